Context: an optimization exercise on an open-source flow, tuned for small area. The choices shown serve that exercise and are no tape-out recipe.
At most, simulation tests tie the RTL to the original design; equivalence was not proved.
Runs are listed by start time; runs that overlapped did not see each other's results, and the first one shown may already differ from the original design.
Not every run is shown, and edits may drop behaviour that the tests do not exercise.
No functional check of the RTL was part of run 1.
No activity file was given, so power comes from the tool's default toggle rates.

`flow/config.mk`:
```
export PLATFORM = sky130hd
export DESIGN_NAME = finalproject
export DESIGN_NICKNAME = finalproject
export VERILOG_FILES = /design/flow/design.v
export SDC_FILE = /design/flow/constraint.sdc
export NUM_CORES = 4
export LEC_CHECK = 0
export CAP_MARGIN = 20
export CORE_MARGIN = 2
export CORE_UTILIZATION = 40
export SLEW_MARGIN = 20
```
`flow/constraint.sdc`:
```
create_clock -name core_clock -period 10.0 [get_ports {clk}]
set_input_delay 2.0000 -clock core_clock [delete_from_list [all_inputs] [get_ports {clk}]]
set_output_delay 2.0000 -clock core_clock [all_outputs]
set_load 0.01 [all_outputs]
```
`flow/design.v`:
```
module finalproject(clk, rst, rows, LEDs, columns, signalout, ss1, ss2, ss3, ss4, ss5, ss6);
input [3:0] rows;  
input clk;  
input rst;  
output [9:0] LEDs;  
output [3:0] columns;  
output signalout;  
output [6:0] ss1, ss2, ss3, ss4, ss5, ss6;  
wire [31:0] countlow, counthigh;  
keypadwithtones kwt(.rows(rows), .clk(clk), .rst(rst), .LEDs(LEDs), .columns(columns), .countlow(countlow), .counthigh(counthigh));
rotatingdisplay rd(.clk(clk), .rst(rst), .ss1(ss1), .ss2(ss2), .ss3(ss3), .ss4(ss4), .ss5(ss5), .ss6(ss6));
toneprocessor tp(.clk(clk), .rst(rst), .countlow(countlow), .counthigh(counthigh), .signalout(signalout));
endmodule
module keypadwithtones(rows, clk, rst, LEDs, columns, countlow, counthigh);
input [3:0] rows; 
input clk;
input rst;
output [9:0] LEDs;
reg [9:0] LEDs;
output [3:0] columns;
reg [3:0] columns;
reg[2:0] progress, colprogress;   
reg [3:0] val1, val2;  
reg [15:0] button1, button2;  
reg [31:0] counter;  
output [31:0] countlow, counthigh;
reg [31:0] countlow, counthigh;
always @(posedge clk) begin  
if (rst) begin
LEDs = 10'b00_0000_0000;   
progress = 3'b000;  
colprogress = 3'b000;  
counter = 0;  
columns = 4'b1110;  
val1 = 4'b0000;
val2 = 4'b0000;
button1 = 16'h0000;
button2 = 16'h0000;
countlow = 1136;  
counthigh = 2272;
end else begin
case(progress) 
3'b000: begin  
case(columns)  
4'b1110: begin 
val1 = ~rows;  
button1 = val1;
columns = 4'b1101;  
end
4'b1101: begin
val1 = ~rows;  
button1 = button1 << 4;  
button1 = button1 + val1;  
columns = 4'b1011;  
end
4'b1011: begin 
val1 = ~rows;  
button1 = button1 << 4;  
button1 = button1 + val1;  
columns = 4'b0111;  
end
4'b0111: begin
val1 = ~rows;  
button1 = button1 << 4;  
button1 = button1 + val1;  
columns = 4'b1110;  
progress = 3'b001;  
end
endcase
end
3'b001: begin   
counter = counter + 1'b1;
if (counter >= 500) begin   
case(columns)  
4'b1110: begin
val2 = ~rows;
button2 = val2;
columns = 4'b1101;
end
4'b1101: begin
val2 = ~rows;
button2 = button2 << 4;
button2 = button2 + val2;
columns = 4'b1011;
end
4'b1011: begin
val2 = ~rows;
button2 = button2 << 4;
button2 = button2 + val2;
columns = 4'b0111;
end
4'b0111: begin
val2 = ~rows;
button2 = button2 << 4;
button2 = button2 + val2;
columns = 4'b1110;
counter = 0;
progress = 3'b010;
end
endcase
end
end
3'b010: begin   
if ((button1 == button2) && (button1 != 16'h0000)) begin  
case(button1)  
	16'h80: begin  
	countlow = 1136;
   counthigh = 2272;
	end
	16'h1: begin  
	LEDs = LEDs + 1'b1;
	countlow = 47755;
	counthigh = 95510;
	end
	16'h10: begin  
	LEDs = LEDs + 2'b10;
		countlow = 42565;
		counthigh = 85131;
	end
	16'h100: begin  
	LEDs = LEDs + 2'b11;
		countlow = 37921;
		counthigh = 75842;
	end
	16'h2: begin  
	LEDs = LEDs + 3'b100;
	countlow = 35803;
   counthigh = 71606;
	end
	16'h20: begin  
	LEDs = LEDs + 3'b101;
		countlow = 31888;
		counthigh = 63776;
	end
	16'h200: begin  
	LEDs = LEDs + 3'b110;
		countlow = 28409;
		counthigh = 56818;
	end
	16'h4: begin  
	LEDs = LEDs + 3'b111;
		countlow = 25390;
		counthigh = 50619;
	end
	16'h40: begin  
	LEDs = LEDs + 4'b1000;
		countlow = 23889;
		counthigh = 47778;
	end
	16'h400: begin  
	LEDs = LEDs + 4'b1001;
		countlow = 21282;
		counthigh = 42564;
	end
	16'h1000: begin  
	LEDs = LEDs + 4'b1010;
		countlow = 18960;
		counthigh = 37921;
	end
	16'h2000: begin  
	LEDs = LEDs + 4'b1011;
		countlow = 17896;
		counthigh = 35793;
	end
	16'h4000: begin  
	LEDs = LEDs + 4'b1100;
		countlow = 15943;
		counthigh = 31887;
	end
	16'h8000: begin  
	LEDs = LEDs + 4'b1101;
		countlow = 14204;
		counthigh = 28409;
	end
	16'h8: begin  
	LEDs = LEDs + 4'b1110;
		countlow = 12651;
		counthigh = 25303;
	end
	16'h800: begin  
	LEDs = LEDs + 4'b1111;
		countlow = 11944;
		counthigh = 23889;
	end
	endcase
progress = 3'b011;  
end else progress = 3'b000;  
end
3'b011: begin
counter = counter + 1'b1;
if (counter >= 5000) begin  
case(columns)  
4'b1110: begin
val2 = ~rows;
button2 = val2;
columns = 4'b1101;
end
4'b1101: begin
val2 = ~rows;
button2 = button2 << 4;
button2 = button2 + val2;
columns = 4'b1011;
end
4'b1011: begin
val2 = ~rows;
button2 = button2 << 4;
button2 = button2 + val2;
columns = 4'b0111;
end
4'b0111: begin
val2 = ~rows;
button2 = button2 << 4;
button2 = button2 + val2;
columns = 4'b1110;
counter = 0;
progress = 3'b100;
end
endcase
end
end
3'b100: begin
if (button2 == 16'h0000) begin  
progress = 3'b000;  
countlow = 1136;  
counthigh = 2272;
end else progress = 3'b011;  
end
endcase 
end
end
endmodule 
module toneprocessor(clk, rst, countlow, counthigh, signalout);
output signalout;
reg signalout;
input clk;
input rst;
input [31:0] countlow, counthigh;
reg [31:0] onesecond, mycounter;
reg [3:0] progress;
always@(posedge clk) begin
if (rst) begin
signalout=0;  
onesecond = 100000000;  
mycounter = 0;  
progress = 4'b0000;  
end else begin
case(progress)
default: begin              
			end
4'b0000: begin
	mycounter = mycounter + 1'b1;  
	if (mycounter < countlow) begin  
	signalout = 0;  
	end
	else begin
	progress = 4'b0001;  
	end
end
4'b0001: begin
	mycounter = mycounter + 1'b1;  
	if ((mycounter >= countlow) && (mycounter < counthigh)) begin 
	signalout = 1;  
	end
	else begin
	progress = 4'b0010;  
	end
end
4'b0010: begin
	mycounter = mycounter + 1'b1;  
	if (mycounter >= counthigh) begin  
	signalout = 0;  
	mycounter = 0;  
	end
	else begin
	progress = 4'b0000;  
	end
end
endcase
end
end
endmodule 
module rotatingdisplay(clk, rst, ss1, ss2, ss3, ss4, ss5, ss6);
input clk;  
input rst;
output reg [6:0] ss1, ss2, ss3, ss4, ss5, ss6;  
reg [31:0] counter;  
reg [6:0] g,e,r1,r2,i,f1,o,x,f2,a,l1,l2,two1,zero1,two2,zero2,start;  
always @(posedge clk) begin  
if (rst) begin
counter = 0;
start = 7'b0000000;
ss1 = 7'hFF;
ss2 = 7'hFF;
ss3 = 7'hFF;
ss4 = 7'hFF;
ss5 = 7'hFF;
ss6 = 7'hFF;
g = 7'b0010000;
e = 7'b0000110;
r1 = 7'b1001110;
r2 = 7'b1001110;
i = 7'b1111001;
f1 = 7'b0001110;
o = 7'b1000000;
x = 7'b0001001;
f2 = 7'b0001110;
a = 7'b0001000;
l1 = 7'b1000111;
l2 = 7'b1000111;
two1 = 7'b0100100;
zero1 = 7'b1000000;
two2 = 7'b0100100;
zero2 = 7'b1000000;
end else begin
counter = counter + 1'b1;
if (counter >= 50000) begin  
counter = 0;  
ss6 = ss5;
ss5 = ss4;
ss4 = ss3;
ss3 = ss2;
ss2 = ss1;
ss1 = g;  
start = g;
g = e;
e = r1;
r1 = r2;
r2 = i;
i = f1;
f1 = o;
o = x;
x = f2;
f2 = a;
a = l1;
l1 = l2;
l2 = two1;
two1 = zero1;
zero1 = two2;
two2 = zero2;
zero2 = start;
end
end
end
endmodule
```
`flow/run.sh`:
```
#!/bin/bash
# synth_recipe.tcl (not shown) runs the flow's synth.tcl, then flattens the netlist and writes it again
# the make line also repeats each setting of config.mk as NAME=value (left out here)
make -C /OpenROAD-flow-scripts/flow DESIGN_CONFIG=/design/flow/config.mk WORK_HOME=/design/flow/orfs CLKGATE_MAP_FILE= SYNTH_SCRIPT=/design/flow/synth_recipe.tcl finish
```
==> results of run 1 <==
worst max-delay path: cells and delay by family (launching register included):
kind            cells  cell delay, ns
xor+xnor            1            0.27
fa+ha+maj           1            0.31
simple gates        6            2.15
flops               1            0.43
mux                 1            0.34
compound gates      5            1.00
through the flow:
step	setup WS [ns]	hold slack (ns)	power [W]	instance area (µm²)	util (%)
after floorplan	6.53	0.432	0.00176	16900	-
after global placement	5.58	0.442	0.00186	17600	42.3
after detailed placement	5.46	0.446	0.00187	17600	42.3
after CTS	5.43	0.454	0.00322	18900	45.1
after global routing	5.13	0.470	0.00334	18900	45.2
final	5.38	0.451	0.00318	18900	45.2
area by class of cell:
type	instances	area (µm²)
fillers	4067	22900
multi-input cells	1573	9540
flip-flops and latches	325	6510
clock buffers	50	1040
repair buffers	71	718
well taps	539	674
inverters	55	206
clock inverters	15	165
flip-flops by register name (all words and copies together), names as in the netlist, 8 cells and up:
signal / count
rd.counter: 32
kwt.counter: 32
kwt.LEDs: 10
kwt.button1: 16
kwt.button2: 16
tp.mycounter: 32
kwt.countlow: 16
kwt.counthigh: 8
final timing paths:
kind	start	end
worst max-delay path	tp.mycounter[0]	tp.progress[0]
worst min-delay path	kwt.countlow[2]	kwt.countlow[2]
worst max register to register	tp.mycounter[0]	tp.progress[0]
worst min register to register	kwt.countlow[2]	kwt.countlow[2]
power by group through the flow:
stage / logic (W) / clock network, W / registers (W)
2_1_floorplan: 0.000362 / 0 / 0.00140
3_3_place_gp: 0.000435 / 0 / 0.00142
3_5_place_dp: 0.000444 / 0 / 0.00143
4_1_cts: 0.000445 / 0.00138 / 0.00140
5_1_grt: 0.000501 / 0.00143 / 0.00141
6_report: 0.000448 / 0.00133 / 0.00140
per-layer routing:
metal / up-vias / part of all wire (%) / wire length, µm / global-route usage (%)
li1: 7379 / - / - / -
met1: 6728 / 49 / 18500 / 23.5
met2: 278 / 45 / 17200 / 27.4
met3: 47 / 4.4 / 1650 / 2.99
met4: 0 / 1.6 / 625 / 4.88
met5: - / 0 / 0 / 0
synthesized netlist by cell type (5+ instances only):
cell type  number
nor2_1        333
dfxtp_1       325
a21oi_1       167
nand2_1       131
nor3_1        124
clkbuf_1       92
nand3_1        87
mux2i_1        85
inv_1          55
o21ai_0        54
xnor2_1        54
nand4_1        52
ha_1           48
buf_2          46
nor4_1         33
xor2_1         33
a22oi_1        25
and3_1         22
and4_1         22
a21o_1         21
nand2b_1       21
a211oi_1       19
or3_1          16
a31oi_1        15
and2_1         13
nor2b_1        13
nand3b_1       11
a2bb2oi_1      10
o311ai_0        9
buf_4           8
o21bai_1        8
or2_2           8
nand4b_1        7
o21a_1          7
clkbuf_2        6
o211ai_1        6
nor4_2          5
or4_1           5
logic make-up (layout without fill, tap and decap cells):
kind of cell / Yosys count / after routing / share of synthesized area (%)
xor+xnor: 87 / 87 / 4.52
fa+ha+maj: 51 / 51 / 3.92
flops: 325 / 325 / 38.6
simple gates: 940 / 940 / 28.0
mux: 87 / 87 / 5.18
other cells: 1 / 16 / 0.0222
buf+inv: 207 / 191 / 5.17
compound gates: 392 / 392 / 14.6
==> summary.txt, run 1 <==
Synth Register Bits=around 330; clock power share=41.9%; layout cell share with drive strength beyond 1=5.17%; routed vias=14400; antenna viol nets, final=0; Flop pwr share=around 44%; number of port buffers=62; Setup-failing EPs final=0; Setup crit end kind=flip-flop; Tcrit/Tclk final=46.2%; startpoint types=flip-flop; latest clock arrival within the worst-skew pair=0.57 ns; RSZ-0062 raised after global routing=false; PD cells=169 nW/µm²; Final GP Congestion=0.866; EDFF count, synth=0; pin count of the biggest net entering global routing=254; R2R Setup Slk=approximately 5.4 ns; DRC viols=0; Slowest-stage cell, CP=nor2_2; Hold Crit Class=reg -> reg; clk slew on worst S/H paths=around 0.060 ns; Final Non-Filler Cells=roughly 2600; critical path class=reg -> reg; most frequent cells in the layout=333 x nor2_1, 325 x dfxtp_1, 167 x a21oi_1; Cell Chain, Critical Path=nand3_1 -> nor2_1 -> and4_1 -> and3_1 -> xor2_1 -> ha_1 -> a21oi_1 -> o21ai_0 -> a221oi_1 -> o211a_1 -> a41oi_2 -> nor2_2 -> and3_1 -> mux2_2; row count=75; Die ar.=43800 µm²; Synth area leaders=dfxtp_1 39%, nor2_1 7.4%, mux2i_1 5.0%; clock root buffer master=clkbuf_16; DP Wirelength=24900 µm; worst reg-to-reg path cell count=14; per-cell routed wire length=14.4 µm; Worst VDD drop=0.100 mV; Internal=approximately 0.0023 W; antenna cells=0; syn avg cell area=8.07 µm²; WL final=37900 µm; Syn. warnings=9; CTS tree=done; Initial DRT Pass Iterations=5; initial antenna violation count=0; Achievable Freq=217 MHz; Initial Util=40.4%; Arr. time, crit path=5.07 ns; first-pass GRT wire length=64000 µm; io pins=63; Max Root-Sink Buffers=3; Final Hold Vio Count=0; FFs w/ async S/R, synth=0%; DIE HEIGHT=209 µm; Die W=209 µm; vias in the first global route=13100; Rel. slew slack=28.4%; Yosys top cell by area=dfxtp_1; Area growth, synth to finish=11.8%; CTS Hold Bufs=0; DRT iter0 DRCs=923; skew final=0.0233 ns; proportion of netlist area held by the largest area contributor=about two fifths; crit-path most repeated cell=and3_1; total of max-cap violations=0; worst hold path cell count=2; Total GRT Usage=17.0%; sw power=0.000900 W; commonest non-fill, non-tap cell in the layout=nor2_1; Worst path max stage delay=0.61 ns; Switching Share=between 20 and 30%; Pins Over Slew Limit=0; postcts setup bufs=0; Main synth FF type=dfxtp_1; Num CTS Buffers=37; Worst-Margin Slew=1.07 ns; outcome=no timing/DRC/antenna violations; grt ovf=0; core area=41800 µm²; nets=2120; placed insts=2563; Post-Syn Area=16900 µm²; CP required=~10 ns; fin crit period=4.62 ns; PostCTS Resize Cnt=0; clk sink count=325; Combinational Power Share=approximately 14%; Cell variety after synth=between 80 and 90; Leak=approximately 7.5 nW; H-tree Lvls=2; instance count of the mapped netlist=2090; setup TNS=0 ns; via density per instance=approximately 5.5; Seq/Total Area, Yosys=38.6%; Crit Path Max Fanout=15
==> run 2, diff against run 1 <==
==> flow/design.v (replaced) <==
module finalproject(clk, rst, rows, LEDs, columns, signalout, ss1, ss2, ss3, ss4, ss5, ss6);
input clk;
input rst;
input [3:0] rows;
output [9:0] LEDs;
output [3:0] columns;
output signalout;
output [6:0] ss1, ss2, ss3, ss4, ss5, ss6;
wire [3:0] tone;
keypadwithtones kwt(.clk(clk), .rst(rst), .rows(rows), .LEDs(LEDs), .columns(columns), .tone(tone));
toneprocessor tp(.clk(clk), .rst(rst), .tone(tone), .signalout(signalout));
rotatingdisplay rd(.clk(clk), .rst(rst), .ss1(ss1), .ss2(ss2), .ss3(ss3), .ss4(ss4), .ss5(ss5), .ss6(ss6));
endmodule
module keypadwithtones(clk, rst, rows, LEDs, columns, tone);
input clk;
input rst;
input [3:0] rows;
output reg [9:0] LEDs;
output [3:0] columns;
output reg [3:0] tone;    
localparam SA = 3'd0, WB = 3'd1, SB = 3'd2, CK2 = 3'd3, WC = 3'd4, SC = 3'd5, CK4 = 3'd6;
reg [2:0] st;
reg [12:0] c;
reg [15:0] button;
reg m;
wire sa = (st == SA), wb = (st == WB), sb = (st == SB), ck2 = (st == CK2);
wire wc = (st == WC), sc = (st == SC), ck4 = (st == CK4);
wire scan = sa | sb | sc;
assign columns[0] = scan & c[0];
assign columns[1] = ~(scan & c[0] & ~c[1]);
assign columns[2] = ~(scan & c[1] & ~c[2]);
assign columns[3] = ~(scan & c[2]);
wire scan_end = scan & c[2];
wire wb_end = wb & c[0] & ~c[1] & c[6] & ~c[8] & c[9] & ~c[11] & ~c[12];
wire wc_end = wc & ~c[0] & c[1] & c[2] & c[3] & c[4] & ~c[5] & c[6] & ~c[7] & ~c[8] & ~c[9] & ~c[11];
wire [12:0] c_step = {c[11:0], ~(c[12] ^ c[11] ^ c[9] ^ c[8])};
wire c_clr = rst | scan_end | wb_end | wc_end | ck2 | ck4;
wire [3:0] val = ~rows;
wire eq = (val == button[11:8]);
wire [15:0] b = {button[11:0], button[15:12]};
wire [3:0] k1, k0;
assign k1[0] = b[0] | b[2] | b[5] | b[8] | b[10] | b[11] | b[13] | b[15];
assign k0[0] = b[1] | b[3] | b[4] | b[6] | b[7] | b[9] | b[12] | b[14];
assign k1[1] = b[2] | b[3] | b[4] | b[8] | b[9] | b[11] | b[12] | b[13];
assign k0[1] = b[0] | b[1] | b[5] | b[6] | b[7] | b[10] | b[14] | b[15];
assign k1[2] = b[1] | b[2] | b[3] | b[5] | b[9] | b[11] | b[14] | b[15];
assign k0[2] = b[0] | b[4] | b[6] | b[7] | b[8] | b[10] | b[12] | b[13];
assign k1[3] = b[3] | b[6] | b[10] | b[11] | b[12] | b[13] | b[14] | b[15];
assign k0[3] = b[0] | b[1] | b[2] | b[4] | b[5] | b[7] | b[8] | b[9];
wire nz = k1[0] | k0[0];
wire multi = |(k1 & k0);
wire take = ck2 & ~m & ~multi;
wire [3:0] addk = take ? k1 : 4'd0;
always @(posedge clk) begin
  if (rst) begin
    LEDs <= 10'd0;
    tone <= 4'd0;
  end else begin
    LEDs <= LEDs + addk;
    if (take & nz) tone <= k1;
    else if (ck4 & ~nz) tone <= 4'd0;
  end
end
always @(posedge clk) begin
  if (rst) st <= SA;
  else case (st)
    SA:  if (scan_end) st <= WB;
    WB:  if (wb_end) st <= SB;
    SB:  if (scan_end) st <= CK2;
    CK2: st <= (nz & ~m) ? WC : SA;
    WC:  if (wc_end) st <= SC;
    SC:  if (scan_end) st <= CK4;
    CK4: st <= nz ? WC : SA;
    default: ;
  endcase
end
always @(posedge clk) begin
  c <= c_clr ? 13'd0 : c_step;
  button <= {button[11:0], (sa | sc) ? val : button[15:12]};
  m <= (m & ~sa) | (sb & ~eq);
end
endmodule
module toneprocessor(clk, rst, tone, signalout);
input clk;
input rst;
input [3:0] tone;
output reg signalout;
reg [16:0] mc;
reg [1:0] region;
localparam [16*17-1:0] LTAB = {17'd11943, 17'd12650, 17'd14203, 17'd15942, 17'd17895, 17'd18959, 17'd21281, 17'd23888, 17'd25389, 17'd28408, 17'd31887, 17'd35802, 17'd37920, 17'd42564, 17'd47754, 17'd1135};
localparam [16*17-1:0] HTAB = {17'd23888, 17'd25302, 17'd28408, 17'd31886, 17'd35792, 17'd37920, 17'd42563, 17'd47777, 17'd50618, 17'd56817, 17'd63775, 17'd71605, 17'd75841, 17'd85130, 17'd95509, 17'd2271};
wire [16:0] lm1 = LTAB[tone*17 +: 17];
wire [16:0] hm1 = HTAB[tone*17 +: 17];
function lt17;
  input [16:0] x, y;
  integer i;
  reg cy;
  begin
    cy = 1'b0;
    for (i = 0; i < 17; i = i + 1)
      cy = (~x[i] & y[i]) | (~x[i] & cy) | (y[i] & cy);
    lt17 = cy;
  end
endfunction
wire a = lt17(mc, lm1);    
wire b = lt17(mc, hm1);    
always @(posedge clk) begin
  if (rst) begin
    signalout <= 1'b0;
    mc <= 17'd0;
    region <= 2'd0;
  end else begin
    case (region)
    2'd0: begin
      mc <= mc + 1'b1;
      if (a) signalout <= 1'b0; else region <= 2'd1;
    end
    2'd1: begin
      mc <= mc + 1'b1;
      if (!a && b) signalout <= 1'b1; else region <= 2'd2;
    end
    2'd2: begin
      if (!b) begin signalout <= 1'b0; mc <= 17'd0; end
      else begin region <= 2'd0; mc <= mc + 1'b1; end
    end
    default: ;
    endcase
  end
end
endmodule
module rotatingdisplay(clk, rst, ss1, ss2, ss3, ss4, ss5, ss6);
input clk;
input rst;
output [6:0] ss1, ss2, ss3, ss4, ss5, ss6;
reg [15:0] counter;
reg [3:0] idx;    
reg full;         
wire step = counter[0] & counter[1] & counter[2] & ~counter[3] & ~counter[4] & ~counter[5] & ~counter[6] & counter[7]
          & ~counter[8] & ~counter[9] & ~counter[11] & counter[12] & ~counter[14] & counter[15];
always @(posedge clk) begin
  counter <= (rst | step) ? 16'd0 : {counter[14:0], ~(counter[15] ^ counter[14] ^ counter[12] ^ counter[3])};
  if (rst) begin
    idx <= 4'd0;
    full <= 1'b0;
  end else if (step) begin
    idx <= idx + 1'b1;
    if (idx == 4'd5) full <= 1'b1;
  end
end
function [6:0] text;
  input [3:0] p;
  case (p)
  4'd0:  text = 7'b0010000;  
  4'd1:  text = 7'b0000110;  
  4'd2:  text = 7'b1001110;  
  4'd3:  text = 7'b1001110;  
  4'd4:  text = 7'b1111001;  
  4'd5:  text = 7'b0001110;  
  4'd6:  text = 7'b1000000;  
  4'd7:  text = 7'b0001001;  
  4'd8:  text = 7'b0001110;  
  4'd9:  text = 7'b0001000;  
  4'd10: text = 7'b1000111;  
  4'd11: text = 7'b1000111;  
  4'd12: text = 7'b0100100;  
  4'd13: text = 7'b1000000;  
  4'd14: text = 7'b0100100;  
  default: text = 7'b1000000;  
  endcase
endfunction
assign ss1 = (!full && idx < 4'd1) ? 7'h7F : text(idx - 4'd1);
assign ss2 = (!full && idx < 4'd2) ? 7'h7F : text(idx - 4'd2);
assign ss3 = (!full && idx < 4'd3) ? 7'h7F : text(idx - 4'd3);
assign ss4 = (!full && idx < 4'd4) ? 7'h7F : text(idx - 4'd4);
assign ss5 = (!full && idx < 4'd5) ? 7'h7F : text(idx - 4'd5);
assign ss6 = (!full && idx < 4'd6) ? 7'h7F : text(idx - 4'd6);
endmodule
==> run 2 against run 1 <==
Combinational power down 85%. Fmax down 17%. Die area down 64%. Non-clock buffer count down 4. Wire length down 61%. Clock power down 71%. Count of clock-buffer cells in the layout down 41. Global-route usage up 1.4 points. Via count down 62%. Largest cell class unchanged. Total power down 74%. Critical endpoint is now ss1[2]. Sequential share of layout area down 9.0 points.
==> summary.txt, run 2 <==
FFs w/ async S/R, synth=0% (unchanged); CP delay by family, top=buffers and inverters (was simple AND/OR/NAND/NOR gates); final core occ=47.8% (was 45.2%); Die W=126 µm (was 209 µm); DIE HEIGHT=126 µm (was 209 µm); setup ws final=4.43 ns (was 5.38 ns); proportion of netlist area held by the largest area contributor=29.8% (was 38.6%); H-tree Lvls=3 (was 2); Hold Crit Class=reg -> reg (unchanged); Leak=2.48 nW (was 7.49 nW); syn avg cell area=8.01 µm² (was 8.07 µm²); Area growth, synth to finish=17.1% (was 11.8%); Worst path max stage delay=0.66 ns (was 0.61 ns); CTS Hold Bufs=0 (unchanged); Crit Path Max Fanout=14 (was 15); first-pass GRT wire length=24700 µm (was 64000 µm); clock power share=46.2% (was 41.9%); EDFF count, synth=0 (unchanged); Seq/Total Area, Yosys=29.8% (was 38.6%); skew final=0.00882 ns (was 0.0233 ns); Max Root-Sink Buffers=2 (was 3); worst reg-to-reg path cell count=10 (was 14); row count=44 (was 75); via density per instance=5.63 (was 5.49); DRT iter0 DRCs=405 (was 923); Num CTS Buffers=9 (was 37); Internal=0.000645 W (was 0.00228 W); most frequent cells after synthesis=91 x nor2_1, 88 x dfxtp_1, 72 x nand2_1 (was 333 x nor2_1, 325 x dfxtp_1, 167 x a21oi_1); clk sink count=88 (was 325); Combinational Power Share=7.8% (was 14.1%); outcome=no timing/DRC/antenna violations (unchanged); sw power=0.000195 W (was 0.000900 W); grt ovf=0 (unchanged); core area=14500 µm² (was 41800 µm²); Worst-Margin Slew=0.845 ns (was 1.07 ns); clk slew on worst S/H paths=0.06 ns (about the same); most frequent cells in the layout=91 x nor2_1, 88 x dfxtp_1, 72 x nand2_1 (was 333 x nor2_1, 325 x dfxtp_1, 167 x a21oi_1); setup TNS=0 ns (unchanged); nets=819 (was 2120); postcts setup bufs=0 (unchanged); CP required=8.00 ns (was 10.45 ns); Die ar.=15800 µm² (was 43800 µm²); initial antenna violation count=0 (unchanged); Initial DRT Pass Iterations=5 (unchanged); DP Wirelength=10700 µm (was 24900 µm); routed vias=5443 (was 14400); placed insts=951 (was 2563); Initial Util=40.8% (was 40.4%); Final Hold Vio Count=0 (unchanged); Stages on worst setup path=8 (was 14); CTS tree=done (unchanged); number of port buffers=62 (unchanged); PostCTS Resize Cnt=0 (unchanged); Setup-failing EPs final=0 (unchanged); Yosys top cell by area=dfxtp_1 (unchanged); Post-Syn Area=5910 µm² (was 16900 µm²); Synth Register Bits=88 (was 325); Achievable Freq=179 MHz (was 217 MHz); total of max-cap violations=0 (unchanged); count leader, synth=nor2_1 (unchanged); startpoint types=flip-flop (unchanged); Main synth FF type=dfxtp_1 (unchanged); Total GRT Usage=18.5% (was 17.0%); latest clock arrival within the worst-skew pair=0.33 ns (was 0.57 ns); worst hold path cell count=0 (was 2); Switching Share=23.2% (was 28.3%); Setup crit end kind=primary output (was flip-flop); clock root buffer master=clkbuf_16 (unchanged); Worst VDD drop=0.0815 mV (was 0.100 mV); io pins=63 (unchanged); vias in the first global route=5103 (was 13100); per-cell routed wire length=15.2 µm (was 14.4 µm); PD cells=121 nW/µm² (was 169 nW/µm²); RSZ-0062 raised after global routing=false (unchanged); Syn. warnings=3 (was 9); Final Non-Filler Cells=967 (was 2628); Top reg by flops=tp.mc; Rel. slew slack=43.3% (was 28.4%); Cell Chain, Critical Path=inv_1 -> ha_1 -> a21boi_0 -> xnor2_1 -> o21ai_0 -> o311ai_0 -> o21bai_1 -> clkdlybuf4s50_1 (was nand3_1 -> nor2_1 -> and4_1 -> and3_1 -> xor2_1 -> ha_1 -> a21oi_1 -> o21ai_0 -> a221oi_1 -> o211a_1 -> a41oi_2 -> nor2_2 -> and3_1 -> mux2_2); Final GP Congestion=0.903 (was 0.866); Tcrit/Tclk final=55.7% (was 46.2%); layout cell share with drive strength beyond 1=5.75% (was 5.17%); Cell variety after synth=84 (was 81); antenna viol nets, final=0 (unchanged); max reg flops=17; DRC viols=0 (unchanged); Pins Over Slew Limit=0 (unchanged); fin crit period=5.57 ns (was 4.62 ns); dpl ws=4.85 ns (was 5.46 ns); Slowest-stage cell, CP=dfxtp_1 (was nor2_2); CP Buf/Inv Count=2 (was 0); pin count of the biggest net entering global routing=53 (was 254); WL final=14700 µm (was 37900 µm); Synth area leaders=dfxtp_1 30%, ha_1 7.2%, nor2_1 5.8% (was dfxtp_1 39%, nor2_1 7.4%, mux2i_1 5.0%); Flop pwr share=46.0% (was 44.0%); critical path class=reg -> out (was reg -> reg); antenna cells=0 (unchanged); Arr. time, crit path=3.57 ns (was 5.07 ns); commonest non-fill, non-tap cell in the layout=nor2_1 (unchanged); instance count of the mapped netlist=737 (was 2090)
[run 2: layer usage]
| layer | global-route usage, % | wire [µm] | up-vias |
|---|---|---|---|
| li1 | - | - | 2694 |
| met1 | 24.8 | 6920 | 2587 |
| met2 | 30.6 | 7030 | 152 |
| met3 | 3.51 | 690 | 10 |
| met4 | 4.38 | 102 | 0 |
| met5 | 0 | 0 | - |
[run 2: cells by family after synthesis]
kind of cell,Yosys count,synth area share (%)
xor+xnor,46,6.82
compound gates,188,21.9
buf+inv,65,5.66
flops,88,29.8
mux,8,1.80
simple gates,302,25.6
fa+ha+maj,40,8.43
[run 2: power groups by stage]
stage          Clock, W  Combinational (W)  Sequential [W]
5_1_grt        0.000415          0.0000750        0.000388
4_1_cts        0.000399          0.0000654        0.000386
3_3_place_gp          0          0.0000626        0.000393
3_5_place_dp          0          0.0000647        0.000394
6_report       0.000388          0.0000656        0.000386
2_1_floorplan         0          0.0000545        0.000385
[run 2: final cells by class]
type	instances	area, µm²
clock inverters	7	128
flip-flops and latches	88	1760
repair buffers	67	658
well taps	184	230
multi-input cells	584	3810
clock buffers	9	225
inverters	28	105
fillers	1437	7560
[run 2: worst paths after layout]
check	from	to	slack, ns
hold / removal	kwt.button[7]	kwt.button[11]	0.37
hold reg to reg	kwt.button[7]	kwt.button[11]	0.37
setup reg to reg	kwt.tone[1]	tp.region[0]	6.13
setup / recovery	rd.idx[2]	ss1[2]	4.43
[run 2: metrics by stage]
step                area, µm²  power (W)  hold slack, ns
floorplan                5910   0.000440           0.350
global placement         6570   0.000456           0.359
detailed placement       6570   0.000458           0.361
CTS                      6920   0.000850           0.369
global route             6920   0.000878           0.377
finish                   6920   0.000840           0.370
==> run 3, diff against run 2 <==
==> flow/flow/run.sh (new file) <==
#!/bin/bash
# Layout flow: the standard synthesis, then the combinational logic between
# the flip-flops is re-mapped for area with ABC (flip-flops untouched), then
# the standard layout from floorplan to finish on the re-mapped netlist.
set -euo pipefail
HERE=$(pwd)
FLOWDIR=$HERE/flow
PLAT=${FLOW_PLATFORM:-sky130hd}
LIB=$FLOW_HOME/platforms/$PLAT/lib/sky130_fd_sc_hd__tt_025C_1v80.lib
RES=$HERE/orfs/results/$PLAT/finalproject/base
YOSYS=$(command -v yosys || echo "$FLOW_HOME/../tools/install/yosys/bin/yosys")

# 1. standard synthesis
bash standard.sh synth > "$HERE/log_1_synth.txt" 2>&1

# 2. re-map the logic
cp "$RES/1_2_yosys.v" "$HERE/std_1_2_yosys.v"
python3 "$FLOWDIR/mkcells.py" "$LIB" "$HERE/cells_comb.v" > "$HERE/log_2_mkcells.txt" 2>&1
DONTUSE=""
for c in $(grep -o 'cell *( *"\?sky130_fd_sc_hd__\(lpflow_[a-z0-9_]*\|probec\?_p_8\)' "$LIB" | sed 's/.*sky130/sky130/' | sort -u); do
  DONTUSE="$DONTUSE -dont_use $c"
done
sed -e "s#LIBFILE#$LIB#g" -e "s#CELLFILE#$HERE/cells_comb.v#" -e "s#INFILE#$HERE/std_1_2_yosys.v#" \
    -e "s#TOPNAME#$FLOW_TOP#" -e "s#DONTUSE#$DONTUSE#" -e "s#ABCSCRIPT#$FLOWDIR/area.abc#" \
    -e "s#STATFILE#$HERE/resyn_stat.txt#" -e "s#OUTFILE#$HERE/resyn.v#" "$FLOWDIR/resyn.ys" > "$HERE/resyn_run.ys"
"$YOSYS" -l "$HERE/log_2_resyn.txt" -q "$HERE/resyn_run.ys" > /dev/null 2>&1
cp "$HERE/resyn.v" "$RES/1_2_yosys.v"
touch "$RES/1_2_yosys.v"

# 3. standard layout on the re-mapped netlist (1_synth.odb is rebuilt from it)
bash standard.sh > "$HERE/log_3_layout.txt" 2>&1
==> flow/flow/area.abc (new file) <==
strash
&get -n
&deepsyn -T 20
&put
dch -f
map -a
==> flow/flow/mkcells.py (new file) <==
import re
import sys
t=open(sys.argv[1]).read()
out=[]
for m in re.finditer(r'\n\s*cell\s*\(\s*"?(\w+)"?\s*\)\s*\{', t):
    name=m.group(1)
    start=m.end(); depth=1; i=start
    while depth:
        if t[i]=='{': depth+=1
        elif t[i]=='}': depth-=1
        i+=1
    body=t[start:i]
    if re.search(r'\b(ff|latch|statetable)\s*\(', body): continue
    pins=[]; funcs={}
    for pm in re.finditer(r'\n\s*pin\s*\(\s*"?(\w+)"?\s*\)\s*\{', body):
        pn=pm.group(1); s=pm.end(); d=1; j=s
        while d:
            if body[j]=='{': d+=1
            elif body[j]=='}': d-=1
            j+=1
        pb=body[s:j]
        dirm=re.search(r'direction\s*:\s*"?(\w+)"?',pb)
        # only top-level attributes: strip nested groups
        top=re.sub(r'\{[^{}]*\}','',pb)
        while re.search(r'\{[^{}]*\}',top): top=re.sub(r'\{[^{}]*\}','',top)
        fm=re.search(r'\bfunction\s*:\s*"([^"]*)"',top)
        pins.append((pn,dirm.group(1) if dirm else None))
        if fm: funcs[pn]=fm.group(1)
    outs=[p for p,d in pins if d=='output']
    if not outs or any(o not in funcs for o in outs): continue
    ins=[p for p,d in pins if d=='input']
    v=f"module {name}({', '.join(ins+outs)});\n"
    for p in ins: v+=f"  input {p};\n"
    for p in outs:
        f=funcs[p].replace('!','~')
        f=re.sub(r'\)\s*\(', ')&(', f)
        f=re.sub(r'(\w)\s+(\w)', r'\1&\2', f)
        f=re.sub(r'(\w)\s+(\w)', r'\1&\2', f)
        v+=f"  output {p};\n  assign {p} = {f};\n"
    v+="endmodule\n"
    out.append(v)
open(sys.argv[2],'w').write("".join(out))
==> flow/flow/resyn.ys (new file) <==
# Re-map the combinational logic of the standard synthesis netlist for area.
# The flip-flops stay exactly as standard synthesis made them (same instances,
# names and cell types); only the logic between them is re-synthesized.
read_liberty -lib LIBFILE
read_verilog -overwrite CELLFILE
read_verilog INFILE
hierarchy -top TOPNAME
flatten
rename -hide w:_*_.*
techmap
opt -purge
abc -liberty LIBFILE DONTUSE -script ABCSCRIPT
opt_clean -purge
hilomap -singleton -hicell sky130_fd_sc_hd__conb_1 HI -locell sky130_fd_sc_hd__conb_1 LO
insbuf -buf sky130_fd_sc_hd__buf_4 A X
splitnets
opt_clean -purge
check
tee -o STATFILE stat -liberty LIBFILE
write_verilog -noattr -noexpr -nohex -nodec OUTFILE
==> flow/standard.sh (new file) <==
#!/bin/bash
# synth_recipe.tcl (not shown) runs the flow's synth.tcl, then flattens the netlist and writes it again
# the make line also repeats each setting of config.mk as NAME=value (left out here)
make -C /OpenROAD-flow-scripts/flow DESIGN_CONFIG=/design/flow/config.mk WORK_HOME=/design/flow/orfs CLKGATE_MAP_FILE= SYNTH_SCRIPT=/design/flow/synth_recipe.tcl "${@:-finish}"
removed: flow/run.sh
==> run 3 against run 2 <==
Still clean on timing, DRC and antenna. Global-route usage rose by 1.6 points. Clock power fell by 41%. Setup slack improved by 0.58 ns. Via count fell by 15%. Cell area fell by 22%. Synthesized area fell by 26%. Sequential power fell by 5%. Total power fell by 26%. Largest cell class unchanged.
==> summary.txt, run 3 <==
outcome=no timing/DRC/antenna violations (unchanged); routed vias=4617 (was 5443); CP delay by family, top=buffers and inverters (unchanged); DP Wirelength=8840 µm (was 10700 µm); Arr. time, crit path=2.99 ns (was 3.57 ns); Initial DRT Pass Iterations=5 (unchanged); antenna viol nets, final=0 (unchanged); Cell Chain, Critical Path=clkinv_1 -> nor2_1 -> nor2_1 -> o32ai_1 -> nand2_1 -> nand3_1 -> o21bai_1 -> clkdlybuf4s50_1 (was inv_1 -> ha_1 -> a21boi_0 -> xnor2_1 -> o21ai_0 -> o311ai_0 -> o21bai_1 -> clkdlybuf4s50_1); Worst path max stage delay=0.54 ns (was 0.66 ns); core area=10800 µm² (was 14500 µm²); placed insts=878 (was 951); Switching Share=25.4% (was 23.2%); Combinational Power Share=4.2% (was 7.8%); Initial Util=40.7% (was 40.8%); Stages on worst setup path=8 (unchanged); nets=755 (was 819); Setup crit end kind=primary output (unchanged); CTS Hold Bufs=0 (unchanged); Post-Syn Area=4390 µm² (was 5910 µm²); layout cell share with drive strength beyond 1=2.52% (was 5.75%); reg-to-reg critical path startpoint=kwt.tone[2] (was kwt.tone[1]); WL final=11200 µm (was 14700 µm); clk sink count=88 (unchanged); worst r2r dst=tp.signalout (was tp.region[0]); setup TNS=0 ns (unchanged); H-tree Lvls=3 (unchanged); clock power share=36.7% (was 46.2%); Achievable Freq=200 MHz (was 179 MHz); Tcrit/Tclk final=49.9% (was 55.7%); Leak=1.94 nW (was 2.48 nW); DRT iter0 DRCs=191 (was 405); latest clock arrival within the worst-skew pair=0.36 ns (was 0.33 ns); Final Hold Vio Count=0 (unchanged); antenna cells=0 (unchanged); fin crit period=4.99 ns (was 5.57 ns); PD cells=116 nW/µm² (was 121 nW/µm²); Die ar.=11800 µm² (was 15800 µm²); Internal=0.000464 W (was 0.000645 W); vias in the first global route=4254 (was 5103); Critical path origin=rd.idx[0] (was rd.idx[2]); Final GP Congestion=0.965 (was 0.903); dpl ws=5.47 ns (was 4.85 ns); Max Root-Sink Buffers=2 (unchanged); CTS tree=done (unchanged); Setup-failing EPs final=0 (unchanged); Worst-Margin Slew=0.637 ns (was 0.845 ns); RSZ-0062 raised after global routing=false (unchanged); Worst VDD drop=0.0915 mV (was 0.0815 mV); Syn. warnings=3 (unchanged); Slowest-stage cell, CP=clkdlybuf4s50_1 (was dfxtp_1); Die W=109 µm (was 126 µm); postcts setup bufs=0 (unchanged); Rel. slew slack=57.1% (was 43.3%); Pins Over Slew Limit=0 (unchanged); Top reg by flops=tp.mc (unchanged); crit-path most repeated cell=nor2_1; total of max-cap violations=0 (unchanged); max reg flops=17 (unchanged); via density per instance=5.16 (was 5.63); Area growth, synth to finish=22.5% (was 17.1%); Total GRT Usage=20.1% (was 18.5%); row count=38 (was 44); CP required=8.00 ns (about the same); commonest non-fill, non-tap cell in the layout=nor2_1 (unchanged); grt ovf=0 (unchanged); clk slew on worst S/H paths=0.09 ns (was 0.06 ns); DRC viols=0 (unchanged); number of port buffers=62 (unchanged); setup ws final=5.01 ns (was 4.43 ns); skew final=0.00878 ns (was 0.00882 ns); R2R Setup Slk=6.05 ns (was 6.13 ns); initial antenna violation count=0 (unchanged); per-cell routed wire length=12.5 µm (was 15.2 µm); startpoint types=flip-flop (unchanged); Final Non-Filler Cells=894 (was 967); first-pass GRT wire length=19000 µm (was 24700 µm); worst reg-to-reg path cell count=21 (was 10); Flop pwr share=59.1% (was 46.0%); clock root buffer master=clkbuf_8 (was clkbuf_16); pin count of the biggest net entering global routing=24 (was 53); PostCTS Resize Cnt=0 (unchanged); syn avg cell area=6.51 µm² (was 8.01 µm²); Num CTS Buffers=9 (unchanged); CP endpoint=ss6[2] (was ss1[2]); instance count of the mapped netlist=674 (was 737); io pins=63 (unchanged); sw power=0.000158 W (was 0.000195 W); critical path class=reg -> out (unchanged); Crit Path Max Fanout=11 (was 14); most frequent cells in the layout=161 x nor2_1, 125 x clkinv_1, 94 x nand2_1 (was 91 x nor2_1, 88 x dfxtp_1, 72 x nand2_1); CP Buf/Inv Count=2 (unchanged); Hold Crit Class=reg -> reg (unchanged); DIE HEIGHT=109 µm (was 126 µm)
-- run 3: layer usage --
layer	vias up	wire length (µm)	GRT usage (%)
li1	2366	-	-
met1	2102	5080	25.6
met4	0	232	9.52
met2	129	5280	32.9
met5	-	0	0
met3	20	611	3.59
-- run 3: cell type report --
class / instances / area [µm²]
sequential: 88 / 1760
multi-input combinational: 461 / 2160
clock buffer: 10 / 128
timing repair buffer: 64 / 636
fill: 1107 / 5420
inverter: 125 / 469
tap: 140 / 175
clock inverter: 6 / 50.0
-- run 3: power groups by stage --
| stage | sequential [W] | clock, W | combinational (W) |
|---|---|---|---|
| 6_report | 0.000368 | 0.000228 | 0.0000262 |
| 4_1_cts | 0.000368 | 0.000237 | 0.0000265 |
| 3_5_place_dp | 0.000376 | 0 | 0.0000264 |
| 5_1_grt | 0.000370 | 0.000252 | 0.0000296 |
| 3_3_place_gp | 0.000376 | 0 | 0.0000259 |
| 2_1_floorplan | 0.000374 | 0 | 0.0000155 |
-- run 3: stage by stage --
stage	util [%]	hold WS [ns]	total power, W	instance area, µm²
after global routing	49.8	0.383	0.000651	5380
after global placement	48.2	0.361	0.000402	5200
after floorplan	-	0.350	0.000389	4390
final	49.8	0.376	0.000622	5380
after CTS	49.8	0.378	0.000631	5380
after detailed placement	48.2	0.365	0.000403	5200
-- run 3: worst min-delay path by stage --
stage                  startpoint              to  slack, ns  depth (start not counted)
global route        kwt.button[6]  kwt.button[10]       0.38                          0
global placement    kwt.button[1]   kwt.button[5]       0.36                          0
detailed placement  kwt.button[6]  kwt.button[10]       0.36                          0
CTS                 kwt.button[6]  kwt.button[10]       0.38                          0
floorplan           kwt.button[2]   kwt.button[6]       0.35                          0
finish              kwt.button[6]  kwt.button[10]       0.38                          0
==> run 4, diff against run 3 <==
--- a/flow/flow/run.sh
+++ b/flow/flow/run.sh
@@ -11,2 +11,5 @@
 YOSYS=$(command -v yosys || echo "$FLOW_HOME/../tools/install/yosys/bin/yosys")
+
+# Port buffers: the smallest buffer cell.
+export BUFFER_PORTS_ARGS="-buffer_cell sky130_fd_sc_hd__buf_1"
 
==> run 4 against run 3 <==
Critical endpoint unchanged. Register-to-register slack lost 0.25 ns. Clock power grew 6%. Total power grew 1.7%. Critical path type unchanged. Largest power group unchanged. Hold slack gained 0.0019 ns. Cell area shrank 7.0%. Utilization shrank 3.5 points. Die area is the same. Sequential power is essentially flat.
==> summary.txt, run 4 <==
outcome=no timing/DRC/antenna violations (unchanged); Num CTS Buffers=9 (unchanged); placed insts=877 (was 878); Crit Path Max Fanout=11 (unchanged); final core occ=46.3% (was 49.8%); WL final=11200 µm (about the same); first-pass GRT wire length=18600 µm (was 19000 µm); Tcrit/Tclk final=47.4% (was 49.9%); number of port buffers=62 (unchanged); fill count=1142 (was 1107); fin crit period=4.74 ns (was 4.99 ns); total of max-cap violations=0 (unchanged); Cell Chain, Critical Path=clkinv_1 -> nor2_1 -> nor2_1 -> o32ai_1 -> nand2_1 -> nand3_1 -> o21bai_1 -> buf_1 (was clkinv_1 -> nor2_1 -> nor2_1 -> o32ai_1 -> nand2_1 -> nand3_1 -> o21bai_1 -> clkdlybuf4s50_1); skew final=0.0126 ns (was 0.00878 ns); Die W=109 µm (unchanged); vias in the first global route=4133 (was 4254); routed vias=4542 (was 4617); row count=38 (unchanged); setup ws final=5.26 ns (was 5.01 ns); grt ovf=0 (unchanged); Syn. warnings=3 (unchanged); CTS Hold Bufs=0 (unchanged); Leak=1.76 nW (was 1.94 nW); PD cells=127 nW/µm² (was 116 nW/µm²); Hold Crit Class=reg -> reg (unchanged); nets=754 (was 755); Initial Util=40.7% (unchanged); CTS tree=done (unchanged); CP Buf/Inv Count=2 (unchanged); clk sink count=88 (unchanged); setup TNS=0 ns (unchanged); DRC viols=0 (unchanged); per-cell routed wire length=12.5 µm (about the same); antenna viol nets, final=0 (unchanged); DIE HEIGHT=109 µm (unchanged); CP required=8.00 ns (about the same); Achievable Freq=211 MHz (was 200 MHz); Worst-Margin Slew=0.762 ns (was 0.637 ns); Final GP Congestion=0.955 (was 0.965); Total GRT Usage=19.7% (was 20.1%); antenna cells=0 (unchanged); pin count of the biggest net entering global routing=24 (unchanged); instance count of the mapped netlist=674 (unchanged); io pins=63 (unchanged); DP Wirelength=8620 µm (was 8840 µm); clock root buffer master=clkbuf_8 (unchanged); most frequent cells in the layout=161 x nor2_1, 125 x clkinv_1, 94 x nand2_1 (unchanged); commonest non-fill, non-tap cell in the layout=nor2_1 (unchanged); RSZ-0062 raised after global routing=false (unchanged); crit-path most repeated cell=nor2_1 (unchanged); Setup-failing EPs final=0 (unchanged); Initial DRT Pass Iterations=5 (unchanged); clk slew on worst S/H paths=0.10 ns (was 0.09 ns); Arr. time, crit path=2.74 ns (was 2.99 ns); Worst path max stage delay=0.54 ns (about the same); latest clock arrival within the worst-skew pair=0.38 ns (was 0.36 ns); Slowest-stage cell, CP=dfxtp_1 (was clkdlybuf4s50_1); hold_ws=0.378 ns (was 0.376 ns); Rel. slew slack=49.2% (was 57.1%); initial antenna violation count=0 (unchanged); critical path class=reg -> out (unchanged); Top reg by flops=tp.mc (unchanged); CP delay by family, top=simple AND/OR/NAND/NOR gates (was buffers and inverters); Pins Over Slew Limit=0 (unchanged); startpoint types=flip-flop (unchanged); Max Root-Sink Buffers=2 (unchanged); postcts setup bufs=0 (unchanged); Setup crit end kind=primary output (unchanged); layout cell share with drive strength beyond 1=2.66% (was 2.52%); H-tree Lvls=3 (unchanged); via density per instance=5.09 (was 5.16); Final Non-Filler Cells=893 (was 894); Die ar.=11800 µm² (unchanged); Worst VDD drop=0.136 mV (was 0.0915 mV); Area growth, synth to finish=13.9% (was 22.5%); PostCTS Resize Cnt=0 (unchanged); syn avg cell area=6.51 µm² (unchanged); DRT iter0 DRCs=357 (was 191); max reg flops=17 (unchanged); Post-Syn Area=4390 µm² (unchanged); core area=10800 µm² (unchanged); dpl ws=5.68 ns (was 5.47 ns); Final Hold Vio Count=0 (unchanged)
run 4: area by class of cell:
type,instances,area (µm²),share of cell area (%)
clock buffers,9,124,2.48
clock inverters,7,68.8,1.38
inverters,125,469,9.38
multi-input cells,461,2160,43.2
flip-flops and latches,88,1760,35.2
well taps,140,175,3.50
repair buffers,63,240,4.80
run 4: worst reg2reg max path: stages (launching register included):
cell      delay, ns
dfxtp_1        0.45
clkinv_1       0.25
nor2_1         0.28
nor2_1         0.14
nand2_1        0.12
nand4_1        0.09
o21ai_0        0.21
o21ai_0        0.31
nand3_1        0.16
nand2_1        0.13
o21a_1         0.20
clkinv_1       0.07
o221ai_1       0.10
a31oi_1        0.17
o221ai_1       0.13
a21oi_1        0.15
nor2_1         0.06
o22ai_1        0.15
o21ai_0        0.14
o21ai_2        0.62
nor3_1         0.13
run 4: final timing paths:
path,startpoint,end,slack (ns),depth (start not counted)
max,rd.idx[0],ss6[2],5.26,8
min reg2reg,kwt.button[6],kwt.button[10],0.38,0
min,kwt.button[6],kwt.button[10],0.38,0
max reg2reg,kwt.tone[2],tp.signalout,5.80,20
run 4: stage by stage:
stage	power, W	cell area, µm²
finish	0.000633	5000
global route	0.000663	5000
CTS	0.000643	5000
detailed placement	0.000399	4810
global placement	0.000399	4800
floorplan	0.000389	4390
run 4: layer usage:
metal  routed length (µm)  part of all wire (%)  GRT usage, %
met5                    0                     0             0
met4                  323                   2.9          10.1
met3                  555                   5.0          4.00
met2                 5070                    45          31.4
met1                 5250                    47          25.3
run 4: power by group:
part	internal, W	switching [W]	leakage [nW]
logic	0.00000779	0.0000149	0.947
registers	0.000360	0.00000871	0.717
clock network	0.0000980	0.000144	0.100
total	0.000466	0.000167	1.76
==> run 5, diff against run 4 <==
--- a/flow/flow/run.sh
+++ b/flow/flow/run.sh
@@ -14,2 +14,4 @@
 export BUFFER_PORTS_ARGS="-buffer_cell sky130_fd_sc_hd__buf_1"
+
+export CTS_ARGS="-sink_clustering_enable -repair_clock_nets -dont_use_dummy_load -sink_clustering_size 25 -buf_list sky130_fd_sc_hd__clkbuf_8"
 
==> run 5 against run 4 <==
First-iteration DRC count decreased by 2.5%. Utilization down 0.64 points. Largest cell class unchanged. Clock power is 22% lower. Clock skew increased by 0.023 ns. Total power is 8.3% lower. Sequential cell count did not move. Critical path depth unchanged. Global-route usage is essentially flat.
==> summary.txt, run 5 <==
outcome=no timing/DRC/antenna violations (unchanged); CP Buf/Inv Count=2 (unchanged); Setup-failing EPs final=0 (unchanged); skew final=0.0354 ns (was 0.0126 ns); RSZ-0062 raised after global routing=false (unchanged); Area growth, synth to finish=12.4% (was 13.9%); CP required=8.00 ns (about the same); Initial Util=40.7% (unchanged); startpoint types=flip-flop (unchanged); antenna cells=0 (unchanged); nets=754 (unchanged); worst hold path cell count=0 (unchanged); CP delay by family, top=simple AND/OR/NAND/NOR gates (unchanged); Worst VDD drop=0.135 mV (was 0.136 mV); fin crit period=4.70 ns (was 4.74 ns); Num CTS Buffers=9 (unchanged); initial antenna violation count=0 (unchanged); Hold Crit Class=reg -> reg (unchanged); Setup crit end kind=primary output (unchanged); Final Hold Vio Count=0 (unchanged); H-tree Lvls=3 (unchanged); routed vias=4513 (was 4542); Worst path max stage delay=0.53 ns (was 0.54 ns); Pins Over Slew Limit=0 (unchanged); Leak=1.73 nW (was 1.76 nW); worst reg-to-reg path cell count=20 (unchanged); Syn. warnings=3 (unchanged); CTS Hold Bufs=0 (unchanged); via density per instance=5.09 (about the same); DRT iter0 DRCs=348 (was 357); clock root buffer master=clkbuf_8 (unchanged); first-pass GRT wire length=18500 µm (was 18600 µm); WL final=11100 µm (was 11200 µm); latest clock arrival within the worst-skew pair=0.38 ns (about the same); Crit Path Max Fanout=11 (unchanged); setup TNS=0 ns (unchanged); Slowest-stage cell, CP=dfxtp_1 (unchanged); Arr. time, crit path=2.70 ns (was 2.74 ns); instance count of the mapped netlist=674 (unchanged); Rel. slew slack=49.4% (was 49.2%); Max Root-Sink Buffers=2 (unchanged); Worst-Margin Slew=0.760 ns (was 0.762 ns); DP Wirelength=8620 µm (unchanged); PD cells=118 nW/µm² (was 127 nW/µm²); commonest non-fill, non-tap cell in the layout=nor2_1 (unchanged); row count=38 (unchanged); max reg flops=17 (unchanged); antenna viol nets, final=0 (unchanged); Tcrit/Tclk final=47.0% (was 47.4%); R2R Setup Slk=5.81 ns (was 5.80 ns); Post-Syn Area=4390 µm² (unchanged); critical path class=reg -> out (unchanged); pin count of the biggest net entering global routing=24 (unchanged); DIE HEIGHT=109 µm (unchanged); Hold Crit Endpoint=kwt.button[10] (unchanged); Top reg by flops=tp.mc (unchanged); postcts setup bufs=0 (unchanged); most frequent cells in the layout=161 x nor2_1, 125 x clkinv_1, 94 x nand2_1 (unchanged); Initial DRT Pass Iterations=5 (unchanged); CTS tree=done (unchanged); Achievable Freq=213 MHz (was 211 MHz); clk sink count=88 (unchanged); crit-path most repeated cell=nor2_1 (unchanged); layout cell share with drive strength beyond 1=1.74% (was 2.66%); Total GRT Usage=19.7% (about the same); PostCTS Resize Cnt=0 (unchanged); Final GP Congestion=0.955 (unchanged); hold_ws=0.376 ns (was 0.378 ns); reg-to-reg critical path startpoint=kwt.tone[2] (unchanged); Die W=109 µm (unchanged); io pins=63 (unchanged); number of port buffers=62 (unchanged); per-cell routed wire length=12.6 µm (was 12.5 µm); Cell Chain, Critical Path=clkinv_1 -> nor2_1 -> nor2_1 -> o32ai_1 -> nand2_1 -> nand3_1 -> o21bai_1 -> buf_1 (unchanged); total of max-cap violations=0 (unchanged); Die ar.=11800 µm² (unchanged); clk slew on worst S/H paths=0.08 ns (was 0.10 ns); grt ovf=0 (unchanged); core area=10800 µm² (unchanged); vias in the first global route=4131 (was 4133); syn avg cell area=6.51 µm² (unchanged); min-delay src=kwt.button[6] (unchanged); worst r2r dst=tp.signalout (unchanged); DRC viols=0 (unchanged)
-- run 5: power by group --
part	total (W)	leakage, nW	switching, W	internal (W)
clock	0.000189	0.0647	0.000109	0.0000805
sequential	0.000369	0.717	0.00000872	0.000360
combinational	0.0000226	0.947	0.0000148	0.00000779
total	0.000581	1.73	0.000132	0.000448
-- run 5: cell type report --
type                    instances  area, µm²
flip-flops and latches         88       1760
fillers                      1150       5860
clock buffers                   9        124
inverters                     125        469
repair buffers                 63        240
well taps                     140        175
multi-input cells             461       2160
-- run 5: worst max path at each step --
stage | start | to | cells after the start
final | rd.idx[0] | ss6[2] | 8
after global routing | rd.idx[0] | ss6[2] | 8
after CTS | rd.idx[0] | ss6[2] | 8
after detailed placement | rd.idx[0] | ss6[2] | 8
after global placement | kwt.tone[2] | tp.signalout | 20
after floorplan | kwt.tone[2] | tp.signalout | 20
-- run 5: layer usage --
metal | track usage (%) | vias up | wire length (µm)
met5 | 0 | - | 0
met4 | 10.1 | 0 | 307
met3 | 4.00 | 26 | 553
met2 | 31.3 | 128 | 5050
met1 | 25.2 | 2001 | 5210
li1 | - | 2358 | -
-- run 5: stage by stage --
stage | total power, W | instances | setup slack [ns] | instance area, µm² | utilization [%]
detailed placement | 0.000399 | 877 | 5.68 | 4810 | 44.6
finish | 0.000581 | 886 | 5.30 | 4930 | 45.7
global route | 0.000610 | 886 | 5.00 | 4930 | 45.7
CTS | 0.000590 | 886 | 5.27 | 4930 | 45.7
global placement | 0.000399 | 877 | 5.64 | 4800 | 44.5
floorplan | 0.000389 | 674 | 6.11 | 4390 | -
==> run 6, diff against run 5 <==
--- a/flow/flow/run.sh
+++ b/flow/flow/run.sh
@@ -15,3 +15,3 @@
 
-export CTS_ARGS="-sink_clustering_enable -repair_clock_nets -dont_use_dummy_load -sink_clustering_size 25 -buf_list sky130_fd_sc_hd__clkbuf_8"
+export CTS_ARGS="-sink_clustering_enable -repair_clock_nets -dont_use_dummy_load -root_buf sky130_fd_sc_hd__clkbuf_8 -buf_list sky130_fd_sc_hd__clkbuf_4"
 
==> run 6 against run 5 <==
Sequential cell count stayed put. Combinational power about the same. Synthesized area unchanged. Global-route usage is the same. Wire length unchanged. Largest cell class unchanged. Sequential share of layout area unchanged. Clock skew did not move. Cell count unchanged. First-iteration DRC count stayed put. Utilization did not move.
==> summary.txt, run 6 <==
DP Wirelength=8620 µm (unchanged); Initial DRT Pass Iterations=5 (unchanged); skew final=0.0354 ns (unchanged); Top reg by flops=tp.mc (unchanged); Hold Crit Class=reg -> reg (unchanged); layout cell share with drive strength beyond 1=1.74% (unchanged); Worst path max stage delay=0.53 ns (about the same); clk sink count=88 (unchanged); postcts setup bufs=0 (unchanged); core area=10800 µm² (unchanged); final core occ=45.7% (unchanged); pin count of the biggest net entering global routing=24 (unchanged); crit-path most repeated cell=nor2_1 (unchanged); commonest non-fill, non-tap cell in the layout=nor2_1 (unchanged); Setup-failing EPs final=0 (unchanged); DRC viols=0 (unchanged); max reg flops=17 (unchanged); fin crit period=4.70 ns (unchanged); Arr. time, crit path=2.70 ns (about the same); Initial Util=40.7% (unchanged); register area=1760 µm² (unchanged); antenna viol nets, final=0 (unchanged); Final GP Congestion=0.955 (unchanged); nets=754 (unchanged); RSZ-0062 raised after global routing=false (unchanged); worst hold path cell count=0 (unchanged); CTS tree=done (unchanged); CP required=8.00 ns (about the same); Die ar.=11800 µm² (unchanged); syn avg cell area=6.51 µm² (unchanged); via density per instance=5.09 (unchanged); Leak=1.73 nW (unchanged); Die W=109 µm (unchanged); latest clock arrival within the worst-skew pair=0.38 ns (about the same); Tcrit/Tclk final=47.0% (unchanged); Area growth, synth to finish=12.4% (unchanged); Worst-Margin Slew=0.760 ns (unchanged); DRT iter0 DRCs=348 (unchanged); number of port buffers=62 (unchanged); most frequent cells in the layout=161 x nor2_1, 125 x clkinv_1, 94 x nand2_1 (unchanged); Pins Over Slew Limit=0 (unchanged); Setup crit end kind=primary output (unchanged); Total GRT Usage=19.7% (unchanged); first-pass GRT wire length=18500 µm (unchanged); Num CTS Buffers=9 (unchanged); footprint of the multi-input gates=2160 µm² (unchanged); outcome=no timing/DRC/antenna violations (unchanged); H-tree Lvls=3 (unchanged); Cell Chain, Critical Path=clkinv_1 -> nor2_1 -> nor2_1 -> o32ai_1 -> nand2_1 -> nand3_1 -> o21bai_1 -> buf_1 (unchanged); Post-Syn Area=4390 µm² (unchanged); total of max-cap violations=0 (unchanged); vias in the first global route=4131 (unchanged); per-cell routed wire length=12.6 µm (unchanged); grt ovf=0 (unchanged); Syn. warnings=3 (unchanged); Rel. slew slack=49.4% (unchanged); PostCTS Resize Cnt=0 (unchanged); WL final=11100 µm (unchanged); critical path class=reg -> out (unchanged); instance count of the mapped netlist=674 (unchanged); DIE HEIGHT=109 µm (unchanged); setup TNS=0 ns (unchanged); initial antenna violation count=0 (unchanged); clock root buffer master=clkbuf_8 (unchanged); routed vias=4513 (unchanged); io pins=63 (unchanged); antenna cells=0 (unchanged); Achievable Freq=213 MHz (unchanged); fill count=1150 (unchanged); CTS Hold Bufs=0 (unchanged); startpoint types=flip-flop (unchanged); Worst VDD drop=0.135 mV (unchanged); clk slew on worst S/H paths=0.08 ns (about the same); Final Hold Vio Count=0 (unchanged); PD cells=118 nW/µm² (unchanged); Slowest-stage cell, CP=dfxtp_1 (unchanged); Max Root-Sink Buffers=2 (unchanged); worst reg-to-reg path cell count=20 (unchanged); row count=38 (unchanged); Crit Path Max Fanout=11 (unchanged)
==> run 6: through the flow <==
| stage | hold slack [ns] | area (µm²) | std cells | worst slack [ns] | total power (W) |
|---|---|---|---|---|---|
| floorplan | 0.350 | 4390 | 674 | 6.11 | 0.000389 |
| global placement | 0.360 | 4800 | 877 | 5.64 | 0.000399 |
| detailed placement | 0.366 | 4810 | 877 | 5.68 | 0.000399 |
| CTS | 0.379 | 4930 | 886 | 5.27 | 0.000590 |
| global route | 0.395 | 4930 | 886 | 5.00 | 0.000610 |
| finish | 0.376 | 4930 | 886 | 5.30 | 0.000581 |
==> run 6: critical path: cells and delay by family, from the launching register on <==
family	cells	cell delay (ns)
compound gates	2	0.51
buf+inv	2	0.55
flops	1	0.53
simple gates	4	0.74
==> run 6: area by class of cell <==
| type | count | share of cell area [%] |
|---|---|---|
| clock buffer | 9 | 2.51 |
| timing repair buffer | 63 | 4.87 |
| sequential | 88 | 35.7 |
| multi-input combinational | 461 | 43.8 |
| tap | 140 | 3.55 |
| inverter | 125 | 9.51 |
==> run 6: path summary, 6_finish.rpt <==
kind,startpoint,endpoint,slack (ns)
hold reg to reg,kwt.button[6],kwt.button[10],0.38
hold / removal,kwt.button[6],kwt.button[10],0.38
setup reg to reg,kwt.tone[2],tp.signalout,5.81
setup / recovery,rd.idx[0],ss6[2],5.30
==> run 6: power by group <==
group / internal, W / leakage, nW / switching (W)
logic: 0.00000779 / 0.947 / 0.0000148
registers: 0.000360 / 0.717 / 0.00000872
clock network: 0.0000805 / 0.0647 / 0.000109
total: 0.000448 / 1.73 / 0.000132
==> run 6: metal layers <==
metal / global-route usage [%] / wire, µm
met1: 25.2 / 5210
met3: 4.00 / 553
met2: 31.3 / 5050
met5: 0 / 0
met4: 10.1 / 307
==> run 7, diff against run 6 <==
--- a/flow/flow/run.sh
+++ b/flow/flow/run.sh
@@ -15,3 +15,3 @@
 
-export CTS_ARGS="-sink_clustering_enable -repair_clock_nets -dont_use_dummy_load -root_buf sky130_fd_sc_hd__clkbuf_8 -buf_list sky130_fd_sc_hd__clkbuf_4"
+export CTS_ARGS="-sink_clustering_enable -repair_clock_nets -dont_use_dummy_load"
 
--- a/flow/config.mk
+++ b/flow/config.mk
@@ -9,3 +9,4 @@
 export CORE_MARGIN = 2
-export CORE_UTILIZATION = 40
+export CORE_UTILIZATION = 70
+export PLACE_DENSITY = 0.8
 export SLEW_MARGIN = 20
==> run 7 against run 6 <==
Hold slack worse by 0.0019 ns. Clock skew decreased by 0.010 ns. Sequential power barely moved. Combinational power is 6% higher. Utilization rose by 35 points. Sequential cell count did not move. Global-route usage up 13 points. Critical path type unchanged. Largest power group unchanged. Fmax increased by 5.6%. Cell area fell by 1.6%. Still clean. Total power is 0.28% higher. Non-clock buffer count is 1 higher.
==> summary.txt, run 7 <==
outcome=no timing/DRC/antenna violations (unchanged); latest clock arrival within the worst-skew pair=0.35 ns (was 0.38 ns); DRC viols=0 (unchanged); number of port buffers=62 (unchanged); critical path class=reg -> out (unchanged); fin crit period=4.45 ns (was 4.70 ns); Leak=1.73 nW (about the same); row count=28 (was 38); Total GRT Usage=32.6% (was 19.7%); Tcrit/Tclk final=44.5% (was 47.0%); Num CTS Buffers=9 (unchanged); clk sink count=88 (unchanged); Setup-failing EPs final=0 (unchanged); routing usage on met2=55.5% (was 31.3%); clk slew on worst S/H paths=0.07 ns (was 0.08 ns); syn avg cell area=6.51 µm² (unchanged); Worst-Margin Slew=0.757 ns (was 0.760 ns); CP Buf/Inv Count=2 (unchanged); Internal=0.000449 W (was 0.000448 W); setup TNS=0 ns (unchanged); Worst path max stage delay=0.48 ns (was 0.53 ns); PostCTS Resize Cnt=0 (unchanged); DP Wirelength=8450 µm (was 8620 µm); Cell Chain, Critical Path=clkinv_1 -> nor2_1 -> nor2_1 -> o32ai_1 -> nand2_1 -> nand3_1 -> o21bai_1 -> buf_1 (unchanged); pin count of the biggest net entering global routing=24 (unchanged); core area=5990 µm² (was 10800 µm²); H-tree Lvls=3 (unchanged); Max Root-Sink Buffers=2 (unchanged); total of max-cap violations=0 (unchanged); Arr. time, crit path=2.45 ns (was 2.70 ns); CTS tree=done (unchanged); Hold Crit Class=reg -> reg (unchanged); postcts setup bufs=0 (unchanged); crit-path most repeated cell=nor2_1 (unchanged); Initial DRT Pass Iterations=5 (unchanged); Achievable Freq=225 MHz (was 213 MHz); Slowest-stage cell, CP=dfxtp_1 (unchanged); skew final=0.0250 ns (was 0.0354 ns); CTS Hold Bufs=0 (unchanged); placed insts=813 (was 877); nets=755 (was 754); antenna cells=0 (unchanged); Switching Share=22.9% (was 22.8%); CP delay by family, top=simple AND/OR/NAND/NOR gates (unchanged); final core occ=81.0% (was 45.7%); Post-Syn Area=4390 µm² (unchanged); io pins=63 (unchanged); Setup crit end kind=primary output (unchanged); met1 usage=41.5% (was 25.2%); PD cells=120 nW/µm² (was 118 nW/µm²); per-cell routed wire length=13.8 µm (was 12.6 µm); Final GP Congestion=1.05 (was 0.955); fill count=414 (was 1150); grt ovf=0 (unchanged); Area growth, synth to finish=10.6% (was 12.4%); commonest non-fill, non-tap cell in the layout=nor2_1 (unchanged); WL final=11400 µm (was 11100 µm); vias in the first global route=4381 (was 4131); Placed Area=4730 µm² (was 4810 µm²); fin area=4850 µm² (was 4930 µm²); Top Usage Layer GRT=met2 (unchanged); via density per instance=5.86 (was 5.09); first-pass GRT wire length=19100 µm (was 18500 µm); layout cell share with drive strength beyond 1=1.74% (about the same); Flop pwr share=63.4% (was 63.5%); instance count of the mapped netlist=674 (unchanged); Top reg by flops=tp.mc (unchanged); clock power share=32.5% (was 32.6%); Final Hold Vio Count=0 (unchanged); Syn. warnings=3 (unchanged); Worst VDD drop=0.168 mV (was 0.135 mV); Final Non-Filler Cells=822 (was 886); Rel. slew slack=49.0% (was 49.4%); Initial Util=73.3% (was 40.7%); Pins Over Slew Limit=0 (unchanged); DRT iter0 DRCs=425 (was 348); Tot Pwr=0.000582 W (was 0.000581 W); DIE HEIGHT=83.2 µm (was 109 µm); Crit Path Max Fanout=11 (unchanged); sw power=0.000134 W (was 0.000132 W); most frequent cells in the layout=161 x nor2_1, 125 x clkinv_1, 94 x nand2_1 (unchanged); clock root buffer master=clkbuf_8 (unchanged); antenna viol nets, final=0 (unchanged); max reg flops=17 (unchanged); Die ar.=6920 µm² (was 11800 µm²); startpoint types=flip-flop (unchanged); met3 Usage GRT=6.36% (was 4.00%); Combinational Power Share=4.1% (was 3.9%); routed vias=4816 (was 4513); CP required=8.00 ns (about the same); initial antenna violation count=0 (unchanged); RSZ-0062 raised after global routing=false (unchanged); Die W=83.2 µm (was 109 µm)
==> run 7: power groups by stage <==
stage	sequential, W	combinational, W	clock, W
6_report	0.000369	0.0000239	0.000189
5_1_grt	0.000370	0.0000264	0.000203
4_1_cts	0.000368	0.0000235	0.000191
3_5_place_dp	0.000376	0.0000231	0
3_3_place_gp	0.000376	0.0000219	0
2_1_floorplan	0.000374	0.0000155	0
==> run 7: worst paths after layout <==
check	start	endpoint	slack [ns]	cells after the start
max reg2reg	kwt.tone[2]	tp.signalout	5.87	21
max	rd.idx[0]	ss6[2]	5.55	8
min	kwt.button[7]	kwt.button[11]	0.37	0
min reg2reg	kwt.button[7]	kwt.button[11]	0.37	0
==> run 7: final cells by class <==
| class | count | area [µm²] | share of cell area [%] |
|---|---|---|---|
| Clock buffer | 9 | 124 | 2.55 |
| Inverter | 125 | 469 | 9.66 |
| Multi-Input combinational cell | 461 | 2160 | 44.5 |
| Sequential cell | 88 | 1760 | 36.3 |
| Tap cell | 75 | 93.8 | 1.93 |
| Timing Repair Buffer | 64 | 248 | 5.10 |
==> run 7: stage by stage <==
| stage | setup slack (ns) | hold slack (ns) |
|---|---|---|
| finish | 5.55 | 0.374 |
| global route | 5.29 | 0.376 |
| CTS | 5.61 | 0.371 |
| detailed placement | 5.97 | 0.361 |
| global placement | 6.03 | 0.357 |
| floorplan | 6.11 | 0.350 |
==> run 7: layer usage <==
layer | wire length, µm | vias to the layer above
li1 | - | 2356
met1 | 4900 | 2173
met2 | 5280 | 251
met3 | 914 | 36
met4 | 272 | 0
met5 | 0 | -
==> run 8, diff against run 7 <==
--- a/flow/config.mk
+++ b/flow/config.mk
@@ -9,4 +9,3 @@
 export CORE_MARGIN = 2
-export CORE_UTILIZATION = 70
-export PLACE_DENSITY = 0.8
+export CORE_UTILIZATION = 40
 export SLEW_MARGIN = 20
==> run 8 against run 7 <==
Setup slack got worse by 0.25 ns. Global-route usage fell by 13 points. Synthesized cell count is the same. Still clean on timing, DRC and antenna. Critical endpoint unchanged. Clock skew grew 0.010 ns. Largest power group unchanged. Critical path type unchanged.
==> summary.txt, run 8 <==
RSZ-0062 raised after global routing=false (unchanged); Crit Path Max Fanout=11 (unchanged); PD cells=118 nW/µm² (was 120 nW/µm²); CP Buf/Inv Count=2 (unchanged); H-tree Lvls=3 (unchanged); WL final=11100 µm (was 11400 µm); CP required=8.00 ns (about the same); Leak=1.73 nW (about the same); Syn. warnings=3 (unchanged); Worst-Margin Slew=0.760 ns (was 0.757 ns); syn avg cell area=6.51 µm² (unchanged); Setup crit end kind=primary output (unchanged); max reg flops=17 (unchanged); via density per instance=5.09 (was 5.86); Arr. time, crit path=2.70 ns (was 2.45 ns); Tcrit/Tclk final=47.0% (was 44.5%); Die W=109 µm (was 83.2 µm); routed vias=4513 (was 4816); CP delay by family, top=simple AND/OR/NAND/NOR gates (unchanged); PostCTS Resize Cnt=0 (unchanged); number of port buffers=62 (unchanged); Setup-failing EPs final=0 (unchanged); startpoint types=flip-flop (unchanged); skew final=0.0354 ns (was 0.0250 ns); antenna cells=0 (unchanged); outcome=no timing/DRC/antenna violations (unchanged); Slowest-stage cell, CP=dfxtp_1 (unchanged); core area=10800 µm² (was 5990 µm²); DRT iter0 DRCs=348 (was 425); io pins=63 (unchanged); nets=754 (was 755); Post-Syn Area=4390 µm² (unchanged); vias in the first global route=4131 (was 4381); most frequent cells in the layout=161 x nor2_1, 125 x clkinv_1, 94 x nand2_1 (unchanged); pin count of the biggest net entering global routing=24 (unchanged); initial antenna violation count=0 (unchanged); fin crit period=4.70 ns (was 4.45 ns); instance count of the mapped netlist=674 (unchanged); Final GP Congestion=0.955 (was 1.05); Total GRT Usage=19.7% (was 32.6%); layout cell share with drive strength beyond 1=1.74% (about the same); clk slew on worst S/H paths=0.08 ns (was 0.07 ns); crit-path most repeated cell=nor2_1 (unchanged); Num CTS Buffers=9 (unchanged); Top reg by flops=tp.mc (unchanged); DRC viols=0 (unchanged); Rel. slew slack=49.4% (was 49.0%); per-cell routed wire length=12.6 µm (was 13.8 µm); clk sink count=88 (unchanged); grt ovf=0 (unchanged); clock root buffer master=clkbuf_8 (unchanged); fill count=1150 (was 414); Worst VDD drop=0.135 mV (was 0.168 mV); Max Root-Sink Buffers=2 (unchanged); setup TNS=0 ns (unchanged); Pins Over Slew Limit=0 (unchanged); Achievable Freq=213 MHz (was 225 MHz); total of max-cap violations=0 (unchanged); Stages on worst setup path=8 (unchanged); Area growth, synth to finish=12.4% (was 10.6%); row count=38 (was 28); commonest non-fill, non-tap cell in the layout=nor2_1 (unchanged); antenna viol nets, final=0 (unchanged); first-pass GRT wire length=18500 µm (was 19100 µm); CTS Hold Bufs=0 (unchanged); DP Wirelength=8620 µm (was 8450 µm); worst hold path cell count=0 (unchanged); postcts setup bufs=0 (unchanged); DIE HEIGHT=109 µm (was 83.2 µm); Final Hold Vio Count=0 (unchanged); CTS tree=done (unchanged); Initial Util=40.7% (was 73.3%); Worst path max stage delay=0.53 ns (was 0.48 ns); worst reg-to-reg path cell count=20 (was 21); Die ar.=11800 µm² (was 6920 µm²); critical path class=reg -> out (unchanged); hold_ws=0.376 ns (was 0.374 ns); Hold Crit Class=reg -> reg (unchanged); Cell Chain, Critical Path=clkinv_1 -> nor2_1 -> nor2_1 -> o32ai_1 -> nand2_1 -> nand3_1 -> o21bai_1 -> buf_1 (unchanged); latest clock arrival within the worst-skew pair=0.38 ns (was 0.35 ns); Initial DRT Pass Iterations=5 (unchanged)
[run 8: routing by layer]
metal	GRT usage, %	vias up	share of wire [%]
li1	-	2358	-
met1	25.2	2001	47
met2	31.3	128	45
met3	4.00	26	5.0
met4	10.1	0	2.8
met5	0	-	0
[run 8: power breakdown]
part / internal [W] / switching, W
logic: 0.00000779 / 0.0000148
clock network: 0.0000805 / 0.000109
registers: 0.000360 / 0.00000872
[run 8: worst paths after layout]
path / slack, ns / end / start
max: 5.30 / ss6[2] / rd.idx[0]
min: 0.38 / kwt.button[10] / kwt.button[6]
max reg2reg: 5.81 / tp.signalout / kwt.tone[2]
min reg2reg: 0.38 / kwt.button[10] / kwt.button[6]
[run 8: area by class of cell]
class	instances	area [µm²]	share of cell area [%]
Inverter	125	469	9.51
Tap cell	140	175	3.55
Sequential cell	88	1760	35.7
Clock buffer	9	124	2.51
Multi-Input combinational cell	461	2160	43.8
Timing Repair Buffer	63	240	4.87
[run 8: stage by stage]
step | total power, W | util, % | setup slack (ns) | area, µm² | instances
2_1_floorplan | 0.000389 | - | 6.11 | 4390 | 674
3_3_place_gp | 0.000399 | 44.5 | 5.64 | 4800 | 877
3_5_place_dp | 0.000399 | 44.6 | 5.68 | 4810 | 877
4_1_cts | 0.000590 | 45.7 | 5.27 | 4930 | 886
5_1_grt | 0.000610 | 45.7 | 5.00 | 4930 | 886
6_report | 0.000581 | 45.7 | 5.30 | 4930 | 886
==> run 9, diff against run 8 <==
--- a/flow/design.v
+++ b/flow/design.v
@@ -89,8 +89,11 @@
 reg [1:0] region;
-localparam [16*17-1:0] LTAB = {17'd11943, 17'd12650, 17'd14203, 17'd15942, 17'd17895, 17'd18959, 17'd21281, 17'd23888, 17'd25389, 17'd28408, 17'd31887, 17'd35802, 17'd37920, 17'd42564, 17'd47754, 17'd1135};
-localparam [16*17-1:0] HTAB = {17'd23888, 17'd25302, 17'd28408, 17'd31886, 17'd35792, 17'd37920, 17'd42563, 17'd47777, 17'd50618, 17'd56817, 17'd63775, 17'd71605, 17'd75841, 17'd85130, 17'd95509, 17'd2271};
-wire [16:0] lm1 = LTAB[tone*17 +: 17];
-wire [16:0] hm1 = HTAB[tone*17 +: 17];
-function lt17;
-  input [16:0] x, y;
+localparam [255:0] LM1 = {16'd11943, 16'd12650, 16'd14203, 16'd15942, 16'd17895, 16'd18959, 16'd21281, 16'd23888, 16'd25389, 16'd28408, 16'd31887, 16'd35802, 16'd37920, 16'd42564, 16'd47754, 16'd1135};
+localparam [255:0] HB = {16'd11943, 16'd12650, 16'd14203, 16'd15942, 16'd17895, 16'd18959, 16'd21281, 16'd23888, 16'd25308, 16'd28408, 16'd31887, 16'd35802, 16'd37920, 16'd42564, 16'd47754, 16'd1135};
+localparam [15:0] DT = 16'hfc84;
+wire [15:0] lm1 = LM1[tone*16 +: 16];
+wire [15:0] hb = HB[tone*16 +: 16];
+wire d = DT[tone];
+function ltc;
+  input [15:0] x, y;
+  input cin;
   integer i;
@@ -98,10 +101,10 @@
   begin
-    cy = 1'b0;
-    for (i = 0; i < 17; i = i + 1)
+    cy = cin;
+    for (i = 0; i < 16; i = i + 1)
       cy = (~x[i] & y[i]) | (~x[i] & cy) | (y[i] & cy);
-    lt17 = cy;
+    ltc = cy;
   end
 endfunction
-wire a = lt17(mc, lm1);    
-wire b = lt17(mc, hm1);    
+wire a = ~mc[16] & ltc(mc[15:0], lm1, 1'b0);    
+wire b = ltc(mc[16:1], hb, d | ~mc[0]);         
 always @(posedge clk) begin
==> flow/flow/run.sh (replaced) <==
#!/bin/bash
# Layout flow: the standard synthesis, then the combinational logic between
# the flip-flops is re-mapped for area with ABC (flip-flops untouched: same
# instances, names and cell types), then the standard layout from
# floorplan to finish on the re-mapped netlist.
set -euo pipefail
HERE=$(pwd)
FLOWDIR=$HERE/flow
PLAT=${FLOW_PLATFORM:-sky130hd}
LIB=$FLOW_HOME/platforms/$PLAT/lib/sky130_fd_sc_hd__tt_025C_1v80.lib
RES=$HERE/orfs/results/$PLAT/finalproject/base
YOSYS=$(command -v yosys || echo "$FLOW_HOME/../tools/install/yosys/bin/yosys")

# Port buffers: the smallest buffer cell.
export BUFFER_PORTS_ARGS="-buffer_cell sky130_fd_sc_hd__buf_1"
# Clock tree without dummy load cells.
export CTS_ARGS="-repair_clock_nets -dont_use_dummy_load"

# 1. standard synthesis
bash standard.sh synth > "$HERE/log_1_synth.txt" 2>&1

# 2. re-map the logic: several ABC runs (random seeds of &deepsyn), keep the smallest
cp "$RES/1_2_yosys.v" "$HERE/std_1_2_yosys.v"
python3 "$FLOWDIR/mkcells.py" "$LIB" "$HERE/cells_comb.v" > "$HERE/log_2_mkcells.txt" 2>&1
DONTUSE=""
for c in $(grep -o 'cell *( *"\?sky130_fd_sc_hd__\(lpflow_[a-z0-9_]*\|probec\?_p_8\)' "$LIB" | sed 's/.*sky130/sky130/' | sort -u); do
  DONTUSE="$DONTUSE -dont_use $c"
done
run_one() {
  local s=$1 d=$HERE/resyn_$1
  mkdir -p "$d"
  sed -e "s/SEED/$s/" "$FLOWDIR/area.abc" > "$d/area.abc"
  sed -e "s#LIBFILE#$LIB#g" -e "s#CELLFILE#$HERE/cells_comb.v#" -e "s#INFILE#$HERE/std_1_2_yosys.v#" \
      -e "s#TOPNAME#$FLOW_TOP#" -e "s#DONTUSE#$DONTUSE#" -e "s#ABCSCRIPT#$d/area.abc#" \
      -e "s#STATFILE#$d/stat.txt#" -e "s#OUTFILE#$d/resyn.v#" "$FLOWDIR/resyn.ys" > "$d/resyn.ys"
  "$YOSYS" -l "$d/log.txt" -q "$d/resyn.ys" > /dev/null 2>&1 || true
}
SEEDS="0 1 2 3 4 5 6 7"
for s in $SEEDS; do
  run_one $s &
  while [ "$(jobs -r | wc -l)" -ge "${NUM_CORES:-4}" ]; do sleep 1; done
done
wait
BEST=""; BESTA=""
for s in $SEEDS; do
  f=$HERE/resyn_$s/stat.txt
  [ -f "$f" ] && [ -f "$HERE/resyn_$s/resyn.v" ] || continue
  a=$(grep "Chip area for module" "$f" | awk '{print $NF}')
  echo "seed $s area $a" >> "$HERE/log_2_resyn_summary.txt"
  if [ -z "$BEST" ] || awk "BEGIN{exit !($a < $BESTA)}"; then BEST=$s; BESTA=$a; fi
done
echo "chosen seed $BEST area $BESTA" >> "$HERE/log_2_resyn_summary.txt"
if [ -n "$BEST" ]; then
  cp "$HERE/resyn_$BEST/resyn.v" "$RES/1_2_yosys.v"
  touch "$RES/1_2_yosys.v"
fi

# 3. standard layout on the re-mapped netlist (1_synth.odb is rebuilt from it)
bash standard.sh > "$HERE/log_3_layout.txt" 2>&1
==> flow/flow/area.abc (replaced) <==
strash
&get -n
&deepsyn -T 20 -S SEED
&put
dch -f
amap
==> run 9 against run 8 <==
Non-clock buffer count did not move. Sequential power barely moved. Still clean on timing, DRC and antenna. Synthesized cell count fell by 11%. Critical path type unchanged. Sequential share of layout area rose by 0.88 points. Global-route usage rose by 0.24 points. Utilization rose by 0.72 points. Cell area fell by 2.4%. Via count fell by 1.7%. Die area fell by 2.4%. Setup slack got worse by 0.45 ns. Largest cell class unchanged.
==> summary.txt, run 9 <==
outcome=no timing/DRC/antenna violations (unchanged); Num CTS Buffers=9 (unchanged); Total GRT Usage=19.9% (was 19.7%); CP endpoint=ss1[5] (was ss6[2]); Setup crit end kind=primary output (unchanged); Final Hold Vio Count=0 (unchanged); instance count of the mapped netlist=599 (was 674); fin area=4810 µm² (was 4930 µm²); DP Wirelength=8420 µm (was 8620 µm); most frequent cells in the layout=148 x nor2_1, 88 x dfxtp_1, 71 x clkinv_1 (was 161 x nor2_1, 125 x clkinv_1, 94 x nand2_1); Crit Path Max Fanout=13 (was 11); Leak=1.61 nW (was 1.73 nW); setup TNS=0 ns (unchanged); sw power=0.000156 W (was 0.000132 W); CTS tree=done (unchanged); R2R Setup Slk=5.24 ns (was 5.81 ns); latest clock arrival within the worst-skew pair=0.35 ns (was 0.38 ns); Flop pwr share=60.3% (was 63.5%); skew final=0.0236 ns (was 0.0354 ns); Critical path origin=rd.idx[0] (unchanged); WL final=11100 µm (about the same); initial antenna violation count=0 (unchanged); Worst VDD drop=0.0902 mV (was 0.135 mV); worst reg-to-reg path cell count=21 (was 20); Tcrit/Tclk final=51.5% (was 47.0%); critical path class=reg -> out (unchanged); Syn. warnings=3 (unchanged); core area=10400 µm² (was 10800 µm²); DIE HEIGHT=107 µm (was 109 µm); antenna cells=0 (unchanged); via density per instance=5.50 (was 5.09); nets=679 (was 754); reg-to-reg critical path startpoint=kwt.tone[2] (unchanged); Achievable Freq=194 MHz (was 213 MHz); Pins Over Slew Limit=0 (unchanged); Die W=107 µm (was 109 µm); Post-Syn Area=4280 µm² (was 4390 µm²); number of port buffers=62 (unchanged); antenna viol nets, final=0 (unchanged); startpoint types=flip-flop (unchanged); Final GP Congestion=0.973 (was 0.955); max reg flops=17 (unchanged); Placed Area=4690 µm² (was 4810 µm²); clk sink count=88 (unchanged); Top reg by flops=tp.mc (unchanged); Max Root-Sink Buffers=2 (unchanged); per-cell routed wire length=13.8 µm (was 12.6 µm); PostCTS Resize Cnt=0 (unchanged); commonest non-fill, non-tap cell in the layout=nor2_1 (unchanged); first-pass GRT wire length=18700 µm (was 18500 µm); CTS Hold Bufs=0 (unchanged); H-tree Lvls=3 (unchanged); routed vias=4435 (was 4513); DRC viols=0 (unchanged); Worst-Margin Slew=0.961 ns (was 0.760 ns); Internal=0.000459 W (was 0.000448 W); Hold Crit Class=reg -> reg (unchanged); Die ar.=11500 µm² (was 11800 µm²); grt ovf=0 (unchanged); syn avg cell area=7.14 µm² (was 6.51 µm²); Initial Util=41.3% (was 40.7%); PD cells=128 nW/µm² (was 118 nW/µm²); clock root buffer master=clkbuf_8 (unchanged); worst r2r dst=tp.mc[14] (was tp.signalout); layout cell share with drive strength beyond 1=1.49% (was 1.74%); Switching Share=25.3% (was 22.8%); pin count of the biggest net entering global routing=26 (was 24); Initial DRT Pass Iterations=7 (was 5); postcts setup bufs=0 (unchanged); clk slew on worst S/H paths=0.09 ns (was 0.08 ns); io pins=63 (unchanged); total of max-cap violations=0 (unchanged); Setup-failing EPs final=0 (unchanged); hold_ws=0.350 ns (was 0.376 ns); vias in the first global route=4047 (was 4131); min-delay src=kwt.button[4] (was kwt.button[6]); Combinational Power Share=9.0% (was 3.9%); row count=37 (was 38); clock power share=30.8% (was 32.6%); CP required=8.00 ns (about the same); Arr. time, crit path=3.15 ns (was 2.70 ns); Area growth, synth to finish=12.5% (was 12.4%); RSZ-0062 raised after global routing=false (unchanged); DRT iter0 DRCs=224 (was 348); fin crit period=5.15 ns (was 4.70 ns); Rel. slew slack=35.4% (was 49.4%)
[run 9: layout make-up]
cell class | count | area, µm²
clock buffers | 9 | 124
fillers | 1094 | 5560
inverters | 71 | 267
multi-input cells | 440 | 2250
flip-flops and latches | 88 | 1760
well taps | 136 | 170
repair buffers | 63 | 240
[run 9: worst min-delay path by stage]
stage,to,slack [ns],depth (start not counted)
2_1_floorplan,kwt.button[11],0.35,0
3_3_place_gp,kwt.button[5],0.36,0
3_5_place_dp,kwt.button[8],0.36,0
4_1_cts,kwt.button[8],0.35,0
5_1_grt,kwt.button[8],0.36,0
6_report,kwt.button[8],0.35,0
[run 9: worst max-delay path, stage by stage (launching register included)]
cell	delay, ns
dfxtp_1	0.65
clkinv_1	0.45
nor2_1	0.25
clkinv_1	0.11
a211oi_1	0.32
nor2_1	0.07
a2111oi_0	0.45
nor2b_1	0.23
a21o_1	0.14
buf_1	0.14
[run 9: layer usage]
layer / up-vias / GRT usage (%) / part of all wire [%]
li1: 2256 / - / -
met1: 2015 / 25.8 / 47
met2: 140 / 32.5 / 45
met3: 24 / 4.24 / 5.8
met4: 0 / 7.51 / 1.7
met5: - / 0 / 0
[run 9: power groups by stage]
stage	sequential (W)	clock (W)	combinational (W)
2_1_floorplan	0.000376	0	0.0000366
3_3_place_gp	0.000379	0	0.0000556
3_5_place_dp	0.000379	0	0.0000552
4_1_cts	0.000371	0.000198	0.0000554
5_1_grt	0.000372	0.000214	0.0000620
6_report	0.000371	0.000189	0.0000553
[run 9: through the flow]
step                cells  setup WS [ns]  power [W]  util, %
global route          807           4.50   0.000648     46.4
CTS                   807           4.84   0.000624     46.4
detailed placement    798           5.24   0.000434     45.2
floorplan             599           5.48   0.000412        -
finish                807           4.85   0.000615     46.4
global placement      798           5.20   0.000434     45.2
==> run 10, diff against run 9 <==
--- a/flow/flow/run.sh
+++ b/flow/flow/run.sh
@@ -16,3 +16,3 @@
 # Clock tree without dummy load cells.
-export CTS_ARGS="-repair_clock_nets -dont_use_dummy_load"
+export CTS_ARGS="-sink_clustering_enable -repair_clock_nets -dont_use_dummy_load -buf_list sky130_fd_sc_hd__clkbuf_16"
 
==> run 10 against run 9 <==
Cell count unchanged. Setup slack improved by 0.0093 ns. Wire length is 0.41% higher. Synthesized cell count is the same. Sequential power is essentially flat. Clock power rose by 46%. Largest cell class unchanged. Fmax is 0.18% higher.
==> summary.txt, run 10 <==
Leak=1.66 nW (was 1.61 nW); layout cell share with drive strength beyond 1=1.49% (unchanged); via density per instance=5.47 (was 5.50); nets=679 (unchanged); fill count=1083 (was 1094); Rel. slew slack=35.9% (was 35.4%); dpl ws=5.24 ns (unchanged); postcts setup bufs=0 (unchanged); Top reg by flops=tp.mc (unchanged); Cell Chain, Critical Path=clkinv_1 -> nor2_1 -> clkinv_1 -> a211oi_1 -> nor2_1 -> a2111oi_0 -> nor2b_1 -> a21o_1 -> buf_1 (unchanged); Setup-failing EPs final=0 (unchanged); Num CTS Buffers=9 (unchanged); met1 usage=25.6% (was 25.8%); Initial DRT Pass Iterations=6 (was 7); Area growth, synth to finish=14.9% (was 12.5%); max reg flops=17 (unchanged); Worst-Margin Slew=0.954 ns (was 0.961 ns); first-pass GRT wire length=18700 µm (about the same); skew final=0.0188 ns (was 0.0236 ns); DRC viols=0 (unchanged); Final Non-Filler Cells=807 (unchanged); Slowest-stage cell, CP=dfxtp_1 (unchanged); syn avg cell area=7.14 µm² (unchanged); routing usage on met2=32.7% (was 32.5%); final core occ=47.4% (was 46.4%); Max Root-Sink Buffers=2 (unchanged); WL final=11100 µm (about the same); Pins Over Slew Limit=0 (unchanged); clock root buffer master=clkbuf_16 (was clkbuf_8); critical path class=reg -> out (unchanged); number of port buffers=62 (unchanged); grt ovf=0 (unchanged); Tcrit/Tclk final=51.4% (was 51.5%); Total GRT Usage=19.9% (about the same); io pins=63 (unchanged); startpoint types=flip-flop (unchanged); setup TNS=0 ns (unchanged); setup ws final=4.86 ns (was 4.85 ns); most frequent cells in the layout=148 x nor2_1, 88 x dfxtp_1, 71 x clkinv_1 (unchanged); Syn. warnings=3 (unchanged); Final GP Congestion=0.973 (unchanged); commonest non-fill, non-tap cell in the layout=nor2_1 (unchanged); Hold Crit Class=reg -> reg (unchanged); PostCTS Resize Cnt=0 (unchanged); vias in the first global route=4062 (was 4047); Die W=107 µm (unchanged); row count=37 (unchanged); Tot Pwr=0.000702 W (was 0.000615 W); latest clock arrival within the worst-skew pair=0.34 ns (was 0.35 ns); Achievable Freq=195 MHz (was 194 MHz); Final Hold Vio Count=0 (unchanged); Die ar.=11500 µm² (unchanged); H-tree Lvls=3 (unchanged); core area=10400 µm² (unchanged); Crit Path Max Fanout=13 (unchanged); routed vias=4416 (was 4435); placed insts=798 (unchanged); DRT iter0 DRCs=205 (was 224); antenna cells=0 (unchanged); clk sink count=88 (unchanged); Worst VDD drop=0.107 mV (was 0.0902 mV); Initial Util=41.3% (unchanged); instance count of the mapped netlist=599 (unchanged); outcome=no timing/DRC/antenna violations (unchanged); antenna viol nets, final=0 (unchanged); clk slew on worst S/H paths=0.07 ns (was 0.09 ns); PD cells=143 nW/µm² (was 128 nW/µm²); fin crit period=5.14 ns (was 5.15 ns); initial antenna violation count=0 (unchanged); pin count of the biggest net entering global routing=26 (unchanged); CP required=8.00 ns (about the same); Arr. time, crit path=3.14 ns (was 3.15 ns); CTS tree=done (unchanged); DIE HEIGHT=107 µm (unchanged); per-cell routed wire length=13.8 µm (about the same); Post-Syn Area=4280 µm² (unchanged); met3 Usage GRT=4.06% (was 4.24%); Worst path max stage delay=0.64 ns (was 0.65 ns); DP Wirelength=8420 µm (unchanged); total of max-cap violations=0 (unchanged); Top Usage Layer GRT=met2 (unchanged); CTS Hold Bufs=0 (unchanged); Setup crit end kind=primary output (unchanged); RSZ-0062 raised after global routing=false (unchanged)
## run 10: per-stage QoR
| step | hold slack [ns] | cell area [µm²] |
|---|---|---|
| floorplan | 0.350 | 4280 |
| global placement | 0.361 | 4690 |
| detailed placement | 0.357 | 4690 |
| CTS | 0.352 | 4910 |
| global route | 0.371 | 4910 |
| finish | 0.354 | 4910 |
## run 10: layout make-up
| cell class | count | area [µm²] | share of cell area [%] |
|---|---|---|---|
| Clock buffer | 9 | 225 | 4.58 |
| Inverter | 71 | 267 | 5.42 |
| Sequential cell | 88 | 1760 | 35.8 |
| Timing Repair Buffer | 63 | 240 | 4.89 |
| Tap cell | 136 | 170 | 3.46 |
| Multi-Input combinational cell | 440 | 2250 | 45.8 |
## run 10: power breakdown
| group | internal [W] | leakage, nW | switching [W] | total (W) |
|---|---|---|---|---|
| clock | 0.000158 | 0.111 | 0.000118 | 0.000276 |
| combinational | 0.0000176 | 0.831 | 0.0000376 | 0.0000553 |
| sequential | 0.000362 | 0.718 | 0.00000970 | 0.000371 |
## run 10: critical path, delay by kind of cell (launching register included)
| kind | cells | cell delay (ns) |
|---|---|---|
| AO/OA/AOI/OAI | 3 | 0.91 |
| buffers and inverters | 3 | 0.71 |
| flip-flops | 1 | 0.64 |
| AND/OR/NAND/NOR | 3 | 0.55 |
## run 10: per-layer routing
| layer | vias to the layer above | part of all wire, % |
|---|---|---|
| li1 | 2264 | - |
| met5 | - | 0 |
| met3 | 18 | 5.8 |
| met4 | 0 | 1.3 |
| met2 | 140 | 46 |
| met1 | 1994 | 47 |
## run 10: worst paths after layout
path | slack (ns) | to | depth (start not counted) | from
min reg2reg | 0.35 | kwt.button[8] | 0 | kwt.button[4]
max reg2reg | 5.26 | tp.mc[14] | 21 | kwt.tone[2]
min | 0.35 | kwt.button[8] | 0 | kwt.button[4]
max | 4.86 | ss1[5] | 9 | rd.idx[0]
==> run 11, diff against run 10 <==
--- a/flow/flow/run.sh
+++ b/flow/flow/run.sh
@@ -16,3 +16,3 @@
 # Clock tree without dummy load cells.
-export CTS_ARGS="-sink_clustering_enable -repair_clock_nets -dont_use_dummy_load -buf_list sky130_fd_sc_hd__clkbuf_16"
+export CTS_ARGS="-sink_clustering_enable -repair_clock_nets -dont_use_dummy_load"
 
==> run 11 against run 10 <==
Clock power fell by 32%. Wire length is 0.41% lower. Register-to-register slack worse by 0.02 ns. Via count rose by 0.43%. Count of clock-buffer cells in the layout stayed put. Still clean on timing, DRC and antenna. Cell count unchanged. First-iteration DRC count is 9.3% higher. Synthesized area stayed put. Total power decreased by 12%. Sequential share of layout area is 0.75 points higher. Largest cell class unchanged. Fmax is 0.18% lower.
==> summary.txt, run 11 <==
Worst path max stage delay=0.65 ns (was 0.64 ns); CTS tree=done (unchanged); Achievable Freq=194 MHz (was 195 MHz); DRT iter0 DRCs=224 (was 205); instance count of the mapped netlist=599 (unchanged); via density per instance=5.50 (was 5.47); core area=10400 µm² (unchanged); Leak=1.61 nW (was 1.66 nW); layout cell share with drive strength beyond 1=1.49% (unchanged); critical path class=reg -> out (unchanged); Slowest-stage cell, CP=dfxtp_1 (unchanged); Top reg by flops=tp.mc (unchanged); Max Root-Sink Buffers=2 (unchanged); sw power=0.000156 W (was 0.000165 W); Final Non-Filler Cells=807 (unchanged); most frequent cells in the layout=148 x nor2_1, 88 x dfxtp_1, 71 x clkinv_1 (unchanged); clk slew on worst S/H paths=0.09 ns (was 0.07 ns); PostCTS Resize Cnt=0 (unchanged); commonest non-fill, non-tap cell in the layout=nor2_1 (unchanged); RSZ-0062 raised after global routing=false (unchanged); DP Wirelength=8420 µm (unchanged); Arr. time, crit path=3.15 ns (was 3.14 ns); DIE HEIGHT=107 µm (unchanged); H-tree Lvls=3 (unchanged); per-cell routed wire length=13.8 µm (about the same); Final GP Congestion=0.973 (unchanged); routed vias=4435 (was 4416); clock root buffer master=clkbuf_8 (was clkbuf_16); fill count=1094 (was 1083); postcts setup bufs=0 (unchanged); outcome=no timing/DRC/antenna violations (unchanged); latest clock arrival within the worst-skew pair=0.35 ns (was 0.34 ns); Die W=107 µm (unchanged); initial antenna violation count=0 (unchanged); total of max-cap violations=0 (unchanged); vias in the first global route=4047 (was 4062); skew final=0.0236 ns (was 0.0188 ns); Pins Over Slew Limit=0 (unchanged); Worst VDD drop=0.0902 mV (was 0.107 mV); first-pass GRT wire length=18700 µm (about the same); Die ar.=11500 µm² (unchanged); pin count of the biggest net entering global routing=26 (unchanged); Tcrit/Tclk final=51.5% (was 51.4%); Initial DRT Pass Iterations=7 (was 6); Setup-failing EPs final=0 (unchanged); Internal=0.000459 W (was 0.000537 W); Num CTS Buffers=9 (unchanged); setup TNS=0 ns (unchanged); Hold Crit Class=reg -> reg (unchanged); row count=37 (unchanged); PD cells=128 nW/µm² (was 143 nW/µm²); Post-Syn Area=4280 µm² (unchanged); grt ovf=0 (unchanged); WL final=11100 µm (about the same); syn avg cell area=7.14 µm² (unchanged); startpoint types=flip-flop (unchanged); Total GRT Usage=19.9% (about the same); CTS Hold Bufs=0 (unchanged); placed insts=798 (unchanged); Cell Chain, Critical Path=clkinv_1 -> nor2_1 -> clkinv_1 -> a211oi_1 -> nor2_1 -> a2111oi_0 -> nor2b_1 -> a21o_1 -> buf_1 (unchanged); io pins=63 (unchanged); nets=679 (unchanged); Setup crit end kind=primary output (unchanged); clock power share=30.8% (was 39.3%); Flop pwr share=60.3% (was 52.9%); Switching Share=25.3% (was 23.5%); Worst-Margin Slew=0.961 ns (was 0.954 ns); clk sink count=88 (unchanged); number of port buffers=62 (unchanged); antenna cells=0 (unchanged); Crit Path Max Fanout=13 (unchanged); fin crit period=5.15 ns (was 5.14 ns); max reg flops=17 (unchanged); CP required=8.00 ns (about the same); antenna viol nets, final=0 (unchanged); Initial Util=41.3% (unchanged); Combinational Power Share=9.0% (was 7.9%); Rel. slew slack=35.4% (was 35.9%); Syn. warnings=3 (unchanged); Final Hold Vio Count=0 (unchanged); DRC viols=0 (unchanged); Area growth, synth to finish=12.5% (was 14.9%)
run 11: cell count changes in the layout (fill, tap and decap cells not counted):
| cell | previous run | this run |
|---|---|---|
| clkbuf_16 | 9 | 0 |
| clkbuf_8 | 0 | 9 |
run 11: path summary, 6_finish.rpt:
kind / startpoint / to / slack [ns] / depth (start not counted)
min: kwt.button[4] / kwt.button[8] / 0.35 / 0
max reg2reg: kwt.tone[2] / tp.mc[14] / 5.24 / 21
max: rd.idx[0] / ss1[5] / 4.85 / 9
min reg2reg: kwt.button[4] / kwt.button[8] / 0.35 / 0
run 11: layer usage:
metal	global-route usage [%]	share of wire (%)
met1	25.8	47
met2	32.5	45
met3	4.24	5.8
met4	7.51	1.7
met5	0	0
run 11: cell type report:
type	count	area, µm²	share of cell area (%)
Timing Repair Buffer	63	240	4.99
Inverter	71	267	5.54
Multi-Input combinational cell	440	2250	46.8
Clock buffer	9	124	2.57
Tap cell	136	170	3.54
Sequential cell	88	1760	36.6
run 11: power groups by stage:
| stage | clock network [W] | logic, W | registers [W] |
|---|---|---|---|
| floorplan | 0 | 0.0000366 | 0.000376 |
| global placement | 0 | 0.0000556 | 0.000379 |
| global route | 0.000214 | 0.0000620 | 0.000372 |
| CTS | 0.000198 | 0.0000554 | 0.000371 |
| finish | 0.000189 | 0.0000553 | 0.000371 |
| detailed placement | 0 | 0.0000552 | 0.000379 |
run 11: metrics by stage:
step	power (W)	util (%)	hold slack (ns)	area [µm²]	worst slack, ns
after floorplan	0.000412	-	0.350	4280	5.48
after global placement	0.000434	45.2	0.361	4690	5.20
after detailed placement	0.000434	45.2	0.357	4690	5.24
after CTS	0.000624	46.4	0.346	4810	4.84
after global routing	0.000648	46.4	0.358	4810	4.50
final	0.000615	46.4	0.350	4810	4.85
run 11: worst max-delay path, delay by kind of cell (launching register included):
kind | cells | cell delay (ns)
AND/OR/NAND/NOR | 3 | 0.55
buffers and inverters | 3 | 0.70
flip-flops | 1 | 0.65
AO/OA/AOI/OAI | 3 | 0.91
==> run 12, diff against run 11 <==
--- a/flow/design.v
+++ b/flow/design.v
@@ -138,4 +138,9 @@
 reg [15:0] counter;
-reg [3:0] idx;    
-reg full;         
+reg [3:0] idx;
+reg full;
+wire [3:0] idx_next;
+assign idx_next[0] = 16'h82cf >> idx;
+assign idx_next[1] = 16'h33d4 >> idx;
+assign idx_next[2] = 16'hd4d2 >> idx;
+assign idx_next[3] = 16'h1f8a >> idx;
 wire step = counter[0] & counter[1] & counter[2] & ~counter[3] & ~counter[4] & ~counter[5] & ~counter[6] & counter[7]
@@ -145,36 +150,51 @@
   if (rst) begin
-    idx <= 4'd0;
+    idx <= 4'd8;
     full <= 1'b0;
   end else if (step) begin
-    idx <= idx + 1'b1;
-    if (idx == 4'd5) full <= 1'b1;
-  end
-end
-function [6:0] text;
-  input [3:0] p;
-  case (p)
-  4'd0:  text = 7'b0010000;  
-  4'd1:  text = 7'b0000110;  
-  4'd2:  text = 7'b1001110;  
-  4'd3:  text = 7'b1001110;  
-  4'd4:  text = 7'b1111001;  
-  4'd5:  text = 7'b0001110;  
-  4'd6:  text = 7'b1000000;  
-  4'd7:  text = 7'b0001001;  
-  4'd8:  text = 7'b0001110;  
-  4'd9:  text = 7'b0001000;  
-  4'd10: text = 7'b1000111;  
-  4'd11: text = 7'b1000111;  
-  4'd12: text = 7'b0100100;  
-  4'd13: text = 7'b1000000;  
-  4'd14: text = 7'b0100100;  
-  default: text = 7'b1000000;  
-  endcase
-endfunction
-assign ss1 = (!full && idx < 4'd1) ? 7'h7F : text(idx - 4'd1);
-assign ss2 = (!full && idx < 4'd2) ? 7'h7F : text(idx - 4'd2);
-assign ss3 = (!full && idx < 4'd3) ? 7'h7F : text(idx - 4'd3);
-assign ss4 = (!full && idx < 4'd4) ? 7'h7F : text(idx - 4'd4);
-assign ss5 = (!full && idx < 4'd5) ? 7'h7F : text(idx - 4'd5);
-assign ss6 = (!full && idx < 4'd6) ? 7'h7F : text(idx - 4'd6);
-endmodule
+    idx <= idx_next;
+    if (idx == 4'd6) full <= 1'b1;
+  end
+end
+assign ss1[0] = 32'h20642164 >> {full, idx};
+assign ss1[1] = 32'h70957195 >> {full, idx};
+assign ss1[2] = 32'h789d799d >> {full, idx};
+assign ss1[3] = 32'h40f341f3 >> {full, idx};
+assign ss1[4] = 32'h04400540 >> {full, idx};
+assign ss1[5] = 32'h08480948 >> {full, idx};
+assign ss1[6] = 32'he354e354 >> {full, idx};
+assign ss2[0] = 32'h008d058d >> {full, idx};
+assign ss2[1] = 32'hc05ec55e >> {full, idx};
+assign ss2[2] = 32'hc35ec75e >> {full, idx};
+assign ss2[3] = 32'ha0d3a5d3 >> {full, idx};
+assign ss2[4] = 32'h10801580 >> {full, idx};
+assign ss2[5] = 32'h03800780 >> {full, idx};
+assign ss2[6] = 32'h0cfc0dfc >> {full, idx};
+assign ss3[0] = 32'h820a970a >> {full, idx};
+assign ss3[1] = 32'h22f837f8 >> {full, idx};
+assign ss3[2] = 32'h2ef83ff8 >> {full, idx};
+assign ss3[3] = 32'ha0e6b5e6 >> {full, idx};
+assign ss3[4] = 32'hc000d500 >> {full, idx};
+assign ss3[5] = 32'h8c009d00 >> {full, idx};
+assign ss3[6] = 32'h93c997c9 >> {full, idx};
+assign ss4[0] = 32'h2a207f20 >> {full, idx};
+assign ss4[1] = 32'h8ac5dfc5 >> {full, idx};
+assign ss4[2] = 32'h9bc5dfc5 >> {full, idx};
+assign ss4[3] = 32'ha0adf5ad >> {full, idx};
+assign ss4[4] = 32'h00305530 >> {full, idx};
+assign ss4[5] = 32'h11205520 >> {full, idx};
+assign ss4[6] = 32'hcea2dfa2 >> {full, idx};
+assign ss5[0] = 32'h09055d15 >> {full, idx};
+assign ss5[1] = 32'h89aaddba >> {full, idx};
+assign ss5[2] = 32'hcdaaddba >> {full, idx};
+assign ss5[3] = 32'h822fd73f >> {full, idx};
+assign ss5[4] = 32'h00415551 >> {full, idx};
+assign ss5[5] = 32'h44015511 >> {full, idx};
+assign ss5[6] = 32'hb931fd31 >> {full, idx};
+assign ss6[0] = 32'h050a555a >> {full, idx};
+assign ss6[1] = 32'ha721f771 >> {full, idx};
+assign ss6[2] = 32'hb731f771 >> {full, idx};
+assign ss6[3] = 32'h2a2b7f7b >> {full, idx};
+assign ss6[4] = 32'h008255d2 >> {full, idx};
+assign ss6[5] = 32'h10125552 >> {full, idx};
+assign ss6[6] = 32'h45675577 >> {full, idx};
+endmodule
--- a/flow/flow/run.sh
+++ b/flow/flow/run.sh
@@ -21,3 +21,4 @@
 
-# 2. re-map the logic: several ABC runs (random seeds of &deepsyn), keep the smallest
+# 2. re-map the logic: several ABC runs (random seeds of &deepsyn), keep the
+#    smallest; then again from that one
 cp "$RES/1_2_yosys.v" "$HERE/std_1_2_yosys.v"
@@ -29,6 +30,6 @@
 run_one() {
-  local s=$1 d=$HERE/resyn_$1
+  local s=$1 in=$2 d=$HERE/resyn_$1
   mkdir -p "$d"
   sed -e "s/SEED/$s/" "$FLOWDIR/area.abc" > "$d/area.abc"
-  sed -e "s#LIBFILE#$LIB#g" -e "s#CELLFILE#$HERE/cells_comb.v#" -e "s#INFILE#$HERE/std_1_2_yosys.v#" \
+  sed -e "s#LIBFILE#$LIB#g" -e "s#CELLFILE#$HERE/cells_comb.v#" -e "s#INFILE#$in#" \
       -e "s#TOPNAME#$FLOW_TOP#" -e "s#DONTUSE#$DONTUSE#" -e "s#ABCSCRIPT#$d/area.abc#" \
@@ -37,17 +38,37 @@
 }
-SEEDS="0 1 2 3 4 5 6 7"
-for s in $SEEDS; do
-  run_one $s &
-  while [ "$(jobs -r | wc -l)" -ge "${NUM_CORES:-4}" ]; do sleep 1; done
-done
-wait
-BEST=""; BESTA=""
-for s in $SEEDS; do
-  f=$HERE/resyn_$s/stat.txt
-  [ -f "$f" ] && [ -f "$HERE/resyn_$s/resyn.v" ] || continue
-  a=$(grep "Chip area for module" "$f" | awk '{print $NF}')
-  echo "seed $s area $a" >> "$HERE/log_2_resyn_summary.txt"
-  if [ -z "$BEST" ] || awk "BEGIN{exit !($a < $BESTA)}"; then BEST=$s; BESTA=$a; fi
-done
-echo "chosen seed $BEST area $BESTA" >> "$HERE/log_2_resyn_summary.txt"
+# best of a set of seeds: prints "seed area"
+best_of() {
+  local best="" besta=""
+  for s in "$@"; do
+    local f=$HERE/resyn_$s/stat.txt
+    [ -f "$f" ] && [ -s "$HERE/resyn_$s/resyn.v" ] || continue
+    local a
+    a=$(grep "Chip area for module" "$f" | awk '{print $NF}')
+    echo "seed $s area $a" >> "$HERE/log_2_resyn_summary.txt"
+    if [ -z "$best" ] || awk "BEGIN{exit !($a < $besta)}"; then best=$s; besta=$a; fi
+  done
+  echo "$best $besta"
+}
+run_pass() {
+  local in=$1; shift
+  for s in "$@"; do
+    run_one $s "$in" &
+    while [ "$(jobs -r | wc -l)" -ge "${NUM_CORES:-4}" ]; do sleep 1; done
+  done
+  wait
+}
+# pass 1 from the standard netlist, pass 2 from the best of pass 1
+P1="0 1 2 3 4 5 6 7"
+P2="10 11 12 13 14 15 16 17"
+run_pass "$HERE/std_1_2_yosys.v" $P1
+read B1 A1 < <(best_of $P1)
+echo "pass 1: seed $B1 area $A1" >> "$HERE/log_2_resyn_summary.txt"
+BEST=$B1
+if [ -n "$B1" ]; then
+  run_pass "$HERE/resyn_$B1/resyn.v" $P2
+  read B2 A2 < <(best_of $P2)
+  echo "pass 2: seed $B2 area $A2" >> "$HERE/log_2_resyn_summary.txt"
+  if [ -n "$B2" ] && awk "BEGIN{exit !($A2 < $A1)}"; then BEST=$B2; fi
+fi
+echo "chosen seed $BEST" >> "$HERE/log_2_resyn_summary.txt"
 if [ -n "$BEST" ]; then
==> run 12 against run 11 <==
Sequential power is 2% higher. Via count is 2.2% lower. Global-route usage is 0.59 points higher. Critical path depth is 2 higher. Fmax is 8.4% lower. Still clean on timing, DRC and antenna. Setup slack worse by 0.47 ns. Wire length is 0.32% lower. Clock skew hardly changed. Largest cell class unchanged. Count of clock-buffer cells in the layout stayed put. Critical path type unchanged. Cell count is 1.1% lower. Register-to-register slack worse by 0.10 ns.
==> summary.txt, run 12 <==
outcome=no timing/DRC/antenna violations (unchanged); Arr. time, crit path=3.62 ns (was 3.15 ns); instance count of the mapped netlist=590 (was 599); Final Hold Vio Count=0 (unchanged); core area=10300 µm² (was 10400 µm²); Tot Pwr=0.000593 W (was 0.000615 W); Hold Crit Class=reg -> reg (unchanged); antenna cells=0 (unchanged); Die ar.=11400 µm² (was 11500 µm²); dpl ws=4.79 ns (was 5.24 ns); Total GRT Usage=20.5% (was 19.9%); per-cell routed wire length=13.9 µm (was 13.8 µm); antenna viol nets, final=0 (unchanged); most frequent cells in the layout=143 x nor2_1, 88 x dfxtp_1, 73 x clkinv_1 (was 148 x nor2_1, 88 x dfxtp_1, 71 x clkinv_1); PD cells=124 nW/µm² (was 128 nW/µm²); max reg flops=17 (unchanged); DIE HEIGHT=107 µm (about the same); Slowest-stage cell, CP=nor2_1 (was dfxtp_1); WL final=11100 µm (about the same); RSZ-0062 raised after global routing=false (unchanged); startpoint types=flip-flop (unchanged); Post-Syn Area=4230 µm² (was 4280 µm²); crit-path most repeated cell=nor2_1; first-pass GRT wire length=18900 µm (was 18700 µm); Worst-Margin Slew=0.925 ns (was 0.961 ns); DRC viols=0 (unchanged); grt ovf=0 (unchanged); Top reg by flops=tp.mc (unchanged); total of max-cap violations=0 (unchanged); Final GP Congestion=0.946 (was 0.973); Area growth, synth to finish=12.7% (was 12.5%); routed vias=4337 (was 4435); Initial Util=41.2% (was 41.3%); H-tree Lvls=3 (unchanged); worst reg-to-reg path cell count=22 (was 21); PostCTS Resize Cnt=0 (unchanged); Pins Over Slew Limit=0 (unchanged); nets=670 (was 679); clk sink count=88 (unchanged); worst hold path cell count=0 (unchanged); skew final=0.0235 ns (was 0.0236 ns); Setup crit end kind=primary output (unchanged); Initial DRT Pass Iterations=5 (was 7); syn avg cell area=7.17 µm² (was 7.14 µm²); Leak=1.60 nW (was 1.61 nW); row count=37 (unchanged); setup TNS=0 ns (unchanged); Num CTS Buffers=9 (unchanged); Rel. slew slack=38.0% (was 35.4%); io pins=63 (unchanged); Max Root-Sink Buffers=2 (unchanged); vias in the first global route=4080 (was 4047); fin crit period=5.62 ns (was 5.15 ns); DP Wirelength=8420 µm (about the same); DRT iter0 DRCs=298 (was 224); CP Buf/Inv Count=3 (unchanged); Achievable Freq=178 MHz (was 194 MHz); Syn. warnings=3 (unchanged); commonest non-fill, non-tap cell in the layout=nor2_1 (unchanged); CTS tree=done (unchanged); CTS Hold Bufs=0 (unchanged); CP required=8.00 ns (about the same); setup ws final=4.38 ns (was 4.85 ns); layout cell share with drive strength beyond 1=1.66% (was 1.49%); Die W=107 µm (about the same); pin count of the biggest net entering global routing=27 (was 26); Worst VDD drop=0.110 mV (was 0.0902 mV); clk slew on worst S/H paths=0.07 ns (was 0.09 ns); Setup-failing EPs final=0 (unchanged); Stages on worst setup path=11 (was 9); latest clock arrival within the worst-skew pair=0.36 ns (was 0.35 ns); Worst path max stage delay=0.48 ns (was 0.65 ns); number of port buffers=62 (unchanged); Tcrit/Tclk final=56.2% (was 51.5%); via density per instance=5.43 (was 5.50); postcts setup bufs=0 (unchanged); Cell Chain, Critical Path=clkinv_1 -> nor2_1 -> clkinv_1 -> o221ai_1 -> nor2_1 -> nor2_1 -> nor3_1 -> nor3_1 -> or2_0 -> o21bai_1 -> buf_1 (was clkinv_1 -> nor2_1 -> clkinv_1 -> a211oi_1 -> nor2_1 -> a2111oi_0 -> nor2b_1 -> a21o_1 -> buf_1); Crit Path Max Fanout=12 (was 13); CP delay by family, top=simple AND/OR/NAND/NOR gates (was compound AO/OA/AOI/OAI gates); critical path class=reg -> out (unchanged); initial antenna violation count=0 (unchanged); clock root buffer master=clkbuf_8 (unchanged)
[run 12: final cells by class]
cell class | count | area, µm²
fill | 1094 | 5510
clock buffer | 9 | 124
timing repair buffer | 63 | 240
multi-input combinational | 429 | 2200
tap | 136 | 170
sequential | 88 | 1760
inverter | 73 | 274
[run 12: worst paths after layout]
path	from	slack, ns	end
setup reg to reg	kwt.tone[3]	5.14	tp.mc[3]
setup / recovery	rd.idx[3]	4.38	ss6[2]
hold / removal	kwt.button[2]	0.36	kwt.button[6]
hold reg to reg	kwt.button[2]	0.36	kwt.button[6]
[run 12: per-layer routing]
metal / share of wire [%] / up-vias / routed length, µm / global-route usage (%)
li1: - / 2221 / - / -
met1: 47 / 1955 / 5160 / 26.3
met2: 46 / 142 / 5060 / 34.1
met3: 5.5 / 19 / 605 / 4.19
met4: 2.1 / 0 / 232 / 7.42
met5: 0 / - / 0 / 0
[run 12: where the power goes]
group          internal [W]  leakage, nW  switching [W]
Clock             0.0000806       0.0647       0.000106
Combinational     0.0000101        0.813      0.0000189
Sequential         0.000365        0.717      0.0000128
Total              0.000456         1.60       0.000137
[run 12: per-stage QoR]
step	instance area (µm²)	util (%)	instances	hold WS (ns)
finish	4770	46.4	798	0.358
global placement	4640	45.2	789	0.357
floorplan	4230	-	590	0.345
global route	4770	46.4	798	0.377
CTS	4760	46.4	798	0.357
detailed placement	4640	45.2	789	0.361
==> run 13, diff against run 12 <==
--- a/flow/flow/run.sh
+++ b/flow/flow/run.sh
@@ -59,15 +59,12 @@
 }
-# pass 1 from the standard netlist, pass 2 from the best of pass 1
-P1="0 1 2 3 4 5 6 7"
-P2="10 11 12 13 14 15 16 17"
-run_pass "$HERE/std_1_2_yosys.v" $P1
-read B1 A1 < <(best_of $P1)
-echo "pass 1: seed $B1 area $A1" >> "$HERE/log_2_resyn_summary.txt"
-BEST=$B1
-if [ -n "$B1" ]; then
-  run_pass "$HERE/resyn_$B1/resyn.v" $P2
-  read B2 A2 < <(best_of $P2)
-  echo "pass 2: seed $B2 area $A2" >> "$HERE/log_2_resyn_summary.txt"
-  if [ -n "$B2" ] && awk "BEGIN{exit !($A2 < $A1)}"; then BEST=$B2; fi
-fi
+PASSES=("0 1 2 3 4 5 6 7 8 9 10 11" "20 21 22 23 24 25 26 27 28 29 30 31" "40 41 42 43 44 45 46 47")
+IN="$HERE/std_1_2_yosys.v"
+BEST=""; BESTA=""
+for P in "${PASSES[@]}"; do
+  run_pass "$IN" $P
+  read B A < <(best_of $P)
+  echo "pass from $IN: seed $B area $A" >> "$HERE/log_2_resyn_summary.txt"
+  if [ -n "$B" ] && { [ -z "$BEST" ] || awk "BEGIN{exit !($A < $BESTA)}"; }; then BEST=$B; BESTA=$A; fi
+  [ -n "$BEST" ] && IN="$HERE/resyn_$BEST/resyn.v"
+done
 echo "chosen seed $BEST" >> "$HERE/log_2_resyn_summary.txt"
==> run 13 against run 12 <==
Still clean on timing, DRC and antenna. Combinational power barely moved. Die area stayed put. First-iteration DRC count stayed put. Setup slack stayed put. Sequential cell count unchanged. Cell area is the same. Critical path type unchanged. Critical endpoint unchanged.
==> summary.txt, run 13 <==
outcome=no timing/DRC/antenna violations (unchanged); DRT iter0 DRCs=298 (unchanged); row count=37 (unchanged); Tcrit/Tclk final=56.2% (unchanged); H-tree Lvls=3 (unchanged); Hold Crit Class=reg -> reg (unchanged); Area growth, synth to finish=12.7% (unchanged); pin count of the biggest net entering global routing=27 (unchanged); Setup crit end kind=primary output (unchanged); fin area=4770 µm² (unchanged); fin crit period=5.62 ns (unchanged); setup TNS=0 ns (unchanged); DIE HEIGHT=107 µm (unchanged); clk sink count=88 (unchanged); CP required=8.00 ns (about the same); Syn. warnings=3 (unchanged); Pins Over Slew Limit=0 (unchanged); CTS Hold Bufs=0 (unchanged); DP Wirelength=8420 µm (unchanged); Arr. time, crit path=3.62 ns (about the same); CTS tree=done (unchanged); Die ar.=11400 µm² (unchanged); Rel. slew slack=38.0% (unchanged); syn avg cell area=7.17 µm² (unchanged); Max Root-Sink Buffers=2 (unchanged); clock root buffer master=clkbuf_8 (unchanged); startpoint types=flip-flop (unchanged); critical path class=reg -> out (unchanged); Tot Pwr=0.000593 W (unchanged); via density per instance=5.43 (unchanged); routed vias=4337 (unchanged); vias in the first global route=4080 (unchanged); first-pass GRT wire length=18900 µm (unchanged); initial antenna violation count=0 (unchanged); core area=10300 µm² (unchanged); Placed Area=4640 µm² (unchanged); Initial DRT Pass Iterations=5 (unchanged); latest clock arrival within the worst-skew pair=0.36 ns (about the same); PostCTS Resize Cnt=0 (unchanged); postcts setup bufs=0 (unchanged); Crit Path Max Fanout=12 (unchanged); Die W=107 µm (unchanged); WL final=11100 µm (unchanged); total of max-cap violations=0 (unchanged); per-cell routed wire length=13.9 µm (unchanged); layout cell share with drive strength beyond 1=1.66% (unchanged); grt ovf=0 (unchanged); io pins=63 (unchanged); RSZ-0062 raised after global routing=false (unchanged); Top reg by flops=tp.mc (unchanged); number of port buffers=62 (unchanged); Worst-Margin Slew=0.925 ns (unchanged); most frequent cells in the layout=143 x nor2_1, 88 x dfxtp_1, 73 x clkinv_1 (unchanged); antenna viol nets, final=0 (unchanged); Total GRT Usage=20.5% (unchanged); skew final=0.0235 ns (unchanged); max reg flops=17 (unchanged); Leak=1.60 nW (unchanged); antenna cells=0 (unchanged); Final GP Congestion=0.946 (unchanged); Initial Util=41.2% (unchanged); clk slew on worst S/H paths=0.07 ns (about the same); Worst VDD drop=0.110 mV (unchanged); PD cells=124 nW/µm² (unchanged); Final Hold Vio Count=0 (unchanged); Achievable Freq=178 MHz (unchanged); Post-Syn Area=4230 µm² (unchanged); DRC viols=0 (unchanged); commonest non-fill, non-tap cell in the layout=nor2_1 (unchanged); instance count of the mapped netlist=590 (unchanged); nets=670 (unchanged); Num CTS Buffers=9 (unchanged); Setup-failing EPs final=0 (unchanged)
[run 13: through the flow]
stage,hold slack (ns),setup WS [ns],instances,util (%)
6_report,0.358,4.38,798,46.4
4_1_cts,0.357,4.39,798,46.4
3_5_place_dp,0.361,4.79,789,45.2
2_1_floorplan,0.345,5.49,590,-
5_1_grt,0.377,4.00,798,46.4
3_3_place_gp,0.357,4.64,789,45.2
[run 13: area by class of cell]
class	count	area, µm²
inverters	73	274
multi-input cells	429	2200
fillers	1094	5510
well taps	136	170
flip-flops and latches	88	1760
repair buffers	63	240
clock buffers	9	124
[run 13: worst paths after layout]
path                   endpoint          start  slack (ns)  cells past startpoint
setup / recovery         ss6[2]      rd.idx[3]        4.38                     11
hold / removal    kwt.button[6]  kwt.button[2]        0.36                      0
setup reg to reg       tp.mc[3]    kwt.tone[3]        5.14                     22
hold reg to reg   kwt.button[6]  kwt.button[2]        0.36                      0
[run 13: critical path: stages, from the launching register on]
cell,delay (ns)
dfxtp_1,0.47
clkinv_1,0.38
nor2_1,0.48
clkinv_1,0.34
o221ai_1,0.38
nor2_1,0.16
nor2_1,0.19
nor3_1,0.11
nor3_1,0.31
or2_0,0.18
o21bai_1,0.11
buf_1,0.17
[run 13: report_power, final]
| group | switching (W) | total (W) | internal, W | leakage, nW |
|---|---|---|---|---|
| logic | 0.0000189 | 0.0000289 | 0.0000101 | 0.813 |
| clock network | 0.000106 | 0.000186 | 0.0000806 | 0.0647 |
| registers | 0.0000128 | 0.000378 | 0.000365 | 0.717 |
[run 13: routing by layer]
layer	GRT usage, %	wire length (µm)	vias to the layer above	share of wire [%]
li1	-	-	2221	-
met1	26.3	5160	1955	47
met5	0	0	-	0
met2	34.1	5060	142	46
met4	7.42	232	0	2.1
met3	4.19	605	19	5.5
==> run 14, diff against run 13 <==
--- a/flow/design.v
+++ b/flow/design.v
@@ -22,3 +22,5 @@
 reg [2:0] st;
-reg [12:0] c;
+reg [12:0] cs;                  
+localparam [12:0] CP = 13'h0aaa;
+wire [12:0] c = cs ^ CP;
 reg [15:0] button;
@@ -77,3 +79,3 @@
 always @(posedge clk) begin
-  c <= c_clr ? 13'd0 : c_step;
+  cs <= c_clr ? CP : c_step ^ CP;
   button <= {button[11:0], (sa | sc) ? val : button[15:12]};
@@ -87,3 +89,4 @@
 output reg signalout;
-reg [16:0] mc;
+reg [16:0] mcn;            
+wire [16:0] mc = ~mcn;
 reg [1:0] region;
@@ -112,3 +115,3 @@
     signalout <= 1'b0;
-    mc <= 17'd0;
+    mcn <= 17'h1ffff;
     region <= 2'd0;
@@ -117,3 +120,3 @@
     2'd0: begin
-      mc <= mc + 1'b1;
+      mcn <= mcn - 1'b1;
       if (a) signalout <= 1'b0; else region <= 2'd1;
@@ -121,3 +124,3 @@
     2'd1: begin
-      mc <= mc + 1'b1;
+      mcn <= mcn - 1'b1;
       if (!a && b) signalout <= 1'b1; else region <= 2'd2;
@@ -125,4 +128,4 @@
     2'd2: begin
-      if (!b) begin signalout <= 1'b0; mc <= 17'd0; end
-      else begin region <= 2'd0; mc <= mc + 1'b1; end
+      if (!b) begin signalout <= 1'b0; mcn <= 17'h1ffff; end
+      else begin region <= 2'd0; mcn <= mcn - 1'b1; end
     end
@@ -137,3 +140,5 @@
 output [6:0] ss1, ss2, ss3, ss4, ss5, ss6;
-reg [15:0] counter;
+reg [15:0] cnts;                
+localparam [15:0] DP = 16'haaaa;
+wire [15:0] counter = cnts ^ DP;
 reg [3:0] idx;
@@ -148,3 +153,3 @@
 always @(posedge clk) begin
-  counter <= (rst | step) ? 16'd0 : {counter[14:0], ~(counter[15] ^ counter[14] ^ counter[12] ^ counter[3])};
+  cnts <= (rst | step) ? DP : {counter[14:0], ~(counter[15] ^ counter[14] ^ counter[12] ^ counter[3])} ^ DP;
   if (rst) begin
--- a/flow/flow/run.sh
+++ b/flow/flow/run.sh
@@ -59,12 +59,15 @@
 }
-PASSES=("0 1 2 3 4 5 6 7 8 9 10 11" "20 21 22 23 24 25 26 27 28 29 30 31" "40 41 42 43 44 45 46 47")
-IN="$HERE/std_1_2_yosys.v"
-BEST=""; BESTA=""
-for P in "${PASSES[@]}"; do
-  run_pass "$IN" $P
-  read B A < <(best_of $P)
-  echo "pass from $IN: seed $B area $A" >> "$HERE/log_2_resyn_summary.txt"
-  if [ -n "$B" ] && { [ -z "$BEST" ] || awk "BEGIN{exit !($A < $BESTA)}"; }; then BEST=$B; BESTA=$A; fi
-  [ -n "$BEST" ] && IN="$HERE/resyn_$BEST/resyn.v"
-done
+# pass 1 from the standard netlist, pass 2 from the best of pass 1
+P1="0 1 2 3 4 5 6 7"
+P2="10 11 12 13 14 15 16 17"
+run_pass "$HERE/std_1_2_yosys.v" $P1
+read B1 A1 < <(best_of $P1)
+echo "pass 1: seed $B1 area $A1" >> "$HERE/log_2_resyn_summary.txt"
+BEST=$B1
+if [ -n "$B1" ]; then
+  run_pass "$HERE/resyn_$B1/resyn.v" $P2
+  read B2 A2 < <(best_of $P2)
+  echo "pass 2: seed $B2 area $A2" >> "$HERE/log_2_resyn_summary.txt"
+  if [ -n "$B2" ] && awk "BEGIN{exit !($A2 < $A1)}"; then BEST=$B2; fi
+fi
 echo "chosen seed $BEST" >> "$HERE/log_2_resyn_summary.txt"
==> run 14 against run 13 <==
Still clean. Total power grew 19%. Sequential share of layout area grew 0.068 points. Cell count shrank 0.88%. Register-to-register slack gained 0.08 ns. First-iteration DRC count shrank 12%. Combinational power grew to 2.9 times the previous value. Wire length shrank 0.70%. Synthesized cell count shrank 1.4%. Die area shrank 0.29%. Critical endpoint is now ss1[1]. Largest cell class unchanged.
==> summary.txt, run 14 <==
DRC viols=0 (unchanged); Syn. warnings=3 (unchanged); per-cell routed wire length=13.9 µm (about the same); pin count of the biggest net entering global routing=27 (unchanged); postcts setup bufs=0 (unchanged); io pins=63 (unchanged); Post-Syn Area=4220 µm² (was 4230 µm²); Max Root-Sink Buffers=2 (unchanged); Worst path max stage delay=0.57 ns (was 0.48 ns); Num CTS Buffers=9 (unchanged); setup ws final=4.80 ns (was 4.38 ns); antenna viol nets, final=0 (unchanged); placed insts=782 (was 789); CP required=8.00 ns (about the same); Initial DRT Pass Iterations=5 (unchanged); CP Buf/Inv Count=4 (was 3); DP Wirelength=8420 µm (about the same); Hold Crit Class=reg -> reg (unchanged); Slowest-stage cell, CP=dfxtp_1 (was nor2_1); clock root buffer master=clkbuf_8 (unchanged); max reg flops=17 (unchanged); Final Non-Filler Cells=791 (was 798); Tot Pwr=0.000708 W (was 0.000593 W); DRT iter0 DRCs=263 (was 298); Initial Util=41.0% (was 41.2%); final core occ=46.3% (was 46.4%); dpl ws=5.20 ns (was 4.79 ns); Worst VDD drop=0.127 mV (was 0.110 mV); core area=10300 µm² (unchanged); fin crit period=5.20 ns (was 5.62 ns); commonest non-fill, non-tap cell in the layout=nor2_1 (unchanged); setup TNS=0 ns (unchanged); Die ar.=11400 µm² (about the same); Cell Chain, Critical Path=clkinv_1 -> nor2_1 -> clkinv_1 -> nor2_1 -> clkinv_1 -> nor2_1 -> nor2_1 -> nand2_1 -> nand2_1 -> nor2_1 -> buf_1 (was clkinv_1 -> nor2_1 -> clkinv_1 -> o221ai_1 -> nor2_1 -> nor2_1 -> nor3_1 -> nor3_1 -> or2_0 -> o21bai_1 -> buf_1); Tcrit/Tclk final=52.0% (was 56.2%); antenna cells=0 (unchanged); Arr. time, crit path=3.20 ns (was 3.62 ns); syn avg cell area=7.25 µm² (was 7.17 µm²); CP delay by family, top=simple AND/OR/NAND/NOR gates (unchanged); fill count=1126 (was 1094); RSZ-0062 raised after global routing=false (unchanged); clk slew on worst S/H paths=0.08 ns (was 0.07 ns); row count=37 (unchanged); Setup crit end kind=primary output (unchanged); via density per instance=5.46 (was 5.43); initial antenna violation count=0 (unchanged); Top reg by flops=tp.mcn (was tp.mc); layout cell share with drive strength beyond 1=1.68% (was 1.66%); H-tree Lvls=3 (unchanged); R2R Setup Slk=5.22 ns (was 5.14 ns); WL final=11000 µm (was 11100 µm); instance count of the mapped netlist=582 (was 590); CTS tree=done (unchanged); Final GP Congestion=0.975 (was 0.946); skew final=0.0389 ns (was 0.0235 ns); DIE HEIGHT=107 µm (about the same); Die W=107 µm (about the same); crit-path most repeated cell=nor2_1 (unchanged); number of port buffers=62 (unchanged); Achievable Freq=192 MHz (was 178 MHz); clk sink count=88 (unchanged); grt ovf=0 (unchanged); Crit Path Max Fanout=18 (was 12); startpoint types=flip-flop (unchanged); nets=663 (was 670); Worst-Margin Slew=0.972 ns (was 0.925 ns); routed vias=4319 (was 4337); critical path class=reg -> out (unchanged); CTS Hold Bufs=0 (unchanged); Setup-failing EPs final=0 (unchanged); Total GRT Usage=20.0% (was 20.5%); most frequent cells in the layout=133 x nor2_1, 88 x dfxtp_1, 65 x nand2_1 (was 143 x nor2_1, 88 x dfxtp_1, 73 x clkinv_1); first-pass GRT wire length=18500 µm (was 18900 µm); Pins Over Slew Limit=0 (unchanged); outcome=no timing/DRC/antenna violations (unchanged); vias in the first global route=3924 (was 4080); Rel. slew slack=34.9% (was 38.0%); latest clock arrival within the worst-skew pair=0.36 ns (about the same); Final Hold Vio Count=0 (unchanged); PD cells=149 nW/µm² (was 124 nW/µm²); Leak=1.68 nW (was 1.60 nW); PostCTS Resize Cnt=0 (unchanged); total of max-cap violations=0 (unchanged); Area growth, synth to finish=12.8% (was 12.7%)
[run 14: final cells by class]
type | instances | area [µm²] | share of cell area [%]
clock buffer | 9 | 124 | 2.60
timing repair buffer | 64 | 248 | 5.21
sequential | 88 | 1760 | 37.0
inverter | 64 | 240 | 5.05
multi-input combinational | 430 | 2220 | 46.6
tap | 136 | 170 | 3.58
[run 14: worst paths after layout]
path / startpoint / end / cells after the start
worst min-delay path: kwt.button[3] / kwt.button[7] / 0
worst min register to register: kwt.button[3] / kwt.button[7] / 0
worst max-delay path: rd.idx[3] / ss1[1] / 11
worst max register to register: kwt.tone[3] / tp.mcn[15] / 22
[run 14: through the flow]
| step | cell area [µm²] | hold slack [ns] |
|---|---|---|
| 2_1_floorplan | 4220 | 0.343 |
| 3_3_place_gp | 4640 | 0.347 |
| 3_5_place_dp | 4640 | 0.352 |
| 4_1_cts | 4760 | 0.353 |
| 5_1_grt | 4760 | 0.357 |
| 6_report | 4760 | 0.356 |
[run 14: layer usage]
layer	global-route usage [%]	vias up	wire [µm]
met4	8.72	0	187
met1	26.6	1957	5120
met2	32.1	136	5040
li1	-	2210	-
met5	0	-	0
met3	3.28	16	642
[run 14: where the power goes]
group,internal [W],total [W],leakage (nW),switching [W]
sequential,0.000397,0.000438,0.719,0.0000405
clock,0.0000807,0.000186,0.0647,0.000105
combinational,0.0000296,0.0000841,0.894,0.0000545
==> run 15, diff against run 14 <==
--- a/flow/flow/run.sh
+++ b/flow/flow/run.sh
@@ -60,4 +60,4 @@
 # pass 1 from the standard netlist, pass 2 from the best of pass 1
-P1="0 1 2 3 4 5 6 7"
-P2="10 11 12 13 14 15 16 17"
+P1="0 1 2 3 4 5 6 7 8 9 10 11 12 13 14 15 16 17 18 19 20 21 22 23"
+P2="30 31 32 33 34 35 36 37 38 39 40 41"
 run_pass "$HERE/std_1_2_yosys.v" $P1
==> run 15 against run 14 <==
Sequential share of layout area is 0.46 points higher. Wire length is 2.7% lower. Fmax is 8.7% lower.
==> summary.txt, run 15 <==
outcome=no timing/DRC/antenna violations (unchanged); DIE HEIGHT=106 µm (was 107 µm); Initial DRT Pass Iterations=5 (unchanged); routed vias=4270 (was 4319); most frequent cells in the layout=151 x nor2_1, 88 x dfxtp_1, 66 x clkinv_1 (was 133 x nor2_1, 88 x dfxtp_1, 65 x nand2_1); Setup-failing EPs final=0 (unchanged); CP required=8.00 ns (about the same); Top reg by flops=tp.mcn (unchanged); Die W=106 µm (was 107 µm); Die ar.=11200 µm² (was 11400 µm²); instance count of the mapped netlist=588 (was 582); R2R Setup Slk=5.36 ns (was 5.22 ns); DRT iter0 DRCs=289 (was 263); DRC viols=0 (unchanged); Tcrit/Tclk final=57.0% (was 52.0%); placed insts=787 (was 782); CTS Hold Bufs=0 (unchanged); critical path class=reg -> out (unchanged); CP delay by family, top=simple AND/OR/NAND/NOR gates (unchanged); row count=37 (unchanged); clock root buffer master=clkbuf_8 (unchanged); Placed Area=4580 µm² (was 4640 µm²); startpoint types=flip-flop (unchanged); postcts setup bufs=0 (unchanged); Worst-Margin Slew=0.933 ns (was 0.972 ns); Syn. warnings=3 (unchanged); Crit Path Max Fanout=18 (unchanged); Final Non-Filler Cells=796 (was 791); H-tree Lvls=3 (unchanged); Total GRT Usage=19.6% (was 20.0%); commonest non-fill, non-tap cell in the layout=nor2_1 (unchanged); latest clock arrival within the worst-skew pair=0.36 ns (about the same); CP Buf/Inv Count=4 (unchanged); max reg flops=17 (unchanged); Setup crit end kind=primary output (unchanged); antenna viol nets, final=0 (unchanged); Cell Chain, Critical Path=clkinv_1 -> nor2_1 -> clkinv_1 -> nor2_1 -> clkinv_1 -> nor2_1 -> nor2_1 -> nand2_1 -> nand2_1 -> nor2_1 -> nor2_1 -> nor3_1 -> nor2b_1 -> buf_1 (was clkinv_1 -> nor2_1 -> clkinv_1 -> nor2_1 -> clkinv_1 -> nor2_1 -> nor2_1 -> nand2_1 -> nand2_1 -> nor2_1 -> buf_1); final core occ=45.9% (was 46.3%); PD cells=132 nW/µm² (was 149 nW/µm²); WL final=10700 µm (was 11000 µm); initial antenna violation count=0 (unchanged); grt ovf=0 (unchanged); Slowest-stage cell, CP=dfxtp_1 (unchanged); DP Wirelength=8270 µm (was 8420 µm); crit-path most repeated cell=nor2_1 (unchanged); Leak=1.65 nW (was 1.68 nW); syn avg cell area=7.09 µm² (was 7.25 µm²); total of max-cap violations=0 (unchanged); Post-Syn Area=4170 µm² (was 4220 µm²); nets=668 (was 663); core area=10200 µm² (was 10300 µm²); pin count of the biggest net entering global routing=23 (was 27); Area growth, synth to finish=12.8% (about the same); antenna cells=0 (unchanged); Worst VDD drop=0.115 mV (was 0.127 mV); Hold Crit Class=reg -> reg (unchanged); Arr. time, crit path=3.70 ns (was 3.20 ns); Pins Over Slew Limit=0 (unchanged); RSZ-0062 raised after global routing=false (unchanged); clk slew on worst S/H paths=0.10 ns (was 0.08 ns); Achievable Freq=176 MHz (was 192 MHz); fin area=4700 µm² (was 4760 µm²); Worst path max stage delay=0.52 ns (was 0.57 ns); per-cell routed wire length=13.4 µm (was 13.9 µm); hold_ws=0.353 ns (was 0.356 ns); layout cell share with drive strength beyond 1=1.52% (was 1.68%); via density per instance=5.36 (was 5.46); CTS tree=done (unchanged); PostCTS Resize Cnt=0 (unchanged); Num CTS Buffers=9 (unchanged); io pins=63 (unchanged); Final GP Congestion=0.914 (was 0.975); skew final=0.0356 ns (was 0.0389 ns); setup TNS=0 ns (unchanged); Rel. slew slack=37.3% (was 34.9%); Final Hold Vio Count=0 (unchanged); first-pass GRT wire length=18000 µm (was 18500 µm); vias in the first global route=3917 (was 3924); fin crit period=5.70 ns (was 5.20 ns); number of port buffers=62 (unchanged); clk sink count=88 (unchanged); Max Root-Sink Buffers=2 (unchanged); Initial Util=40.7% (was 41.0%)
[run 15: routing by layer]
| layer | vias up | track usage (%) | part of all wire, % |
|---|---|---|---|
| met1 | 1913 | 25.7 | 48 |
| li1 | 2211 | - | - |
| met5 | - | 0 | 0 |
| met3 | 16 | 3.19 | 5.6 |
| met2 | 130 | 32.5 | 45 |
| met4 | 0 | 7.33 | 1.8 |
[run 15: final timing paths]
check	start	endpoint	cells past startpoint
worst max register to register	kwt.tone[0]	tp.mcn[7]	22
worst max-delay path	rd.idx[3]	ss1[1]	14
worst min-delay path	kwt.cs[4]	kwt.cs[5]	1
worst min register to register	kwt.cs[4]	kwt.cs[5]	1
[run 15: cell type report]
cell class              count  area (µm²)
inverters                  66         248
flip-flops and latches     88        1760
clock buffers               9         124
fillers                  1118        5530
multi-input cells         434        2160
well taps                 136         170
repair buffers             63         240
[run 15: through the flow]
step	worst slack, ns	power (W)
after floorplan	5.21	0.000422
after global placement	4.79	0.000438
after detailed placement	4.74	0.000439
after CTS	4.38	0.000628
after global routing	3.96	0.000651
final	4.30	0.000619
[run 15: where the power goes]
group,switching (W),internal [W]
Combinational,0.0000241,0.0000129
Clock,0.000107,0.0000807
Sequential,0.0000199,0.000374
Total,0.000151,0.000468
==> run 16, diff against run 15 <==
--- a/flow/flow/run.sh
+++ b/flow/flow/run.sh
@@ -60,4 +60,4 @@
 # pass 1 from the standard netlist, pass 2 from the best of pass 1
-P1="0 1 2 3 4 5 6 7 8 9 10 11 12 13 14 15 16 17 18 19 20 21 22 23"
-P2="30 31 32 33 34 35 36 37 38 39 40 41"
+P1="$(seq -s ' ' 0 47)"
+P2="$(seq -s ' ' 50 73)"
 run_pass "$HERE/std_1_2_yosys.v" $P1
==> run 16 against run 15 <==
Clock skew is the same. Hold slack is the same. Register-to-register slack about the same. Non-clock buffer count unchanged. Cell area unchanged. Synthesized area did not move. Sequential cell count is the same. Combinational power hardly changed. Fmax unchanged. Critical endpoint unchanged. Largest cell class unchanged.
==> summary.txt, run 16 <==
Worst path max stage delay=0.52 ns (about the same); clock root buffer master=clkbuf_8 (unchanged); commonest non-fill, non-tap cell in the layout=nor2_1 (unchanged); Final Hold Vio Count=0 (unchanged); Final Non-Filler Cells=796 (unchanged); syn avg cell area=7.09 µm² (unchanged); max reg flops=17 (unchanged); PD cells=132 nW/µm² (unchanged); Tot Pwr=0.000619 W (unchanged); Top reg by flops=tp.mcn (unchanged); vias in the first global route=3917 (unchanged); routed vias=4270 (unchanged); latest clock arrival within the worst-skew pair=0.36 ns (about the same); total of max-cap violations=0 (unchanged); instance count of the mapped netlist=588 (unchanged); postcts setup bufs=0 (unchanged); Die ar.=11200 µm² (unchanged); Setup-failing EPs final=0 (unchanged); Leak=1.65 nW (unchanged); core area=10200 µm² (unchanged); pin count of the biggest net entering global routing=23 (unchanged); fill count=1118 (unchanged); Worst VDD drop=0.115 mV (unchanged); row count=37 (unchanged); worst reg-to-reg path cell count=22 (unchanged); Crit Path Max Fanout=18 (unchanged); PostCTS Resize Cnt=0 (unchanged); startpoint types=flip-flop (unchanged); DRC viols=0 (unchanged); CTS tree=done (unchanged); reg-to-reg critical path startpoint=kwt.tone[0] (unchanged); Syn. warnings=3 (unchanged); Worst-Margin Slew=0.933 ns (unchanged); Post-Syn Area=4170 µm² (unchanged); per-cell routed wire length=13.4 µm (unchanged); antenna cells=0 (unchanged); io pins=63 (unchanged); skew final=0.0356 ns (unchanged); Area growth, synth to finish=12.8% (unchanged); Setup crit end kind=primary output (unchanged); Tcrit/Tclk final=57.0% (unchanged); CP Buf/Inv Count=4 (unchanged); outcome=no timing/DRC/antenna violations (unchanged); Initial Util=40.7% (unchanged); Cell Chain, Critical Path=clkinv_1 -> nor2_1 -> clkinv_1 -> nor2_1 -> clkinv_1 -> nor2_1 -> nor2_1 -> nand2_1 -> nand2_1 -> nor2_1 -> nor2_1 -> nor3_1 -> nor2b_1 -> buf_1 (unchanged); Slowest-stage cell, CP=dfxtp_1 (unchanged); Hold Crit Class=reg -> reg (unchanged); DIE HEIGHT=106 µm (unchanged); Pins Over Slew Limit=0 (unchanged); Final GP Congestion=0.914 (unchanged); first-pass GRT wire length=18000 µm (unchanged); clk sink count=88 (unchanged); placed insts=787 (unchanged); WL final=10700 µm (unchanged); CP required=8.00 ns (about the same); critical path class=reg -> out (unchanged); H-tree Lvls=3 (unchanged); Hold Crit Endpoint=kwt.cs[5] (unchanged); fin crit period=5.70 ns (unchanged); Total GRT Usage=19.6% (unchanged); nets=668 (unchanged); CTS Hold Bufs=0 (unchanged); Achievable Freq=176 MHz (unchanged); R2R Setup Slk=5.36 ns (about the same); grt ovf=0 (unchanged); min-delay src=kwt.cs[4] (unchanged); DP Wirelength=8270 µm (unchanged); Max Root-Sink Buffers=2 (unchanged); setup TNS=0 ns (unchanged); antenna viol nets, final=0 (unchanged); Arr. time, crit path=3.70 ns (about the same); most frequent cells in the layout=151 x nor2_1, 88 x dfxtp_1, 66 x clkinv_1 (unchanged); Rel. slew slack=37.3% (unchanged); RSZ-0062 raised after global routing=false (unchanged); crit-path most repeated cell=nor2_1 (unchanged); number of port buffers=62 (unchanged); Num CTS Buffers=9 (unchanged); clk slew on worst S/H paths=0.10 ns (about the same); worst hold path cell count=1 (unchanged); via density per instance=5.36 (unchanged); DRT iter0 DRCs=289 (unchanged); Initial DRT Pass Iterations=5 (unchanged); worst r2r dst=tp.mcn[7] (unchanged); CP delay by family, top=simple AND/OR/NAND/NOR gates (unchanged); initial antenna violation count=0 (unchanged); Die W=106 µm (unchanged); layout cell share with drive strength beyond 1=1.52% (unchanged)
-- run 16: stage by stage --
stage / cell area, µm² / util (%) / setup slack, ns / hold WS, ns
CTS: 4700 / 45.9 / 4.38 / 0.347
floorplan: 4170 / - / 5.21 / 0.343
global route: 4700 / 45.9 / 3.96 / 0.364
global placement: 4580 / 44.7 / 4.79 / 0.346
detailed placement: 4580 / 44.7 / 4.74 / 0.349
finish: 4700 / 45.9 / 4.30 / 0.353
-- run 16: worst max path at each step --
stage | start | slack (ns) | to | cells after the start
floorplan | rd.idx[3] | 5.21 | ss1[1] | 13
global placement | rd.idx[3] | 4.79 | ss1[1] | 14
detailed placement | rd.idx[3] | 4.74 | ss1[1] | 14
CTS | rd.idx[3] | 4.38 | ss1[1] | 14
global route | rd.idx[3] | 3.96 | ss1[1] | 14
finish | rd.idx[3] | 4.30 | ss1[1] | 14
-- run 16: layout make-up --
cell class | count | area (µm²) | share of cell area, %
Timing Repair Buffer | 63 | 240 | 5.11
Tap cell | 136 | 170 | 3.62
Sequential cell | 88 | 1760 | 37.5
Clock buffer | 9 | 124 | 2.64
Multi-Input combinational cell | 434 | 2160 | 45.9
Inverter | 66 | 248 | 5.27
-- run 16: layer usage --
metal / part of all wire, % / wire, µm / GRT usage (%) / vias to the layer above
li1: - / - / - / 2211
met1: 48 / 5090 / 25.7 / 1913
met2: 45 / 4810 / 32.5 / 130
met3: 5.6 / 599 / 3.19 / 16
met4: 1.8 / 192 / 7.33 / 0
met5: 0 / 0 / 0 / -
-- run 16: worst register-to-register path: cells and delay by family, from the launching register on --
family | cells | cell delay [ns]
flops | 1 | 0.47
compound gates | 12 | 1.89
buf+inv | 2 | 0.73
simple gates | 8 | 1.47
-- run 16: power by group --
group	leakage, nW	total (W)	switching, W	internal, W
registers	0.719	0.000394	0.0000199	0.000374
clock network	0.0647	0.000188	0.000107	0.0000807
logic	0.870	0.0000370	0.0000241	0.0000129
total	1.65	0.000619	0.000151	0.000468
==> run 17, diff against run 16 <==
==> flow/flow/run.sh (replaced) <==
#!/bin/bash
# Layout flow: the standard synthesis, then the combinational logic between
# the flip-flops is re-mapped for area with ABC (flip-flops untouched: same
# instances, names and cell types), then the standard layout from
# floorplan to finish on the re-mapped netlist.
set -euo pipefail
HERE=$(pwd)
FLOWDIR=$HERE/flow
PLAT=${FLOW_PLATFORM:-sky130hd}
LIB=$FLOW_HOME/platforms/$PLAT/lib/sky130_fd_sc_hd__tt_025C_1v80.lib
RES=$HERE/orfs/results/$PLAT/finalproject/base
YOSYS=$(command -v yosys || echo "$FLOW_HOME/../tools/install/yosys/bin/yosys")

# Port buffers: the smallest buffer cell.
export BUFFER_PORTS_ARGS="-buffer_cell sky130_fd_sc_hd__buf_1"
# Clock tree without dummy load cells.
export CTS_ARGS="-sink_clustering_enable -repair_clock_nets -dont_use_dummy_load"

# 1. standard synthesis
bash standard.sh synth > "$HERE/log_1_synth.txt" 2>&1

# 2. re-map the logic: many ABC runs (random seeds of &deepsyn), keep the
#    smallest; then again from that one
cp "$RES/1_2_yosys.v" "$HERE/std_1_2_yosys.v"
python3 "$FLOWDIR/mkcells.py" "$LIB" "$HERE/cells_comb.v" > "$HERE/log_2_mkcells.txt" 2>&1
DONTUSE=""
for c in $(grep -o 'cell *( *"\?sky130_fd_sc_hd__\(lpflow_[a-z0-9_]*\|probec\?_p_8\)' "$LIB" | sed 's/.*sky130/sky130/' | sort -u); do
  DONTUSE="$DONTUSE -dont_use $c"
done
# run_one TAG SEED INPUT: one ABC run (&deepsyn seed SEED) in resyn_TAG_SEED
run_one() {
  local d=$HERE/resyn_$1_$2
  mkdir -p "$d"
  sed -e "s/SEED/$2/" "$FLOWDIR/area.abc" > "$d/area.abc"
  sed -e "s#LIBFILE#$LIB#g" -e "s#CELLFILE#$HERE/cells_comb.v#" -e "s#INFILE#$3#" \
      -e "s#TOPNAME#$FLOW_TOP#" -e "s#DONTUSE#$DONTUSE#" -e "s#ABCSCRIPT#$d/area.abc#" \
      -e "s#STATFILE#$d/stat.txt#" -e "s#OUTFILE#$d/resyn.v#" "$FLOWDIR/resyn.ys" > "$d/resyn.ys"
  "$YOSYS" -l "$d/log.txt" -q "$d/resyn.ys" > /dev/null 2>&1 || true
}
# run_pass TAG INPUT SEEDS...: the runs of one pass, NUM_CORES at a time; then
# prints the folder of the smallest result and its area
run_pass() {
  local tag=$1 in=$2; shift 2
  for s in "$@"; do
    run_one "$tag" "$s" "$in" &
    while [ "$(jobs -r | wc -l)" -ge "${NUM_CORES:-4}" ]; do sleep 1; done
  done
  wait
  local best="" besta=""
  for s in "$@"; do
    local d=$HERE/resyn_${tag}_$s
    [ -f "$d/stat.txt" ] && [ -s "$d/resyn.v" ] || continue
    local a
    a=$(grep "Chip area for module" "$d/stat.txt" | awk '{print $NF}')
    echo "pass $tag seed $s area $a" >> "$HERE/log_2_resyn_summary.txt"
    if [ -z "$best" ] || awk "BEGIN{exit !($a < $besta)}"; then best=$d; besta=$a; fi
  done
  echo "$best $besta"
}
# pass 1 from the standard netlist, pass 2 from the best of pass 1
read D1 A1 < <(run_pass p1 "$HERE/std_1_2_yosys.v" $(seq 0 95))
echo "pass 1 best: $D1 area $A1" >> "$HERE/log_2_resyn_summary.txt"
BEST=$D1
if [ -n "$D1" ]; then
  read D2 A2 < <(run_pass p2 "$D1/resyn.v" $(seq 0 31))
  echo "pass 2 best: $D2 area $A2" >> "$HERE/log_2_resyn_summary.txt"
  if [ -n "$D2" ] && awk "BEGIN{exit !($A2 < $A1)}"; then BEST=$D2; fi
fi
echo "chosen: $BEST" >> "$HERE/log_2_resyn_summary.txt"
if [ -n "$BEST" ]; then
  cp "$BEST/resyn.v" "$RES/1_2_yosys.v"
  touch "$RES/1_2_yosys.v"
fi

# 3. standard layout on the re-mapped netlist (1_synth.odb is rebuilt from it)
bash standard.sh > "$HERE/log_3_layout.txt" 2>&1
==> run 17 against run 16 <==
Combinational power is 46% lower. Sequential share of layout area is 0.27 points higher. Fmax is 9.0% higher. Synthesized area is 0.99% lower. Via count is 1.6% lower. Cell count is 2.9% lower. Count of clock-buffer cells in the layout stayed put. Sequential cell count stayed put. Die area is 0.95% lower. Clock skew is 0.0077 ns lower. Register-to-register slack worse by 0.08 ns.
==> summary.txt, run 17 <==
outcome=no timing/DRC/antenna violations (unchanged); max reg flops=17 (unchanged); Top reg by flops=tp.mcn (unchanged); Initial Util=40.5% (was 40.7%); Final Hold Vio Count=0 (unchanged); clock root buffer master=clkbuf_8 (unchanged); vias in the first global route=3953 (was 3917); Leak=1.63 nW (was 1.65 nW); pin count of the biggest net entering global routing=25 (was 23); latest clock arrival within the worst-skew pair=0.35 ns (was 0.36 ns); Die ar.=11100 µm² (was 11200 µm²); Worst VDD drop=0.0874 mV (was 0.115 mV); grt ovf=0 (unchanged); DIE HEIGHT=106 µm (about the same); Post-Syn Area=4130 µm² (was 4170 µm²); antenna viol nets, final=0 (unchanged); routed vias=4202 (was 4270); instance count of the mapped netlist=564 (was 588); H-tree Lvls=3 (unchanged); Area growth, synth to finish=13.1% (was 12.8%); CTS tree=done (unchanged); core area=10200 µm² (about the same); Max Root-Sink Buffers=2 (unchanged); Tcrit/Tclk final=52.3% (was 57.0%); min-delay src=kwt.button[5] (was kwt.cs[4]); Total GRT Usage=19.2% (was 19.6%); Cell Chain, Critical Path=clkinv_1 -> nor2_1 -> clkinv_1 -> nor2_1 -> a211oi_1 -> and3_1 -> o21ai_0 -> o21ai_0 -> nand2_1 -> o22ai_1 -> buf_1 (was clkinv_1 -> nor2_1 -> clkinv_1 -> nor2_1 -> clkinv_1 -> nor2_1 -> nor2_1 -> nand2_1 -> nand2_1 -> nor2_1 -> nor2_1 -> nor3_1 -> nor2b_1 -> buf_1); PD cells=123 nW/µm² (was 132 nW/µm²); clk sink count=88 (unchanged); number of port buffers=62 (unchanged); Num CTS Buffers=9 (unchanged); reg-to-reg critical path startpoint=kwt.tone[2] (was kwt.tone[0]); Setup crit end kind=primary output (unchanged); first-pass GRT wire length=17900 µm (was 18000 µm); commonest non-fill, non-tap cell in the layout=nor2_1 (unchanged); most frequent cells in the layout=131 x nor2_1, 88 x dfxtp_1, 69 x nand2_1 (was 151 x nor2_1, 88 x dfxtp_1, 66 x clkinv_1); Slowest-stage cell, CP=dfxtp_1 (unchanged); antenna cells=0 (unchanged); Arr. time, crit path=3.23 ns (was 3.70 ns); PostCTS Resize Cnt=0 (unchanged); CP required=8.00 ns (about the same); startpoint types=flip-flop (unchanged); row count=37 (unchanged); Achievable Freq=191 MHz (was 176 MHz); fin area=4670 µm² (was 4700 µm²); placed insts=764 (was 787); Worst-Margin Slew=0.702 ns (was 0.933 ns); postcts setup bufs=0 (unchanged); total of max-cap violations=0 (unchanged); Rel. slew slack=52.8% (was 37.3%); Final GP Congestion=0.929 (was 0.914); dpl ws=5.21 ns (was 4.74 ns); setup TNS=0 ns (unchanged); fin crit period=5.23 ns (was 5.70 ns); R2R Setup Slk=5.28 ns (was 5.36 ns); via density per instance=5.44 (was 5.36); layout cell share with drive strength beyond 1=1.73% (was 1.52%); Placed Area=4540 µm² (was 4580 µm²); DRC viols=0 (unchanged); io pins=63 (unchanged); Critical path origin=rd.idx[1] (was rd.idx[3]); clk slew on worst S/H paths=0.09 ns (was 0.10 ns); RSZ-0062 raised after global routing=false (unchanged); Final Non-Filler Cells=773 (was 796); Setup-failing EPs final=0 (unchanged); Crit Path Max Fanout=13 (was 18); Initial DRT Pass Iterations=5 (unchanged); Pins Over Slew Limit=0 (unchanged); skew final=0.0279 ns (was 0.0356 ns); initial antenna violation count=0 (unchanged); hold_ws=0.348 ns (was 0.353 ns); DRT iter0 DRCs=292 (was 289); nets=645 (was 668); Die W=106 µm (about the same); setup ws final=4.77 ns (was 4.30 ns); per-cell routed wire length=13.4 µm (about the same); Hold Crit Class=reg -> reg (unchanged); Syn. warnings=3 (unchanged); WL final=10400 µm (was 10700 µm); CTS Hold Bufs=0 (unchanged); Worst path max stage delay=0.62 ns (was 0.52 ns); DP Wirelength=7790 µm (was 8270 µm); critical path class=reg -> out (unchanged); syn avg cell area=7.31 µm² (was 7.09 µm²)
## run 17: worst max-delay path: cells and delay by family (launching register included)
kind                   cells  cell delay [ns]
AO/OA/AOI/OAI              4             0.56
buffers and inverters      3             0.78
flip-flops                 1             0.62
AND/OR/NAND/NOR            4             0.92
## run 17: worst paths after layout
kind,end,depth (start not counted)
worst max-delay path,ss1[5],11
worst max register to register,tp.mcn[15],30
worst min register to register,kwt.button[9],0
worst min-delay path,kwt.button[9],0
## run 17: stage by stage
step | util [%] | power [W]
floorplan | - | 0.000387
global placement | 44.6 | 0.000396
detailed placement | 44.6 | 0.000397
CTS | 45.8 | 0.000584
global route | 45.8 | 0.000604
finish | 45.8 | 0.000576
## run 17: final cells by class
| cell class | count | area, µm² |
|---|---|---|
| multi-input cells | 414 | 2130 |
| fillers | 1090 | 5520 |
| inverters | 62 | 233 |
| flip-flops and latches | 88 | 1760 |
| repair buffers | 64 | 248 |
| clock buffers | 9 | 124 |
| well taps | 136 | 170 |
## run 17: per-layer routing
layer  wire [µm]  GRT usage [%]
met1        4930           25.8
met2        4780           31.2
met3         527           3.59
met4         157           6.11
met5           0              0
## run 17: where the power goes
part           switching, W  total [W]  internal, W
clock network      0.000107   0.000187    0.0000807
registers        0.00000867   0.000369     0.000360
logic             0.0000132  0.0000199   0.00000670
total              0.000129   0.000576     0.000447
==> run 18, diff against run 17 <==
--- a/flow/flow/run.sh
+++ b/flow/flow/run.sh
@@ -59,11 +59,12 @@
 }
-# pass 1 from the standard netlist, pass 2 from the best of pass 1
-read D1 A1 < <(run_pass p1 "$HERE/std_1_2_yosys.v" $(seq 0 95))
-echo "pass 1 best: $D1 area $A1" >> "$HERE/log_2_resyn_summary.txt"
-BEST=$D1
-if [ -n "$D1" ]; then
-  read D2 A2 < <(run_pass p2 "$D1/resyn.v" $(seq 0 31))
-  echo "pass 2 best: $D2 area $A2" >> "$HERE/log_2_resyn_summary.txt"
-  if [ -n "$D2" ] && awk "BEGIN{exit !($A2 < $A1)}"; then BEST=$D2; fi
-fi
+read D A < <(run_pass p1 "$HERE/std_1_2_yosys.v" $(seq 0 100))
+echo "pass 1 best: $D area $A" >> "$HERE/log_2_resyn_summary.txt"
+BEST=$D; BESTA=$A
+for p in "p2 63" "p3 31"; do
+  set -- $p
+  [ -n "$BEST" ] || break
+  read D A < <(run_pass "$1" "$BEST/resyn.v" $(seq 0 "$2"))
+  echo "pass $1 best: $D area $A" >> "$HERE/log_2_resyn_summary.txt"
+  if [ -n "$D" ] && awk "BEGIN{exit !($A < $BESTA)}"; then BEST=$D; BESTA=$A; fi
+done
 echo "chosen: $BEST" >> "$HERE/log_2_resyn_summary.txt"
==> run 18 against run 17 <==
Still clean on timing, DRC and antenna. Setup slack unchanged. Sequential share of layout area unchanged. Total power unchanged. Clock power about the same. Critical path depth unchanged. Cell count unchanged. Global-route usage unchanged. Via count unchanged. Largest cell class unchanged. Largest power group unchanged.
==> summary.txt, run 18 <==
io pins=63 (unchanged); Rel. slew slack=52.8% (unchanged); PD cells=123 nW/µm² (unchanged); Placed Area=4540 µm² (unchanged); placed insts=764 (unchanged); Hold Crit Class=reg -> reg (unchanged); Max Root-Sink Buffers=2 (unchanged); H-tree Lvls=3 (unchanged); Final GP Congestion=0.929 (unchanged); first-pass GRT wire length=17900 µm (unchanged); Initial Util=40.5% (unchanged); via density per instance=5.44 (unchanged); Initial DRT Pass Iterations=5 (unchanged); Achievable Freq=191 MHz (unchanged); outcome=no timing/DRC/antenna violations (unchanged); Arr. time, crit path=3.23 ns (about the same); Final Hold Vio Count=0 (unchanged); fin area=4670 µm² (unchanged); Num CTS Buffers=9 (unchanged); core area=10200 µm² (unchanged); clock root buffer master=clkbuf_8 (unchanged); clk sink count=88 (unchanged); Pins Over Slew Limit=0 (unchanged); most frequent cells in the layout=131 x nor2_1, 88 x dfxtp_1, 69 x nand2_1 (unchanged); CP required=8.00 ns (about the same); vias in the first global route=3953 (unchanged); antenna cells=0 (unchanged); Die ar.=11100 µm² (unchanged); Total GRT Usage=19.2% (unchanged); latest clock arrival within the worst-skew pair=0.35 ns (about the same); Leak=1.63 nW (unchanged); antenna viol nets, final=0 (unchanged); Crit Path Max Fanout=13 (unchanged); routed vias=4202 (unchanged); Post-Syn Area=4130 µm² (unchanged); DP Wirelength=7790 µm (unchanged); setup TNS=0 ns (unchanged); grt ovf=0 (unchanged); Die W=106 µm (unchanged); PostCTS Resize Cnt=0 (unchanged); syn avg cell area=7.31 µm² (unchanged); CTS tree=done (unchanged); Final Non-Filler Cells=773 (unchanged); layout cell share with drive strength beyond 1=1.73% (unchanged); skew final=0.0279 ns (unchanged); startpoint types=flip-flop (unchanged); number of port buffers=62 (unchanged); DIE HEIGHT=106 µm (unchanged); postcts setup bufs=0 (unchanged); clk slew on worst S/H paths=0.09 ns (about the same); max reg flops=17 (unchanged); fin crit period=5.23 ns (unchanged); total of max-cap violations=0 (unchanged); critical path class=reg -> out (unchanged); CTS Hold Bufs=0 (unchanged); commonest non-fill, non-tap cell in the layout=nor2_1 (unchanged); Syn. warnings=3 (unchanged); Worst-Margin Slew=0.702 ns (unchanged); nets=645 (unchanged); Top reg by flops=tp.mcn (unchanged); initial antenna violation count=0 (unchanged); DRC viols=0 (unchanged); Worst VDD drop=0.0874 mV (unchanged); Setup-failing EPs final=0 (unchanged); pin count of the biggest net entering global routing=25 (unchanged); WL final=10400 µm (unchanged); Setup crit end kind=primary output (unchanged); Tcrit/Tclk final=52.3% (unchanged); DRT iter0 DRCs=292 (unchanged); row count=37 (unchanged); per-cell routed wire length=13.4 µm (unchanged); instance count of the mapped netlist=564 (unchanged); RSZ-0062 raised after global routing=false (unchanged); Area growth, synth to finish=13.1% (unchanged)
-- run 18: metrics by stage --
stage	util, %	worst slack [ns]	hold WS (ns)	power [W]
after floorplan	-	5.46	0.343	0.000387
after global placement	44.6	5.13	0.350	0.000396
after detailed placement	44.6	5.21	0.359	0.000397
after CTS	45.8	4.84	0.347	0.000584
after global routing	45.8	4.44	0.359	0.000604
final	45.8	4.77	0.348	0.000576
-- run 18: layout make-up --
cell class	instances	area [µm²]
Clock buffer	9	124
Fill cell	1090	5520
Inverter	62	233
Multi-Input combinational cell	414	2130
Sequential cell	88	1760
Tap cell	136	170
Timing Repair Buffer	64	248
-- run 18: layer usage --
| layer | GRT usage [%] | vias up | share of wire [%] |
|---|---|---|---|
| met5 | 0 | - | 0 |
| met4 | 6.11 | 0 | 1.5 |
| met3 | 3.59 | 20 | 5.1 |
| met2 | 31.2 | 126 | 46 |
| met1 | 25.8 | 1903 | 47 |
| li1 | - | 2153 | - |
-- run 18: power breakdown --
| group | internal [W] | total, W | leakage (nW) | switching [W] |
|---|---|---|---|---|
| clock network | 0.0000807 | 0.000187 | 0.0647 | 0.000107 |
| registers | 0.000360 | 0.000369 | 0.719 | 0.00000867 |
| logic | 0.00000670 | 0.0000199 | 0.848 | 0.0000132 |
-- run 18: worst paths after layout --
kind / start / end / slack, ns / depth (start not counted)
max: rd.idx[1] / ss1[5] / 4.77 / 11
max reg2reg: kwt.tone[2] / tp.mcn[15] / 5.28 / 30
min: kwt.button[5] / kwt.button[9] / 0.35 / 0
min reg2reg: kwt.button[5] / kwt.button[9] / 0.35 / 0
-- run 18: critical path, stage by stage (launching register included) --
cell and delay, ns:
dfxtp_1 0.62, clkinv_1 0.41, nor2_1 0.35, clkinv_1 0.22, nor2_1 0.24, a211oi_1 0.12, and3_1 0.21, o21ai_0 0.21
o21ai_0 0.15, nand2_1 0.12, o22ai_1 0.08, buf_1 0.15
==> run 19, diff against run 18 <==
--- a/flow/flow/run.sh
+++ b/flow/flow/run.sh
@@ -29,3 +29,3 @@
 done
-# run_one TAG SEED INPUT: one ABC run (&deepsyn seed SEED) in resyn_TAG_SEED
+# run_one TAG SEED INPUT: one ABC run (&deepsyn seed SEED, script flow/$SCRIPT) in resyn_TAG_SEED
 run_one() {
@@ -33,3 +33,3 @@
   mkdir -p "$d"
-  sed -e "s/SEED/$2/" "$FLOWDIR/area.abc" > "$d/area.abc"
+  sed -e "s/SEED/$2/" "$FLOWDIR/${SCRIPT:-area.abc}" > "$d/area.abc"
   sed -e "s#LIBFILE#$LIB#g" -e "s#CELLFILE#$HERE/cells_comb.v#" -e "s#INFILE#$3#" \
@@ -59,12 +59,9 @@
 }
-read D A < <(run_pass p1 "$HERE/std_1_2_yosys.v" $(seq 0 100))
-echo "pass 1 best: $D area $A" >> "$HERE/log_2_resyn_summary.txt"
-BEST=$D; BESTA=$A
-for p in "p2 63" "p3 31"; do
-  set -- $p
-  [ -n "$BEST" ] || break
-  read D A < <(run_pass "$1" "$BEST/resyn.v" $(seq 0 "$2"))
-  echo "pass $1 best: $D area $A" >> "$HERE/log_2_resyn_summary.txt"
-  if [ -n "$D" ] && awk "BEGIN{exit !($A < $BESTA)}"; then BEST=$D; BESTA=$A; fi
-done
+# two sets of runs from the standard netlist, with two ABC scripts; keep the smallest
+read D1 A1 < <(SCRIPT=area.abc run_pass a "$HERE/std_1_2_yosys.v" $(seq 40 70))
+echo "script area.abc best: $D1 area $A1" >> "$HERE/log_2_resyn_summary.txt"
+read D2 A2 < <(SCRIPT=area2.abc run_pass b "$HERE/std_1_2_yosys.v" $(seq 0 100))
+echo "script area2.abc best: $D2 area $A2" >> "$HERE/log_2_resyn_summary.txt"
+BEST=$D1
+if [ -z "$D1" ] || { [ -n "$D2" ] && awk "BEGIN{exit !($A2 < $A1)}"; }; then BEST=$D2; fi
 echo "chosen: $BEST" >> "$HERE/log_2_resyn_summary.txt"
==> flow/flow/area2.abc (new file) <==
strash
&get -n
&deepsyn -T 20 -S SEED
&put
dc2
dch -f
amap
==> run 19 against run 18 <==
Total power did not move. Hold slack unchanged. Setup slack unchanged. Largest power group unchanged. Sequential cell count stayed put. Die area unchanged.
==> summary.txt, run 19 <==
outcome=no timing/DRC/antenna violations (unchanged); skew final=0.0279 ns (unchanged); routed vias=4202 (unchanged); WL final=10400 µm (unchanged); critical path class=reg -> out (unchanged); RSZ-0062 raised after global routing=false (unchanged); Crit Path Max Fanout=13 (unchanged); DP Wirelength=7790 µm (unchanged); Cell Chain, Critical Path=clkinv_1 -> nor2_1 -> clkinv_1 -> nor2_1 -> a211oi_1 -> and3_1 -> o21ai_0 -> o21ai_0 -> nand2_1 -> o22ai_1 -> buf_1 (unchanged); Initial DRT Pass Iterations=5 (unchanged); io pins=63 (unchanged); vias in the first global route=3953 (unchanged); postcts setup bufs=0 (unchanged); Leak=1.63 nW (unchanged); Setup crit end kind=primary output (unchanged); Total GRT Usage=19.2% (unchanged); Initial Util=40.5% (unchanged); latest clock arrival within the worst-skew pair=0.35 ns (about the same); Final GP Congestion=0.929 (unchanged); Area growth, synth to finish=13.1% (unchanged); Worst-Margin Slew=0.702 ns (unchanged); Setup-failing EPs final=0 (unchanged); Syn. warnings=3 (unchanged); antenna viol nets, final=0 (unchanged); CP delay by family, top=simple AND/OR/NAND/NOR gates (unchanged); fill count=1090 (unchanged); commonest non-fill, non-tap cell in the layout=nor2_1 (unchanged); instance count of the mapped netlist=564 (unchanged); DRC viols=0 (unchanged); Pins Over Slew Limit=0 (unchanged); hold_ws=0.348 ns (unchanged); Post-Syn Area=4130 µm² (unchanged); syn avg cell area=7.31 µm² (unchanged); CTS tree=done (unchanged); clock root buffer master=clkbuf_8 (unchanged); clk slew on worst S/H paths=0.09 ns (about the same); CTS Hold Bufs=0 (unchanged); per-cell routed wire length=13.4 µm (unchanged); antenna cells=0 (unchanged); setup TNS=0 ns (unchanged); pin count of the biggest net entering global routing=25 (unchanged); clk sink count=88 (unchanged); Slowest-stage cell, CP=dfxtp_1 (unchanged); Max Root-Sink Buffers=2 (unchanged); Die W=106 µm (unchanged); CP required=8.00 ns (about the same); PD cells=123 nW/µm² (unchanged); Arr. time, crit path=3.23 ns (about the same); Hold Crit Class=reg -> reg (unchanged); Top reg by flops=tp.mcn (unchanged); first-pass GRT wire length=17900 µm (unchanged); Rel. slew slack=52.8% (unchanged); max reg flops=17 (unchanged); core area=10200 µm² (unchanged); fin crit period=5.23 ns (unchanged); Num CTS Buffers=9 (unchanged); Worst path max stage delay=0.62 ns (about the same); total of max-cap violations=0 (unchanged); Tot Pwr=0.000576 W (unchanged); via density per instance=5.44 (unchanged); Worst VDD drop=0.0874 mV (unchanged); Achievable Freq=191 MHz (unchanged); row count=37 (unchanged); register area=1760 µm² (unchanged); layout cell share with drive strength beyond 1=1.73% (unchanged); H-tree Lvls=3 (unchanged); nets=645 (unchanged); grt ovf=0 (unchanged); final core occ=45.8% (unchanged); CP Buf/Inv Count=3 (unchanged); Final Non-Filler Cells=773 (unchanged); startpoint types=flip-flop (unchanged); DIE HEIGHT=106 µm (unchanged); Tcrit/Tclk final=52.3% (unchanged); most frequent cells in the layout=131 x nor2_1, 88 x dfxtp_1, 69 x nand2_1 (unchanged); number of port buffers=62 (unchanged); DRT iter0 DRCs=292 (unchanged); Die ar.=11100 µm² (unchanged); initial antenna violation count=0 (unchanged); Final Hold Vio Count=0 (unchanged); placed insts=764 (unchanged); PostCTS Resize Cnt=0 (unchanged); footprint of the multi-input gates=2130 µm² (unchanged)
-- run 19: metal layers --
metal / track usage [%] / up-vias / wire, µm
li1: - / 2153 / -
met1: 25.8 / 1903 / 4930
met2: 31.2 / 126 / 4780
met3: 3.59 / 20 / 527
met4: 6.11 / 0 / 157
met5: 0 / - / 0
-- run 19: final cells by class --
cell class	count	area share (%)
timing repair buffer	64	5.31
multi-input combinational	414	45.7
inverter	62	4.99
clock buffer	9	2.65
tap	136	3.65
sequential	88	37.7
-- run 19: final timing paths --
kind                      start       endpoint  slack (ns)  cells past startpoint
setup / recovery      rd.idx[1]         ss1[5]        4.77                     11
hold / removal    kwt.button[5]  kwt.button[9]        0.35                      0
setup reg to reg    kwt.tone[2]     tp.mcn[15]        5.28                     30
hold reg to reg   kwt.button[5]  kwt.button[9]        0.35                      0
-- run 19: where the power goes --
part / total, W / switching, W / internal [W]
logic: 0.0000199 / 0.0000132 / 0.00000670
clock network: 0.000187 / 0.000107 / 0.0000807
registers: 0.000369 / 0.00000867 / 0.000360
total: 0.000576 / 0.000129 / 0.000447
-- run 19: metrics by stage --
stage	instance area [µm²]	setup WS, ns
final	4670	4.77
after global routing	4670	4.44
after CTS	4670	4.84
after detailed placement	4540	5.21
after global placement	4540	5.13
after floorplan	4130	5.46

[afterwards: timing with drivers on the ports]
How much do the figures lean on ideal ports? The routed layouts below were timed once more, with nothing changed but the port constraints.
Step 1: set_driving_cell puts a clkbuf_16 on clk and a buf_2 on each other input, an assumption about the parent block.
Step 2 adds t to the input delays and takes it off the output delays; t is the mean of the earliest and latest rising clock arrival at the registers after step 1. Input paths then give back, and output paths get back, about the clock's delay inside the block.
Slacks: ideal / step 1 / step 2; pairs: ideal / step 1.
| run | t (ns) | slack for setup (ns) | latest minus earliest clock arrival (ns) |
|---|---|---|---|
| run 1 | 0.613 | 5.381 / 5.381 / 5.381 | 0.023 / 0.023 |
| run 2 | 0.372 | 4.428 / 4.386 / 4.758 | 0.009 / 0.009 |
| run 3 | 0.391 | 5.008 / 4.975 / 5.366 | 0.010 / 0.010 |
| run 4 | 0.408 | 5.263 / 5.230 / 5.638 | 0.014 / 0.014 |
| run 5 | 0.396 | 5.298 / 5.265 / 5.661 | 0.036 / 0.036 |
| run 6 | 0.396 | 5.298 / 5.265 / 5.661 | 0.036 / 0.036 |
| run 7 | 0.368 | 5.548 / 5.519 / 5.865 | 0.025 / 0.025 |
| run 8 | 0.396 | 5.298 / 5.265 / 5.661 | 0.036 / 0.036 |
| run 9 | 0.377 | 4.850 / 4.817 / 5.193 | 0.025 / 0.025 |
| run 10 | 0.363 | 4.859 / 4.823 / 5.186 | 0.020 / 0.019 |
| run 11 | 0.377 | 4.850 / 4.817 / 5.193 | 0.025 / 0.025 |
| run 12 | 0.378 | 4.379 / 4.346 / 4.724 | 0.023 / 0.024 |
| run 13 | 0.378 | 4.379 / 4.346 / 4.724 | 0.023 / 0.024 |
| run 14 | 0.374 | 4.798 / 4.764 / 5.138 | 0.039 / 0.039 |
| run 15 | 0.378 | 4.303 / 4.270 / 4.648 | 0.037 / 0.038 |
| run 16 | 0.378 | 4.303 / 4.270 / 4.648 | 0.037 / 0.038 |
| run 17 | 0.371 | 4.772 / 4.740 / 5.111 | 0.028 / 0.028 |
| run 18 | 0.371 | 4.772 / 4.740 / 5.111 | 0.028 / 0.028 |
| run 19 | 0.371 | 4.772 / 4.740 / 5.111 | 0.028 / 0.028 |
After both steps setup and hold are still met in every run listed.
